Source: an optimization exercise on an open RTL-to-GDS flow (aim: small area). Production flows keep margins and buffers that such runs may drop. The RTL was checked by simulation tests, not by an equivalence proof against the original design. Runs are listed by start time; runs that overlapped did not see each other's results, and the first one shown may already differ from the original design. Some runs may be left out. An edit can pass the tests and still lose a function that they never use.

**design/flow/design.v**
```verilog
module half_adder(
    input a,
    input b,
    output y,
    output cout
);
    assign cout = a & b;  
    assign y    = a ^ b;
endmodule
module full_adder(
    input  a,
    input  b,
    input  cin,
    output y,
    output cout
);
    wire xor_ab;
    assign xor_ab   = a ^ b;
    assign y        = xor_ab ^ cin;
    assign cout     = (xor_ab & cin) | (a & b);
endmodule
module rc_adder #(parameter integer C_WIDTH = 32)
(
    input  [C_WIDTH-1:0]a,
    input  [C_WIDTH-1:0]b,
    input               cin,
    output [C_WIDTH:0]  y
);
    wire carry[C_WIDTH-1:0];
    full_adder U_0(
        .a    (a[0]),
        .b    (b[0]),
        .cin  (cin),
        .y    (y[0]),
        .cout (carry[0]));
    generate
        genvar i;
        for(i = 1; i < C_WIDTH; i = i + 1) begin: add_digit
            full_adder U_adder(
                .a    (a[i]),
                .b    (b[i]),
                .cin  (carry[i - 1]),
                .cout (carry[i]),
                .y    (y[i]));
        end
    endgenerate
    assign y[C_WIDTH] = carry[C_WIDTH-1];
endmodule
module cl_adder_4
(
    input  c_in,
    input  [3:0]a,
    input  [3:0]b,
    output [3:0]y,
    output c_out
);
    genvar i;
    for (i = 0; i < 4; i = i+1) begin: add_digit
        wire Q;
        wire G;
        wire C;
        assign add_digit[i].Q = a[i] ^ b[i];
        assign add_digit[i].G = a[i] & b[i];
        if (i == 0) begin
            assign y[i] = add_digit[i].Q ^ c_in;
        end else begin
            assign y[i] = add_digit[i].Q ^ add_digit[i-1].C;
        end
    end
    assign c_out = add_digit[3].C;
    assign add_digit[0].C = add_digit[0].G |
                            c_in           & add_digit[0].Q;
    assign add_digit[1].C = add_digit[1].G | 
                            add_digit[0].G & add_digit[1].Q |
                            c_in           & add_digit[0].Q & add_digit[1].Q;
    assign add_digit[2].C = add_digit[2].G |
                            add_digit[1].G & add_digit[2].Q |
                            add_digit[0].G & add_digit[1].Q & add_digit[2].Q |
                            c_in           & add_digit[0].Q & add_digit[1].Q & add_digit[2].Q;
    assign add_digit[3].C = add_digit[3].G |
                            add_digit[2].G & add_digit[3].Q |
                            add_digit[1].G & add_digit[2].Q & add_digit[3].Q |
                            add_digit[0].G & add_digit[1].Q & add_digit[2].Q & add_digit[3].Q |
                            c_in           & add_digit[0].Q & add_digit[1].Q & add_digit[2].Q & add_digit[3].Q;
endmodule
module cl_adder #(parameter integer C_WIDTH = 32)
(
    input  [C_WIDTH-1:0] a,
    input  [C_WIDTH-1:0] b,
    input                cin,
    output [C_WIDTH:0]   y
);
    genvar i;
    for (i = 0; i < (C_WIDTH/4); i = i+1) begin: add_digit
        wire c_out;
        if (i == 0) begin
            cl_adder_4 U_adder (
                .c_in  (cin),
                .a     (a[(i+1)*4-1:i*4]),
                .b     (b[(i+1)*4-1:i*4]),
                .y     (y[(i+1)*4-1:i*4]),
                .c_out (add_digit[i].c_out)
            );
        end else begin
            cl_adder_4 U_adder (
                .c_in  (add_digit[i-1].c_out),
                .a     (a[(i+1)*4-1:i*4]),
                .b     (b[(i+1)*4-1:i*4]),
                .y     (y[(i+1)*4-1:i*4]),
                .c_out (add_digit[i].c_out)
            );
        end
    end
    if (C_WIDTH % 4) begin
        wire carry[C_WIDTH%4-1:0];
        localparam integer next_digit = (C_WIDTH/4)*4;
        for (i = 0; i < (C_WIDTH % 4); i = i+1) begin
            if (i == 0) begin
                full_adder U_adder(
                    .a    (a[next_digit+i]),
                    .b    (b[next_digit+i]),
                    .cin  (add_digit[C_WIDTH/4-1].c_out),
                    .cout (carry[i]),
                    .y    (y[next_digit+i]));
            end else begin
                full_adder U_adder(
                    .a    (a[next_digit+i]),
                    .b    (b[next_digit+i]),
                    .cin  (carry[i-1]),
                    .cout (carry[i]),
                    .y    (y[next_digit+i]));
            end
        end
        assign y[C_WIDTH] = carry[C_WIDTH%4-1];
    end else begin
        assign y[C_WIDTH] = add_digit[C_WIDTH/4-1].c_out;
    end
endmodule
module ctl_add_sub #
    (
        parameter integer C_WIDTH = 32,
        parameter integer USE_CLA = 1
    )
    (
        input wire [C_WIDTH-1:0]  a,
        input wire [C_WIDTH-1:0]  b,
        input wire                d,
        output wire [C_WIDTH-1:0] y,
        output wire               pos
    );
    wire [C_WIDTH-1:0] neg_b;
    wire [C_WIDTH:0]   rem;
    genvar i;
    for (i = 0; i < C_WIDTH; i = i+1) begin
        assign neg_b[i] = ~b[i];
    end
    if (USE_CLA) begin
        cl_adder #(.C_WIDTH(C_WIDTH)) U_adder (
            .a   (a),
            .b   (neg_b),
            .cin (1'b1),
            .y   (rem)
        );
    end else begin
        rc_adder #(.C_WIDTH(C_WIDTH)) U_adder (
            .a   (a),
            .b   (neg_b),
            .cin (1'b1),
            .y   (rem)
        );
    end
    assign y[C_WIDTH-1:0] = d ? rem[C_WIDTH-1:0] : a;
    assign pos            = rem[C_WIDTH];
endmodule
module radix4_partial_divider #
    (
        parameter integer C_WIDTH  = 32,
        parameter integer NUM_SUBS = 4,
        parameter integer USE_CLA  = 0
    )
    (
        input wire [2*C_WIDTH-1:0]  a,
        input wire [C_WIDTH-1:0]    b,
        output wire [2*C_WIDTH-1:0] q
    );
    genvar i;
    wire [C_WIDTH-1:0] divisor_x1;
    wire [C_WIDTH:0]   divisor_x2;
    wire [C_WIDTH+1:0] divisor_x3;
    assign divisor_x1 = b;
    assign divisor_x2 = {b[C_WIDTH-1:0], 1'b0};
    adder #(.C_WIDTH(C_WIDTH+1), .USE_CLA(USE_CLA)) U_add
        (
            .a ({1'b0, divisor_x1}),
            .b (divisor_x2),
            .y (divisor_x3)
        );
    for (i = NUM_SUBS; i >= 0; i = i-1) begin: div_digit
        wire [C_WIDTH-1:0] rem;
        wire [2:0]         q_1;
        wire [1:0]         q_digit;
        wire [C_WIDTH-1:0] dividend;
        wire [C_WIDTH-1:0] rem_x1;
        wire [C_WIDTH-1:0] rem_x2;
        wire [C_WIDTH-1:0] rem_x3;
        if (i == NUM_SUBS) begin
            assign div_digit[i].rem = a[2*C_WIDTH-1:C_WIDTH];
        end else begin
            assign dividend   = {div_digit[i+1].rem[C_WIDTH-3:0], a[C_WIDTH-2*(NUM_SUBS-i)+1:C_WIDTH-2*(NUM_SUBS-i)]};
            ctl_add_sub #(.C_WIDTH(C_WIDTH), .USE_CLA(USE_CLA)) U_subx1
            (
                .a   (div_digit[i].dividend),
                .b   (divisor_x1),
                .d   (div_digit[i].q_1[0]),
                .y   (div_digit[i].rem_x1),
                .pos (div_digit[i].q_1[0])
            );
            ctl_add_sub #(.C_WIDTH(C_WIDTH), .USE_CLA(USE_CLA)) U_subx2
            (
                .a   (div_digit[i].dividend),
                .b   (divisor_x2[C_WIDTH-1:0]),
                .d   (div_digit[i].q_1[1]),
                .y   (div_digit[i].rem_x2),
                .pos (div_digit[i].q_1[1])
            );
            ctl_add_sub #(.C_WIDTH(C_WIDTH), .USE_CLA(USE_CLA)) U_subx3
            (
                .a   (div_digit[i].dividend),
                .b   (divisor_x3[C_WIDTH-1:0]),
                .d   (div_digit[i].q_1[2]),
                .y   (div_digit[i].rem_x3),
                .pos (div_digit[i].q_1[2])
            );
            assign div_digit[i].rem     = q_1[2] & !divisor_x3[C_WIDTH+1] & !divisor_x3[C_WIDTH]? div_digit[i].rem_x3 :
                                          q_1[1] & !divisor_x2[C_WIDTH] ? div_digit[i].rem_x2 :
                                          q_1[0] ? div_digit[i].rem_x1 :
                                          dividend;
            assign div_digit[i].q_digit = q_1[2] & !divisor_x3[C_WIDTH+1] & !divisor_x3[C_WIDTH] ? 2'h3 :
                                          q_1[1] & !divisor_x2[C_WIDTH] ? 2'h2 :
                                          q_1[0] ? 2'h1 :
                                          2'h0;
        end
    end
    for (i = 0; i < NUM_SUBS; i = i+1) begin: div_result
        assign q[2*i+1:2*i] = div_digit[i].q_digit;
    end
    assign q[2*C_WIDTH-1:2*NUM_SUBS] = { div_digit[0].rem[C_WIDTH-1:0], a[C_WIDTH-2*NUM_SUBS-1:0] };
endmodule
module radix4_divider #
    (
        parameter integer C_WIDTH = 32,
        parameter integer USE_CLA = 0
    )
    (
        input wire  [C_WIDTH-1:0] a,
        input wire  [C_WIDTH-1:0] b,
        output wire [C_WIDTH-1:0] q,
        output wire [C_WIDTH-1:0] r,
        input wire  ctl_clk,
        input wire  trigger,
        output wire ready,
        output wire done,
        input wire  reset
    );
    localparam NUM_SUBS     = 2;
    localparam MUL_ST_RESET = 2'h0;
    localparam MUL_ST_CAL   = 2'h1;
    localparam MUL_ST_DONE  = 2'h2;
    localparam MUL_ST_ERROR = 2'h3;
    wire done_sig;
    reg done_reg;
    reg [C_WIDTH-1: 0] count;
    reg [1:0] state_reg;
    reg [C_WIDTH-1:0] b_reg;
    reg [2*C_WIDTH-1:0] calc_reg;
    reg [C_WIDTH-1:0]   q_reg;
    reg [C_WIDTH-1:0]   r_reg;
    wire [2*C_WIDTH-1:0] part_result;
    wire dummy;
    assign ready = reset && ((state_reg == MUL_ST_RESET) || (state_reg == MUL_ST_DONE));
    always @(posedge ctl_clk) begin
        if (!reset) begin
            state_reg <= MUL_ST_RESET;
        end else begin
            case (state_reg)
                MUL_ST_RESET: begin
                    if (trigger) begin
                        state_reg <= MUL_ST_CAL;
                    end
                end
                MUL_ST_CAL: begin
                    if (done_sig)
                        state_reg <= MUL_ST_DONE;
                end
                MUL_ST_DONE: begin
                    if (trigger) begin
                        state_reg <= MUL_ST_CAL;
                    end else begin
                        state_reg <= MUL_ST_RESET;
                    end
                end
                default: begin
                    state_reg <= MUL_ST_RESET;
                end
            endcase
        end
    end
    assign done_sig = (count >= (C_WIDTH/(2*NUM_SUBS))) ? 1 : 0;
    always @(posedge ctl_clk) begin
        if (!reset) begin
            b_reg <= 0;
            calc_reg <= 0;
        end else begin
            if (ready && trigger) begin
                b_reg <= b;
                calc_reg[2*C_WIDTH-1:C_WIDTH] <= 0;
                calc_reg[C_WIDTH-1:0]         <= a;
            end else if ((state_reg == MUL_ST_CAL) && !done_sig) begin
                b_reg <= b_reg;
                calc_reg <= part_result;
            end else begin
                b_reg    <= b_reg;
                calc_reg <= calc_reg;
            end
        end
    end
    radix4_partial_divider #(.C_WIDTH(C_WIDTH), .NUM_SUBS(NUM_SUBS), .USE_CLA(USE_CLA)) U_part_div (
        .a(calc_reg[2*C_WIDTH-1:0]),
        .b(b_reg),
        .q(part_result)
    );
    always @(posedge ctl_clk) begin
        if (reset && (state_reg == MUL_ST_CAL) && !done_sig) begin
            count <= count + 1;
        end else begin
            count <= 0;
        end
    end
    always @(posedge ctl_clk) begin
        if (!reset) begin
            q_reg    <= 0;
            r_reg    <= 0;
            done_reg <= 0;
        end else begin
            if (done_sig == 1) begin
                q_reg    <= calc_reg[C_WIDTH-1:0];
                r_reg    <= calc_reg[2*C_WIDTH-1:C_WIDTH];
                done_reg <= 1'b1;
            end else begin
                q_reg    <= q_reg;
                done_reg <= 1'b0;
            end
        end
    end
    assign q    = q_reg;
    assign r    = r_reg;
    assign done = done_reg;
endmodule
module radix4_partial_multiplier #
    (
        parameter integer C_WIDTH    = 32,
        parameter integer USE_CLA    = 0,
        parameter integer NUM_ADDER  = 2
    )
    (
        input wire  [C_WIDTH-1:0]             a,
        input wire  [2*NUM_ADDER-1:0]         b,
        output wire [2*NUM_ADDER+C_WIDTH-1:0] y
    );
    genvar i;
    wire [C_WIDTH:0]   a_x2;
    wire [C_WIDTH+1:0] a_x3;
    wire dummy;
    assign a_x2 = { a, 1'b0 };
    adder #(.C_WIDTH(C_WIDTH+1), .USE_CLA(USE_CLA)) U_adder_x3
    (
        .a({1'b0, a}),
        .b(a_x2),
        .y(a_x3)
    );
    for (i = 0; i < NUM_ADDER; i = i+1) begin: mul_digit
        wire [C_WIDTH+2:0] sum;
        wire [C_WIDTH+1:0] a_rad4;
        assign mul_digit[i].a_rad4 = (b[2*i+1:2*i] == 2'b00) ? 0 :
                                     (b[2*i+1:2*i] == 2'b01) ? {2'h0, a} :
                                     (b[2*i+1:2*i] == 2'b10) ? {1'h0, a_x2} :
                                     a_x3;
        if (i == 0) begin
            assign mul_digit[i].sum = { 1'b0, mul_digit[i].a_rad4 };
        end else begin
            adder #(.C_WIDTH(C_WIDTH+2), .USE_CLA(USE_CLA)) U_adder
            (
                .a(mul_digit[i].a_rad4),
                .b({1'h0, mul_digit[i-1].sum[C_WIDTH+2:2]}),
                .y(mul_digit[i].sum)
            );
        end
    end
    for (i = 0; i <= NUM_ADDER; i = i+1) begin: mul_result
        if (i < NUM_ADDER) begin
            assign y[2*i+1:2*i] = mul_digit[i].sum[1:0];
        end else begin
            assign y[C_WIDTH+2*NUM_ADDER-1:2*NUM_ADDER] = mul_digit[NUM_ADDER-1].sum[C_WIDTH+2:2];
        end
    end
endmodule
module radix_multiplier #
    (
        parameter integer C_WIDTH     = 32,
        parameter integer USE_CLA     = 0,
        parameter integer FIXED_POINT = 8
    )
    (
        input wire  [C_WIDTH-1:0] a,
        input wire  [C_WIDTH-1:0] b,
        output wire [C_WIDTH-1:0] y,
        output wire overflow,
        input wire  ctl_clk,
        input wire  trigger,
        output wire ready,
        output wire done,
        input wire  reset
    );
    localparam NUM_ADDER    = 2;
    localparam MUL_ST_RESET = 2'h0;
    localparam MUL_ST_CAL   = 2'h1;
    localparam MUL_ST_DONE  = 2'h2;
    localparam MUL_ST_ERROR = 2'h3;
    wire done_sig;
    reg done_reg;
    reg [C_WIDTH-1: 0] count;
    reg [1:0] state_reg;
    reg [C_WIDTH-1:0] a_reg;
    reg [2*C_WIDTH:0] y_reg;   
    reg [C_WIDTH-1:0] out_reg;
    reg               of_reg;
    wire [C_WIDTH+2*NUM_ADDER-1:0] part_result;
    wire [C_WIDTH+2*NUM_ADDER-1:0] sum;
    wire dummy;
    wire [2*NUM_ADDER-1:0]dummy1;
    assign ready = reset && ((state_reg == MUL_ST_RESET) || (state_reg == MUL_ST_DONE));
    always @(posedge ctl_clk) begin
        if (!reset) begin
            state_reg <= MUL_ST_RESET;
        end else begin
            case (state_reg)
                MUL_ST_RESET: begin
                    if (trigger) begin
                        state_reg <= MUL_ST_CAL;
                    end
                end
                MUL_ST_CAL: begin
                    if (done_sig)
                        state_reg <= MUL_ST_DONE;
                end
                MUL_ST_DONE: begin
                    if (trigger) begin
                        state_reg <= MUL_ST_CAL;
                    end else begin
                        state_reg <= MUL_ST_RESET;
                    end
                end
                default: begin
                    state_reg <= MUL_ST_RESET;
                end
            endcase
        end
    end
    assign done_sig = (count >= (C_WIDTH/(2*NUM_ADDER))) ? 1 : 0;
    if ((C_WIDTH - 2*NUM_ADDER) > 0) begin
        always @(posedge ctl_clk) begin
            if (!reset) begin
                a_reg <= 0;
                y_reg <= 0;
            end else begin
                if (ready && trigger) begin
                    a_reg <= a;
                    y_reg[2*C_WIDTH-1:C_WIDTH] <= 0;
                    y_reg[C_WIDTH-1:0]         <= b;
                end else if ((state_reg == MUL_ST_CAL) && !done_sig) begin
                    a_reg <= a_reg;
                    y_reg[2*C_WIDTH-1:C_WIDTH-2*NUM_ADDER] <= sum;
                    y_reg[C_WIDTH-2*NUM_ADDER-1:0]         <= y_reg[C_WIDTH-1:2*NUM_ADDER];
                end else begin
                    a_reg <= a_reg;
                    y_reg <= y_reg;
                end
            end
        end
    end else begin
        always @(posedge ctl_clk) begin
            if (!reset) begin
                a_reg <= 0;
                y_reg <= 0;
            end else begin
                if (ready && trigger) begin
                    a_reg <= a;
                    y_reg[2*C_WIDTH-1:0] <= 0;
                end else if ((state_reg == MUL_ST_CAL) && !done_sig) begin
                    a_reg <= a_reg;
                    y_reg[2*C_WIDTH-1:C_WIDTH-2*NUM_ADDER] <= sum;
                end else begin
                    a_reg <= a_reg;
                    y_reg <= y_reg;
                end
            end
        end
    end
    radix4_partial_multiplier #(.C_WIDTH(C_WIDTH), .NUM_ADDER(NUM_ADDER), .USE_CLA(USE_CLA)) U_part_mul (
        .a(a_reg),
        .b(y_reg[2*NUM_ADDER-1:0]),
        .y(part_result)
    );
    adder #(.C_WIDTH(C_WIDTH+2*NUM_ADDER), .USE_CLA(USE_CLA)) U_adder (
        .a(part_result),
        .b({ dummy1, y_reg[2*C_WIDTH-1:C_WIDTH] }),
        .y({ dummy,sum })
    );
    assign dummy1 = 0;
    always @(posedge ctl_clk) begin
        if (reset && (state_reg == MUL_ST_CAL) && !done_sig) begin
            count <= count + 1;
        end else begin
            count <= 0;
        end
    end
    always @(posedge ctl_clk) begin
        if (!reset) begin
            out_reg  <= 0;
            of_reg   <= 0;
            done_reg <= 0;
        end else begin
            if (done_sig == 1) begin
                out_reg  <= y_reg[C_WIDTH-1+FIXED_POINT:FIXED_POINT];
                of_reg   <= (y_reg[2*C_WIDTH-1:C_WIDTH+FIXED_POINT] != 0) ? 1'b1 : 1'b0;
                done_reg <= 1'b1;
            end else begin
                out_reg  <= out_reg;
                of_reg   <= of_reg;
                done_reg <= 1'b0;
            end
        end
    end
    assign y        = out_reg;
    assign done     = done_reg;
    assign overflow = of_reg;
endmodule
module sign_converter #
    (
        parameter integer C_WIDTH = 32
    )
    (
        input                sign,
        input [C_WIDTH-1:0]  value_in,
        output [C_WIDTH-1:0] value_out
    );
    wire [C_WIDTH-1:0] negated;
    genvar i;
    for (i = 0; i < C_WIDTH; i = i+1) begin: digit
        wire negated;
        wire carry;
        assign negated = value_in[i] ^ sign;
        if (i == 0) begin
            half_adder U_adder (
                .a    (digit[i].negated),
                .b    (sign),
                .y    (value_out[i]),
                .cout (digit[i].carry)
            );
        end else begin
            half_adder U_adder (
                .a    (digit[i].negated),
                .b    (digit[i-1].carry),
                .y    (value_out[i]),
                .cout (digit[i].carry)
            );
        end
    end
endmodule
module adder #
    (
        parameter integer C_WIDTH = 32,
        parameter integer USE_CLA = 0
    )
    (
        input  [C_WIDTH-1:0] a,
        input  [C_WIDTH-1:0] b,
        output [C_WIDTH:0]   y
    );
    if (USE_CLA) begin
        cl_adder #(.C_WIDTH(C_WIDTH)) U_adder (
            .a   (a),
            .b   (b),
            .cin (1'b0),
            .y   (y)
        );
    end else begin
        rc_adder #(.C_WIDTH(C_WIDTH)) U_adder (
            .a   (a),
            .b   (b),
            .cin (1'b0),
            .y   (y)
        );
    end
endmodule
module subtractor #
    (
        parameter integer C_WIDTH = 32,
        parameter integer USE_CLA = 0
    )
    (
        input  [C_WIDTH-1:0] a,
        input  [C_WIDTH-1:0] b,
        input                sub,
        output [C_WIDTH:0]   y
    );
    wire [C_WIDTH-1:0] neg_b;
    wire [C_WIDTH:0]   sum;
    genvar i;
    for (i = 0; i < C_WIDTH; i = i+1) begin
        assign neg_b[i] = sub ^ b[i];
    end
    if (USE_CLA) begin
        cl_adder #(.C_WIDTH(C_WIDTH)) U_adder (
            .a   (a),
            .b   (neg_b),
            .cin (sub),
            .y   (sum)
        );
    end else begin
        rc_adder #(.C_WIDTH(C_WIDTH)) U_adder (
            .a   (a),
            .b   (neg_b),
            .cin (sub),
            .y   (sum)
        );
    end
    assign y[C_WIDTH-1:0] = sum[C_WIDTH-1:0];
    assign y[C_WIDTH]     = ~sub & sum[C_WIDTH];
endmodule
module multiplier #
    (
        parameter integer C_WIDTH     = 32,
        parameter integer FIXED_POINT = 8,
        parameter integer USE_CLA     = 1,
        parameter integer MUL_TYPE    = 3
    )
    (
        input wire  [C_WIDTH-1:0] a,
        input wire  [C_WIDTH-1:0] b,
        output wire [C_WIDTH-1:0] y,
        input wire  signed_cal,
        input wire  ctl_clk,
        input wire  trigger,
        output wire ready,
        output wire done,
        output wire overflow,
        input wire  reset
    );
    localparam integer max_val = (1 << (C_WIDTH-1)) - 1;
    wire [C_WIDTH-1:0] unsigned_a;
    wire [C_WIDTH-1:0] unsigned_b;
    wire [C_WIDTH-1:0] unsigned_y;
    wire [C_WIDTH-1:0] clipped;
    wire of_sig;
    wire sign;
    sign_converter #(.C_WIDTH(C_WIDTH)) U_sign_a (
        .sign     (a[C_WIDTH-1] & signed_cal),
        .value_in (a),
        .value_out(unsigned_a)
    );
    sign_converter #(.C_WIDTH(C_WIDTH)) U_sign_b (
        .sign     (b[C_WIDTH-1] & signed_cal),
        .value_in (b),
        .value_out(unsigned_b)
    );
    assign sign = (a[C_WIDTH-1] ^ b[C_WIDTH-1]) & signed_cal;
    radix_multiplier #(.C_WIDTH(C_WIDTH), .FIXED_POINT(FIXED_POINT), .USE_CLA(USE_CLA)) U_mul (
        .a(unsigned_a),
        .b(unsigned_b),
        .y(unsigned_y),
        .ctl_clk(ctl_clk),
        .trigger(trigger),
        .ready(ready),
        .done(done),
        .overflow(of_sig),
        .reset(reset)
    );
    assign overflow = of_sig | (signed_cal & unsigned_y[C_WIDTH-1]);
    assign clipped = overflow ? max_val : unsigned_y;
    sign_converter #(.C_WIDTH(C_WIDTH)) U_sign_y (
        .sign     (sign),
        .value_in (clipped),
        .value_out(y)
    );
endmodule
module divider #
    (
        parameter integer C_WIDTH     = 32,
        parameter integer USE_CLA     = 1,
        parameter integer DIV_TYPE    = 0
    )
    (
        input wire  [C_WIDTH-1:0] a,
        input wire  [C_WIDTH-1:0] b,
        output wire [C_WIDTH-1:0] q,
        output wire [C_WIDTH-1:0] r,
        input wire  signed_cal,
        input wire  ctl_clk,
        input wire  trigger,
        output wire ready,
        output wire done,
        input wire  reset
    );
    wire [C_WIDTH-1:0] unsigned_a;
    wire [C_WIDTH-1:0] unsigned_b;
    wire [C_WIDTH-1:0] unsigned_q;
    wire [C_WIDTH-1:0] unsigned_r;
    wire sign;
    sign_converter #(.C_WIDTH(C_WIDTH)) U_sign_a (
        .sign     (a[C_WIDTH-1] & signed_cal),
        .value_in (a),
        .value_out(unsigned_a)
    );
    sign_converter #(.C_WIDTH(C_WIDTH)) U_sign_b (
        .sign     (b[C_WIDTH-1] & signed_cal),
        .value_in (b),
        .value_out(unsigned_b)
    );
    assign sign = (a[C_WIDTH-1] ^ b[C_WIDTH-1]) & signed_cal;
    radix4_divider #(.C_WIDTH(C_WIDTH), .USE_CLA(USE_CLA)) U_div (
        .a(unsigned_a),
        .b(unsigned_b),
        .q(unsigned_q),
        .r(unsigned_r),
        .ctl_clk(ctl_clk),
        .trigger(trigger),
        .ready(ready),
        .done(done),
        .reset(reset)
    );
    sign_converter #(.C_WIDTH(C_WIDTH)) U_sign_q (
        .sign     (sign),
        .value_in (unsigned_q),
        .value_out(q)
    );
    sign_converter #(.C_WIDTH(C_WIDTH)) U_sign_r (
        .sign     (sign),
        .value_in (unsigned_r),
        .value_out(r)
    );
endmodule
module clk_div #(
        parameter integer C_WIDTH = 8
    )
    (
        input                clk_in,
        input                reset,
        input  [C_WIDTH-1:0] div_rate,
        output               clk_out,
        output               rise,
        output               fall
    );
    wire toggle;
    reg [C_WIDTH-1:0] count;
    reg               clk;
    always @(posedge clk_in) begin
        if (!reset) begin
            count <= 0;
            clk   <= 0;
        end else begin
            if (count < ((div_rate >> 1) - 1)) begin
                count <= count+1;
            end else begin
                count <= 0;
                clk   <= ~clk;
            end
        end
    end
    assign clk_out = clk;
    assign toggle = !(count < ((div_rate >> 1) - 1));
    assign rise   = reset && toggle && !clk;
    assign fall   = reset && toggle && clk;
endmodule
module tdm_mul #(
        parameter integer C_WIDTH     = 32,
        parameter integer FIXED_POINT = 8,
        parameter integer MUL_TYPE    = 3,
        parameter integer NUM_UNITS   = 32
    )
    (
        input wire  [C_WIDTH*NUM_UNITS-1:0] multiplicands,
        input wire  [C_WIDTH*NUM_UNITS-1:0] multipliers,
        output wire [C_WIDTH*NUM_UNITS-1:0] products,
        input wire               ctl_clk,
        input wire               ctl_rst,
        input wire               main_clk,
        input wire               main_en,
        input wire               main_rst
    );
    localparam IDX_WIDTH = $clog2(NUM_UNITS);
    localparam STAT_RESET = 2'h0;
    localparam STAT_CALC  = 2'h1;
    localparam STAT_DONE  = 2'h2;
    genvar i;
    reg trig_reg;
    reg [1:0]state_reg;
    reg [IDX_WIDTH-1:0]idx_reg;
    wire done_sig;
    wire calc_done;
    wire trig_sig;
    wire ready_sig;
    wire overflow;
    wire [C_WIDTH-1:0] in_a[NUM_UNITS-1:0];
    wire [C_WIDTH-1:0] in_b[NUM_UNITS-1:0];
    wire [C_WIDTH-1:0] mul_in_a;
    wire [C_WIDTH-1:0] mul_in_b;
    wire [C_WIDTH-1:0] mul_out;
    for (i = 0; i < NUM_UNITS; i = i+1) begin: input_mux
        reg [C_WIDTH-1:0] a;
        reg [C_WIDTH-1:0] b;
        reg [C_WIDTH-1:0] y;
        assign products[C_WIDTH*(i+1)-1:C_WIDTH*i] = input_mux[i].y;
        assign in_a[i] = input_mux[i].a;
        assign in_b[i] = input_mux[i].b;
        always @(posedge ctl_clk) begin
            if (!main_rst) begin
                input_mux[i].a <= 0;
                input_mux[i].b <= 0;
            end else if (main_en) begin
                input_mux[i].a <= multiplicands[C_WIDTH*(i+1)-1:C_WIDTH*i];
                input_mux[i].b <= multipliers  [C_WIDTH*(i+1)-1:C_WIDTH*i];
            end
        end
        always @(posedge ctl_clk) begin
            if (!ctl_rst) begin
                input_mux[i].y <= 0;
            end else begin
                if (calc_done) begin
                    if (idx_reg == i) begin
                        input_mux[i].y <= mul_out;
                    end else begin
                        input_mux[i].y <= input_mux[i].y;
                    end
                end else begin
                    input_mux[i].y <= input_mux[i].y;
                end
            end
        end
    end
    always @(posedge ctl_clk) begin
        if (!ctl_rst) begin
            state_reg <= STAT_RESET;
        end else begin
            case (state_reg)
                STAT_RESET: begin
                    if (main_clk) begin
                        state_reg <= STAT_CALC;
                    end else begin
                        state_reg <= STAT_RESET;
                    end
                end
                STAT_CALC: begin
                    if (done_sig) begin
                        state_reg <= STAT_DONE;
                    end else begin
                        state_reg <= STAT_CALC;
                    end
                end
                STAT_DONE: begin
                    if (main_clk) begin
                        state_reg <= STAT_DONE;
                    end else begin
                        state_reg <= STAT_RESET;
                    end
                end
                default: begin
                    state_reg <= STAT_RESET;
                end
            endcase
        end
    end
    assign done_sig = (idx_reg == (NUM_UNITS - 1)) ? 1 : 0;
    always @(posedge ctl_clk) begin
        if (!ctl_rst) begin
            idx_reg <= 0;
        end else begin
            if (calc_done) begin
                idx_reg <= idx_reg+1;
            end else begin
                idx_reg <= idx_reg;
            end
        end
    end
    assign mul_in_a = in_a[idx_reg];
    assign mul_in_b = in_b[idx_reg];
    always @(posedge ctl_clk) begin
        if (!ctl_rst) begin
            trig_reg <= 1'b0;
        end else begin
            if ((state_reg == STAT_CALC) && ready_sig)begin
                trig_reg <= 1'b1;
            end else begin
                trig_reg <= 1'b0;
            end
        end
    end
    multiplier #(
        .C_WIDTH(C_WIDTH),
        .FIXED_POINT(FIXED_POINT),
        .MUL_TYPE(MUL_TYPE),
        .USE_CLA(1)
    ) U_mul
    (
        .a(mul_in_a),
        .b(mul_in_b),
        .y(mul_out),
        .overflow(overflow),
        .signed_cal(1'b1),
        .ctl_clk(ctl_clk),
        .reset(ctl_rst),
        .trigger(trig_reg),
        .done(calc_done),
        .ready(ready_sig)
    );
endmodule
module tdm_div #(
        parameter integer C_WIDTH     = 32,
        parameter integer DIV_TYPE    = 3,
        parameter integer NUM_UNITS   = 32
    )
    (
        input wire  [C_WIDTH*NUM_UNITS-1:0] dividends,
        input wire  [C_WIDTH*NUM_UNITS-1:0] divisors,
        output wire [C_WIDTH*NUM_UNITS-1:0] quotients,
        output wire [C_WIDTH*NUM_UNITS-1:0] reminders,
        input wire               ctl_clk,
        input wire               ctl_rst,
        input wire               main_clk,
        input wire               main_en,
        input wire               main_rst
    );
    localparam IDX_WIDTH = $clog2(NUM_UNITS);
    localparam STAT_RESET = 2'h0;
    localparam STAT_CALC  = 2'h1;
    localparam STAT_DONE  = 2'h2;
    genvar i;
    reg trig_reg;
    reg [1:0]state_reg;
    reg [IDX_WIDTH-1:0]idx_reg;
    wire done_sig;
    wire calc_done;
    wire trig_sig;
    wire ready_sig;
    wire overflow;
    wire [C_WIDTH-1:0] in_a[NUM_UNITS-1:0];
    wire [C_WIDTH-1:0] in_b[NUM_UNITS-1:0];
    wire [C_WIDTH-1:0] div_in_a;
    wire [C_WIDTH-1:0] div_in_b;
    wire [C_WIDTH-1:0] div_q_out;
    wire [C_WIDTH-1:0] div_r_out;
    for (i = 0; i < NUM_UNITS; i = i+1) begin: input_mux
        reg [C_WIDTH-1:0] a;
        reg [C_WIDTH-1:0] b;
        reg [C_WIDTH-1:0] q;
        reg [C_WIDTH-1:0] r;
        assign quotients[C_WIDTH*(i+1)-1:C_WIDTH*i] = input_mux[i].q;
        assign reminders[C_WIDTH*(i+1)-1:C_WIDTH*i] = input_mux[i].r;
        assign in_a[i] = input_mux[i].a;
        assign in_b[i] = input_mux[i].b;
        always @(posedge ctl_clk) begin
            if (!main_rst) begin
                input_mux[i].a <= 0;
                input_mux[i].b <= 0;
            end else if (main_en) begin
                input_mux[i].a <= dividends[C_WIDTH*(i+1)-1:C_WIDTH*i];
                input_mux[i].b <= divisors [C_WIDTH*(i+1)-1:C_WIDTH*i];
            end
        end
        always @(posedge ctl_clk) begin
            if (!ctl_rst) begin
                input_mux[i].q <= 0;
                input_mux[i].r <= 0;
            end else begin
                if (calc_done) begin
                    if (idx_reg == i) begin
                        input_mux[i].q <= div_q_out;
                        input_mux[i].r <= div_r_out;
                    end else begin
                        input_mux[i].q <= input_mux[i].q;
                        input_mux[i].r <= input_mux[i].r;
                    end
                end else begin
                    input_mux[i].q <= input_mux[i].q;
                    input_mux[i].r <= input_mux[i].r;
                end
            end
        end
    end
    always @(posedge ctl_clk) begin
        if (!ctl_rst) begin
            state_reg <= STAT_RESET;
        end else begin
            case (state_reg)
                STAT_RESET: begin
                    if (main_clk) begin
                        state_reg <= STAT_CALC;
                    end else begin
                        state_reg <= STAT_RESET;
                    end
                end
                STAT_CALC: begin
                    if (done_sig) begin
                        state_reg <= STAT_DONE;
                    end else begin
                        state_reg <= STAT_CALC;
                    end
                end
                STAT_DONE: begin
                    if (main_clk) begin
                        state_reg <= STAT_DONE;
                    end else begin
                        state_reg <= STAT_RESET;
                    end
                end
                default: begin
                    state_reg <= STAT_RESET;
                end
            endcase
        end
    end
    assign done_sig = (idx_reg == (NUM_UNITS - 1)) ? 1 : 0;
    always @(posedge ctl_clk) begin
        if (!ctl_rst) begin
            idx_reg <= 0;
        end else begin
            if (calc_done) begin
                idx_reg <= idx_reg+1;
            end else begin
                idx_reg <= idx_reg;
            end
        end
    end
    assign div_in_a = in_a[idx_reg];
    assign div_in_b = in_b[idx_reg];
    always @(posedge ctl_clk) begin
        if (!ctl_rst) begin
            trig_reg <= 1'b0;
        end else begin
            if ((state_reg == STAT_CALC) && ready_sig)begin
                trig_reg <= 1'b1;
            end else begin
                trig_reg <= 1'b0;
            end
        end
    end
    divider #(
        .C_WIDTH(C_WIDTH),
        .DIV_TYPE(DIV_TYPE),
        .USE_CLA(1)
    ) U_div
    (
        .a(div_in_a),
        .b(div_in_b),
        .q(div_q_out),
        .r(div_r_out),
        .signed_cal(1'b1),
        .ctl_clk(ctl_clk),
        .reset(ctl_rst),
        .trigger(trig_reg),
        .done(calc_done),
        .ready(ready_sig)
    );
endmodule
module reset_gen (
    input  fast_clk,
    input  fast_rst,
    input  slow_clk,
    output slow_rst
    );
    reg rst_reg;
    reg hold;
    always @(posedge fast_clk) begin
        if (!fast_rst) begin
            rst_reg <= 0;
        end else begin
            if (slow_clk | hold) begin
                rst_reg <= rst_reg;
            end else begin
                rst_reg <= 1'b1;
            end
        end
    end
    always @(posedge fast_clk) begin
        if (!fast_rst) begin
            hold <= 1;
        end else begin
            if (!slow_clk) begin
                hold <= hold;
            end else begin
                hold <= 1'b0;
            end
        end
    end
    assign slow_rst = rst_reg;
endmodule
module wave_gen #(
        parameter integer C_WIDTH       = 32,
        parameter integer FIXED_POINT   = 8,
        parameter integer MAX_POWER_IDX = 24
    )
    (
        input                clk_in,
        input                clk_en,
        input                reset,
        input  [1:0]         wave_type,
        input  [C_WIDTH-1:0] gradient,
        output [C_WIDTH-1:0] wave_out
    );
    localparam integer amplitude    = 3;
    localparam integer MAX_IDX      = MAX_POWER_IDX+amplitude;
    localparam integer max_val      = (1 << (MAX_IDX))-1;
    localparam integer max_val_half = (1 << (MAX_IDX-1))-1;
    localparam integer max_val_qtr  = (1 << (MAX_IDX-2))-1;
    localparam integer neg_max      = ~max_val + 1;
    localparam integer neg_max_half = ~max_val_half + 1;
    localparam integer neg_max_qtr  = ~max_val_qtr + 1;
    localparam integer max_val_x3   = ((1 << (MAX_IDX-1)) * 3) - 1;
    localparam integer BITWIDTH     = C_WIDTH - FIXED_POINT;
    reg [C_WIDTH-1:0] phase_reg;
    wire [C_WIDTH-1:0] sqr_out;
    wire [C_WIDTH-1:0] saw_out;
    wire [C_WIDTH-1:0] tri_out;
    wire [C_WIDTH-1:0] tri_first;
    wire [C_WIDTH-1:0] tri_latter;
    wire [C_WIDTH-1:0] grad;
    assign grad = gradient << amplitude;
    always @(posedge clk_in) begin
        if (!reset) begin
            phase_reg <= 0;
        end else if (clk_en) begin
            if (grad == 0) begin
                phase_reg <= 0;
            end else
            if ((phase_reg + grad) >= max_val) begin
                phase_reg <= 0;
            end else begin
                phase_reg <= phase_reg + grad;
            end
        end
    end
    subtractor #(.C_WIDTH(C_WIDTH), .USE_CLA(0)) U_sub_saw (
        .a(phase_reg),
        .b(max_val_half),
        .y(saw_out),
        .sub(1'b1)
    );
    assign sqr_out = phase_reg[MAX_IDX-1] ? max_val_qtr : neg_max_qtr;
    subtractor #(.C_WIDTH(C_WIDTH), .USE_CLA(0)) U_sub_tri1 (
        .a({phase_reg[C_WIDTH-2:0], 1'b0}),  
        .b(max_val_half),
        .y(tri_first),
        .sub(1'b1)
    );
    subtractor #(.C_WIDTH(C_WIDTH), .USE_CLA(0)) U_sub_tri2 (
        .a(max_val_x3),
        .b({phase_reg[C_WIDTH-2:0], 1'b0}),
        .y(tri_latter),
        .sub(1'b1)
    );
    assign tri_out = phase_reg[MAX_IDX-1] ? tri_latter : tri_first;
    assign wave_out = wave_type[1] ?
                      wave_type[0] ? 0       : tri_out :
                      wave_type[0] ? saw_out : sqr_out;
endmodule
module vco #
    (
        parameter integer BITWIDTH    = 24,
        parameter integer FIXED_POINT = 8,
        parameter integer NUM_UNITS   = 32,
        parameter integer FREQ_WIDTH  = 16,
        localparam integer C_WIDTH    = BITWIDTH+FIXED_POINT
    )
    (
        input  [FREQ_WIDTH*NUM_UNITS-1:0] freq_in,
        input  [2*NUM_UNITS-1:0]          wave_type,
        output [C_WIDTH*NUM_UNITS-1:0]    wave_out,
        input                             aud_freq,  
        input                             aud_clk,
        input                             aud_en,
        input                             aud_rst,
        output [C_WIDTH*NUM_UNITS-1:0] dividends,
        output [C_WIDTH*NUM_UNITS-1:0] divisors,
        input  [C_WIDTH*NUM_UNITS-1:0] quotients
    );
    localparam integer MAX_POWER_IDX = 24;  
    wire [BITWIDTH-1:0]           sample_rate;
    wire [C_WIDTH-FREQ_WIDTH-1:0] freq_dummy;
    wire [2*FIXED_POINT-1:0]      fraction;
    genvar i;
    assign sample_rate = aud_freq ? 96000 : 48000;
    assign freq_dummy  = 0;
    assign fraction    = 0;
    for (i = 0; i < NUM_UNITS; i = i+1) begin: gen_units
        assign dividends[C_WIDTH*(i+1)-1:C_WIDTH*i] = {freq_in[FREQ_WIDTH*(i+1)-1:FREQ_WIDTH*i], freq_dummy};
        assign divisors[C_WIDTH*(i+1)-1:C_WIDTH*i]  = {fraction[2*FIXED_POINT-1:0], sample_rate[BITWIDTH-1:FIXED_POINT]};
        wave_gen #(.C_WIDTH(C_WIDTH), .FIXED_POINT(FIXED_POINT), .MAX_POWER_IDX(MAX_POWER_IDX)) U_gen (
            .clk_in(aud_clk),
            .clk_en(aud_en),
            .reset(aud_rst),
            .wave_type(wave_type[2*(i+1)-1:2*i]),
            .gradient(quotients[C_WIDTH*(i+1)-1:C_WIDTH*i]),
            .wave_out(wave_out[C_WIDTH*(i+1)-1:C_WIDTH*i])
        );
    end
endmodule
module env_gen #
    (
        parameter integer FIXED_POINT = 8,
        parameter integer NUM_UNITS   = 32
    )
    (
        input  [FIXED_POINT*NUM_UNITS-1:0] attack_in,   
        input  [FIXED_POINT*NUM_UNITS-1:0] decay_in,    
        input  [FIXED_POINT*NUM_UNITS-1:0] sustain_in,
        input  [FIXED_POINT*NUM_UNITS-1:0] release_in,
        output [FIXED_POINT*NUM_UNITS-1:0] env_out,
        input  [NUM_UNITS-1:0]          trigger,
        output [NUM_UNITS-1:0]          in_use,
        input                           aud_clk,
        input                           aud_en,
        input                           aud_rst
    );
    localparam integer EG_STAT_RESET   = 3'h0;
    localparam integer EG_STAT_ATTACK  = 3'h1;
    localparam integer EG_STAT_DECAY   = 3'h2;
    localparam integer EG_STAT_SUSTAIN = 3'h3;
    localparam integer EG_STAT_RELEASE = 3'h4;
    localparam integer peak_val        = (1 << (2 * FIXED_POINT)) - 1;
    localparam integer release_val     = (1 << FIXED_POINT) - 1;
    genvar i;
    for (i = 0; i < NUM_UNITS; i = i+1) begin: eg_unit
        wire [FIXED_POINT-1:0] attack_sig;
        wire [FIXED_POINT-1:0] decay_sig;
        wire [FIXED_POINT-1:0] sustain_sig;
        wire [FIXED_POINT-1:0] release_sig;
        wire                   trig_sig;
        reg [2*FIXED_POINT+1:0] count;
        reg [2:0]               eg_stat;
        reg                     used_reg;
        assign attack_sig  = attack_in  [FIXED_POINT*(i+1)-1:FIXED_POINT*i];
        assign decay_sig   = decay_in   [FIXED_POINT*(i+1)-1:FIXED_POINT*i];
        assign sustain_sig = sustain_in [FIXED_POINT*(i+1)-1:FIXED_POINT*i];
        assign release_sig = release_in [FIXED_POINT*(i+1)-1:FIXED_POINT*i];
        assign trig_sig    = trigger    [i];
        assign in_use[i]   = used_reg;
        always @(posedge aud_clk) begin
            if (!aud_rst) begin
                eg_stat  <= EG_STAT_RESET;
                count    <= 0;
                used_reg <= 1'b0;
            end else if (aud_en) begin
                case (eg_stat)
                    EG_STAT_RESET: begin
                        if (trig_sig) begin
                            eg_stat  <= EG_STAT_ATTACK;
                            used_reg <= 1'b1;
                        end else begin
                            eg_stat  <= EG_STAT_RESET;
                            used_reg <= 1'b0;
                        end
                        count <= 0;
                    end
                    EG_STAT_ATTACK: begin
                        if ((count + (attack_sig + 1)) >= peak_val) begin
                            eg_stat <= EG_STAT_DECAY;
                            count   <= peak_val;
                        end else begin
                            eg_stat <= EG_STAT_ATTACK;
                            count   <= count + (attack_sig + 1);
                        end
                        used_reg <= 1'b1;
                    end
                    EG_STAT_DECAY: begin
                        if ((count - (decay_sig + 1)) <= (sustain_sig << FIXED_POINT)) begin
                            eg_stat <= EG_STAT_SUSTAIN;
                            count   <= (sustain_sig << FIXED_POINT);
                        end else begin
                            eg_stat <= EG_STAT_DECAY;
                            count   <= count - (decay_sig + 1);
                        end
                        used_reg <= 1'b1;
                    end
                    EG_STAT_SUSTAIN: begin
                        if (!trig_sig) begin
                            eg_stat <= EG_STAT_RELEASE;
                        end else begin
                            eg_stat <= EG_STAT_SUSTAIN;
                        end
                        used_reg <= 1'b1;
                    end
                    EG_STAT_RELEASE: begin
                        if ((count - (release_sig + 1)) <= release_val) begin
                            eg_stat  <= EG_STAT_RESET;
                            count    <= 0;
                            used_reg <= 1'b0;
                        end else begin
                            eg_stat  <= EG_STAT_RELEASE;
                            count    <= count - (release_sig + 1);
                            used_reg <= 1'b1;
                        end
                    end
                    default: begin
                        eg_stat  <= EG_STAT_RESET;
                        count    <= 0;
                        used_reg <= 1'b0;
                    end
                endcase
            end
        end
        assign env_out[FIXED_POINT*(i+1)-1:FIXED_POINT*i] = eg_unit[i].count[2*FIXED_POINT-1:FIXED_POINT];
    end
endmodule
module vca #
    (
        parameter integer  BITWIDTH    = 24,
        parameter integer  FIXED_POINT = 8,
        parameter integer  NUM_UNITS   = 32,
        localparam integer C_WIDTH     = BITWIDTH+FIXED_POINT
    )
    (
        input  [C_WIDTH*NUM_UNITS-1:0]     wave_in,
        input  [FIXED_POINT*NUM_UNITS-1:0] gain_in,
        output [C_WIDTH*NUM_UNITS-1:0]     wave_out,
        output [C_WIDTH*NUM_UNITS-1:0]   multiplicands,
        output [C_WIDTH*NUM_UNITS-1:0]   multipliers,
        input  [C_WIDTH*NUM_UNITS-1:0]   products
    );
    wire [BITWIDTH-1:0] padding;
    genvar i;
    assign multiplicands = wave_in;
    assign padding       = 0;
    for (i = 0; i < NUM_UNITS; i = i+1) begin: gen_units
        assign multipliers [C_WIDTH*(i+1)-1:C_WIDTH*i] = {padding, gain_in[FIXED_POINT*(i+1)-1:FIXED_POINT*i]};
    end
    assign wave_out = products;
endmodule
module aud_mixer #
    (
        parameter integer BITWIDTH    = 24,
        parameter integer AMP_WIDTH   = 16,
        parameter integer FIXED_POINT = 8,
        parameter integer NUM_UNITS   = 128
    )
    (
        input wire  [(BITWIDTH+FIXED_POINT)*NUM_UNITS-1:0] wave_in,
        input wire  [AMP_WIDTH*NUM_UNITS-1:0] amp,
        input wire                           aud_clk,
        input wire                           aud_en,
        input wire                           aud_rst,
        input wire                           ctl_clk,
        input wire                           ctl_rst,
        output wire [BITWIDTH-1:0]           wave_out
    );
    localparam C_WIDTH    = BITWIDTH+FIXED_POINT;
    localparam IDX_WIDTH  = $clog2(NUM_UNITS);
    localparam STAT_RESET = 2'h0;
    localparam STAT_CALC  = 2'h1;
    localparam STAT_DONE  = 2'h2;
    localparam MAX_VAL    = (1 << (C_WIDTH-1)) - 1;
    genvar i;
    genvar j;
    reg                         trig_reg;
    reg [1:0]                   state_reg;
    reg [IDX_WIDTH-1:0]         idx_reg;
    reg [C_WIDTH+IDX_WIDTH-1:0] accum;
    reg [BITWIDTH-1:0]          wave_out_reg;
    wire done_sig;
    wire calc_done;
    wire trig_sig;
    wire ready_sig;
    wire [C_WIDTH-1:0] in_a[NUM_UNITS-1:0];
    wire [C_WIDTH-1:0] in_b[NUM_UNITS-1:0];
    wire [C_WIDTH-1:0] mul_in_a;
    wire [C_WIDTH-1:0] mul_in_b;
    wire [C_WIDTH-1:0] mul_out;
    wire [C_WIDTH-AMP_WIDTH-1:0] dummy;
    wire [IDX_WIDTH-1:0]        sign_ext;
    wire overflow;
    wire overflow_dummy;
    assign dummy = 0;
    for (i = 0; i < NUM_UNITS; i = i+1) begin: input_mux
        reg [C_WIDTH-1:0] y;
        assign in_a[i] = wave_in [C_WIDTH*(i+1)-1:C_WIDTH*i];
        assign in_b[i] = { dummy, amp [AMP_WIDTH*(i+1)-1:AMP_WIDTH*i] };
    end
    always @(posedge ctl_clk) begin
        if (!ctl_rst) begin
            accum <= 0;
        end else begin
            if (calc_done) begin
                accum <= accum + {sign_ext, mul_out};
            end else begin
                if ((state_reg == STAT_RESET) && (aud_clk)) begin
                    accum <= 0;
                end else begin
                    accum <= accum;
                end
            end
        end
    end
    always @(posedge ctl_clk) begin
        if (!aud_rst) begin
            wave_out_reg <= 0;
        end else if (aud_en) begin
            wave_out_reg <= accum[C_WIDTH-1:FIXED_POINT];
        end
    end
    assign wave_out = wave_out_reg;
    for (j = 0; j < IDX_WIDTH; j = j+1) begin
        assign sign_ext[j] = mul_out[C_WIDTH-1];
    end
    always @(posedge ctl_clk) begin
        if (!ctl_rst) begin
            state_reg <= STAT_RESET;
        end else begin
            case (state_reg)
                STAT_RESET: begin
                    if (aud_clk) begin
                        state_reg <= STAT_CALC;
                    end else begin
                        state_reg <= STAT_RESET;
                    end
                end
                STAT_CALC: begin
                    if (done_sig) begin
                        state_reg <= STAT_DONE;
                    end else begin
                        state_reg <= STAT_CALC;
                    end
                end
                STAT_DONE: begin
                    if (aud_clk) begin
                        state_reg <= STAT_DONE;
                    end else begin
                        state_reg <= STAT_RESET;
                    end
                end
                default: begin
                    state_reg <= STAT_RESET;
                end
            endcase
        end
    end
    assign done_sig = (idx_reg == (NUM_UNITS - 1)) ? 1 : 0;
    always @(posedge ctl_clk) begin
        if (!ctl_rst) begin
            idx_reg <= 0;
        end else begin
            if (calc_done) begin
                idx_reg <= idx_reg+1;
            end else begin
                idx_reg <= idx_reg;
            end
        end
    end
    assign mul_in_a = in_a[idx_reg];
    assign mul_in_b = in_b[idx_reg];
    always @(posedge ctl_clk) begin
        if (!ctl_rst) begin
            trig_reg <= 1'b0;
        end else begin
            if ((state_reg == STAT_CALC) && ready_sig)begin
                trig_reg <= 1'b1;
            end else begin
                trig_reg <= 1'b0;
            end
        end
    end
    multiplier #(
        .C_WIDTH(C_WIDTH),
        .FIXED_POINT(FIXED_POINT),
        .MUL_TYPE(3),
        .USE_CLA(1)
    ) U_mul
    (
        .a(mul_in_a),
        .b(mul_in_b),
        .y(mul_out),
        .signed_cal(1'b1),
        .ctl_clk(ctl_clk),
        .reset(ctl_rst),
        .trigger(trig_reg),
        .done(calc_done),
        .ready(ready_sig),
        .overflow(overflow_dummy)
    );
endmodule
module i2s_tx_mod #
    (
        parameter integer BITWIDTH = 24
    )
    (
        input  wire [BITWIDTH-1:0] wave_in_l,
        input  wire [BITWIDTH-1:0] wave_in_r,
        input  wire                ctl_clk,
        input  wire                ctl_rst,
        input  wire                aud_freq,
        output wire                aud_clk,
        output wire                aud_en,
        output wire                aud_rst,
        output wire                i2s_mclk,
        output wire                i2s_bclk,
        output wire                i2s_lrck,
        output wire                i2s_tx
    );
    localparam integer MCLK_RATE = 4;  
    localparam integer C_WIDTH = 32;
    wire mclk;
    wire bclk;
    wire bclk_rst;
    wire bclk_rise;
    wire bclk_fall;
    wire [5:0]  bclk_div_rate;
    wire [11:0] aud_clk_rate;
    wire [C_WIDTH-BITWIDTH-1:0]dummy;
    reg [C_WIDTH-1:0] wave_l_reg;
    reg [C_WIDTH-1:0] wave_r_reg;
    reg               chg_reg;
    reg               aclk_chg;
    assign aud_clk_rate  = aud_freq ? 12'd1024 : 12'd2048;
    assign bclk_div_rate = aud_freq ? 6'd16 : 6'd32;
    clk_div #(.C_WIDTH(4)) U_mclk (
        .clk_in   (ctl_clk),
        .reset    (ctl_rst),
        .div_rate (4'd4),
        .clk_out  (mclk),
        .rise     (),
        .fall     ()
    );
    clk_div #(.C_WIDTH(6)) U_bclk (
        .clk_in   (ctl_clk),
        .reset    (ctl_rst),
        .div_rate (bclk_div_rate),
        .clk_out  (bclk),
        .rise     (bclk_rise),
        .fall     (bclk_fall)
    );
    clk_div #(.C_WIDTH(12)) U_clkdiv (
        .clk_in   (ctl_clk),
        .reset    (ctl_rst),
        .div_rate (aud_clk_rate),
        .clk_out  (aud_clk),
        .rise     (aud_en),
        .fall     ()
    );
    reset_gen U_audrst (
        .fast_clk (ctl_clk),
        .fast_rst (ctl_rst),
        .slow_clk (aud_clk),
        .slow_rst (aud_rst)
    );
    reset_gen U_bclkrst (
        .fast_clk (ctl_clk),
        .fast_rst (ctl_rst),
        .slow_clk (bclk),
        .slow_rst (bclk_rst)
    );
    assign i2s_lrck = aud_clk;
    assign i2s_mclk = mclk;
    assign i2s_bclk = bclk;
    assign dummy    = 0;
    always @(posedge ctl_clk) begin
        if (!aud_rst) begin
            chg_reg  <= 0;
            aclk_chg <= 0;
        end else if (bclk_rise) begin
            chg_reg  <= i2s_lrck;
            aclk_chg <= i2s_lrck ^ chg_reg;
        end
    end
    always @(posedge ctl_clk) begin
        if (!bclk_rst) begin
            wave_l_reg <= 0;
            wave_r_reg <= 0;
        end else if (bclk_fall) begin
            if (aclk_chg && !i2s_lrck) begin
                wave_l_reg <= {wave_in_l, dummy};
                wave_r_reg <= {wave_in_r, dummy};
            end else begin
                wave_l_reg <= {wave_l_reg[C_WIDTH-2:0], wave_l_reg[C_WIDTH-1]};
                wave_r_reg <= {wave_r_reg[C_WIDTH-2:0], wave_r_reg[C_WIDTH-1]};
            end
        end
    end
    assign i2s_tx = aud_clk ? wave_r_reg[C_WIDTH-1] : wave_l_reg[C_WIDTH-1];
endmodule
module synth #(
    parameter integer BITWIDTH    = 24,
    parameter integer FIXED_POINT = 8,
    parameter integer FREQ_WIDTH  = 16,
    parameter integer AMP_WIDTH   = 16,
    parameter integer NUM_UNITS   = 8
    )
    (
        input  wire                            aud_freq,  
        input  wire [NUM_UNITS-1:0]            trigger,
        output wire [NUM_UNITS-1:0]            ch_in_use,
        input  wire [FREQ_WIDTH*NUM_UNITS-1:0] vco_freq_in,
        input  wire [2*NUM_UNITS-1:0]          vco_wave_type,
        input  wire [FIXED_POINT*NUM_UNITS-1:0] vca_attack_in,
        input  wire [FIXED_POINT*NUM_UNITS-1:0] vca_decay_in,
        input  wire [FIXED_POINT*NUM_UNITS-1:0] vca_sustain_in,
        input  wire [FIXED_POINT*NUM_UNITS-1:0] vca_release_in,
        input  wire [AMP_WIDTH*NUM_UNITS-1:0]   amp_in_l,
        input  wire [AMP_WIDTH*NUM_UNITS-1:0]   amp_in_r,
        output wire i2s_mclk,
        output wire i2s_bclk,
        output wire i2s_lrck,
        output wire i2s_tx,
        input  wire ctl_clk,
        input  wire ctl_rst
    );
    localparam integer C_WIDTH    = BITWIDTH + FIXED_POINT;
    wire aud_clk;
    wire aud_en;
    wire aud_rst;
    wire [C_WIDTH*NUM_UNITS-1:0] vco_out;
    wire [C_WIDTH*NUM_UNITS-1:0] vca_out;
    wire [FIXED_POINT*NUM_UNITS-1:0] vca_eg_out;
    wire [C_WIDTH*NUM_UNITS-1:0] multiplicands;
    wire [C_WIDTH*NUM_UNITS-1:0] multipliers;
    wire [C_WIDTH*NUM_UNITS-1:0] products;
    wire [C_WIDTH*NUM_UNITS-1:0] dividends;
    wire [C_WIDTH*NUM_UNITS-1:0] divisors;
    wire [C_WIDTH*NUM_UNITS-1:0] quotients;
    wire [C_WIDTH*NUM_UNITS-1:0] reminders;
    wire [BITWIDTH-1:0] wave_out_l;
    wire [BITWIDTH-1:0] wave_out_r;
    tdm_mul #(
        .C_WIDTH     (C_WIDTH),
        .FIXED_POINT (FIXED_POINT),
        .MUL_TYPE    (3),
        .NUM_UNITS   (NUM_UNITS)
    ) U_mul (
        .multiplicands (multiplicands),
        .multipliers   (multipliers),
        .products      (products),
        .ctl_clk       (ctl_clk),
        .ctl_rst       (ctl_rst),
        .main_clk      (aud_clk),
        .main_en       (aud_en),
        .main_rst      (aud_rst)
    );
    tdm_div #(
        .C_WIDTH   (C_WIDTH),
        .DIV_TYPE  (3),
        .NUM_UNITS (NUM_UNITS)
    ) U_div (
        .dividends (dividends),
        .divisors  (divisors),
        .quotients (quotients),
        .reminders (reminders),
        .ctl_clk   (ctl_clk),
        .ctl_rst   (ctl_rst),
        .main_clk  (aud_clk),
        .main_en   (aud_en),
        .main_rst  (aud_rst)
    );
    vco #(
        .BITWIDTH    (BITWIDTH),
        .FIXED_POINT (FIXED_POINT),
        .NUM_UNITS   (NUM_UNITS),
        .FREQ_WIDTH  (FREQ_WIDTH)
    ) U_vco (
        .freq_in   (vco_freq_in),
        .wave_type (vco_wave_type),
        .aud_clk   (ctl_clk),
        .aud_en    (aud_en),
        .aud_rst   (aud_rst),
        .aud_freq  (aud_freq),
        .wave_out  (vco_out),
        .dividends     (dividends),
        .divisors      (divisors),
        .quotients     (quotients)
    );
    vca #(
        .BITWIDTH    (BITWIDTH),
        .FIXED_POINT (FIXED_POINT),
        .NUM_UNITS   (NUM_UNITS)
    ) U_vca (
        .wave_in  (vco_out),
        .gain_in  (vca_eg_out),
        .wave_out (vca_out),
        .multiplicands (multiplicands[C_WIDTH*NUM_UNITS-1:0]),
        .multipliers   (multipliers[C_WIDTH*NUM_UNITS-1:0]),
        .products      (products[C_WIDTH*NUM_UNITS-1:0])
    );
    env_gen #(.FIXED_POINT(FIXED_POINT), .NUM_UNITS(NUM_UNITS)) U_vca_eg (
        .attack_in  (vca_attack_in),
        .decay_in   (vca_decay_in),
        .sustain_in (vca_sustain_in),
        .release_in (vca_release_in),
        .env_out    (vca_eg_out),
        .trigger    (trigger),
        .in_use     (ch_in_use),
        .aud_clk    (ctl_clk),
        .aud_en     (aud_en),
        .aud_rst    (aud_rst)
    );
    aud_mixer #(.BITWIDTH(BITWIDTH), .AMP_WIDTH(AMP_WIDTH), .FIXED_POINT(FIXED_POINT), .NUM_UNITS(NUM_UNITS)) U_mix_l (
        .wave_in  (vca_out),
        .amp      (amp_in_l),
        .aud_clk  (aud_clk),
        .aud_en   (aud_en),
        .aud_rst  (aud_rst),
        .ctl_clk  (ctl_clk),
        .ctl_rst  (ctl_rst),
        .wave_out (wave_out_l)
    );
    aud_mixer #(.BITWIDTH(BITWIDTH), .AMP_WIDTH(AMP_WIDTH), .FIXED_POINT(FIXED_POINT), .NUM_UNITS(NUM_UNITS)) U_mix_r (
        .wave_in  (vca_out),
        .amp      (amp_in_r),
        .aud_clk  (aud_clk),
        .aud_en   (aud_en),
        .aud_rst  (aud_rst),
        .ctl_clk  (ctl_clk),
        .ctl_rst  (ctl_rst),
        .wave_out (wave_out_r)
    );
    i2s_tx_mod #(.BITWIDTH(BITWIDTH)) U_i2s (
        .wave_in_l (wave_out_l),
        .wave_in_r (wave_out_r),
        .ctl_clk   (ctl_clk),
        .ctl_rst   (ctl_rst),
        .aud_clk   (aud_clk),
        .aud_en    (aud_en),
        .aud_rst   (aud_rst),
        .aud_freq  (aud_freq),
        .i2s_mclk  (i2s_mclk),
        .i2s_bclk  (i2s_bclk),
        .i2s_lrck  (i2s_lrck),
        .i2s_tx    (i2s_tx)
    );
endmodule
```
**design/flow/run.sh**
```bash
#!/bin/bash
# synth_recipe.tcl (not shown) runs the flow's synth.tcl, then flattens the netlist and writes it again
# the make line also repeats each setting of config.mk as NAME=value (left out here)
make -C /OpenROAD-flow-scripts/flow DESIGN_CONFIG=/design/flow/config.mk WORK_HOME=/design/flow/orfs CLKGATE_MAP_FILE= SYNTH_SCRIPT=/design/flow/synth_recipe.tcl finish
```
**design/flow/config.mk**
```make
export PLATFORM = sky130hd
export DESIGN_NAME = synth
export DESIGN_NICKNAME = synth
export VERILOG_FILES = /design/flow/design.v
export SDC_FILE = /design/flow/constraint.sdc
export NUM_CORES = 4
export LEC_CHECK = 0
export CAP_MARGIN = 20
export CORE_MARGIN = 2
export CORE_UTILIZATION = 40
export SLEW_MARGIN = 20
```
**design/flow/constraint.sdc**
```tcl
create_clock -name core_clock -period 20.0 [get_ports {ctl_clk}]
set_input_delay 4.0000 -clock core_clock [delete_from_list [all_inputs] [get_ports {ctl_clk}]]
set_output_delay 4.0000 -clock core_clock [all_outputs]
set_load 0.01 [all_outputs]
```
==> results of run 1 <==
-- cells by family after synthesis --
kind of cell / after synthesis
compound gates: 4926
xor+xnor: 1296
fa+ha+maj: 1520
buf+inv: 1815
flops: 2191
mux: 504
other cells: 1
simple gates: 6650
-- cells in the final DEF, fill, tap and decap left out, types with 87 or more instances in the layout --
cell type / n
a21o_1: 223
buf_4: 244
nor2_1: 1489
a31oi_1: 96
nand3_1: 456
nand4_1: 227
dfxtp_1: 2185
inv_1: 554
a22o_1: 346
fa_1: 121
nor2b_1: 125
xor2_1: 355
o211ai_1: 87
a222oi_1: 162
and3_1: 113
ha_1: 1384
a211oi_1: 298
conb_1: 115
nand2_1: 3011
nor4_1: 146
nand2b_1: 214
nor3_1: 412
clkbuf_16: 275
mux2i_1: 187
clkdlybuf4s50_1: 677
a22oi_1: 228
o21a_1: 228
o21ai_0: 771
mux2_2: 314
a221oi_1: 123
xnor2_1: 940
a21oi_1: 1647
-- final timing paths --
| kind | startpoint | endpoint | cells after the start |
|---|---|---|---|
| hold reg to reg | U_mul.U_mul.U_mul.state_reg[1]$_SDFFE_PN0P_ | U_mul.U_mul.U_mul.state_reg[1]$_SDFFE_PN0P_ | 1 |
| hold / removal | U_mul.U_mul.U_mul.state_reg[1]$_SDFFE_PN0P_ | U_mul.U_mul.U_mul.state_reg[1]$_SDFFE_PN0P_ | 1 |
| setup reg to reg | U_div.U_div.U_div.b_reg[5]$_SDFFE_PN0P_ | U_div.U_div.U_div.calc_reg[49]$_SDFFE_PP0P_ | 57 |
| setup / recovery | U_div.U_div.U_div.b_reg[5]$_SDFFE_PN0P_ | U_div.U_div.U_div.calc_reg[49]$_SDFFE_PP0P_ | 57 |
-- layout make-up --
| type | instances | area, sq um |
|---|---|---|
| antenna | 26 | 65.1 |
| clock buffer | 374 | 7680 |
| clock inverter | 89 | 1070 |
| fill | 36907 | 203000 |
| inverter | 562 | 2120 |
| multi-input combinational | 15011 | 99700 |
| sequential | 2191 | 43900 |
| tap | 4972 | 6220 |
| timing repair buffer | 929 | 8760 |
-- routing by layer --
layer	wire length (um)	up-vias	share of wire, %	track usage [%]
met4	25200	8	5.0	11.8
met3	32400	1000	6.4	3.37
met2	230000	4503	45	41.8
met1	219000	64963	43	33.2
met5	54	-	0.011	0
li1	-	67353	-	-
-- per-stage QoR --
stage	worst slack [ps]	util, %	hold WS, ps	instances	area [sq um]
finish	5230	45.5	424	24154	169000
global route	4060	45.5	460	24148	169000
CTS	5230	45.5	432	24126	169000
detailed placement	5320	43.1	423	23663	161000
global placement	5340	43.1	412	23663	161000
floorplan	7270	-	406	19017	150000
-- critical path, delay by kind of cell (launching register included) --
family	cells	cell delay (ps)
AO/OA/AOI/OAI	12	2360
buffers and inverters	3	970
AND/OR/NAND/NOR	21	5370
adder cells (fa/ha/maj)	20	5340
flip-flops	1	390
XOR/XNOR	1	190
==> flow_summary.toml, run 1 <==
[outcome]
outcome = "finished clean"

[routing]
wirelength_mm = 506
vias = 137827
vias_per_cell = 5.71
drt_pass1_iterations = 10
drc = 0
drtIter0Drc = 12519
detail_route.wl_per_cell_um = 21.0
ant_nets = 0

[global_routing]
overflow = 0
antenna_found_initial = 31
grt_pass1_wl_mm = 775
grt_max_degree = 231
first_global_vias = 130065
grt_usage_pct = 25.5

[hold_path]
hold_path_class = "reg -> reg"

[synth]
yosysMostFrequentCell = "nand2_1"
ys_async_sr_fraction_pct = 0
seq_area_frac_synth_pct = 29.3
synth_top_family_by_area = "compound AO/OA/AOI/OAI gates"
yosys_warnings = 18
muxShareOfSynthArea_pct = 3.64
synth_area_leader_cell = "dfxtp_1"
synth-simple-area-share_pct = 19.8
ys_seq_elements = 2191
post_synth_instance_area_sq_um = 150000
postSynthAreaPerCell_sq_um = 7.92
synth_ff_type = "dfxtp_1"
synth-edff-count = 0
synth_compound_area_share_pct = 21.7
synth_top_area_share_pct = 29.3
synthDistinctLibCells = 100
syn_inst = 18903
synthTopCellsByCount = "3019 x nand2_1, 2191 x dfxtp_1, 1648 x a21oi_1"
synth_top_cells_by_area = "dfxtp_1 29%, ha_1 12%, nand2_1 7.6%, a21oi_1 5.5%, xnor2_1 5.5%"
synth_xor_area_share_pct = 7.58
synth_fa_ha_area_share_pct = 13.3

[clocking]
cts_inserted_buffers = 266
post_cts_buffers = 0
clkSlewWorstSetupHoldPaths_ps = 60
cts_tree = "done"
htree_num_levels = 5
cts.sink_count = 2191
clock_latency_ps = 930
ctsHoldBuffers = 0
cts_buffer_depth = 4
root_buffer = "clkbuf_16"
ctsResizeCount = 0

[sta]
tightest_slew_ps = 1230
finClkSkew_ps = 74.2
fin_crit_sh_pct = 73.9
relSlewSlack_pct = 18.3
slew_viol_final = 0
setup_viol = 0
tns_ps = 0
fmax_ghz = 0.0677
rsz0062_at_grt = "no"
hold_violations = 0
fin_crit_ps = 14770

[worst_setup_path]
cp_max_fo = 26
cpMaxStageDelayCell = "nor2_1"
cp.required_ps = 20770
cp-end-kind = "flop"
path_class = "reg -> reg"
reg2reg_slack_ps = 5230
worst_path_most_repeated_cell = "ha_1"
start_kind = "flop"
max_stage_delay_ps = 850
worst_ep_arrival_time_ps = 15540

[die]
die_y_um = 616
fp-row-count = 224
io_pins = 679
start_util_pct = 40.2
die_w_um = 616
coreArea_sq_um = 372000
die_area_sq_um = 379000

[finish]
largest_reg_flops = 256
area_growth_pct = 13.1
drive_above_1_share_pct = 6.11
nets = 21144

[job]
drv_cap = 0

[placement]
place_congestion = 0.936
port_buffers = 678
place_hpwl_mm = 360
Power of run 1 is not shown: the default activity estimate is doubtful for this run.
==> run 2, diff against run 1 <==
==> design/flow/design.v (replaced) <==
module synth #(
    parameter integer BITWIDTH    = 24,
    parameter integer FIXED_POINT = 8,
    parameter integer FREQ_WIDTH  = 16,
    parameter integer AMP_WIDTH   = 16,
    parameter integer NUM_UNITS   = 8
    )
    (
        input  wire                            aud_freq,  
        input  wire [NUM_UNITS-1:0]            trigger,
        output wire [NUM_UNITS-1:0]            ch_in_use,
        input  wire [FREQ_WIDTH*NUM_UNITS-1:0] vco_freq_in,
        input  wire [2*NUM_UNITS-1:0]          vco_wave_type,
        input  wire [FIXED_POINT*NUM_UNITS-1:0] vca_attack_in,
        input  wire [FIXED_POINT*NUM_UNITS-1:0] vca_decay_in,
        input  wire [FIXED_POINT*NUM_UNITS-1:0] vca_sustain_in,
        input  wire [FIXED_POINT*NUM_UNITS-1:0] vca_release_in,
        input  wire [AMP_WIDTH*NUM_UNITS-1:0]   amp_in_l,
        input  wire [AMP_WIDTH*NUM_UNITS-1:0]   amp_in_r,
        output wire i2s_mclk,
        output wire i2s_bclk,
        output wire i2s_lrck,
        output wire i2s_tx,
        input  wire ctl_clk,
        input  wire ctl_rst
    );
    reg       mcnt;
    reg       mclk_r;
    always @(posedge ctl_clk) begin
        if (!ctl_rst) begin
            mcnt   <= 1'b0;
            mclk_r <= 1'b0;
        end else if (!mcnt) begin
            mcnt   <= 1'b1;
        end else begin
            mcnt   <= 1'b0;
            mclk_r <= ~mclk_r;
        end
    end
    reg [3:0] bcnt;
    reg       bclk_r;
    wire      btog      = aud_freq ? (bcnt >= 4'd7) : (bcnt >= 4'd15);
    wire      bclk_rise = ctl_rst && btog && !bclk_r;
    wire      bclk_fall = ctl_rst && btog && bclk_r;
    always @(posedge ctl_clk) begin
        if (!ctl_rst) begin
            bcnt   <= 4'd0;
            bclk_r <= 1'b0;
        end else if (!btog) begin
            bcnt   <= bcnt + 4'd1;
        end else begin
            bcnt   <= 4'd0;
            bclk_r <= ~bclk_r;
        end
    end
    reg [9:0] acnt;
    reg       lrck_r;
    wire      atog   = aud_freq ? (acnt >= 10'd511) : (acnt == 10'd1023);
    wire      aud_en = ctl_rst && atog && !lrck_r;
    always @(posedge ctl_clk) begin
        if (!ctl_rst) begin
            acnt   <= 10'd0;
            lrck_r <= 1'b0;
        end else if (!atog) begin
            acnt   <= acnt + 10'd1;
        end else begin
            acnt   <= 10'd0;
            lrck_r <= ~lrck_r;
        end
    end
    reg ahold, arst;
    always @(posedge ctl_clk) begin
        if (!ctl_rst) begin
            arst  <= 1'b0;
            ahold <= 1'b1;
        end else begin
            if (!(lrck_r | ahold)) arst <= 1'b1;
            if (lrck_r) ahold <= 1'b0;
        end
    end
    reg bhold, brst;
    always @(posedge ctl_clk) begin
        if (!ctl_rst) begin
            brst  <= 1'b0;
            bhold <= 1'b1;
        end else begin
            if (!(bclk_r | bhold)) brst <= 1'b1;
            if (bclk_r) bhold <= 1'b0;
        end
    end
    assign i2s_mclk = mclk_r;
    assign i2s_bclk = bclk_r;
    assign i2s_lrck = lrck_r;
    reg       act;
    reg [5:0] u;
    reg [2:0] vi;
    always @(posedge ctl_clk) begin
        if (!ctl_rst) begin
            act <= 1'b0;
            u   <= 6'd0;
            vi  <= 3'd0;
        end else if (!act) begin
            u  <= 6'd0;
            vi <= 3'd0;
            if (!lrck_r && acnt == 10'd39) act <= 1'b1;
        end else if (u == 6'd48) begin
            u  <= 6'd0;
            vi <= vi + 3'd1;
            if (vi == 3'd7) act <= 1'b0;
        end else begin
            u <= u + 6'd1;
        end
    end
    wire p0  = act && (u == 6'd0);
    wire p24 = act && (u == 6'd24);
    wire p40 = act && (u == 6'd40);
    wire p48 = act && (u == 6'd48);
    reg  [8*27-1:0] ring_p;    
    reg  [8*16-1:0] ring_f;    
    reg  [8*21-1:0] ring_e;    
    reg  [8*27-1:0] ring_y0;   
    reg  [8*27-1:0] ring_y1;   
    wire [26:0] hp  = ring_p [8*27-1 -: 27];
    wire [15:0] hf  = ring_f [8*16-1 -: 16];
    wire [20:0] he  = ring_e [8*21-1 -: 21];
    wire [26:0] hy0 = ring_y0[8*27-1 -: 27];
    wire [26:0] hy1 = ring_y1[8*27-1 -: 27];
    wire [26:0] p_new;
    wire [20:0] e_new;
    wire [26:0] y_new;
    wire [15:0] f_live = vco_freq_in[16*vi +: 16];
    wire [26:0] in_p  = ahold ? 27'd0 : (p48 ? p_new  : hp);
    wire [15:0] in_f  = ahold ? 16'd0 : (p24 ? f_live : hf);
    wire [20:0] in_e  = ahold ? 21'd0 : (p40 ? e_new  : he);
    wire [26:0] in_y0 = ahold ? 27'd0 : (p0  ? hy1    : hy0);
    wire [26:0] in_y1 = ahold ? 27'd0 : (p48 ? y_new  : hy1);
    always @(posedge ctl_clk) begin
        ring_p  <= {ring_p [7*27-1:0], in_p};
        ring_f  <= {ring_f [7*16-1:0], in_f};
        ring_e  <= {ring_e [7*21-1:0], in_e};
        ring_y0 <= {ring_y0[7*27-1:0], in_y0};
        ring_y1 <= {ring_y1[7*27-1:0], in_y1};
    end
    reg  [25:0] mq;
    reg  [25:0] acc;
    reg  [7:0]  lo;
    reg  [7:0]  greg;
    reg         sgn;
    reg  [25:0] w_mag;
    reg         w_neg;
    reg         w_addg;
    wire [1:0]  wt = vco_wave_type[2*vi +: 2];
    always @(*) begin
        w_addg = 1'b0;
        case (wt)
            2'd0: begin
                w_mag = 26'h1FFFFFF;
                w_neg = !hp[26];
            end
            2'd1: begin
                w_mag  = hp[26] ? hp[25:0] : ~hp[25:0];
                w_neg  = !hp[26];
                w_addg = hp[26];
            end
            2'd2: begin
                w_mag = {hp[24:0] ^ {25{~hp[25]}}, 1'b1};
                w_neg = (hp[26] == hp[25]);
            end
            default: begin
                w_mag = 26'd0;
                w_neg = 1'b0;
            end
        endcase
    end
    wire [7:0]  gain   = he[15:8];
    wire [3:0]  j      = u[3:0] - 4'd1;
    wire        ch_r   = (u >= 6'd17);
    wire        ampbit = ch_r ? amp_in_r[{vi, j}] : amp_in_l[{vi, j}];
    wire        mbit   = (u >= 6'd1 && u <= 6'd32) ? ampbit :
                         (u >= 6'd41 && u <= 6'd48) ? greg[0] : 1'b0;
    wire [25:0] ain    = (u == 6'd1 || u == 6'd17) ? 26'd0 : acc;
    wire [26:0] msum   = {1'b0, ain} + {1'b0, (mbit ? mq : 26'd0)};
    always @(posedge ctl_clk) begin
        if (p0) begin
            mq  <= hy0[25:0];
            sgn <= hy0[26];
        end else if (p40) begin
            mq  <= w_mag;
            sgn <= w_neg;
        end
        acc  <= p40 ? {18'd0, (w_addg ? gain : 8'd0)} : msum[26:1];
        lo   <= {msum[0], lo[7:1]};
        greg <= p40 ? gain : {1'b0, greg[7:1]};
    end
    assign y_new = {sgn, msum[26:1]};
    reg  [31:0] accl, accr;
    wire        clip  = |acc[25:23];
    wire [30:0] t31   = clip ? 31'h7FFFFFFF : {acc[22:0], lo};
    wire [31:0] base  = (vi == 3'd0) ? 32'd0 : ((u == 6'd33) ? accr : accl);
    wire [31:0] addv  = base + ({1'b0, t31} ^ {32{sgn}}) + {31'd0, sgn};
    always @(posedge ctl_clk) begin
        if (act && u == 6'd17) accl <= addv;
        if (act && u == 6'd33) accr <= addv;
    end
    reg         af_lat;
    always @(posedge ctl_clk) begin
        if (aud_en) af_lat <= aud_freq;
    end
    reg  [8:0]  rem;
    reg  [23:0] dq;
    reg         dneg;
    wire [15:0] absf = hf[15] ? (~hf + 16'd1) : hf;
    wire [9:0]  dvs  = af_lat ? 10'd375 : 10'd187;
    wire [9:0]  r2   = {rem, dq[23]};
    wire        qb   = (r2 >= dvs);
    wire [9:0]  r2s  = r2 - dvs;
    always @(posedge ctl_clk) begin
        if (p24) begin
            rem  <= {1'b0, absf[15:8]};
            dq   <= {absf[7:0], 16'd0};
            dneg <= hf[15];
        end else begin
            rem  <= qb ? r2s[8:0] : r2[8:0];
            dq   <= {dq[22:0], qb};
        end
    end
    wire [23:0] q     = {dq[22:0], qb};
    wire [26:0] g     = {q, 3'b000};
    wire [27:0] psum  = {1'b0, hp} + ({1'b0, g} ^ {28{dneg}}) + {27'd0, dneg};
    wire        pwrap = dneg ? psum[27] : (psum[27] | (&psum[26:0]));
    assign p_new = ((q == 24'd0) || pwrap) ? 27'd0 : psum[26:0];
    wire [2:0]  es   = he[20:18];
    wire [17:0] ec   = he[17:0];
    wire        trg  = trigger[vi];
    wire [7:0]  e_at = vca_attack_in [8*vi +: 8];
    wire [7:0]  e_de = vca_decay_in  [8*vi +: 8];
    wire [7:0]  e_su = vca_sustain_in[8*vi +: 8];
    wire [7:0]  e_re = vca_release_in[8*vi +: 8];
    wire        e_add = (es == 3'd1);
    wire [7:0]  e_x   = e_add ? e_at : ((es == 3'd2) ? e_de : e_re);
    wire [18:0] e_sum = {1'b0, ec} + {1'b0, {10'd0, e_x} ^ {18{~e_add}}} + {18'd0, e_add};
    reg  [2:0]  es_n;
    reg  [17:0] ec_n;
    always @(*) begin
        es_n = 3'd0;
        ec_n = 18'd0;
        case (es)
            3'd0: begin
                es_n = trg ? 3'd1 : 3'd0;
            end
            3'd1: begin
                if (e_sum[17:0] >= 18'd65535) begin
                    es_n = 3'd2;
                    ec_n = 18'd65535;
                end else begin
                    es_n = 3'd1;
                    ec_n = e_sum[17:0];
                end
            end
            3'd2: begin
                if (e_sum[18] && (e_sum[17:0] <= {2'b00, e_su, 8'd0})) begin
                    es_n = 3'd3;
                    ec_n = {2'b00, e_su, 8'd0};
                end else begin
                    es_n = 3'd2;
                    ec_n = e_sum[17:0];
                end
            end
            3'd3: begin
                es_n = trg ? 3'd3 : 3'd4;
                ec_n = ec;
            end
            3'd4: begin
                if (e_sum[18] && (e_sum[17:0] <= 18'd255)) begin
                    es_n = 3'd0;
                    ec_n = 18'd0;
                end else begin
                    es_n = 3'd4;
                    ec_n = e_sum[17:0];
                end
            end
            default: begin
                es_n = 3'd0;
                ec_n = 18'd0;
            end
        endcase
    end
    assign e_new = {es_n, ec_n};
    reg [7:0] used_next;
    reg [7:0] used;
    always @(posedge ctl_clk) begin
        if (p40) used_next[vi] <= (es_n != 3'd0);
        if (!arst) used <= 8'd0;
        else if (aud_en) used <= used_next;
    end
    assign ch_in_use = used;
    reg        chg_reg, aclk_chg;
    reg [31:0] wl, wr;
    always @(posedge ctl_clk) begin
        if (!arst) begin
            chg_reg  <= 1'b0;
            aclk_chg <= 1'b0;
        end else if (bclk_rise) begin
            chg_reg  <= lrck_r;
            aclk_chg <= lrck_r ^ chg_reg;
        end
    end
    always @(posedge ctl_clk) begin
        if (!brst) begin
            wl <= 32'd0;
            wr <= 32'd0;
        end else if (bclk_fall) begin
            if (aclk_chg && !lrck_r) begin
                wl <= {accl[31:8], 8'd0};
                wr <= {accr[31:8], 8'd0};
            end else begin
                wl <= {wl[30:0], wl[31]};
                wr <= {wr[30:0], wr[31]};
            end
        end
    end
    assign i2s_tx = lrck_r ? wr[31] : wl[31];
endmodule
==> run 2 against run 1 <==
Worst setup slack better by 4700 ps. Core utilization is 5.9 points higher. Critical path depth is 33 lower. Register-to-register slack better by 6100 ps. Clock skew is 48 ps lower. Flip-flop and latch count is 965 lower. Area after synthesis is 70% lower. Sequential share of layout area is 19 points higher. Highest routed layer unchanged.
==> flow_summary.toml, run 2 <==
[sta]
finClkSkew_ps = 26.4
whs_ps = 317
fin_crit_ps = 10040
tightest_slew_ps = 1090
tns_ps = 0
hold_violations = 0
setup_viol = 0
fmax_ghz = 0.0996
slew_viol_final = 0
rsz0062_at_grt = "no"
fin_crit_sh_pct = 50.2
relSlewSlack_pct = 27.5

[worst_setup_path]
cp_max_fo = 9
worst_ep_arrival_time_ps = 10580
cp.required_ps = 20540
rr_worst_depth = 24
cpMaxStageDelayCell = "clkdlybuf4s50_1"
startpoint = "vca_attack_in[6]"
worst_path_dominant_cell_family = "compound AO/OA/AOI/OAI gates"
worstReg2RegStart = "vi[0]$_SDFFE_PN0P_"
reg2reg_slack_ps = 11370
path_cells = "clkdlybuf4s50_1, mux2_2, o21ai_0, a21oi_1, a31oi_1, o21ai_0, ha_1, a21o_1, a31oi_1, and2_1, a211oi_1, a2111o_1, and2_1, ha_1, nand4_1, nor3_1, nor4bb_1, o221ai_1, nor4_1, o21ai_0, a21oi_2, nand2_2, a221oi_1, a211oi_1"
path_depth = 24
max_stage_delay_ps = 680
critPathBufInv = 1
reg2reg_to = "ring_e[2]$_SDFF_PP0_"
worstSetupEndpoint = "ring_e[2]$_SDFF_PP0_"
cp-end-kind = "flop"
worst_path_most_repeated_cell = "o21ai_0"
path_class = "in -> reg"
start_kind = "input pin"

[hold_path]
hold_path_class = "reg -> reg"

[global_routing]
first_global_vias = 30388
antenna_found_initial = 29
grt_usage_pct = 23.8
grt_pass1_wl_mm = 199
grt_max_degree = 113
overflow = 0

[clocking]
ctsHoldBuffers = 0
ctsResizeCount = 0
post_cts_buffers = 0
root_buffer = "clkbuf_16"
clock_latency_ps = 700
cts_inserted_buffers = 116
cts.sink_count = 1226
clkSlewWorstSetupHoldPaths_ps = 60
cts_tree = "done"
htree_num_levels = 3
cts_buffer_depth = 3

[placement]
port_buffers = 678
place_congestion = 0.955
place_inst = 5887
place_hpwl_mm = 105

[finish]
area_growth_pct = 27.5
final_util_pct = 51.4
fill_cells = 9840
nets = 5316
finalNonFillerCells = 6119
final_common_cell = "dfxtp_1"
final_cell_mix = "1119 x dfxtp_1, 678 x clkdlybuf4s50_1, 484 x nand2_1"
drive_above_1_share_pct = 10.6
reg_top3 = "ring_p (216), ring_y0 (216), ring_y1 (216)"
multiInputGateArea_sq_um = 18100
seqCellArea_sq_um = 25600

[routing]
drt_pass1_iterations = 6
wirelength_mm = 137
detail_route.wl_per_cell_um = 22.4
drc = 0
vias_per_cell = 5.05
ant_nets = 0
drtIter0Drc = 1986
vias = 30928

[synth]
syn_inst = 3878
yosysMostFrequentCell = "dfxtp_1"
synth-edff-count = 101
post_synth_instance_area_sq_um = 44600
synth_ff_type = "dfxtp_1"
ys_seq_elements = 1226
yosys_warnings = 1
ys_async_sr_fraction_pct = 0
synth_area_leader_cell = "dfxtp_1"
postSynthAreaPerCell_sq_um = 11.5
synth_top_cells_by_area = "dfxtp_1 51%, mux4_2 9.4%, edfxtp_1 6.8%, nand2_1 4.1%, ha_1 3.6%"
synth_top_area_share_pct = 50.5
seq_area_frac_synth_pct = 57.4
synthDistinctLibCells = 88
synthTopCellsByCount = "1125 x dfxtp_1, 486 x nand2_1, 242 x nor2_1"

[outcome]
outcome = "finished clean"

[die]
die_area_sq_um = 114000
start_util_pct = 40.3
die_w_um = 338
fp-row-count = 122
io_pins = 679
die_y_um = 338
coreArea_sq_um = 111000

[job]
drv_cap = 0
==> run 2: cell types whose count changed in the layout (fill, tap and decap cells not counted), sizes merged, moves of 334 or more <==
cell   previous run  this run
nor3            414        35
nand3           456       106
nor2           1502       242
nand2          3020       488
inv             577        67
ha             1395       128
xnor2           941       105
dfxtp          2191      1125
o21ai           780       151
a21oi          1648       188
a22o            346        12
==> run 2: worst min path at each step <==
| stage | startpoint | end | slack, ps | cells after the start |
|---|---|---|---|---|
| 5_1_grt | ring_f[79]$_DFF_P_ | ring_f[95]$_DFF_P_ | 320 | 0 |
| 3_3_place_gp | ring_p[175]$_DFF_P_ | ring_p[202]$_DFF_P_ | 310 | 0 |
| 4_1_cts | ring_p[135]$_DFF_P_ | ring_p[162]$_DFF_P_ | 320 | 0 |
| 3_5_place_dp | ring_e[135]$_DFF_P_ | ring_e[156]$_DFF_P_ | 310 | 0 |
| 6_report | ring_y0[52]$_DFF_P_ | ring_y0[79]$_DFF_P_ | 320 | 0 |
| 2_1_floorplan | ring_e[79]$_DFF_P_ | ring_e[100]$_DFF_P_ | 310 | 0 |
==> run 2: logic make-up after synthesis <==
family	after synthesis	share of synthesized area, %
XOR/XNOR	230	4.52
AO/OA/AOI/OAI	673	10.1
AND/OR/NAND/NOR	1125	11.5
adder cells (fa/ha/maj)	132	3.77
buffers and inverters	256	2.24
multiplexers	236	10.5
flip-flops	1226	57.4
==> run 2: cell type report <==
class / count / share of cell area, %
repair buffers: 716 / 12.4
clock buffers: 156 / 5.90
multi-input cells: 2396 / 31.8
well taps: 1488 / 3.28
clock inverters: 60 / 1.09
diodes: 16 / 0.0705
flip-flops and latches: 1226 / 45.0
inverters: 61 / 0.403
==> run 2: worst register-to-register path, stage by stage (launching register included) <==
cell and delay [ps]:
dfxtp_4 900, buf_4 680, buf_4 860, mux4_2 700, nand2_1 350, a31oi_1 150, o21ai_0 340, ha_1 310
and2_0 260, o21ai_0 440, and2_1 260, a211oi_1 100, a2111o_1 460, and2_1 200, ha_1 310, nand4_1 160
nor3_1 220, nor4bb_1 230, o221ai_1 150, nor4_1 320, o21ai_0 230, a21oi_2 220, nand2_2 180, a221oi_1 350
a211oi_1 90
==> run 2: per-layer routing <==
metal  global-route usage (%)  part of all wire [%]  vias up  wire length [um]
li1                         -                     -    14981                 -
met1                     31.2                    44    14910             60400
met2                     39.0                    47      828             64100
met3                     4.09                   5.0      195              6850
met4                     9.35                   4.0       14              5440
met5                        0                 0.066        -                91
==> run 2: through the flow <==
stage | setup slack, ps | instance area (sq um)
after global placement | 9250 | 52800
after global routing | 9580 | 56800
after detailed placement | 9170 | 52800
final | 9960 | 56800
after floorplan | 11240 | 44600
after CTS | 9890 | 56800
Power of run 2 is not shown: the default activity estimate is doubtful for this run.
==> run 3, diff against run 2 <==
--- a/design/flow/design.v
+++ b/design/flow/design.v
@@ -131,7 +131,7 @@
     wire [15:0] f_live = vco_freq_in[16*vi +: 16];
-    wire [26:0] in_p  = ahold ? 27'd0 : (p48 ? p_new  : hp);
-    wire [15:0] in_f  = ahold ? 16'd0 : (p24 ? f_live : hf);
-    wire [20:0] in_e  = ahold ? 21'd0 : (p40 ? e_new  : he);
-    wire [26:0] in_y0 = ahold ? 27'd0 : (p0  ? hy1    : hy0);
-    wire [26:0] in_y1 = ahold ? 27'd0 : (p48 ? y_new  : hy1);
+    wire [26:0] in_p  = p48 ? (ahold ? 27'd0 : p_new)  : hp;
+    wire [15:0] in_f  = p24 ? (ahold ? 16'd0 : f_live) : hf;
+    wire [20:0] in_e  = p40 ? (ahold ? 21'd0 : e_new)  : he;
+    wire [26:0] in_y0 = p0  ? (ahold ? 27'd0 : hy1)    : hy0;
+    wire [26:0] in_y1 = p48 ? (ahold ? 27'd0 : y_new)  : hy1;
     always @(posedge ctl_clk) begin
@@ -146,3 +146,2 @@
     reg  [7:0]  lo;
-    reg  [7:0]  greg;
     reg         sgn;
@@ -179,3 +178,3 @@
     wire        mbit   = (u >= 6'd1 && u <= 6'd32) ? ampbit :
-                         (u >= 6'd41 && u <= 6'd48) ? greg[0] : 1'b0;
+                         (u >= 6'd41 && u <= 6'd48) ? lo[0] : 1'b0;
     wire [25:0] ain    = (u == 6'd1 || u == 6'd17) ? 26'd0 : acc;
@@ -191,4 +190,3 @@
         acc  <= p40 ? {18'd0, (w_addg ? gain : 8'd0)} : msum[26:1];
-        lo   <= {msum[0], lo[7:1]};
-        greg <= p40 ? gain : {1'b0, greg[7:1]};
+        lo   <= p40 ? gain : {msum[0], lo[7:1]};
     end
@@ -297,3 +295,2 @@
     reg        chg_reg, aclk_chg;
-    reg [31:0] wl, wr;
     always @(posedge ctl_clk) begin
@@ -307,2 +304,5 @@
     end
+    reg [31:0] wl;
+    reg [24:0] wr;
+    wire       wload = bclk_fall && aclk_chg && !lrck_r;
     always @(posedge ctl_clk) begin
@@ -310,10 +310,10 @@
             wl <= 32'd0;
-            wr <= 32'd0;
-        end else if (bclk_fall) begin
-            if (aclk_chg && !lrck_r) begin
+            wr <= 25'd0;
+        end else begin
+            if (wload) begin
                 wl <= {accl[31:8], 8'd0};
-                wr <= {accr[31:8], 8'd0};
+                wr <= {1'b0, accr[31:8]};
             end else begin
-                wl <= {wl[30:0], wl[31]};
-                wr <= {wr[30:0], wr[31]};
+                if (bclk_fall) wl <= {wl[30:0], wl[31]};
+                if (bclk_fall && lrck_r) wr <= {wr[23:0], 1'b0};
             end
@@ -321,3 +321,3 @@
     end
-    assign i2s_tx = lrck_r ? wr[31] : wl[31];
+    assign i2s_tx = lrck_r ? wr[24] : wl[31];
 endmodule
--- a/design/flow/config.mk
+++ b/design/flow/config.mk
@@ -7,2 +7,3 @@
 export LEC_CHECK = 0
+export ABC_AREA = 1
 export CAP_MARGIN = 20
==> run 3 against run 2 <==
Still clean on timing, DRC and antenna. Clock-buffer cell count up 5. Flip-flop and latch count down 15. Non-clock buffer count up 4. Sequential share of layout area down 0.51 points. Largest cell class unchanged. Highest routed layer is now met4.
==> flow_summary.toml, run 3 <==
[die]
coreArea_sq_um = 111000
die_area_sq_um = 114000
start_util_pct = 40.3
io_pins = 679
die_w_um = 338
fp-row-count = 122
die_y_um = 338

[clocking]
cts_buffer_depth = 3
cts_inserted_buffers = 113
root_buffer = "clkbuf_16"
post_cts_buffers = 0
cts_tree = "done"
clock_latency_ps = 680
ctsResizeCount = 0
ctsHoldBuffers = 0
htree_num_levels = 3
clkSlewWorstSetupHoldPaths_ps = 60
cts.sink_count = 1211

[synth]
seq_area_frac_synth_pct = 56.6
post_synth_instance_area_sq_um = 44600
postSynthAreaPerCell_sq_um = 8.93
synth_top_area_share_pct = 49.8
ys_seq_elements = 1211
synth_area_leader_cell = "dfxtp_1"
synthTopCellsByCount = "1110 x dfxtp_1, 831 x nand2_1, 504 x nor2_1"
synth_ff_type = "dfxtp_1"
yosysMostFrequentCell = "dfxtp_1"
synth_top_cells_by_area = "dfxtp_1 50%, nand2_1 7.0%, edfxtp_1 6.8%, o21ai_0 5.4%, nor2_1 4.2%"
yosys_warnings = 1
ys_async_sr_fraction_pct = 0
synthDistinctLibCells = 64
syn_inst = 4994
synth-edff-count = 101

[global_routing]
antenna_found_initial = 5
first_global_vias = 34158
grt_usage_pct = 23.0
overflow = 0
grt_max_degree = 149
grt_pass1_wl_mm = 201

[placement]
place_congestion = 0.956
place_hpwl_mm = 99.5
place_ws_ps = 10100
port_buffers = 678

[sta]
setup_viol = 0
fin_crit_ps = 9490
finClkSkew_ps = 18.1
tns_ps = 0
relSlewSlack_pct = 18.7
setup_ws_ps = 10510
fmax_ghz = 0.105
rsz0062_at_grt = "no"
tightest_slew_ps = 1210
slew_viol_final = 0
fin_crit_sh_pct = 47.4
hold_violations = 0

[finish]
final_cell_mix = "1105 x dfxtp_1, 830 x nand2_1, 678 x clkdlybuf4s50_1"
final_common_cell = "dfxtp_1"
seqCellArea_sq_um = 25300
drive_above_1_share_pct = 5.50
fill_cells = 10259
reg_top3 = "ring_p (216), ring_y0 (216), ring_y1 (216)"
area_growth_pct = 27.3
nets = 6391
multiInputGateArea_sq_um = 17000

[worst_setup_path]
worstReg2RegStart = "u[0]$_SDFF_PP0_"
cp-end-kind = "flop"
path_class = "in -> reg"
cpMaxStageDelayCell = "o21ai_0"
rr_worst_depth = 41
worst_ep_arrival_time_ps = 10020
cp.required_ps = 20540
start_kind = "input pin"
reg2reg_slack_ps = 11460
cp_max_fo = 26
max_stage_delay_ps = 940
reg2reg_to = "ring_y1[25]$_DFF_P_"
worst_path_most_repeated_cell = "nand2_1"

[routing]
ant_nets = 0
vias = 35772
detail_route.wl_per_cell_um = 18.8
drt_pass1_iterations = 6
drtIter0Drc = 2550
vias_per_cell = 4.98
wirelength_mm = 135
drc = 0

[outcome]
outcome = "finished clean"

[hold_path]
hold_path_class = "reg -> reg"
hold_start = "ring_e[30]$_DFF_P_"
worstHoldPathCells = 0
worstHoldEndpoint = "ring_e[51]$_DFF_P_"

[job]
drv_cap = 0
[run 3: metrics by stage]
stage	hold slack, ps	instances	cell area (sq um)	util (%)
after floorplan	310	4994	44600	-
after global placement	310	6965	52700	47.6
after detailed placement	312	6965	52700	47.6
after CTS	311	7175	56800	51.3
after global routing	313	7179	56800	51.3
final	309	7181	56800	51.3
[run 3: cells by family (layout without fill, tap and decap cells)]
kind of cell	count (synthesis)	after routing	synth area share [%]
xor+xnor	214	214	4.27
simple gates	1725	1725	16.0
flops	1211	1211	56.6
mux	6	6	0.135
other cells	0	6	0
buf+inv	639	1332	5.48
fa+ha+maj	132	132	3.77
compound gates	1067	1067	13.7
[run 3: area by class of cell]
cell class                      instances  share of cell area (%)
Inverter                              402                    2.67
Clock inverter                         49                    1.26
Clock buffer                          161                    5.88
Antenna cell                            6                  0.0264
Sequential cell                      1211                    44.5
Timing Repair Buffer                  720                    12.5
Tap cell                             1488                    3.28
Multi-Input combinational cell       3144                    29.9
[run 3: worst max-delay path by stage]
stage                startpoint                   to  slack [ps]  cells after the start
2_1_floorplan  vca_decay_in[33]    ring_e[1]$_DFF_P_       11630                     29
3_3_place_gp       amp_in_r[88]  ring_y1[25]$_DFF_P_       10070                     33
3_5_place_dp       amp_in_r[88]  ring_y1[25]$_DFF_P_       10100                     33
4_1_cts            amp_in_r[88]  ring_y1[25]$_DFF_P_       10800                     33
5_1_grt            amp_in_r[88]  ring_y1[25]$_DFF_P_       10180                     33
6_report           amp_in_r[88]  ring_y1[25]$_DFF_P_       10510                     33
[run 3: metal layers]
metal / global-route usage, % / up-vias / wire, um
li1: - / 17841 / -
met1: 31.2 / 16722 / 61500
met2: 36.7 / 1005 / 60600
met3: 4.78 / 204 / 8620
met4: 7.14 / 0 / 3930
met5: 0 / - / 0
[run 3: critical path: cells and delay by family]
kind	cells	cell delay, ps
AOI/OAI and AO/OA	12	3190
and+or+nand+nor	17	1450
buffers and inverters	2	730
adders and majority gates	2	630
Power of run 3 is not shown: the default activity estimate is doubtful for this run.
==> run 4, diff against run 3 <==
==> design/flow/flow/run.sh (new file) <==
#!/bin/bash
# Layout: the standard flow (standard.sh) with two changes:
#  - synthesis: flow/my_synth.tcl wraps synth_recipe.tcl, changing only the
#    ABC mapping script; adders are left to ABC (no ADDER_MAP_FILE),
#  - port buffers: every input and output port still gets a buffer, made
#    from sky130_fd_sc_hd__buf_1.
set -euo pipefail
W=$(pwd)
export FLOW_WORK=$W
export BUFFER_PORTS_ARGS="-buffer_cell sky130_fd_sc_hd__buf_1"
sed -e "s#SYNTH_SCRIPT=[^ ]*synth_recipe.tcl#SYNTH_SCRIPT=$W/flow/my_synth.tcl ADDER_MAP_FILE=#" standard.sh > my_standard.sh
grep -q "my_synth.tcl" my_standard.sh
bash my_standard.sh > standard.log 2>&1
==> design/flow/flow/my_synth.tcl (new file) <==
# The standard flow's synthesis (synth_recipe.tcl, sourced below) with one change: ABC maps
# the combinational logic with yosys's default ABC script, without the flow's
# area/speed script, delay target or driver/load constraints. Registers and
# everything before and after ABC are as in the standard synthesis.
proc abc {args} {
  set out {}
  set skip 0
  foreach a $args {
    if {$skip} { set skip 0; continue }
    if {$a eq "-script" || $a eq "-D" || $a eq "-constr"} { set skip 1; continue }
    lappend out $a
  }
  yosys abc {*}$out
}
source $::env(FLOW_WORK)/synth_recipe.tcl
==> design/flow/standard.sh (new file) <==
#!/bin/bash
# synth_recipe.tcl (not shown) runs the flow's synth.tcl, then flattens the netlist and writes it again
# the make line also repeats each setting of config.mk as NAME=value (left out here)
make -C /OpenROAD-flow-scripts/flow DESIGN_CONFIG=/design/flow/config.mk WORK_HOME=/design/flow/orfs CLKGATE_MAP_FILE= SYNTH_SCRIPT=/design/flow/synth_recipe.tcl "${@:-finish}"
--- a/design/flow/config.mk
+++ b/design/flow/config.mk
@@ -7,3 +7,2 @@
 export LEC_CHECK = 0
-export ABC_AREA = 1
 export CAP_MARGIN = 20
removed: design/flow/run.sh
==> run 4 against run 3 <==
Still clean on timing, DRC and antenna. Clock skew increased by 21 ps. Sequential share of layout area increased by 6.9 points. Global-route usage increased by 3.0 points. Flip-flop and latch count unchanged. Fmax decreased by 14%. Register-to-register slack got worse by 1700 ps. Synthesized cell count decreased by 25%. Critical path depth decreased by 5. Core utilization decreased by 2.0 points. Worst setup slack got worse by 1500 ps. Critical path type unchanged.
==> flow_summary.toml, run 4 <==
[outcome]
outcome = "finished clean"

[global_routing]
grt_pass1_wl_mm = 197
met2_usage_pct = 41.3
grt_max_degree = 55
grt_util_met3_pct = 4.07
busiest_layer = "met2"
use_met1_pct = 36.2
first_global_vias = 30144
overflow = 0
antenna_found_initial = 29
grt_usage_pct = 26.0

[clocking]
htree_num_levels = 3
ctsResizeCount = 0
clkSlewWorstSetupHoldPaths_ps = 70
ctsHoldBuffers = 0
cts_tree = "done"
cts_buffer_depth = 3
cts_inserted_buffers = 112
root_buffer = "clkbuf_16"
clock_latency_ps = 700
cts.sink_count = 1211
post_cts_buffers = 0

[worst_setup_path]
worst_ep_arrival_time_ps = 11590
worstReg2RegStart = "u[5]$_SDFF_PP0_"
worstSetupEndpoint = "ring_y1[24]$_DFF_P_"
cp-end-kind = "flop"
cp_max_fo = 37
startpoint = "amp_in_l[108]"
start_kind = "input pin"
reg2reg_slack_ps = 9790
rr_worst_depth = 29
path_class = "in -> reg"
reg2reg_to = "ring_y1[24]$_DFF_P_"
cp.required_ps = 20600

[sta]
relSlewSlack_pct = 20.9
slew_viol_final = 0
tns_ps = 0
fin_crit_ps = 10990
rsz0062_at_grt = "no"
fin_crit_sh_pct = 54.9
tightest_slew_ps = 1190
hold_violations = 0
fmax_ghz = 0.0910
finClkSkew_ps = 39.2
setup_viol = 0

[synth]
yosys_warnings = 1
post_synth_instance_area_sq_um = 40100
synth-edff-count = 101
ys_seq_elements = 1211
ys_async_sr_fraction_pct = 0
synthDistinctLibCells = 67
yosysMostFrequentCell = "dfxtp_1"
syn_inst = 3751
synth_area_leader_cell = "dfxtp_1"
synth_top_cells_by_area = "dfxtp_1 55%, edfxtp_1 7.6%, nand2_1 4.9%, nor2_1 3.3%, a21oi_1 3.2%"
synthTopCellsByCount = "1110 x dfxtp_1, 529 x nand2_1, 355 x nor2_1"
postSynthAreaPerCell_sq_um = 10.7
synth_ff_type = "dfxtp_1"
synth_top_area_share_pct = 55.4
seq_area_frac_synth_pct = 62.9

[finish]
fill_cells = 9273
seqCellArea_sq_um = 25300
reg_top3 = "ring_p (216), ring_y0 (216), ring_y1 (216)"
multiInputGateArea_sq_um = 14800
nets = 5279
area_growth_pct = 22.5
final_cell_mix = "1109 x dfxtp_1, 678 x buf_1, 526 x nand2_1"
drive_above_1_share_pct = 6.63
final_common_cell = "dfxtp_1"

[placement]
place_congestion = 1.02
place_hpwl_mm = 102
port_buffers = 678

[die]
coreArea_sq_um = 99700
die_y_um = 321
fp-row-count = 116
start_util_pct = 40.3
io_pins = 679
die_w_um = 321
die_area_sq_um = 103000

[routing]
ant_nets = 0
vias = 31468
wirelength_mm = 136
detail_route.wl_per_cell_um = 22.6
drtIter0Drc = 2723
vias_per_cell = 5.22
drc = 0
drt_pass1_iterations = 9

[job]
drv_cap = 0

[hold_path]
hold_path_class = "reg -> reg"
worstHoldPathCells = 0
[run 4: cell count changes in the layout (fill, tap and decap cells not counted), moves of 66 or more]
| cell | before | now |
|---|---|---|
| a22o_1 | 1 | 75 |
| buf_1 | 0 | 678 |
| clkdlybuf4s50_1 | 678 | 0 |
| ha_1 | 128 | 0 |
| inv_1 | 371 | 0 |
| nand2_1 | 830 | 526 |
| nand3_1 | 265 | 50 |
| nor2_1 | 499 | 349 |
| o21ai_0 | 477 | 242 |
| xnor2_1 | 78 | 144 |
[run 4: layer usage]
| metal | part of all wire [%] | vias to the layer above |
|---|---|---|
| met5 | 0.038 | - |
| met4 | 3.4 | 10 |
| met3 | 5.5 | 179 |
| met2 | 45 | 1017 |
| met1 | 46 | 15036 |
| li1 | - | 15226 |
[run 4: through the flow]
stage	std cells	area (sq um)	util, %	setup WS, ps	hold WS, ps
floorplan	3751	40100	-	8090	310
global route	6022	49100	49.3	8450	308
finish	6028	49200	49.3	9010	293
global placement	5796	44900	45.1	8620	310
CTS	6007	49100	49.2	9100	308
detailed placement	5796	44900	45.1	8360	312
[run 4: worst min path at each step]
stage | start | to | slack, ps
after global routing | ring_y1[87]$_DFF_P_ | ring_y1[114]$_DFF_P_ | 310
after detailed placement | ring_e[131]$_DFF_P_ | ring_e[152]$_DFF_P_ | 310
after floorplan | ring_e[79]$_DFF_P_ | ring_e[100]$_DFF_P_ | 310
after CTS | ring_y1[139]$_DFF_P_ | ring_y1[166]$_DFF_P_ | 310
final | ring_y1[139]$_DFF_P_ | ring_y1[166]$_DFF_P_ | 290
after global placement | ring_p[155]$_DFF_P_ | ring_p[182]$_DFF_P_ | 310
[run 4: worst max-delay path, cell delays in order]
cell	delay (ps)
buf_1	90
nand3_1	180
a32o_1	340
a2111oi_0	620
a311oi_1	100
a31oi_1	200
o22ai_1	90
and2_0	190
o31ai_4	240
buf_4	410
nand4_1	250
maj3_1	450
maj3_1	410
nor2b_1	180
o21a_1	170
o21a_1	160
o21a_1	170
o311a_1	210
o2111ai_1	210
a211oi_1	470
o21ai_0	210
a211oi_1	590
o211ai_1	210
a2111oi_0	570
o2111a_1	310
o21ai_0	140
and3_1	220
o31ai_1	170
[run 4: area by class of cell]
cell class                      instances  share of cell area (%)
Sequential cell                      1211                    51.4
Tap cell                             1298                    3.30
Multi-Input combinational cell       2493                    30.2
Clock inverter                         47                    1.27
Timing Repair Buffer                  747                    6.23
Antenna cell                           21                   0.107
Clock buffer                          164                    7.19
Inverter                               47                   0.359
[run 4: kinds of logic (layout without fill, tap and decap cells)]
logic type	Yosys count	in the layout	share of synthesized area, %
flip-flops	1211	1211	62.9
multiplexers	50	50	1.91
adder cells (fa/ha/maj)	7	7	0.175
AND/OR/NAND/NOR	1186	1186	12.8
AO/OA/AOI/OAI	971	971	15.7
buffers and inverters	47	1005	0.440
other	0	21	0
XOR/XNOR	279	279	6.09
Power of run 4 is not shown: the default activity estimate is doubtful for this run.
==> run 5, diff against run 4 <==
--- a/design/flow/config.mk
+++ b/design/flow/config.mk
@@ -10,2 +10,4 @@
 export CORE_UTILIZATION = 40
+export CTS_CLUSTER_DIAMETER = 100
+export CTS_CLUSTER_SIZE = 24
 export SLEW_MARGIN = 20
==> run 5 against run 4 <==
Global-route usage shrank 0.37 points. Critical path depth did not move. Sequential share of layout area rose by 2.8 points.
==> flow_summary.toml, run 5 <==
[synth]
synthTopCellsByCount = "1110 x dfxtp_1, 529 x nand2_1, 355 x nor2_1"
synthDistinctLibCells = 67
yosys_warnings = 1
syn_inst = 3751
ys_seq_elements = 1211
synth_top_cells_by_area = "dfxtp_1 55%, edfxtp_1 7.6%, nand2_1 4.9%, nor2_1 3.3%, a21oi_1 3.2%"
ys_async_sr_fraction_pct = 0
yosysMostFrequentCell = "dfxtp_1"
synth_area_leader_cell = "dfxtp_1"
postSynthAreaPerCell_sq_um = 10.7
synth_ff_type = "dfxtp_1"
synth-edff-count = 101
post_synth_instance_area_sq_um = 40100
synth_top_area_share_pct = 55.4
seq_area_frac_synth_pct = 62.9

[sta]
slew_viol_final = 0
fmax_ghz = 0.0902
tns_ps = 0
tightest_slew_ps = 1240
setup_viol = 0
rsz0062_at_grt = "no"
hold_violations = 0
finClkSkew_ps = 30.2
fin_crit_ps = 11090
relSlewSlack_pct = 17.5
fin_crit_sh_pct = 55.4

[global_routing]
grt_usage_pct = 25.6
overflow = 0
grt_max_degree = 55
first_global_vias = 29454
antenna_found_initial = 30
grt_pass1_wl_mm = 195

[worst_setup_path]
start_kind = "input pin"
cp_max_fo = 37
cp.required_ps = 20550
worstReg2RegStart = "u[0]$_SDFF_PP0_"
reg2reg_to = "ring_y1[24]$_DFF_P_"
rr_worst_depth = 30
worst_ep_arrival_time_ps = 11640
cp-end-kind = "flop"
reg2reg_slack_ps = 9790
path_class = "in -> reg"

[hold_path]
hold_path_class = "reg -> reg"
worstHoldPathCells = 0
worstHoldEndpoint = "ring_p[64]$_DFF_P_"
hold_start = "ring_p[37]$_DFF_P_"

[finish]
drive_above_1_share_pct = 3.91
finalNonFillerCells = 5904
final_cell_mix = "1109 x dfxtp_1, 678 x buf_1, 526 x nand2_1"
area_growth_pct = 16.1
fin_area_sq_um = 46600
nets = 5224
fill_cells = 9531
reg_top3 = "ring_p (216), ring_y0 (216), ring_y1 (216)"
final_util_pct = 46.7
final_common_cell = "dfxtp_1"

[clocking]
clkSlewWorstSetupHoldPaths_ps = 90
cts_tree = "done"
cts.sink_count = 1211
htree_num_levels = 2
root_buffer = "clkbuf_16"
ctsHoldBuffers = 0
cts_inserted_buffers = 57
post_cts_buffers = 0
ctsResizeCount = 0
cts_buffer_depth = 3
clock_latency_ps = 650

[placement]
port_buffers = 678
place_inst = 5796
placed_area_sq_um = 44900
place_congestion = 1.02
place_hpwl_mm = 102

[job]
drv_cap = 0

[routing]
vias_per_cell = 5.26
drt_pass1_iterations = 7
detail_route.wl_per_cell_um = 22.9
drtIter0Drc = 2461
drc = 0
wirelength_mm = 135
vias = 31046
ant_nets = 0

[die]
io_pins = 679
fp-row-count = 116
die_w_um = 321
die_y_um = 321
die_area_sq_um = 103000
coreArea_sq_um = 99700
start_util_pct = 40.3

[outcome]
outcome = "finished clean"
## run 5: cell count changes in the layout (fill, tap and decap cells not counted), sizes merged
| cell | delta |
|---|---|
| bufinv | -8 |
| clkbuf | -86 |
| clkinv | -24 |
| clkinvlp | -4 |
| diode | +2 |
| inv | -4 |
## run 5: kinds of logic after synthesis
kind of cell / count (synthesis) / synth area share [%]
adders and majority gates: 7 / 0.175
DFF: 1211 / 62.9
buffers and inverters: 47 / 0.440
xor gates and xnor gates: 279 / 6.09
muxes: 50 / 1.91
and+or+nand+nor: 1186 / 12.8
AOI/OAI and AO/OA: 971 / 15.7
## run 5: per-layer routing
layer / track usage, % / part of all wire [%] / vias to the layer above
li1: - / - / 15035
met1: 36.0 / 46 / 14917
met4: 8.14 / 3.3 / 10
met3: 3.55 / 5.3 / 162
met2: 40.7 / 45 / 922
met5: 0 / 0.051 / -
## run 5: metrics by stage
| stage | hold WS [ps] | worst slack (ps) |
|---|---|---|
| 2_1_floorplan | 310 | 8090 |
| 3_3_place_gp | 310 | 8620 |
| 3_5_place_dp | 312 | 8360 |
| 4_1_cts | 311 | 9050 |
| 5_1_grt | 315 | 8390 |
| 6_report | 311 | 8910 |
## run 5: worst max path at each step
stage | from | to | slack (ps)
floorplan | amp_in_r[29] | ring_y1[24]$_DFF_P_ | 8090
global placement | amp_in_r[24] | ring_y1[24]$_DFF_P_ | 8620
detailed placement | amp_in_l[108] | ring_y1[24]$_DFF_P_ | 8360
CTS | amp_in_l[108] | ring_y1[24]$_DFF_P_ | 9050
global route | amp_in_l[108] | ring_y1[24]$_DFF_P_ | 8390
finish | amp_in_l[108] | ring_y1[24]$_DFF_P_ | 8910
## run 5: cell type report
type,count,area (sq um),share of cell area [%]
sequential,1211,25300,54.2
multi-input combinational,2493,14800,31.8
timing repair buffer,747,3060,6.57
tap,1298,1620,3.48
clock buffer,78,1520,3.25
inverter,47,176,0.379
clock inverter,7,82.6,0.177
antenna,23,57.6,0.124
## run 5: worst max-delay path, cell delays in order
cell       delay, ps
buf_1             90
nand3_1          180
a32o_1           340
a2111oi_0        620
a311oi_1         110
a31oi_1          200
o22ai_1           90
and2_0           190
o31ai_4          240
buf_4            410
nand4_1          250
maj3_1           450
maj3_1           400
nor2b_1          180
o21a_1           170
o21a_1           160
o21a_1           170
o311a_1          210
o2111ai_1        210
a211oi_1         490
o21ai_0          220
a211oi_1         600
o211ai_1         210
a2111oi_0        570
o2111a_1         310
o21ai_0          140
and3_1           220
o31ai_1          170
Power of run 5 is not shown: the default activity estimate is doubtful for this run.
==> run 6, diff against run 5 <==
--- a/design/flow/config.mk
+++ b/design/flow/config.mk
@@ -10,4 +10,4 @@
 export CORE_UTILIZATION = 40
-export CTS_CLUSTER_DIAMETER = 100
-export CTS_CLUSTER_SIZE = 24
+export CTS_CLUSTER_DIAMETER = 120
+export CTS_CLUSTER_SIZE = 30
 export SLEW_MARGIN = 20
==> run 6 against run 5 <==
Die area unchanged. Area after synthesis is the same. Flip-flop and latch count stayed put. Final cell count shrank 0.37%. Clock skew increased by 8.2 ps. Fmax is 0.19% lower. Clock-buffer cell count is 13 lower. Design area decreased by 0.72%. Core utilization fell by 0.34 points. Sequential share of layout area up 0.39 points. Global-route usage shrank 0.098 points. Critical path type unchanged.
==> flow_summary.toml, run 6 <==
[outcome]
outcome = "finished clean"

[clocking]
post_cts_buffers = 0
htree_num_levels = 2
ctsResizeCount = 0
cts_tree = "done"
cts_inserted_buffers = 46
clock_latency_ps = 640
ctsHoldBuffers = 0
root_buffer = "clkbuf_16"
cts_buffer_depth = 3
clkSlewWorstSetupHoldPaths_ps = 110
cts.sink_count = 1211

[routing]
drtIter0Drc = 2611
detail_route.wl_per_cell_um = 22.9
drt_pass1_iterations = 7
vias = 30811
wirelength_mm = 135
drc = 0
ant_nets = 0
vias_per_cell = 5.24

[sta]
tns_ps = 0
rsz0062_at_grt = "no"
slew_viol_final = 0
fmax_ghz = 0.0900
fin_crit_ps = 11110
finClkSkew_ps = 38.4
setup_viol = 0
relSlewSlack_pct = 27.1
fin_crit_sh_pct = 55.5
hold_violations = 0
tightest_slew_ps = 1090

[finish]
seqCellArea_sq_um = 25300
area_growth_pct = 15.3
final_cell_mix = "1109 x dfxtp_1, 678 x buf_1, 526 x nand2_1"
drive_above_1_share_pct = 3.57
nets = 5213
reg_top3 = "ring_p (216), ring_y0 (216), ring_y1 (216)"
fill_cells = 9580
multiInputGateArea_sq_um = 14800
final_common_cell = "dfxtp_1"

[global_routing]
busiest_layer = "met2"
first_global_vias = 29283
grt_usage_pct = 25.5
grt_max_degree = 55
met2_usage_pct = 40.7
grt_util_met3_pct = 3.29
use_met1_pct = 36.1
overflow = 0
antenna_found_initial = 30
grt_pass1_wl_mm = 194

[hold_path]
hold_path_class = "reg -> reg"
hold_start = "ring_e[138]$_DFF_P_"
worstHoldPathCells = 0
worstHoldEndpoint = "ring_e[159]$_DFF_P_"

[synth]
synth_area_leader_cell = "dfxtp_1"
synth_ff_type = "dfxtp_1"
ys_seq_elements = 1211
post_synth_instance_area_sq_um = 40100
synthDistinctLibCells = 67
synth_top_area_share_pct = 55.4
yosys_warnings = 1
ys_async_sr_fraction_pct = 0
yosysMostFrequentCell = "dfxtp_1"
synth_top_cells_by_area = "dfxtp_1 55%, edfxtp_1 7.6%, nand2_1 4.9%, nor2_1 3.3%, a21oi_1 3.2%"
postSynthAreaPerCell_sq_um = 10.7
synthTopCellsByCount = "1110 x dfxtp_1, 529 x nand2_1, 355 x nor2_1"
synth-edff-count = 101
syn_inst = 3751
seq_area_frac_synth_pct = 62.9

[worst_setup_path]
cp_max_fo = 37
worst_ep_arrival_time_ps = 11640
cp-end-kind = "flop"
worstReg2RegStart = "u[0]$_SDFF_PP0_"
start_kind = "input pin"
cpMaxStageDelayCell = "a2111oi_0"
worst_path_most_repeated_cell = "o21a_1"
path_class = "in -> reg"
max_stage_delay_ps = 620
reg2reg_slack_ps = 9720
rr_worst_depth = 30
reg2reg_to = "ring_y1[24]$_DFF_P_"
cp.required_ps = 20540

[die]
die_area_sq_um = 103000
start_util_pct = 40.3
die_w_um = 321
fp-row-count = 116
io_pins = 679
die_y_um = 321
coreArea_sq_um = 99700

[placement]
place_hpwl_mm = 102
port_buffers = 678
place_congestion = 1.02

[job]
drv_cap = 0
-- run 6: cell counts after synthesis --
No cell type changed its count.
-- run 6: worst max-delay path by stage --
stage                       start             endpoint
floorplan            amp_in_r[29]  ring_y1[24]$_DFF_P_
global placement     amp_in_r[24]  ring_y1[24]$_DFF_P_
detailed placement  amp_in_l[108]  ring_y1[24]$_DFF_P_
CTS                 amp_in_l[108]  ring_y1[24]$_DFF_P_
global route        amp_in_l[108]  ring_y1[24]$_DFF_P_
finish              amp_in_l[108]  ring_y1[24]$_DFF_P_
-- run 6: cell type report --
cell class / instances / share of cell area (%)
diodes: 19 / 0.103
inverters: 47 / 0.381
well taps: 1298 / 3.51
clock inverters: 2 / 0.0622
clock buffers: 65 / 2.69
repair buffers: 747 / 6.62
flip-flops and latches: 1211 / 54.6
multi-input cells: 2493 / 32.0
-- run 6: worst max-delay path, delay by kind of cell --
| kind | cells | cell delay (ps) |
|---|---|---|
| AO/OA/AOI/OAI | 19 | 5250 |
| AND/OR/NAND/NOR | 5 | 1020 |
| adder cells (fa/ha/maj) | 2 | 850 |
| buffers and inverters | 2 | 500 |
-- run 6: per-layer routing --
layer	part of all wire (%)	vias to the layer above
li1	-	14983
met1	47	14749
met2	45	906
met3	5.3	163
met4	3.1	10
met5	0.049	-
-- run 6: per-stage QoR --
stage / hold slack, ps / utilization, % / worst slack (ps) / std cells / cell area, sq um
CTS: 313 / 46.4 / 9040 / 5863 / 46200
finish: 307 / 46.4 / 8890 / 5882 / 46300
detailed placement: 312 / 45.1 / 8360 / 5796 / 44900
global route: 316 / 46.4 / 8380 / 5878 / 46300
global placement: 310 / 45.1 / 8620 / 5796 / 44900
floorplan: 310 / - / 8090 / 3751 / 40100
-- run 6: cell families after synthesis --
group	after synthesis	share of synthesized area, %
flip-flops	1211	62.9
AND/OR/NAND/NOR	1186	12.8
AO/OA/AOI/OAI	971	15.7
XOR/XNOR	279	6.09
multiplexers	50	1.91
buffers and inverters	47	0.440
adder cells (fa/ha/maj)	7	0.175
Power of run 6 is not shown: the default activity estimate is doubtful for this run.
==> run 7, diff against run 6 <==
--- a/design/flow/design.v
+++ b/design/flow/design.v
@@ -286,8 +286,10 @@
     assign e_new = {es_n, ec_n};
-    reg [7:0] used_next;
     reg [7:0] used;
+    integer   k;
     always @(posedge ctl_clk) begin
-        if (p40) used_next[vi] <= (es_n != 3'd0);
         if (!arst) used <= 8'd0;
-        else if (aud_en) used <= used_next;
+        else if (aud_en) begin
+            for (k = 0; k < 8; k = k + 1)
+                used[(14 - k) % 8] <= (ring_e[21*k+18 +: 3] != 3'd0);
+        end
     end
--- a/design/flow/config.mk
+++ b/design/flow/config.mk
@@ -9,5 +9,5 @@
 export CORE_MARGIN = 2
-export CORE_UTILIZATION = 40
-export CTS_CLUSTER_DIAMETER = 120
-export CTS_CLUSTER_SIZE = 30
+export CORE_UTILIZATION = 55
+export CTS_CLUSTER_DIAMETER = 100
+export CTS_CLUSTER_SIZE = 24
 export SLEW_MARGIN = 20
==> run 7 against run 6 <==
Non-clock buffer count fell by 4. Still clean on timing, DRC and antenna. Routed wire length shrank 1.5%. Critical endpoint unchanged. Synthesized cell count fell by 1.4%. Critical path type unchanged.
==> flow_summary.toml, run 7 <==
[global_routing]
overflow = 0
antenna_found_initial = 39
busiest_layer = "met2"
grt_usage_pct = 34.3
grt_util_met3_pct = 9.14
first_global_vias = 29680
grt_pass1_wl_mm = 190
met2_usage_pct = 50.9
use_met1_pct = 47.5
grt_max_degree = 87

[worst_setup_path]
startpoint = "amp_in_r[31]"
path_cells = "buf_1, a21boi_0, a211o_1, o221ai_1, a21oi_1, nor4_1, a221oi_1, nor4b_1, maj3_1, and2_0, o21ai_0, a21boi_0, o21a_1, o21ai_0, a311oi_1, o311a_1, o2111ai_1, a31oi_1, o2111ai_1, a311oi_1, o2111a_1, o21ai_0, a21o_1, a32o_1"
worst_path_dominant_cell_family = "compound AO/OA/AOI/OAI gates"
path_depth = 24
cpMaxStageDelayCell = "nor4b_1"
path_class = "in -> reg"
critPathBufInv = 1
start_kind = "input pin"
rr_worst_depth = 28
worst_path_most_repeated_cell = "o21ai_0"
cp_max_fo = 5
worstReg2RegStart = "u[0]$_SDFF_PP0_"
cp.required_ps = 20540
worstSetupEndpoint = "ring_y1[24]$_DFF_P_"
worst_ep_arrival_time_ps = 10920
max_stage_delay_ps = 690
reg2reg_to = "ring_y1[24]$_DFF_P_"
cp-end-kind = "flop"
reg2reg_slack_ps = 10600

[routing]
drc = 0
vias_per_cell = 5.83
detail_route.wl_per_cell_um = 24.1
drtIter0Drc = 3290
vias = 32038
drt_pass1_iterations = 8
ant_nets = 0
wirelength_mm = 133

[clocking]
htree_num_levels = 2
post_cts_buffers = 0
cts_buffer_depth = 3
root_buffer = "clkbuf_16"
ctsHoldBuffers = 0
cts_tree = "done"
cts_inserted_buffers = 56
cts.sink_count = 1203
ctsResizeCount = 0
clock_latency_ps = 660
clkSlewWorstSetupHoldPaths_ps = 90

[synth]
ys_seq_elements = 1203
seq_area_frac_synth_pct = 62.5
ys_async_sr_fraction_pct = 0
synth_top_cells_by_area = "dfxtp_1 56%, edfxtp_1 7.0%, nand2_1 4.8%, xor2_1 3.3%, o21ai_0 3.2%"
synth_area_leader_cell = "dfxtp_1"
post_synth_instance_area_sq_um = 40000
yosysMostFrequentCell = "dfxtp_1"
postSynthAreaPerCell_sq_um = 10.8
synth_top_area_share_pct = 55.6
syn_inst = 3698
synthTopCellsByCount = "1110 x dfxtp_1, 508 x nand2_1, 280 x nor2_1"
synth-edff-count = 93
synth_ff_type = "dfxtp_1"
synthDistinctLibCells = 68
yosys_warnings = 1

[outcome]
outcome = "finished clean"

[finish]
nets = 5166
area_growth_pct = 14.9
drive_above_1_share_pct = 3.92
final_cell_mix = "1107 x dfxtp_1, 678 x buf_1, 505 x nand2_1"
final_common_cell = "dfxtp_1"
reg_top3 = "ring_p (216), ring_y0 (216), ring_y1 (216)"

[sta]
fin_crit_sh_pct = 51.9
relSlewSlack_pct = 18.2
hold_violations = 0
rsz0062_at_grt = "no"
fin_crit_ps = 10390
fmax_ghz = 0.0963
tns_ps = 0
tightest_slew_ps = 1230
finClkSkew_ps = 36.5
slew_viol_final = 0
setup_viol = 0

[die]
coreArea_sq_um = 71700
die_w_um = 274
io_pins = 679
die_y_um = 274
start_util_pct = 55.8
die_area_sq_um = 74900
fp-row-count = 98

[hold_path]
hold_path_class = "reg -> reg"
hold_start = "ring_y1[113]$_DFF_P_"

[placement]
place_hpwl_mm = 100
port_buffers = 678
place_congestion = 1.13

[job]
drv_cap = 0
-- run 7: cells by family after synthesis --
group / after synthesis / share of synthesized area (%)
xor gates and xnor gates: 279 / 6.11
DFF: 1203 / 62.5
muxes: 43 / 1.80
adders and majority gates: 7 / 0.175
AOI/OAI and AO/OA: 984 / 16.3
buffers and inverters: 49 / 0.460
and+or+nand+nor: 1133 / 12.6
-- run 7: area by class of cell --
class,instances,area [sq um]
fillers,5894,25800
clock inverters,5,72.6
multi-input cells,2446,14900
well taps,950,1190
flip-flops and latches,1203,25000
clock buffers,75,1490
repair buffers,743,3040
diodes,23,57.6
inverters,49,184
-- run 7: per-layer routing --
layer	up-vias	part of all wire, %
met5	-	0.12
li1	14994	-
met2	1490	43
met3	286	9.0
met1	15262	44
met4	6	4.4
-- run 7: worst min path at each step --
stage                      endpoint  slack (ps)  depth (start not counted)
3_3_place_gp    ring_p[125]$_DFF_P_         310                          0
3_5_place_dp    ring_e[117]$_DFF_P_         310                          0
2_1_floorplan   ring_e[100]$_DFF_P_         310                          0
5_1_grt        ring_y1[140]$_DFF_P_         300                          0
4_1_cts        ring_y1[140]$_DFF_P_         310                          0
6_report       ring_y1[140]$_DFF_P_         300                          0
-- run 7: through the flow --
stage	worst slack, ps	std cells	utilization [%]	hold WS, ps	area [sq um]
final	9610	5494	64.1	301	46000
after global routing	9220	5483	64.0	304	45900
after CTS	9940	5471	64.0	305	45900
after detailed placement	9290	5391	61.8	312	44300
after global placement	9390	5389	61.8	310	44300
after floorplan	7430	3698	-	310	40000
-- run 7: worst reg2reg max path: cells and delay by family (launching register included) --
| kind | cells | cell delay (ps) |
|---|---|---|
| compound gates | 18 | 5100 |
| flops | 1 | 310 |
| buf+inv | 3 | 1280 |
| simple gates | 5 | 1900 |
| fa+ha+maj | 1 | 330 |
| mux | 1 | 400 |
Power of run 7 is not shown: the default activity estimate is doubtful for this run.
==> run 8, diff against run 7 <==
--- a/design/flow/config.mk
+++ b/design/flow/config.mk
@@ -9,3 +9,3 @@
 export CORE_MARGIN = 2
-export CORE_UTILIZATION = 55
+export CORE_UTILIZATION = 40
 export CTS_CLUSTER_DIAMETER = 100
==> run 8 against run 7 <==
Area after synthesis unchanged. Core utilization fell by 17 points. Non-clock buffer count increased by 5. Flip-flop and latch count did not move. Clock skew is 4.5 ps higher. Fmax up 1.3%.
==> flow_summary.toml, run 8 <==
[clocking]
cts_inserted_buffers = 56
post_cts_buffers = 0
cts_buffer_depth = 3
cts_tree = "done"
cts.sink_count = 1203
clock_latency_ps = 660
ctsResizeCount = 0
root_buffer = "clkbuf_16"
ctsHoldBuffers = 0
clkSlewWorstSetupHoldPaths_ps = 100
htree_num_levels = 2

[synth]
synth_top_area_share_pct = 55.6
yosys_warnings = 1
synthTopCellsByCount = "1110 x dfxtp_1, 508 x nand2_1, 280 x nor2_1"
synthDistinctLibCells = 68
postSynthAreaPerCell_sq_um = 10.8
synth_area_leader_cell = "dfxtp_1"
ys_async_sr_fraction_pct = 0
yosysMostFrequentCell = "dfxtp_1"
synth_top_cells_by_area = "dfxtp_1 56%, edfxtp_1 7.0%, nand2_1 4.8%, xor2_1 3.3%, o21ai_0 3.2%"
syn_inst = 3698
post_synth_instance_area_sq_um = 40000
ys_seq_elements = 1203
seq_area_frac_synth_pct = 62.5
synth_ff_type = "dfxtp_1"
synth-edff-count = 93

[routing]
ant_nets = 0
vias_per_cell = 5.38
drc = 0
drt_pass1_iterations = 10
drtIter0Drc = 2604
vias = 31426
detail_route.wl_per_cell_um = 24.8
wirelength_mm = 145

[finish]
nets = 5171
area_growth_pct = 16.0
drive_above_1_share_pct = 4.13
reg_top3 = "ring_p (216), ring_y0 (216), ring_y1 (216)"
final_cell_mix = "1107 x dfxtp_1, 678 x buf_1, 504 x nand2_1"
final_common_cell = "dfxtp_1"

[global_routing]
grt_usage_pct = 27.6
grt_max_degree = 70
antenna_found_initial = 35
grt_pass1_wl_mm = 207
overflow = 0
first_global_vias = 29754

[sta]
rsz0062_at_grt = "no"
finClkSkew_ps = 41.0
relSlewSlack_pct = 16.0
tightest_slew_ps = 1260
hold_violations = 0
fin_crit_ps = 10260
fmax_ghz = 0.0975
tns_ps = 0
whs_ps = 315
setup_viol = 0
fin_crit_sh_pct = 51.3
slew_viol_final = 0

[die]
fp-row-count = 115
die_area_sq_um = 103000
coreArea_sq_um = 98700
die_w_um = 320
die_y_um = 320
io_pins = 679
start_util_pct = 40.5

[hold_path]
hold_path_class = "reg -> reg"

[worst_setup_path]
cp.required_ps = 20550
cp-end-kind = "flop"
start_kind = "input pin"
worst_ep_arrival_time_ps = 10810
cp_max_fo = 5
path_class = "in -> reg"

[placement]
place_congestion = 1.08
port_buffers = 678
place_hpwl_mm = 112

[outcome]
outcome = "finished clean"

[job]
drv_cap = 0
==> run 8: path summary, 6_finish.rpt <==
kind	cells after the start	slack, ps	start	endpoint
setup reg to reg	28	10740	u[0]$_SDFF_PP0_	ring_y1[24]$_DFF_P_
hold / removal	0	310	ring_y0[81]$_DFF_P_	ring_y0[108]$_DFF_P_
setup / recovery	25	9740	amp_in_l[76]	ring_y1[24]$_DFF_P_
hold reg to reg	0	310	ring_y0[81]$_DFF_P_	ring_y0[108]$_DFF_P_
==> run 8: critical path, stage by stage <==
cell and delay [ps]:
buf_1 100, nand3_1 200, a32o_1 390, a2111o_1 420
o311ai_0 110, a21oi_1 110, a2111oi_0 540, a221oi_1 320
nor4b_1 670, maj3_1 320, and2_0 180, o21ai_0 120
a21boi_0 290, o21a_1 170, o21ai_0 110, a311oi_1 370
o311a_1 320, o2111ai_1 180, a31oi_1 400, o2111ai_1 210
a311oi_1 410, o2111a_1 270, o21ai_0 150, a21o_1 200
a32o_1 250
==> run 8: layout make-up <==
cell class	instances	area, sq um
inverter	49	184
multi-input combinational	2446	14900
timing repair buffer	748	3080
tap	1287	1610
antenna	27	67.6
clock buffer	72	1460
clock inverter	7	86.3
fill	9453	52300
sequential	1203	25000
==> run 8: per-stage QoR <==
stage          area [sq um]  worst slack, ps  util, %  instances
6_report              46400             9740     47.0       5839
5_1_grt               46400             9310     47.0       5833
4_1_cts               46300             9870     46.9       5812
3_5_place_dp          44800             9180     45.4       5733
3_3_place_gp          44800             9270     45.4       5733
2_1_floorplan         40000             7430        -       3698
==> run 8: cell families after synthesis <==
kind of cell             share of synthesized area [%]
adder cells (fa/ha/maj)                          0.175
multiplexers                                      1.80
AO/OA/AOI/OAI                                     16.3
buffers and inverters                            0.460
AND/OR/NAND/NOR                                   12.6
flip-flops                                        62.5
XOR/XNOR                                          6.11
==> run 8: routing by layer <==
| metal | up-vias | routed length (um) | track usage, % |
|---|---|---|---|
| li1 | 14995 | - | - |
| met1 | 15101 | 67400 | 39.1 |
| met2 | 1120 | 63500 | 42.8 |
| met3 | 210 | 9040 | 4.39 |
| met4 | 0 | 5210 | 9.56 |
| met5 | - | 0 | 0 |
Power of run 8 is not shown: the default activity estimate is doubtful for this run.
==> run 9, diff against run 8 <==
--- a/design/flow/design.v
+++ b/design/flow/design.v
@@ -113,4 +113,6 @@
     end
+    wire [7:0] voh = 8'd1 << vi;    
+    integer    av;
     wire p0  = act && (u == 6'd0);
-    wire p24 = act && (u == 6'd24);
+    wire p16 = act && (u == 6'd16);
     wire p40 = act && (u == 6'd40);
@@ -130,5 +132,5 @@
     wire [26:0] y_new;
-    wire [15:0] f_live = vco_freq_in[16*vi +: 16];
-    wire [26:0] in_p  = p48 ? (ahold ? 27'd0 : p_new)  : hp;
-    wire [15:0] in_f  = p24 ? (ahold ? 16'd0 : f_live) : hf;
+    reg  [15:0] f_live;
+    wire [26:0] in_p  = p40 ? (ahold ? 27'd0 : p_new)  : hp;
+    wire [15:0] in_f  = p16 ? (ahold ? 16'd0 : f_live) : hf;
     wire [20:0] in_e  = p40 ? (ahold ? 21'd0 : e_new)  : he;
@@ -150,3 +152,3 @@
     reg         w_addg;
-    wire [1:0]  wt = vco_wave_type[2*vi +: 2];
+    reg  [1:0]  wt;
     always @(*) begin
@@ -174,9 +176,51 @@
     wire [7:0]  gain   = he[15:8];
-    wire [3:0]  j      = u[3:0] - 4'd1;
-    wire        ch_r   = (u >= 6'd17);
-    wire        ampbit = ch_r ? amp_in_r[{vi, j}] : amp_in_l[{vi, j}];
-    wire        mbit   = (u >= 6'd1 && u <= 6'd32) ? ampbit :
+    wire        sel_acc = act && (u == 6'd17 || u == 6'd34);
+    wire        sel_p   = p40;
+    wire        ch_r   = (u >= 6'd18);
+    wire [3:0]  j      = ch_r ? (u[3:0] - 4'd2) : (u[3:0] - 4'd1);
+    reg  [15:0] amp_l_v, amp_r_v;
+    always @(*) begin
+        amp_l_v = 16'd0;
+        amp_r_v = 16'd0;
+        for (av = 0; av < 8; av = av + 1) begin
+            amp_l_v = amp_l_v | (amp_in_l[16*av +: 16] & {16{voh[av]}});
+            amp_r_v = amp_r_v | (amp_in_r[16*av +: 16] & {16{voh[av]}});
+        end
+    end
+    always @(*) begin
+        f_live = 16'd0;
+        wt     = 2'd0;
+        trg    = 1'b0;
+        e_at   = 8'd0;
+        e_de   = 8'd0;
+        e_su   = 8'd0;
+        e_re   = 8'd0;
+        for (av = 0; av < 8; av = av + 1) begin
+            f_live = f_live | (vco_freq_in   [16*av +: 16] & {16{voh[av]}});
+            wt     = wt     | (vco_wave_type [2*av +: 2]   & {2{voh[av]}});
+            trg    = trg    | (trigger[av] & voh[av]);
+            e_at   = e_at   | (vca_attack_in [8*av +: 8]   & {8{voh[av]}});
+            e_de   = e_de   | (vca_decay_in  [8*av +: 8]   & {8{voh[av]}});
+            e_su   = e_su   | (vca_sustain_in[8*av +: 8]   & {8{voh[av]}});
+            e_re   = e_re   | (vca_release_in[8*av +: 8]   & {8{voh[av]}});
+        end
+    end
+    wire [15:0] amp_v  = ch_r ? amp_r_v : amp_l_v;
+    wire        ampbit = amp_v[j];
+    wire        mbit   = ((u >= 6'd1 && u <= 6'd16) || (u >= 6'd18 && u <= 6'd33)) ? ampbit :
                          (u >= 6'd41 && u <= 6'd48) ? lo[0] : 1'b0;
-    wire [25:0] ain    = (u == 6'd1 || u == 6'd17) ? 26'd0 : acc;
-    wire [26:0] msum   = {1'b0, ain} + {1'b0, (mbit ? mq : 26'd0)};
+    wire [25:0] ain    = (u == 6'd1 || u == 6'd18) ? 26'd0 : acc;
+    wire [31:0] base;
+    wire [30:0] t31;
+    wire [23:0] q;
+    wire        dneg_w;
+    wire [26:0] g      = {q, 3'b000};
+    wire [31:0] op_a   = sel_acc ? base :
+                         sel_p   ? {5'd0, hp} : {6'd0, ain};
+    wire [31:0] op_b   = sel_acc ? ({1'b0, t31} ^ {32{sgn}}) :
+                         sel_p   ? {4'd0, {1'b0, g} ^ {28{dneg_w}}} :
+                                   {6'd0, (mbit ? mq : 26'd0)};
+    wire        op_c   = sel_acc ? sgn : (sel_p ? dneg_w : 1'b0);
+    wire [31:0] sum    = op_a + op_b + {31'd0, op_c};
+    wire [26:0] msum   = sum[26:0];
     always @(posedge ctl_clk) begin
@@ -195,8 +239,7 @@
     wire        clip  = |acc[25:23];
-    wire [30:0] t31   = clip ? 31'h7FFFFFFF : {acc[22:0], lo};
-    wire [31:0] base  = (vi == 3'd0) ? 32'd0 : ((u == 6'd33) ? accr : accl);
-    wire [31:0] addv  = base + ({1'b0, t31} ^ {32{sgn}}) + {31'd0, sgn};
+    assign      t31   = clip ? 31'h7FFFFFFF : {acc[22:0], lo};
+    assign      base  = (vi == 3'd0) ? 32'd0 : ((u == 6'd34) ? accr : accl);
     always @(posedge ctl_clk) begin
-        if (act && u == 6'd17) accl <= addv;
-        if (act && u == 6'd33) accr <= addv;
+        if (act && u == 6'd17) accl <= sum;
+        if (act && u == 6'd34) accr <= sum;
     end
@@ -215,3 +258,3 @@
     always @(posedge ctl_clk) begin
-        if (p24) begin
+        if (p16) begin
             rem  <= {1'b0, absf[15:8]};
@@ -224,5 +267,5 @@
     end
-    wire [23:0] q     = {dq[22:0], qb};
-    wire [26:0] g     = {q, 3'b000};
-    wire [27:0] psum  = {1'b0, hp} + ({1'b0, g} ^ {28{dneg}}) + {27'd0, dneg};
+    assign q      = {dq[22:0], qb};
+    assign dneg_w = dneg;
+    wire [27:0] psum  = sum[27:0];
     wire        pwrap = dneg ? psum[27] : (psum[27] | (&psum[26:0]));
@@ -231,7 +274,7 @@
     wire [17:0] ec   = he[17:0];
-    wire        trg  = trigger[vi];
-    wire [7:0]  e_at = vca_attack_in [8*vi +: 8];
-    wire [7:0]  e_de = vca_decay_in  [8*vi +: 8];
-    wire [7:0]  e_su = vca_sustain_in[8*vi +: 8];
-    wire [7:0]  e_re = vca_release_in[8*vi +: 8];
+    reg         trg;
+    reg  [7:0]  e_at;
+    reg  [7:0]  e_de;
+    reg  [7:0]  e_su;
+    reg  [7:0]  e_re;
     wire        e_add = (es == 3'd1);
--- a/design/flow/flow/run.sh
+++ b/design/flow/flow/run.sh
@@ -3,3 +3,4 @@
 #  - synthesis: flow/my_synth.tcl wraps synth_recipe.tcl, changing only the
-#    ABC mapping script; adders are left to ABC (no ADDER_MAP_FILE),
+#    ABC mapping script (flow/amap.abc); adders are left to ABC (no
+#    ADDER_MAP_FILE),
 #  - port buffers: every input and output port still gets a buffer, made
==> design/flow/flow/amap.abc (new file) <==
strash
&get -n
&fraig -x
&put
scorr
dc2
strash
dch -f
amap -m
==> design/flow/flow/my_synth.tcl (replaced) <==
# The standard flow's synthesis (synth_recipe.tcl, sourced below) with one change: ABC maps
# the combinational logic with flow/amap.abc (area-oriented amap mapping),
# without the flow's area/speed script, delay target or driver/load
# constraints. Registers and everything before and after ABC are as in the
# standard synthesis.
proc abc {args} {
  set out [list -script $::env(FLOW_WORK)/flow/amap.abc]
  set skip 0
  foreach a $args {
    if {$skip} { set skip 0; continue }
    if {$a eq "-script" || $a eq "-D" || $a eq "-constr"} { set skip 1; continue }
    lappend out $a
  }
  yosys abc {*}$out
}
source $::env(FLOW_WORK)/synth_recipe.tcl
==> run 9 against run 8 <==
Non-clock buffer count down 5. Critical path depth up 26. Clock skew down 17 ps. Synthesized cell count down 10%. Clock-buffer cell count up 2. Worst setup slack worse by 3100 ps. Still clean. Flip-flop and latch count unchanged. Register-to-register slack worse by 2300 ps.
==> flow_summary.toml, run 9 <==
[clocking]
cts_buffer_depth = 3
post_cts_buffers = 0
htree_num_levels = 2
cts_tree = "done"
cts.sink_count = 1203
root_buffer = "clkbuf_16"
ctsResizeCount = 0
cts_inserted_buffers = 56
clkSlewWorstSetupHoldPaths_ps = 100
ctsHoldBuffers = 0
clock_latency_ps = 640

[hold_path]
hold_start = "ring_p[187]$_DFF_P_"
worstHoldEndpoint = "ring_p[214]$_DFF_P_"
worstHoldPathCells = 0
hold_path_class = "reg -> reg"

[sta]
relSlewSlack_pct = 25.0
rsz0062_at_grt = "no"
setup_viol = 0
tns_ps = 0
hold_violations = 0
slew_viol_final = 0
fin_crit_sh_pct = 66.8
finClkSkew_ps = 23.6
fin_crit_ps = 13350
tightest_slew_ps = 1120
fmax_ghz = 0.0749

[die]
io_pins = 679
coreArea_sq_um = 91800
die_w_um = 309
start_util_pct = 40.4
die_area_sq_um = 95300
fp-row-count = 111
die_y_um = 309

[synth]
yosys_warnings = 1
synth-simple-area-share_pct = 9.09
synth_compound_area_share_pct = 21.3
synth_top_area_share_pct = 59.9
synth_area_leader_cell = "dfxtp_1"
postSynthAreaPerCell_sq_um = 11.2
synth-edff-count = 93
synth_xor_area_share_pct = 0.0236
synthDistinctLibCells = 49
synth_ff_type = "dfxtp_1"
synth_top_family_by_area = "compound AO/OA/AOI/OAI gates"
syn_inst = 3317
muxShareOfSynthArea_pct = 0.0303
ys_seq_elements = 1203
ys_async_sr_fraction_pct = 0
synthTopCellsByCount = "1110 x dfxtp_1, 303 x nor2_1, 271 x nand2_1"
seq_area_frac_synth_pct = 67.4
synth_top_cells_by_area = "dfxtp_1 60%, edfxtp_1 7.5%, o22ai_1 3.4%, a222oi_1 3.1%, nor2_1 3.1%"
post_synth_instance_area_sq_um = 37100
synth_fa_ha_area_share_pct = 0
yosysMostFrequentCell = "dfxtp_1"

[job]
drv_cap = 0

[global_routing]
grt_max_degree = 104
grt_usage_pct = 27.0
antenna_found_initial = 22
first_global_vias = 28188
overflow = 0
grt_pass1_wl_mm = 189

[routing]
detail_route.wl_per_cell_um = 24.7
ant_nets = 0
drt_pass1_iterations = 9
vias = 30168
drtIter0Drc = 3286
vias_per_cell = 5.59
wirelength_mm = 133
drc = 0

[worst_setup_path]
cp.required_ps = 20560
critPathBufInv = 4
worst_path_dominant_cell_family = "compound AO/OA/AOI/OAI gates"
reg2reg_slack_ps = 8390
worstReg2RegStart = "vi[1]$_SDFFE_PN0P_"
cp-end-kind = "flop"
cpMaxStageDelayCell = "buf_1"
path_class = "in -> reg"
worst_ep_arrival_time_ps = 13910
reg2reg_to = "ring_p[13]$_DFF_P_"
rr_worst_depth = 57
start_kind = "input pin"
max_stage_delay_ps = 500
cp_max_fo = 26

[finish]
finalNonFillerCells = 5392
fin_area_sq_um = 43500
final_cell_mix = "1110 x dfxtp_1, 678 x buf_1, 295 x nor2_1"
fill_cells = 8650
drive_above_1_share_pct = 3.65
nets = 4785
area_growth_pct = 17.1
final_util_pct = 47.3
final_common_cell = "dfxtp_1"
reg_top3 = "ring_p (216), ring_y0 (216), ring_y1 (216)"

[placement]
place_inst = 5302
place_congestion = 1.02
place_hpwl_mm = 98.1
port_buffers = 678
placed_area_sq_um = 41900

[outcome]
outcome = "finished clean"
==> run 9: cell type report <==
class / instances / area, sq um / area share (%)
Inverter: 210 / 788 / 1.81
Clock buffer: 74 / 1490 / 3.43
Multi-Input combinational cell: 1904 / 11500 / 26.4
Antenna cell: 10 / 25.0 / 0.0576
Timing Repair Buffer: 743 / 3080 / 7.08
Clock inverter: 5 / 45.0 / 0.104
Sequential cell: 1203 / 25000 / 57.6
Tap cell: 1243 / 1560 / 3.58
==> run 9: worst max-delay path by stage <==
stage,cells past startpoint,endpoint,start,slack [ps]
2_1_floorplan,48,ring_p[10]$_DFF_P_,u[5]$_SDFF_PP0_,4170
3_3_place_gp,51,ring_p[8]$_DFF_P_,amp_in_r[87],6590
3_5_place_dp,51,ring_p[15]$_DFF_P_,amp_in_r[81],6530
4_1_cts,51,ring_p[13]$_DFF_P_,amp_in_r[81],7160
5_1_grt,51,ring_p[26]$_DFF_P_,amp_in_r[81],5880
6_report,51,ring_p[13]$_DFF_P_,amp_in_r[81],6650
==> run 9: worst reg2reg max path, delay by kind of cell, from the launching register on <==
kind | cells | cell delay, ps
AO/OA/AOI/OAI | 30 | 5820
AND/OR/NAND/NOR | 21 | 3140
buffers and inverters | 6 | 2060
flip-flops | 1 | 520
==> run 9: through the flow <==
| step | worst slack [ps] | hold WS, ps |
|---|---|---|
| after floorplan | 4170 | 310 |
| after global placement | 6590 | 310 |
| after detailed placement | 6530 | 312 |
| after CTS | 7160 | 311 |
| after global routing | 5880 | 326 |
| final | 6650 | 318 |
==> run 9: routing by layer <==
metal  vias up  part of all wire, %  GRT usage (%)
li1      14130                    -              -
met1     14433                   43           35.6
met2      1374                   45           43.5
met3       221                  7.8           5.41
met4        10                  4.3           11.0
met5         -                0.052              0
==> run 9: cells by family (layout without fill, tap and decap cells) <==
kind of cell | Yosys count | count (layout)
AOI/OAI and AO/OA | 1117 | 1117
xor gates and xnor gates | 1 | 1
buffers and inverters | 210 | 1032
DFF | 1203 | 1203
muxes | 1 | 1
other | 0 | 10
and+or+nand+nor | 785 | 785
Power of run 9 is not shown: the default activity estimate is doubtful for this run.
==> run 10, diff against run 9 <==
--- a/design/flow/flow/run.sh
+++ b/design/flow/flow/run.sh
@@ -3,4 +3,3 @@
 #  - synthesis: flow/my_synth.tcl wraps synth_recipe.tcl, changing only the
-#    ABC mapping script (flow/amap.abc); adders are left to ABC (no
-#    ADDER_MAP_FILE),
+#    ABC mapping script; adders are left to ABC (no ADDER_MAP_FILE),
 #  - port buffers: every input and output port still gets a buffer, made
==> design/flow/flow/my_synth.tcl (replaced) <==
# The standard flow's synthesis (synth_recipe.tcl, sourced below) with one change: ABC maps
# the combinational logic with yosys's default ABC script, without the flow's
# area/speed script, delay target or driver/load constraints. Registers and
# everything before and after ABC are as in the standard synthesis.
proc abc {args} {
  set out {}
  set skip 0
  foreach a $args {
    if {$skip} { set skip 0; continue }
    if {$a eq "-script" || $a eq "-D" || $a eq "-constr"} { set skip 1; continue }
    lappend out $a
  }
  yosys abc {*}$out
}
source $::env(FLOW_WORK)/synth_recipe.tcl
removed: design/flow/flow/amap.abc
==> run 10 against run 9 <==
Flip-flop and latch count unchanged. Sequential share of layout area fell by 1.2 points. Clock skew is 7.1 ps higher. Synthesized cell count rose by 0.48%. Critical path type unchanged. Core utilization is 0.43 points lower. Critical endpoint is now ring_p[10]$_DFF_P_.
==> flow_summary.toml, run 10 <==
[routing]
drtIter0Drc = 3654
drt_pass1_iterations = 11
vias_per_cell = 5.56
wirelength_mm = 147
vias = 30194
drc = 0
ant_nets = 0
detail_route.wl_per_cell_um = 27.0

[clocking]
cts_inserted_buffers = 56
clock_latency_ps = 660
ctsResizeCount = 0
htree_num_levels = 2
ctsHoldBuffers = 0
clkSlewWorstSetupHoldPaths_ps = 90
post_cts_buffers = 0
cts_tree = "done"
cts_buffer_depth = 3
cts.sink_count = 1203
root_buffer = "clkbuf_16"

[worst_setup_path]
startpoint = "amp_in_l[125]"
worst_path_most_repeated_cell = "a311oi_1"
worst_ep_arrival_time_ps = 12840
cp_max_fo = 26
path_class = "in -> reg"
worstReg2RegStart = "vi[1]$_SDFFE_PN0P_"
cp.required_ps = 20520
start_kind = "input pin"
cp-end-kind = "flop"
max_stage_delay_ps = 1040
cpMaxStageDelayCell = "a2111oi_1"

[finish]
fin_area_sq_um = 44400
multiInputGateArea_sq_um = 12900
final_util_pct = 46.9
area_growth_pct = 16.7
nets = 4804
drive_above_1_share_pct = 3.68
seqCellArea_sq_um = 25000
final_common_cell = "dfxtp_1"
final_cell_mix = "1109 x dfxtp_1, 678 x buf_1, 409 x nand2_1"
fill_cells = 9049
reg_top3 = "ring_p (216), ring_y0 (216), ring_y1 (216)"

[synth]
synthTopCellsByCount = "1110 x dfxtp_1, 412 x nand2_1, 231 x o21ai_0"
postSynthAreaPerCell_sq_um = 11.4
seq_area_frac_synth_pct = 65.8
synth_top_area_share_pct = 58.4
ys_seq_elements = 1203
synthDistinctLibCells = 65
yosys_warnings = 1
yosysMostFrequentCell = "dfxtp_1"
synth-edff-count = 93
synth_area_leader_cell = "dfxtp_1"
synth_ff_type = "dfxtp_1"
synth_top_cells_by_area = "dfxtp_1 58%, edfxtp_1 7.3%, nand2_1 4.1%, a222oi_1 3.4%, o21ai_0 3.0%"
syn_inst = 3333
ys_async_sr_fraction_pct = 0
post_synth_instance_area_sq_um = 38000

[placement]
port_buffers = 678
placed_area_sq_um = 42800
place_hpwl_mm = 110
place_ws_ps = 7320
place_congestion = 0.949

[global_routing]
antenna_found_initial = 23
grt_max_degree = 83
first_global_vias = 28245
overflow = 0
grt_pass1_wl_mm = 206
grt_usage_pct = 29.1

[hold_path]
hold_path_class = "reg -> reg"
hold_start = "ring_e[69]$_DFF_P_"

[die]
die_y_um = 312
io_pins = 679
die_w_um = 312
start_util_pct = 40.2
coreArea_sq_um = 94600
die_area_sq_um = 97500
fp-row-count = 113

[sta]
slew_viol_final = 0
hold_violations = 0
tightest_slew_ps = 1300
rsz0062_at_grt = "no"
tns_ps = 0
relSlewSlack_pct = 13.6
finClkSkew_ps = 30.7
fin_crit_sh_pct = 61.6
setup_viol = 0
setup_ws_ps = 7680
fin_crit_ps = 12320
fmax_ghz = 0.0812

[outcome]
outcome = "finished clean"

[job]
drv_cap = 0
-- run 10: area by class of cell --
cell class / count / share of cell area (%)
multi-input combinational: 2084 / 29.2
timing repair buffer: 746 / 6.91
inverter: 46 / 0.389
clock buffer: 76 / 3.40
antenna: 9 / 0.0508
clock inverter: 4 / 0.138
tap: 1265 / 3.57
sequential: 1203 / 56.4
-- run 10: cells by family (layout without fill, tap and decap cells) --
group	Yosys count	in the layout	share of synthesized area [%]
multiplexers	34	34	0.898
AND/OR/NAND/NOR	956	956	11.5
adder cells (fa/ha/maj)	4	4	0.105
XOR/XNOR	156	156	3.63
flip-flops	1203	1203	65.8
AO/OA/AOI/OAI	934	934	17.6
buffers and inverters	46	872	0.454
other	0	9	0
-- run 10: metal layers --
metal / vias up / share of wire [%] / wire length (um) / global-route usage, %
met2: 1271 / 43 / 63400 / 44.5
met5: - / 0.046 / 67 / 0
met1: 14723 / 47 / 69600 / 43.5
met3: 191 / 6.7 / 9860 / 3.52
li1: 13999 / - / - / -
met4: 10 / 2.7 / 3900 / 7.74
-- run 10: path summary, 6_finish.rpt --
check / to / slack [ps] / cells past startpoint
worst max-delay path: ring_p[10]$_DFF_P_ / 7680 / 30
worst max register to register: ring_p[10]$_DFF_P_ / 9490 / 31
worst min register to register: ring_e[90]$_DFF_P_ / 320 / 0
worst min-delay path: ring_e[90]$_DFF_P_ / 320 / 0
-- run 10: worst max-delay path: cells and delay by family --
kind | cells | cell delay, ps
AO/OA/AOI/OAI | 22 | 6970
XOR/XNOR | 1 | 350
buffers and inverters | 3 | 700
AND/OR/NAND/NOR | 4 | 780
-- run 10: through the flow --
stage          std cells  hold slack, ps
6_report            5433             316
5_1_grt             5431             320
4_1_cts             5423             313
3_5_place_dp        5343             312
3_3_place_gp        5343             310
2_1_floorplan       3333             310
Power of run 10 is not shown: the default activity estimate is doubtful for this run.
==> run 11, diff against run 10 <==
--- a/design/flow/design.v
+++ b/design/flow/design.v
@@ -80,12 +80,2 @@
     end
-    reg bhold, brst;
-    always @(posedge ctl_clk) begin
-        if (!ctl_rst) begin
-            brst  <= 1'b0;
-            bhold <= 1'b1;
-        end else begin
-            if (!(bclk_r | bhold)) brst <= 1'b1;
-            if (bclk_r) bhold <= 1'b0;
-        end
-    end
     assign i2s_mclk = mclk_r;
@@ -113,3 +103,3 @@
     end
-    wire [7:0] voh = 8'd1 << vi;    
+    wire [7:0] voh = ahold ? 8'd0 : (8'd1 << vi);
     integer    av;
@@ -133,4 +123,4 @@
     reg  [15:0] f_live;
-    wire [26:0] in_p  = p40 ? (ahold ? 27'd0 : p_new)  : hp;
-    wire [15:0] in_f  = p16 ? (ahold ? 16'd0 : f_live) : hf;
+    wire [26:0] in_p  = p40 ? p_new  : hp;
+    wire [15:0] in_f  = p16 ? f_live : hf;
     wire [20:0] in_e  = p40 ? (ahold ? 21'd0 : e_new)  : he;
@@ -271,3 +261,3 @@
     wire        pwrap = dneg ? psum[27] : (psum[27] | (&psum[26:0]));
-    assign p_new = ((q == 24'd0) || pwrap) ? 27'd0 : psum[26:0];
+    assign p_new = (ahold || (q == 24'd0) || pwrap) ? 27'd0 : psum[26:0];
     wire [2:0]  es   = he[20:18];
@@ -351,18 +341,16 @@
     reg [24:0] wr;
+    reg        wvalid;
     wire       wload = bclk_fall && aclk_chg && !lrck_r;
     always @(posedge ctl_clk) begin
-        if (!brst) begin
-            wl <= 32'd0;
-            wr <= 25'd0;
+        if (wload) begin
+            wl <= {accl[31:8], 8'd0};
+            wr <= {1'b0, accr[31:8]};
         end else begin
-            if (wload) begin
-                wl <= {accl[31:8], 8'd0};
-                wr <= {1'b0, accr[31:8]};
-            end else begin
-                if (bclk_fall) wl <= {wl[30:0], wl[31]};
-                if (bclk_fall && lrck_r) wr <= {wr[23:0], 1'b0};
-            end
+            if (bclk_fall) wl <= {wl[30:0], wl[31]};
+            if (bclk_fall && lrck_r) wr <= {wr[23:0], 1'b0};
         end
+        if (!arst) wvalid <= 1'b0;
+        else if (wload) wvalid <= 1'b1;
     end
-    assign i2s_tx = lrck_r ? wr[24] : wl[31];
+    assign i2s_tx = wvalid && (lrck_r ? wr[24] : wl[31]);
 endmodule
--- a/design/flow/flow/run.sh
+++ b/design/flow/flow/run.sh
@@ -3,3 +3,4 @@
 #  - synthesis: flow/my_synth.tcl wraps synth_recipe.tcl, changing only the
-#    ABC mapping script; adders are left to ABC (no ADDER_MAP_FILE),
+#    ABC mapping script (flow/amap.abc); adders are left to ABC (no
+#    ADDER_MAP_FILE),
 #  - port buffers: every input and output port still gets a buffer, made
==> design/flow/flow/amap.abc (new file) <==
strash
&get -n
&fraig -x
&put
scorr
dc2
strash
dch -f
amap -m
==> design/flow/flow/my_synth.tcl (replaced) <==
# The standard flow's synthesis (synth_recipe.tcl, sourced below) with one change: ABC maps
# the combinational logic with flow/amap.abc (area-oriented amap mapping),
# without the flow's area/speed script, delay target or driver/load
# constraints. Registers and everything before and after ABC are as in the
# standard synthesis.
proc abc {args} {
  set out [list -script $::env(FLOW_WORK)/flow/amap.abc]
  set skip 0
  foreach a $args {
    if {$skip} { set skip 0; continue }
    if {$a eq "-script" || $a eq "-D" || $a eq "-constr"} { set skip 1; continue }
    lappend out $a
  }
  yosys abc {*}$out
}
source $::env(FLOW_WORK)/synth_recipe.tcl
==> run 11 against run 10 <==
Still clean. Worst hold slack worse by 23 ps. Flip-flop and latch count down 1. Via count down 0.77%. Die area down 2.5%. Critical path type unchanged. Largest cell class unchanged.
==> flow_summary.toml, run 11 <==
[outcome]
outcome = "finished clean"

[synth]
synth-edff-count = 141
synthTopCellsByCount = "1061 x dfxtp_1, 325 x nor2_1, 224 x clkinv_1"
ys_seq_elements = 1202
synthDistinctLibCells = 51
yosysMostFrequentCell = "dfxtp_1"
postSynthAreaPerCell_sq_um = 11.8
syn_inst = 3139
seq_area_frac_synth_pct = 68.7
synth_ff_type = "dfxtp_1"
ys_async_sr_fraction_pct = 0
post_synth_instance_area_sq_um = 37100
yosys_warnings = 1
synth_top_area_share_pct = 57.3
synth_top_cells_by_area = "dfxtp_1 57%, edfxtp_1 11%, a222oi_1 4.2%, nor2_1 3.3%, a221oi_1 2.4%"
synth_area_leader_cell = "dfxtp_1"

[finish]
fill_cells = 8513
multiInputGateArea_sq_um = 10900
area_growth_pct = 17.3
final_cell_mix = "1061 x dfxtp_1, 678 x buf_1, 311 x nor2_1"
reg_top3 = "ring_p (216), ring_y0 (216), ring_y1 (216)"
nets = 4610
seqCellArea_sq_um = 25500
drive_above_1_share_pct = 3.93
final_common_cell = "dfxtp_1"
final_util_pct = 47.3
fin_area_sq_um = 43500

[hold_path]
worstHoldPathCells = 0
hold_path_class = "reg -> reg"

[placement]
placed_area_sq_um = 41800
place_hpwl_mm = 105
place_ws_ps = 6300
place_congestion = 1.00
port_buffers = 678

[clocking]
cts.sink_count = 1202
cts_inserted_buffers = 56
cts_tree = "done"
cts_buffer_depth = 3
root_buffer = "clkbuf_16"
post_cts_buffers = 0
clock_latency_ps = 670
clkSlewWorstSetupHoldPaths_ps = 90
ctsResizeCount = 0
ctsHoldBuffers = 0
htree_num_levels = 2

[job]
drv_cap = 0

[global_routing]
grt_usage_pct = 29.4
antenna_found_initial = 37
grt_max_degree = 116
first_global_vias = 27536
grt_pass1_wl_mm = 200
overflow = 0

[die]
start_util_pct = 40.4
die_area_sq_um = 95100
coreArea_sq_um = 91800
die_y_um = 308
fp-row-count = 111
die_w_um = 308
io_pins = 679

[worst_setup_path]
path_depth = 47
critPathBufInv = 5
cpMaxStageDelayCell = "o41ai_1"
worst_ep_arrival_time_ps = 13820
max_stage_delay_ps = 790
worst_path_most_repeated_cell = "a31oi_1"
cp_max_fo = 27
cp.required_ps = 20510
path_class = "in -> reg"
worst_path_dominant_cell_family = "compound AO/OA/AOI/OAI gates"
start_kind = "input pin"
rr_worst_depth = 53
cp-end-kind = "flop"

[sta]
fin_crit_ps = 13300
rsz0062_at_grt = "no"
hold_violations = 0
tns_ps = 0
relSlewSlack_pct = 19.3
setup_ws_ps = 6700
tightest_slew_ps = 1210
fin_crit_sh_pct = 66.5
finClkSkew_ps = 49.0
fmax_ghz = 0.0752
setup_viol = 0
slew_viol_final = 0

[routing]
drtIter0Drc = 3856
ant_nets = 0
detail_route.wl_per_cell_um = 27.6
drt_pass1_iterations = 14
wirelength_mm = 144
drc = 0
vias = 29963
vias_per_cell = 5.73
[run 11: changes by cell type after synthesis, sizes merged, moves of 49 or more]
cell and delta:
a22o -60, a32o +54, clkinv +178, dfxtp -49
nand2 -211, nor2 +128, o21ai -97, o22ai +126
xnor2 -61, xor2 -92
[run 11: final timing paths]
kind                                          from                  to  slack, ps
worst max-delay path                  amp_in_l[19]  ring_p[15]$_DFF_P_       6700
worst min-delay path            ring_p[71]$_DFF_P_  ring_p[98]$_DFF_P_        290
worst max register to register     u[1]$_SDFF_PP0_  ring_p[15]$_DFF_P_       7240
worst min register to register  ring_p[71]$_DFF_P_  ring_p[98]$_DFF_P_        290
[run 11: worst reg2reg max path, delay by kind of cell, from the launching register on]
family / cells / cell delay (ps)
compound gates: 26 / 6010
buf+inv: 8 / 2420
flops: 1 / 390
simple gates: 19 / 3820
[run 11: cell families (layout without fill, tap and decap cells)]
kind of cell	Yosys count	after routing	share of synthesized area (%)
DFF	1202	1202	68.7
buffers and inverters	224	1051	2.27
xor gates and xnor gates	2	2	0.0473
muxes	2	2	0.0574
other	0	18	0
AOI/OAI and AO/OA	1012	1012	20.9
and+or+nand+nor	697	697	7.99
[run 11: area by class of cell]
| type | instances | share of cell area [%] |
|---|---|---|
| tap | 1243 | 3.58 |
| clock inverter | 4 | 0.164 |
| inverter | 224 | 1.93 |
| sequential | 1202 | 58.6 |
| antenna | 18 | 0.104 |
| clock buffer | 77 | 3.50 |
| multi-input combinational | 1713 | 25.0 |
| timing repair buffer | 746 | 7.07 |
[run 11: metal layers]
metal	GRT usage [%]	up-vias	wire, um
li1	-	13655	-
met1	40.6	14476	62600
met2	42.7	1593	60400
met3	8.66	233	15000
met4	12.6	6	6070
met5	0	-	46
[run 11: through the flow]
stage                     hold WS [ps]  instances
after global routing               306       5220
final                              294       5227
after global placement             310       5126
after detailed placement           312       5126
after floorplan                    310       3139
after CTS                          305       5207
Power of run 11 is not shown: the default activity estimate is doubtful for this run.
==> run 12, diff against run 11 <==
--- a/design/flow/config.mk
+++ b/design/flow/config.mk
@@ -7,3 +7,3 @@
 export LEC_CHECK = 0
-export CAP_MARGIN = 20
+export CAP_MARGIN = 5
 export CORE_MARGIN = 2
@@ -12,2 +12,2 @@
 export CTS_CLUSTER_SIZE = 24
-export SLEW_MARGIN = 20
+export SLEW_MARGIN = 5
==> run 12 against run 11 <==
Sequential share of layout area is essentially flat. Routed wire length about the same. Die area unchanged. Worst hold slack better by 0.97 ps. Critical endpoint unchanged. Register-to-register slack worse by 210 ps. Fmax shrank 0.22%. Flip-flop and latch count did not move. Worst setup slack worse by 30 ps. Largest cell class unchanged. Clock-buffer cell count did not move.
==> flow_summary.toml, run 12 <==
[synth]
synth_ff_type = "dfxtp_1"
yosys_warnings = 1
synthDistinctLibCells = 51
muxShareOfSynthArea_pct = 0.0574
synthTopCellsByCount = "1061 x dfxtp_1, 325 x nor2_1, 224 x clkinv_1"
seq_area_frac_synth_pct = 68.7
synth_top_cells_by_area = "dfxtp_1 57%, edfxtp_1 11%, a222oi_1 4.2%, nor2_1 3.3%, a221oi_1 2.4%"
yosysMostFrequentCell = "dfxtp_1"
postSynthAreaPerCell_sq_um = 11.8
synth_fa_ha_area_share_pct = 0
synth_compound_area_share_pct = 20.9
post_synth_instance_area_sq_um = 37100
ys_seq_elements = 1202
synth-edff-count = 141
synth_xor_area_share_pct = 0.0473
synth_area_leader_cell = "dfxtp_1"
synth-simple-area-share_pct = 7.99
synth_top_family_by_area = "compound AO/OA/AOI/OAI gates"
syn_inst = 3139
ys_async_sr_fraction_pct = 0
synth_top_area_share_pct = 57.3

[global_routing]
first_global_vias = 27536
overflow = 0
grt_pass1_wl_mm = 200
grt_max_degree = 116
antenna_found_initial = 38
grt_usage_pct = 29.4

[clocking]
ctsHoldBuffers = 0
cts_buffer_depth = 3
clkSlewWorstSetupHoldPaths_ps = 90
cts.sink_count = 1202
root_buffer = "clkbuf_16"
htree_num_levels = 2
post_cts_buffers = 0
cts_tree = "done"
ctsResizeCount = 0
cts_inserted_buffers = 56
clock_latency_ps = 670

[worst_setup_path]
cp-end-kind = "flop"
worst_ep_arrival_time_ps = 13850
start_kind = "input pin"
cpMaxStageDelayCell = "o41ai_1"
cp_max_fo = 27
worst_path_most_repeated_cell = "a31oi_1"
max_stage_delay_ps = 820
path_class = "in -> reg"
cp.required_ps = 20520

[sta]
tns_ps = 0
finClkSkew_ps = 47.0
rsz0062_at_grt = "no"
hold_violations = 0
fin_crit_ps = 13330
tightest_slew_ps = 1260
slew_viol_final = 0
fin_crit_sh_pct = 66.7
fmax_ghz = 0.0750
relSlewSlack_pct = 15.9
setup_viol = 0

[finish]
drive_above_1_share_pct = 3.91
final_cell_mix = "1061 x dfxtp_1, 678 x buf_1, 311 x nor2_1"
area_growth_pct = 17.2
nets = 4609
reg_top3 = "ring_p (216), ring_y0 (216), ring_y1 (216)"
final_common_cell = "dfxtp_1"

[die]
io_pins = 679
die_y_um = 308
die_w_um = 308
coreArea_sq_um = 91800
die_area_sq_um = 95100
start_util_pct = 40.4
fp-row-count = 111

[placement]
port_buffers = 678
place_hpwl_mm = 105
place_congestion = 1.00

[job]
drv_cap = 0

[routing]
drt_pass1_iterations = 10
vias_per_cell = 5.73
vias = 29952
drtIter0Drc = 3764
drc = 0
wirelength_mm = 144
ant_nets = 0
detail_route.wl_per_cell_um = 27.6

[outcome]
outcome = "finished clean"

[hold_path]
hold_path_class = "reg -> reg"
-- run 12: cell counts after synthesis --
No cell type changed its count.
-- run 12: path summary, 6_finish.rpt --
path | cells past startpoint | start | slack [ps] | end
setup / recovery | 47 | amp_in_l[19] | 6670 | ring_p[15]$_DFF_P_
hold / removal | 0 | ring_p[71]$_DFF_P_ | 290 | ring_p[98]$_DFF_P_
setup reg to reg | 57 | u[1]$_SDFF_PP0_ | 7030 | ring_p[15]$_DFF_P_
hold reg to reg | 0 | ring_p[71]$_DFF_P_ | 290 | ring_p[98]$_DFF_P_
-- run 12: cells by family after synthesis --
logic type / count (synthesis)
buf+inv: 224
xor+xnor: 2
compound gates: 1012
flops: 1202
simple gates: 697
mux: 2
-- run 12: area by class of cell --
cell class / instances / area [sq um]
Antenna cell: 23 / 57.6
Clock buffer: 77 / 1520
Clock inverter: 4 / 71.3
Fill cell: 8515 / 48300
Inverter: 224 / 841
Multi-Input combinational cell: 1713 / 10900
Sequential cell: 1202 / 25500
Tap cell: 1243 / 1560
Timing Repair Buffer: 745 / 3060
-- run 12: worst max-delay path, delay by kind of cell --
family	cells	cell delay, ps
buffers and inverters	5	1150
AOI/OAI and AO/OA	27	6380
and+or+nand+nor	15	2280
-- run 12: stage by stage --
| step | util (%) | hold WS, ps | setup slack, ps | cell area [sq um] | std cells |
|---|---|---|---|---|---|
| global route | 47.3 | 306 | 6020 | 43400 | 5219 |
| CTS | 47.3 | 305 | 6910 | 43400 | 5207 |
| detailed placement | 45.5 | 312 | 6290 | 41800 | 5126 |
| floorplan | - | 310 | 3800 | 37100 | 3139 |
| finish | 47.3 | 294 | 6670 | 43500 | 5231 |
| global placement | 45.5 | 310 | 6110 | 41800 | 5126 |
-- run 12: per-layer routing --
layer | share of wire, % | global-route usage, % | wire [um]
met5 | 0.042 | 0 | 60
met1 | 44 | 40.6 | 62800
met2 | 42 | 42.7 | 60300
met4 | 4.3 | 12.6 | 6140
met3 | 10 | 8.66 | 14900
Power of run 12 is not shown: the default activity estimate is doubtful for this run.
==> run 13, diff against run 12 <==
--- a/design/flow/config.mk
+++ b/design/flow/config.mk
@@ -7,3 +7,3 @@
 export LEC_CHECK = 0
-export CAP_MARGIN = 5
+export CAP_MARGIN = 20
 export CORE_MARGIN = 2
@@ -12,2 +12,4 @@
 export CTS_CLUSTER_SIZE = 24
-export SLEW_MARGIN = 5
+export GPL_ROUTABILITY_DRIVEN = 0
+export GPL_TIMING_DRIVEN = 0
+export SLEW_MARGIN = 20
==> run 13 against run 12 <==
Still clean on timing, DRC and antenna. Design area up 1.7%. Non-clock buffer count up 18. Area after synthesis unchanged. Sequential share of layout area down 0.99 points. Global-route usage down 1.6 points. Core utilization up 0.82 points. Critical path type unchanged. Largest cell class unchanged. Highest routed layer unchanged.
==> flow_summary.toml, run 13 <==
[synth]
seq_area_frac_synth_pct = 68.7
synth_area_leader_cell = "dfxtp_1"
postSynthAreaPerCell_sq_um = 11.8
synth_top_cells_by_area = "dfxtp_1 57%, edfxtp_1 11%, a222oi_1 4.2%, nor2_1 3.3%, a221oi_1 2.4%"
synth-edff-count = 141
ys_seq_elements = 1202
yosys_warnings = 1
syn_inst = 3139
synth_top_area_share_pct = 57.3
synth_ff_type = "dfxtp_1"
yosysMostFrequentCell = "dfxtp_1"
post_synth_instance_area_sq_um = 37100
synthTopCellsByCount = "1061 x dfxtp_1, 325 x nor2_1, 224 x clkinv_1"
ys_async_sr_fraction_pct = 0
synthDistinctLibCells = 51

[clocking]
cts.sink_count = 1202
clkSlewWorstSetupHoldPaths_ps = 90
post_cts_buffers = 0
cts_inserted_buffers = 56
htree_num_levels = 2
ctsHoldBuffers = 0
root_buffer = "clkbuf_16"
cts_tree = "done"
ctsResizeCount = 0
clock_latency_ps = 660
cts_buffer_depth = 3

[global_routing]
grt_pass1_wl_mm = 191
grt_max_degree = 85
overflow = 0
first_global_vias = 27988
grt_usage_pct = 27.8
antenna_found_initial = 41

[worst_setup_path]
max_stage_delay_ps = 820
worstReg2RegStart = "u[1]$_SDFF_PP0_"
cp.required_ps = 20500
worst_ep_arrival_time_ps = 15250
worst_path_most_repeated_cell = "a21oi_1"
reg2reg_to = "ring_p[6]$_DFF_P_"
cpMaxStageDelayCell = "a21o_1"
reg2reg_slack_ps = 5620
cp_max_fo = 26
start_kind = "input pin"
rr_worst_depth = 54
cp-end-kind = "flop"
path_class = "in -> reg"

[finish]
seqCellArea_sq_um = 25500
reg_top3 = "ring_p (216), ring_y0 (216), ring_y1 (216)"
multiInputGateArea_sq_um = 10900
fill_cells = 8382
drive_above_1_share_pct = 4.78
final_cell_mix = "1059 x dfxtp_1, 678 x buf_1, 309 x nor2_1"
area_growth_pct = 19.3
nets = 4627
final_common_cell = "dfxtp_1"

[die]
die_y_um = 308
start_util_pct = 40.4
coreArea_sq_um = 91800
io_pins = 679
die_area_sq_um = 95100
die_w_um = 308
fp-row-count = 111

[routing]
ant_nets = 0
drtIter0Drc = 4683
vias_per_cell = 5.80
drt_pass1_iterations = 17
detail_route.wl_per_cell_um = 26.0
drc = 0
wirelength_mm = 137
vias = 30430

[placement]
place_ws_ps = 4830
place_hpwl_mm = 102
port_buffers = 678

[sta]
hold_violations = 0
rsz0062_at_grt = "no"
tightest_slew_ps = 1210
slew_viol_final = 0
setup_ws_ps = 5250
tns_ps = 0
finClkSkew_ps = 36.7
setup_viol = 0
fmax_ghz = 0.0678
relSlewSlack_pct = 19.4
fin_crit_ps = 14750
fin_crit_sh_pct = 73.7

[job]
drv_cap = 0

[outcome]
outcome = "finished clean"

[hold_path]
worstHoldPathCells = 0
worstHoldEndpoint = "ring_y1[142]$_DFF_P_"
hold_start = "ring_y1[115]$_DFF_P_"
hold_path_class = "reg -> reg"
==> run 13: how the worst max path moves through the flow <==
stage,end,slack (ps),from
after floorplan,ring_p[0]$_DFF_P_,3800,u[5]$_SDFF_PP0_
after CTS,ring_p[8]$_DFF_P_,5470,amp_in_r[113]
after global routing,ring_p[8]$_DFF_P_,4260,amp_in_r[16]
after detailed placement,ring_p[8]$_DFF_P_,4830,amp_in_r[113]
final,ring_p[6]$_DFF_P_,5250,amp_in_r[16]
after global placement,ring_p[6]$_DFF_P_,-6740,u[5]$_SDFF_PP0_
==> run 13: cell type report <==
cell class / instances / share of cell area, %
clock inverter: 2 / 0.105
sequential: 1202 / 57.6
inverter: 224 / 1.94
multi-input combinational: 1713 / 24.8
timing repair buffer: 763 / 8.44
antenna: 29 / 0.164
clock buffer: 75 / 3.43
tap: 1243 / 3.52
==> run 13: cells by family (layout without fill, tap and decap cells) <==
group | count (synthesis) | count (layout) | synth area share [%]
buffers and inverters | 224 | 1064 | 2.27
muxes | 2 | 2 | 0.0574
other | 0 | 29 | 0
DFF | 1202 | 1202 | 68.7
xor gates and xnor gates | 2 | 2 | 0.0473
and+or+nand+nor | 697 | 697 | 7.99
AOI/OAI and AO/OA | 1012 | 1012 | 20.9
==> run 13: per-stage QoR <==
step	utilization, %	cells	cell area [sq um]	hold slack [ps]
2_1_floorplan	-	3139	37100	310
3_3_place_gp	44.8	5060	41200	309
3_5_place_dp	46.4	5145	42600	312
4_1_cts	48.1	5222	44100	306
5_1_grt	48.1	5243	44200	313
6_report	48.2	5251	44200	310
==> run 13: layer usage <==
| layer | routed length [um] | vias up | GRT usage, % | part of all wire [%] |
|---|---|---|---|---|
| met2 | 54600 | 1800 | 39.1 | 40 |
| met3 | 16200 | 319 | 9.89 | 12 |
| met5 | 384 | - | 2.53 | 0.28 |
| met4 | 6460 | 22 | 11.9 | 4.7 |
| li1 | - | 13701 | - | - |
| met1 | 58900 | 14588 | 38.3 | 43 |
==> run 13: critical path: cells and delay by family <==
family | cells | cell delay [ps]
AO/OA/AOI/OAI | 27 | 6790
AND/OR/NAND/NOR | 17 | 2950
buffers and inverters | 5 | 1440
Power of run 13 is not shown: the default activity estimate is doubtful for this run.
==> run 14, diff against run 13 <==
--- a/design/flow/design.v
+++ b/design/flow/design.v
@@ -106,4 +106,4 @@
     wire p0  = act && (u == 6'd0);
-    wire p16 = act && (u == 6'd16);
-    wire p40 = act && (u == 6'd40);
+    wire p8  = act && (u == 6'd8);
+    wire p24 = act && (u == 6'd24);
     wire p48 = act && (u == 6'd48);
@@ -123,7 +123,7 @@
     reg  [15:0] f_live;
-    wire [26:0] in_p  = p40 ? p_new  : hp;
-    wire [15:0] in_f  = p16 ? f_live : hf;
-    wire [20:0] in_e  = p40 ? (ahold ? 21'd0 : e_new)  : he;
-    wire [26:0] in_y0 = p0  ? (ahold ? 27'd0 : hy1)    : hy0;
-    wire [26:0] in_y1 = p48 ? (ahold ? 27'd0 : y_new)  : hy1;
+    wire [26:0] in_p  = p48 ? p_new  : hp;
+    wire [15:0] in_f  = p24 ? f_live : hf;
+    wire [20:0] in_e  = p0  ? (ahold ? 21'd0 : e_new)  : he;
+    wire [26:0] in_y0 = p8  ? (ahold ? 27'd0 : hy1)    : hy0;
+    wire [26:0] in_y1 = p8  ? (ahold ? 27'd0 : y_new)  : hy1;
     always @(posedge ctl_clk) begin
@@ -166,6 +166,7 @@
     wire [7:0]  gain   = he[15:8];
-    wire        sel_acc = act && (u == 6'd17 || u == 6'd34);
-    wire        sel_p   = p40;
-    wire        ch_r   = (u >= 6'd18);
-    wire [3:0]  j      = ch_r ? (u[3:0] - 4'd2) : (u[3:0] - 4'd1);
+    wire        sel_env = p0;
+    wire        sel_acc = act && (u == 6'd25 || u == 6'd42);
+    wire        sel_p   = p48;
+    wire        ch_r   = (u >= 6'd26);
+    wire [3:0]  j      = ch_r ? (u[3:0] - 4'd10) : (u[3:0] - 4'd9);
     reg  [15:0] amp_l_v, amp_r_v;
@@ -199,5 +200,8 @@
     wire        ampbit = amp_v[j];
-    wire        mbit   = ((u >= 6'd1 && u <= 6'd16) || (u >= 6'd18 && u <= 6'd33)) ? ampbit :
-                         (u >= 6'd41 && u <= 6'd48) ? lo[0] : 1'b0;
-    wire [25:0] ain    = (u == 6'd1 || u == 6'd18) ? 26'd0 : acc;
+    wire        mbit   = ((u >= 6'd9 && u <= 6'd24) || (u >= 6'd26 && u <= 6'd41)) ? ampbit :
+                         (u >= 6'd1 && u <= 6'd8) ? lo[0] : 1'b0;
+    wire [25:0] ain    = (u == 6'd9 || u == 6'd26) ? 26'd0 : acc;
+    wire [17:0] env_a;
+    wire [17:0] env_b;
+    wire        env_c;
     wire [31:0] base;
@@ -208,7 +212,9 @@
     wire [31:0] op_a   = sel_acc ? base :
-                         sel_p   ? {5'd0, hp} : {6'd0, ain};
+                         sel_p   ? {5'd0, hp} :
+                         sel_env ? {14'd0, env_a} : {6'd0, ain};
     wire [31:0] op_b   = sel_acc ? ({1'b0, t31} ^ {32{sgn}}) :
                          sel_p   ? {4'd0, {1'b0, g} ^ {28{dneg_w}}} :
+                         sel_env ? {14'd0, env_b} :
                                    {6'd0, (mbit ? mq : 26'd0)};
-    wire        op_c   = sel_acc ? sgn : (sel_p ? dneg_w : 1'b0);
+    wire        op_c   = sel_acc ? sgn : sel_p ? dneg_w : sel_env ? env_c : 1'b0;
     wire [31:0] sum    = op_a + op_b + {31'd0, op_c};
@@ -217,10 +223,10 @@
         if (p0) begin
-            mq  <= hy0[25:0];
-            sgn <= hy0[26];
-        end else if (p40) begin
             mq  <= w_mag;
             sgn <= w_neg;
+        end else if (p8) begin
+            mq  <= hy0[25:0];
+            sgn <= hy0[26];
         end
-        acc  <= p40 ? {18'd0, (w_addg ? gain : 8'd0)} : msum[26:1];
-        lo   <= p40 ? gain : {msum[0], lo[7:1]};
+        acc  <= p0 ? {18'd0, (w_addg ? gain : 8'd0)} : msum[26:1];
+        lo   <= p0 ? gain : {msum[0], lo[7:1]};
     end
@@ -230,6 +236,6 @@
     assign      t31   = clip ? 31'h7FFFFFFF : {acc[22:0], lo};
-    assign      base  = (vi == 3'd0) ? 32'd0 : ((u == 6'd34) ? accr : accl);
+    assign      base  = (vi == 3'd0) ? 32'd0 : ((u == 6'd42) ? accr : accl);
     always @(posedge ctl_clk) begin
-        if (act && u == 6'd17) accl <= sum;
-        if (act && u == 6'd34) accr <= sum;
+        if (act && u == 6'd25) accl <= sum;
+        if (act && u == 6'd42) accr <= sum;
     end
@@ -248,3 +254,3 @@
     always @(posedge ctl_clk) begin
-        if (p16) begin
+        if (p24) begin
             rem  <= {1'b0, absf[15:8]};
@@ -271,3 +277,6 @@
     wire [7:0]  e_x   = e_add ? e_at : ((es == 3'd2) ? e_de : e_re);
-    wire [18:0] e_sum = {1'b0, ec} + {1'b0, {10'd0, e_x} ^ {18{~e_add}}} + {18'd0, e_add};
+    assign env_a = ec;
+    assign env_b = {10'd0, e_x} ^ {18{~e_add}};
+    assign env_c = e_add;
+    wire [18:0] e_sum = sum[18:0];
     reg  [2:0]  es_n;
==> design/flow/flow/amap.abc (replaced) <==
strash
dc2
strash
dc2
strash
dch -f
amap -m
--- a/design/flow/config.mk
+++ b/design/flow/config.mk
@@ -12,4 +12,2 @@
 export CTS_CLUSTER_SIZE = 24
-export GPL_ROUTABILITY_DRIVEN = 0
-export GPL_TIMING_DRIVEN = 0
 export SLEW_MARGIN = 20
==> run 14 against run 13 <==
Still clean. Sequential share of layout area grew 1.9 points. Global-route usage fell by 4.0 points. Flip-flop and latch count did not move. Register-to-register slack better by 640 ps. Core utilization shrank 0.80 points. Fmax shrank 1.3%. Synthesized cell count decreased by 2.0%. Die area down 1.3%. Critical path type unchanged. Largest cell class unchanged. Highest routed layer unchanged.
==> flow_summary.toml, run 14 <==
[outcome]
outcome = "finished clean"

[global_routing]
first_global_vias = 26255
grt_usage_pct = 23.9
overflow = 0
antenna_found_initial = 22
grt_pass1_wl_mm = 169
grt_max_degree = 66

[sta]
fin_crit_sh_pct = 74.7
tns_ps = 0
tightest_slew_ps = 1100
hold_violations = 0
slew_viol_final = 0
relSlewSlack_pct = 26.7
fin_crit_ps = 14940
rsz0062_at_grt = "no"
fmax_ghz = 0.0669
finClkSkew_ps = 41.1
setup_viol = 0

[clocking]
ctsResizeCount = 0
cts_inserted_buffers = 56
cts.sink_count = 1202
ctsHoldBuffers = 0
cts_buffer_depth = 3
root_buffer = "clkbuf_16"
htree_num_levels = 2
clkSlewWorstSetupHoldPaths_ps = 90
post_cts_buffers = 0
clock_latency_ps = 670
cts_tree = "done"

[die]
die_area_sq_um = 93900
fp-row-count = 110
die_w_um = 306
coreArea_sq_um = 90300
die_y_um = 306
io_pins = 679
start_util_pct = 40.5

[job]
drv_cap = 0

[finish]
nets = 4532
area_growth_pct = 16.9
final_common_cell = "dfxtp_1"
fill_cells = 8317
seqCellArea_sq_um = 25500
multiInputGateArea_sq_um = 10300
final_cell_mix = "1061 x dfxtp_1, 678 x buf_1, 274 x nor2_1"
drive_above_1_share_pct = 3.89
reg_top3 = "ring_p (216), ring_y0 (216), ring_y1 (216)"

[worst_setup_path]
worst_ep_arrival_time_ps = 15460
cp_max_fo = 27
critPathBufInv = 6
cp-end-kind = "flop"
path_class = "in -> reg"
worst_path_most_repeated_cell = "nor2_1"
max_stage_delay_ps = 720
worst_path_dominant_cell_family = "compound AO/OA/AOI/OAI gates"
reg2reg_slack_ps = 6260
start_kind = "input pin"
cp.required_ps = 20520
cpMaxStageDelayCell = "clkinv_1"

[synth]
synthTopCellsByCount = "1061 x dfxtp_1, 282 x nor2_1, 251 x clkinv_1"
yosys_warnings = 1
post_synth_instance_area_sq_um = 36600
postSynthAreaPerCell_sq_um = 11.9
ys_async_sr_fraction_pct = 0
seq_area_frac_synth_pct = 69.6
synth_top_cells_by_area = "dfxtp_1 58%, edfxtp_1 12%, a222oi_1 3.8%, o22ai_1 3.4%, nor2_1 2.9%"
syn_inst = 3075
synth_top_area_share_pct = 58.1
synth_ff_type = "dfxtp_1"
yosysMostFrequentCell = "dfxtp_1"
ys_seq_elements = 1202
synthDistinctLibCells = 49
synth-edff-count = 141
synth_area_leader_cell = "dfxtp_1"

[hold_path]
hold_path_class = "reg -> reg"

[routing]
drc = 0
ant_nets = 0
vias = 28854
wirelength_mm = 117
vias_per_cell = 5.69
detail_route.wl_per_cell_um = 23.1
drt_pass1_iterations = 9
drtIter0Drc = 3283

[placement]
place_hpwl_mm = 84.6
place_congestion = 0.943
port_buffers = 678
## run 14: changes by cell type in the layout (fill, tap and decap cells not counted), moves of 32 or more
cell / previous run / this run
nand2_1: 197 / 145
a221oi_1: 98 / 66
a21oi_1: 109 / 72
nor2_1: 309 / 274
o22ai_1: 134 / 197
clkinv_1: 216 / 249
## run 14: final timing paths
check / start / end / depth (start not counted)
worst min register to register: ring_y1[16]$_DFF_P_ / ring_y1[43]$_DFF_P_ / 0
worst max register to register: ahold$_SDFFE_PN1P_ / ring_p[17]$_DFF_P_ / 65
worst min-delay path: ring_y1[16]$_DFF_P_ / ring_y1[43]$_DFF_P_ / 0
worst max-delay path: amp_in_l[75] / ring_p[17]$_DFF_P_ / 61
## run 14: per-stage QoR
step | instance area [sq um] | setup WS, ps | cells | hold slack, ps | utilization, %
finish | 42800 | 5060 | 5073 | 314 | 47.4
global route | 42800 | 3560 | 5071 | 325 | 47.4
CTS | 42700 | 5370 | 5060 | 317 | 47.3
detailed placement | 41200 | 4800 | 4982 | 312 | 45.6
global placement | 41200 | 4980 | 4982 | 309 | 45.6
floorplan | 36600 | 2740 | 3075 | 310 | -
## run 14: per-layer routing
metal	wire length, um	vias to the layer above	track usage, %
li1	-	13297	-
met1	49700	13752	32.5
met2	51600	1561	36.6
met3	11500	226	5.92
met4	4480	18	9.20
met5	104	-	0
## run 14: cells by family after synthesis
| logic type | after synthesis | share of synthesized area [%] |
|---|---|---|
| simple gates | 648 | 7.84 |
| flops | 1202 | 69.6 |
| compound gates | 966 | 19.9 |
| buf+inv | 259 | 2.66 |
## run 14: layout make-up
| type | instances | area share [%] |
|---|---|---|
| diodes | 12 | 0.0702 |
| clock buffers | 73 | 3.43 |
| clock inverters | 5 | 0.170 |
| inverters | 251 | 2.20 |
| multi-input cells | 1614 | 24.1 |
| flip-flops and latches | 1202 | 59.6 |
| well taps | 1176 | 3.44 |
| repair buffers | 740 | 7.04 |
Power of run 14 is not shown: the default activity estimate is doubtful for this run.
==> run 15, diff against run 14 <==
--- a/design/flow/config.mk
+++ b/design/flow/config.mk
@@ -10,2 +10,3 @@
 export CORE_UTILIZATION = 40
+export CTS_BUF_LIST = sky130_fd_sc_hd__clkbuf_4 sky130_fd_sc_hd__clkbuf_8 sky130_fd_sc_hd__clkbuf_16
 export CTS_CLUSTER_DIAMETER = 100
==> run 15 against run 14 <==
Still clean. Area after synthesis stayed put. Non-clock buffer count stayed put. Critical path depth stayed put.
==> flow_summary.toml, run 15 <==
[finish]
area_growth_pct = 17.1
final_cell_mix = "1061 x dfxtp_1, 678 x buf_1, 274 x nor2_1"
reg_top3 = "ring_p (216), ring_y0 (216), ring_y1 (216)"
final_common_cell = "dfxtp_1"
drive_above_1_share_pct = 4.32
nets = 4532

[outcome]
outcome = "finished clean"

[global_routing]
overflow = 0
grt_max_degree = 66
antenna_found_initial = 22
grt_usage_pct = 23.9
first_global_vias = 26259
grt_pass1_wl_mm = 169

[placement]
port_buffers = 678
place_hpwl_mm = 84.6
place_congestion = 0.943

[synth]
syn_inst = 3075
post_synth_instance_area_sq_um = 36600
yosysMostFrequentCell = "dfxtp_1"
ys_seq_elements = 1202
seq_area_frac_synth_pct = 69.6
synth_area_leader_cell = "dfxtp_1"
synth_top_cells_by_area = "dfxtp_1 58%, edfxtp_1 12%, a222oi_1 3.8%, o22ai_1 3.4%, nor2_1 2.9%"
synth-edff-count = 141
postSynthAreaPerCell_sq_um = 11.9
synthTopCellsByCount = "1061 x dfxtp_1, 282 x nor2_1, 251 x clkinv_1"
synth_top_area_share_pct = 58.1
synthDistinctLibCells = 49
ys_async_sr_fraction_pct = 0
synth_ff_type = "dfxtp_1"
yosys_warnings = 1

[worst_setup_path]
worst_path_most_repeated_cell = "nor2_1"
worst_path_dominant_cell_family = "compound AO/OA/AOI/OAI gates"
cpMaxStageDelayCell = "clkinv_1"
rr_worst_depth = 65
path_class = "in -> reg"
max_stage_delay_ps = 730
cp.required_ps = 20530
cp-end-kind = "flop"
cp_max_fo = 27
start_kind = "input pin"
critPathBufInv = 6
path_depth = 61
worst_ep_arrival_time_ps = 15380

[sta]
relSlewSlack_pct = 21.0
hold_violations = 0
fin_crit_sh_pct = 74.2
rsz0062_at_grt = "no"
setup_viol = 0
slew_viol_final = 0
tightest_slew_ps = 1180
fmax_ghz = 0.0674
tns_ps = 0
whs_ps = 313
fin_crit_ps = 14850
finClkSkew_ps = 44.8

[die]
coreArea_sq_um = 90300
start_util_pct = 40.5
io_pins = 679
die_y_um = 306
die_w_um = 306
fp-row-count = 110
die_area_sq_um = 93900

[clocking]
cts.sink_count = 1202
cts_tree = "done"
htree_num_levels = 2
post_cts_buffers = 0
ctsHoldBuffers = 0
cts_inserted_buffers = 56
clock_latency_ps = 670
root_buffer = "clkbuf_16"
clkSlewWorstSetupHoldPaths_ps = 90
ctsResizeCount = 0
cts_buffer_depth = 3

[routing]
vias_per_cell = 5.68
m1WireLength_mm = 49.7
wirelength_mm = 118
detail_route.wl_per_cell_um = 23.2
drc = 0
vias = 28833
top_layer = "met5"
drtIter0Drc = 3350
dr_wl_met3_mm = 11.5
wl_met2_mm = 51.4
ant_nets = 0
drt_pass1_iterations = 10

[hold_path]
hold_path_class = "reg -> reg"
worstHoldPathCells = 0

[job]
drv_cap = 0
==> run 15: changes by cell type in the layout (fill, tap and decap cells not counted) <==
cell / previous run / this run
clkbuf_1: 17 / 0
clkbuf_4: 1 / 18
diode_2: 12 / 11
==> run 15: layout make-up <==
type	count	area (sq um)
multi-input cells	1614	10300
clock buffers	73	1530
clock inverters	5	72.6
fillers	8303	47500
repair buffers	740	3010
well taps	1176	1470
diodes	11	27.5
flip-flops and latches	1202	25500
inverters	251	942
==> run 15: cell families after synthesis <==
group                  after synthesis  share of synthesized area (%)
buffers and inverters              259                           2.66
DFF                               1202                           69.6
AOI/OAI and AO/OA                  966                           19.9
and+or+nand+nor                    648                           7.84
==> run 15: path summary, 6_finish.rpt <==
check	startpoint	end	slack, ps
worst max-delay path	amp_in_l[75]	ring_p[24]$_DFF_P_	5150
worst min-delay path	ring_y1[16]$_DFF_P_	ring_y1[43]$_DFF_P_	310
worst max register to register	ahold$_SDFFE_PN1P_	ring_p[24]$_DFF_P_	6370
worst min register to register	ring_y1[16]$_DFF_P_	ring_y1[43]$_DFF_P_	310
==> run 15: through the flow <==
stage | std cells | utilization [%] | setup slack, ps | area (sq um)
CTS | 5060 | 47.4 | 5370 | 42800
global placement | 4982 | 45.6 | 4980 | 41200
finish | 5072 | 47.4 | 5150 | 42800
floorplan | 3075 | - | 2740 | 36600
global route | 5071 | 47.4 | 3560 | 42800
detailed placement | 4982 | 45.6 | 4800 | 41200
==> run 15: layer usage <==
layer / track usage [%] / vias to the layer above
met1: 32.5 / 13709
li1: - / 13299
met5: 0 / -
met2: 36.5 / 1552
met3: 5.83 / 255
met4: 9.48 / 18
Power of run 15 is not shown: the default activity estimate is doubtful for this run.

## afterwards: timing with drivers on the ports
The flow's constraints put no driver on any port. The routed layouts listed below were extracted and timed again, unchanged, in two steps. Step 1 assumes that a clkbuf_16 drives the clock port and a buf_2 every other input. Step 2 moves the port delays by t, midway between the first and last clock arrival at a register: inputs arrive t later, outputs are due t later. That takes back most of the time a late clock gives input paths. a / b / c = ideal ports / drivers / drivers and shift; a / b = the first two.
run | t, ns | slack for setup (ns) | worst slew at a driven data input, ns
run 1 | 1.014 | 5.227 / 5.227 / 5.227 | 0.37
run 2 | 0.742 | 9.959 / 9.979 / 9.237 | 0.28
run 3 | 0.749 | 10.513 / 10.557 / 9.808 | 0.12
run 4 | 0.752 | 9.011 / 9.059 / 8.307 | 0.21
run 5 | 0.710 | 8.913 / 8.960 / 8.250 | 0.21
run 6 | 0.696 | 8.892 / 8.942 / 8.246 | 0.20
run 7 | 0.718 | 9.614 / 9.649 / 8.932 | 0.18
run 8 | 0.709 | 9.744 / 9.789 / 9.081 | 0.23
run 9 | 0.697 | 6.645 / 6.692 / 5.995 | 0.22
run 10 | 0.721 | 7.681 / 7.738 / 7.017 | 0.28
run 11 | 0.718 | 6.696 / 6.735 / 6.017 | 0.19
run 12 | 0.718 | 6.667 / 6.696 / 5.978 | 0.20
run 13 | 0.714 | 5.250 / 5.282 / 4.568 | 0.22
run 14 | 0.716 | 5.059 / 5.101 / 4.385 | 0.17
run 15 | 0.718 | 5.152 / 5.194 / 4.476 | 0.16
After both steps every run listed still meets setup and hold. For run 2, which loses most, drivers alone change the setup slack by +0.020 ns; drivers and shift together by -0.722 ns.
